What follows belongs to an exercise in optimizing a design on an open flow for small area, a short achievable clock period and few clock cycles; a production flow would make more cautious choices. The RTL was checked by simulation tests, not by an equivalence proof against the original design. Runs are listed by start time; runs that overlapped did not see each other's results, and the first one shown may already differ from the original design. Not every run is shown, and edits may drop behaviour that the tests do not exercise. Power and IR drop assume default switching activity.

--- flow/config.mk ---
export PLATFORM = sky130hd
export DESIGN_NAME = FPU
export DESIGN_NICKNAME = FPU
export VERILOG_FILES = /design/flow/design.v
export SDC_FILE = /design/flow/constraint.sdc
export NUM_CORES = 4
export LEC_CHECK = 0
export CAP_MARGIN = 20
export CORE_MARGIN = 2
export CORE_UTILIZATION = 35
export GPL_TIMING_DRIVEN = 0
export SLEW_MARGIN = 20
--- flow/constraint.sdc ---
create_clock -name core_clock -period 12.0 [get_ports {clk}]
set_input_delay 2.4000 -clock core_clock [delete_from_list [all_inputs] [get_ports {clk}]]
set_output_delay 2.4000 -clock core_clock [all_outputs]
set_load 0.01 [all_outputs]
--- flow/design.v ---
`default_nettype none
module fabs (
    input wire [31:0] x,
    output wire [31:0] y,
    input wire clk,
    input wire rstn);
assign y = {1'b0, x[30:0]};
endmodule
module fneg (
    input wire [31:0] x,
    output wire [31:0] y,
    input wire clk,
    input wire rstn);
wire s = x[31];
assign y = {~s, x[30:0]};
endmodule
`default_nettype wire
`default_nettype none
module fadd #(NSTAGE = 2)(
    input wire [31:0] x1,
    input wire [31:0] x2,
    output wire [31:0] y,
    output wire ovf,
    input wire clk,
    input wire rstn); 
wire [31:0] lx = (x1[30:0] >= x2[30:0]) ? x1 : x2;
wire [31:0] sx = (x1[30:0] >= x2[30:0]) ? x2 : x1;
wire [7:0] shift = lx[30:23] - sx[30:23];
wire [25:0] lf25 = {1'b1, lx[22:0], 2'b00};
wire [23:0] sfp1 = (sx[30:23] == 8'b0) ? 0 : {1'b1, sx[22:0]};
wire [25:0] sf25 =  (shift == 0) ? {sfp1, 2'b00} :
                    (shift == 1) ? {1'b0, sfp1, 1'b0} :
                    (shift == 2) ? {2'b0, sfp1} :
                    (shift == 3) ? {3'b0, sfp1[23:1]} :
                    (shift == 4) ? {4'b0, sfp1[23:2]} :
                    (shift == 5) ? {5'b0, sfp1[23:3]} :
                    (shift == 6) ? {6'b0, sfp1[23:4]} :
                    (shift == 7) ? {7'b0, sfp1[23:5]} :
                    (shift == 8) ? {8'b0, sfp1[23:6]} :
                    (shift == 9) ? {9'b0, sfp1[23:7]} :
                    (shift == 10) ? {10'b0, sfp1[23:8]} :
                    (shift == 11) ? {11'b0, sfp1[23:9]} :
                    (shift == 12) ? {12'b0, sfp1[23:10]} :
                    (shift == 13) ? {13'b0, sfp1[23:11]} :
                    (shift == 14) ? {14'b0, sfp1[23:12]} :
                    (shift == 15) ? {15'b0, sfp1[23:13]} :
                    (shift == 16) ? {16'b0, sfp1[23:14]} :
                    (shift == 17) ? {17'b0, sfp1[23:15]} :
                    (shift == 18) ? {18'b0, sfp1[23:16]} :
                    (shift == 19) ? {19'b0, sfp1[23:17]} :
                    (shift == 20) ? {20'b0, sfp1[23:18]} :
                    (shift == 21) ? {21'b0, sfp1[23:19]} :
                    (shift == 22) ? {22'b0, sfp1[23:20]} :
                    (shift == 23) ? {23'b0, sfp1[23:21]} :
                    (shift == 24) ? {24'b0, sfp1[23:22]} :
                    (shift == 25) ? {25'b0, sfp1[23]} : 26'b0;
reg [31:0] lxr[1:0];
reg [31:0] sxr;
reg [25:0] lf25r, sf25r;
wire [26:0] af26 = (lxr[0][31]^sxr[31]) ? lf25r - sf25r : lf25r + sf25r;
wire inc =  (af26[26]) ? af26[2] :
            (af26[25]) ? af26[1] :
            (af26[24]) ? af26[0] : 0;
wire [23:0] afnc =  (af26[26]) ? af26[26:3] :
                    (af26[25]) ? af26[25:2] :
                    (af26[24]) ? af26[24:1] :
                    (af26[23]) ? af26[23:0] : 
                    (af26[22]) ? {af26[22:0], 1'b0} :
                    (af26[21]) ? {af26[21:0], 2'b0} :
                    (af26[20]) ? {af26[20:0], 3'b0} :
                    (af26[19]) ? {af26[19:0], 4'b0} :
                    (af26[18]) ? {af26[18:0], 5'b0} :
                    (af26[17]) ? {af26[17:0], 6'b0} :
                    (af26[16]) ? {af26[16:0], 7'b0} :
                    (af26[15]) ? {af26[15:0], 8'b0} :
                    (af26[14]) ? {af26[14:0], 9'b0} :
                    (af26[13]) ? {af26[13:0], 10'b0} :
                    (af26[12]) ? {af26[12:0], 11'b0} :
                    (af26[11]) ? {af26[11:0], 12'b0} :
                    (af26[10]) ? {af26[10:0], 13'b0} :
                    (af26[9]) ? {af26[9:0], 14'b0} :
                    (af26[8]) ? {af26[8:0], 15'b0} :
                    (af26[7]) ? {af26[7:0], 16'b0} :
                    (af26[6]) ? {af26[6:0], 17'b0} :
                    (af26[5]) ? {af26[5:0], 18'b0} :
                    (af26[4]) ? {af26[4:0], 19'b0} :
                    (af26[3]) ? {af26[3:0], 20'b0} :
                    (af26[2]) ? {af26[2:0], 21'b0} :
                    (af26[1]) ? {af26[1:0], 22'b0} :
                    (af26[0]) ? {af26[0], 23'b0} : 0;
wire [4:0] top =    (af26[26]) ? 26 :
                    (af26[25]) ? 25 :
                    (af26[24]) ? 24 :
                    (af26[23]) ? 23 : 
                    (af26[22]) ? 22 :
                    (af26[21]) ? 21 :
                    (af26[20]) ? 20 :
                    (af26[19]) ? 19 :
                    (af26[18]) ? 18 :
                    (af26[17]) ? 17 :
                    (af26[16]) ? 16 :
                    (af26[15]) ? 15 :
                    (af26[14]) ? 14 :
                    (af26[13]) ? 13 :
                    (af26[12]) ? 12 :
                    (af26[11]) ? 11 :
                    (af26[10]) ? 10 :
                    (af26[9]) ? 9 :
                    (af26[8]) ? 8 :
                    (af26[7]) ? 7 :
                    (af26[6]) ? 6 :
                    (af26[5]) ? 5 :
                    (af26[4]) ? 4 :
                    (af26[3]) ? 3 :
                    (af26[2]) ? 2 :
                    (af26[1]) ? 1 :
                    (af26[0]) ? 0 : 0;
reg [23:0] afncr;
reg incr;
reg [4:0] topr;
wire [24:0] af = afncr + incr;
wire [4:0] ttop = topr + af[24];
wire [8:0] ae = lxr[1][30:23] + ttop - 25;
wire ys = lxr[1][31];
wire [7:0] ye = (ae[8]) ? ((ttop >= 25) ? 8'b11111111 : 8'b0) : ae[7:0];
wire [22:0] yf = (ye == 8'b0 || ye == 8'b11111111) ? 23'b0 : af[22:0];
assign y = (&lxr[1][30:23]) ? lxr[1] : {ys, ye, yf};
assign ovf = (ye == 8'b0 || ye == 8'b11111111) && (|af[22:0]);
always @(posedge clk) begin
    if(~rstn) begin
        lxr[0] <= 'b0;
        sxr <= 'b0;
        lf25r <= 'b0;
        sf25r <= 'b0;
        afncr <= 'b0;
        incr <= 'b0;
        topr <= 'b0;
    end else begin
        lxr[0] <= lx;
        lxr[1] <= lxr[0];
        sxr <= sx;
        lf25r <= lf25;
        sf25r <= sf25;
        afncr <= afnc;
        incr <= inc;
        topr <= top;
    end
end
endmodule
`default_nettype wire
`default_nettype none
module fsub #(NSTAGE = 2)(
    input wire [31:0] x1,
    input wire [31:0] x2,
    output wire [31:0] y,
    output wire ovf,
    input wire clk,
    input wire rstn); 
wire [31:0] lx = (x1[30:0] >= x2[30:0]) ? x1 : {~x2[31], x2[30:0]};
wire [31:0] sx = (x1[30:0] >= x2[30:0]) ? {~x2[31], x2[30:0]} : x1;
wire [7:0] shift = lx[30:23] - sx[30:23];
wire [25:0] lf25 = {1'b1, lx[22:0], 2'b00};
wire [23:0] sfp1 = (sx[30:23] == 8'b0) ? 0 : {1'b1, sx[22:0]};
wire [25:0] sf25 =  (shift == 0) ? {sfp1, 2'b00} :
                    (shift == 1) ? {1'b0, sfp1, 1'b0} :
                    (shift == 2) ? {2'b0, sfp1} :
                    (shift == 3) ? {3'b0, sfp1[23:1]} :
                    (shift == 4) ? {4'b0, sfp1[23:2]} :
                    (shift == 5) ? {5'b0, sfp1[23:3]} :
                    (shift == 6) ? {6'b0, sfp1[23:4]} :
                    (shift == 7) ? {7'b0, sfp1[23:5]} :
                    (shift == 8) ? {8'b0, sfp1[23:6]} :
                    (shift == 9) ? {9'b0, sfp1[23:7]} :
                    (shift == 10) ? {10'b0, sfp1[23:8]} :
                    (shift == 11) ? {11'b0, sfp1[23:9]} :
                    (shift == 12) ? {12'b0, sfp1[23:10]} :
                    (shift == 13) ? {13'b0, sfp1[23:11]} :
                    (shift == 14) ? {14'b0, sfp1[23:12]} :
                    (shift == 15) ? {15'b0, sfp1[23:13]} :
                    (shift == 16) ? {16'b0, sfp1[23:14]} :
                    (shift == 17) ? {17'b0, sfp1[23:15]} :
                    (shift == 18) ? {18'b0, sfp1[23:16]} :
                    (shift == 19) ? {19'b0, sfp1[23:17]} :
                    (shift == 20) ? {20'b0, sfp1[23:18]} :
                    (shift == 21) ? {21'b0, sfp1[23:19]} :
                    (shift == 22) ? {22'b0, sfp1[23:20]} :
                    (shift == 23) ? {23'b0, sfp1[23:21]} :
                    (shift == 24) ? {24'b0, sfp1[23:22]} :
                    (shift == 25) ? {25'b0, sfp1[23]} : 26'b0;
reg [31:0] lxr[1:0];
reg [31:0] sxr;
reg [25:0] lf25r, sf25r;
wire [26:0] af26 = (lxr[0][31]^sxr[31]) ? lf25r - sf25r : lf25r + sf25r;
wire inc =  (af26[26]) ? af26[2] :
            (af26[25]) ? af26[1] :
            (af26[24]) ? af26[0] : 0;
wire [23:0] afnc =  (af26[26]) ? af26[26:3] :
                    (af26[25]) ? af26[25:2] :
                    (af26[24]) ? af26[24:1] :
                    (af26[23]) ? af26[23:0] : 
                    (af26[22]) ? {af26[22:0], 1'b0} :
                    (af26[21]) ? {af26[21:0], 2'b0} :
                    (af26[20]) ? {af26[20:0], 3'b0} :
                    (af26[19]) ? {af26[19:0], 4'b0} :
                    (af26[18]) ? {af26[18:0], 5'b0} :
                    (af26[17]) ? {af26[17:0], 6'b0} :
                    (af26[16]) ? {af26[16:0], 7'b0} :
                    (af26[15]) ? {af26[15:0], 8'b0} :
                    (af26[14]) ? {af26[14:0], 9'b0} :
                    (af26[13]) ? {af26[13:0], 10'b0} :
                    (af26[12]) ? {af26[12:0], 11'b0} :
                    (af26[11]) ? {af26[11:0], 12'b0} :
                    (af26[10]) ? {af26[10:0], 13'b0} :
                    (af26[9]) ? {af26[9:0], 14'b0} :
                    (af26[8]) ? {af26[8:0], 15'b0} :
                    (af26[7]) ? {af26[7:0], 16'b0} :
                    (af26[6]) ? {af26[6:0], 17'b0} :
                    (af26[5]) ? {af26[5:0], 18'b0} :
                    (af26[4]) ? {af26[4:0], 19'b0} :
                    (af26[3]) ? {af26[3:0], 20'b0} :
                    (af26[2]) ? {af26[2:0], 21'b0} :
                    (af26[1]) ? {af26[1:0], 22'b0} :
                    (af26[0]) ? {af26[0], 23'b0} : 0;
wire [4:0] top =    (af26[26]) ? 26 :
                    (af26[25]) ? 25 :
                    (af26[24]) ? 24 :
                    (af26[23]) ? 23 : 
                    (af26[22]) ? 22 :
                    (af26[21]) ? 21 :
                    (af26[20]) ? 20 :
                    (af26[19]) ? 19 :
                    (af26[18]) ? 18 :
                    (af26[17]) ? 17 :
                    (af26[16]) ? 16 :
                    (af26[15]) ? 15 :
                    (af26[14]) ? 14 :
                    (af26[13]) ? 13 :
                    (af26[12]) ? 12 :
                    (af26[11]) ? 11 :
                    (af26[10]) ? 10 :
                    (af26[9]) ? 9 :
                    (af26[8]) ? 8 :
                    (af26[7]) ? 7 :
                    (af26[6]) ? 6 :
                    (af26[5]) ? 5 :
                    (af26[4]) ? 4 :
                    (af26[3]) ? 3 :
                    (af26[2]) ? 2 :
                    (af26[1]) ? 1 :
                    (af26[0]) ? 0 : 0;
reg [23:0] afncr;
reg incr;
reg [4:0] topr;
wire [24:0] af = afncr + incr;
wire [4:0] ttop = topr + af[24];
wire [8:0] ae = lxr[1][30:23] + ttop - 25;
wire ys = lxr[1][31];
wire [7:0] ye = (ae[8]) ? ((ttop >= 25) ? 8'b11111111 : 8'b0) : ae[7:0];
wire [22:0] yf = (ye == 8'b0 || ye == 8'b11111111) ? 23'b0 : af[22:0];
assign y = (&lxr[1][30:23]) ? lxr[1] : {ys, ye, yf};
assign ovf = (ye == 8'b0 || ye == 8'b11111111) && (|af[22:0]);
always @(posedge clk) begin
    if(~rstn) begin
        lxr[0] <= 'b0;
        sxr <= 'b0;
        lf25r <= 'b0;
        sf25r <= 'b0;
        afncr <= 'b0;
        incr <= 'b0;
        topr <= 'b0;
    end else begin
        lxr[0] <= lx;
        lxr[1] <= lxr[0];
        sxr <= sx;
        lf25r <= lf25;
        sf25r <= sf25;
        afncr <= afnc;
        incr <= inc;
        topr <= top;
    end
end
endmodule
`default_nettype wire
`default_nettype none
module fmul #(parameter NSTAGE = 2)(
    input wire [31:0] x1,
    input wire [31:0] x2,
    output wire [31:0] y,
    output wire ovf,
    input wire clk,
    input wire rstn);
wire [22:0] m1 = x1[22:0];
wire [22:0] m2 = x2[22:0];
wire [12:0] hi1 = {1'b1, m1[22:11]};
wire [10:0] lo1 = m1[10:0];
wire [12:0] hi2 = {1'b1, m2[22:11]};
wire [10:0] lo2 = m2[10:0];
reg [31:0] x1r[2:0];
reg [31:0] x2r[2:0];
reg [12:0] hi1r, hi2r;
reg [10:0] lo1r, lo2r;
wire [25:0] hh = hi1r * hi2r;
wire [23:0] hl = hi1r * lo2r;
wire [23:0] lh = lo1r * hi2r;
reg [25:0] hhr;
reg [23:0] hlr;
reg [23:0] lhr;
wire [26:0] mmul = hhr + hlr[23:11] + lhr[23:11] + 2;
wire [22:0] ym0 =   (mmul[26] == 1) ? mmul[25:3] :
                    (mmul[25] == 1) ? mmul[24:2] :
                    (mmul[24] == 1) ? mmul[23:1] : mmul[22:0];
wire s1 = x1r[1][31];
wire s2 = x2r[1][31];
wire ys = s1 ^ s2;
wire [7:0] e1= x1r[1][30:23];
wire [7:0] e2= x2r[1][30:23];
wire [9:0] ye0 = e1 + e2 + 129;       
wire iszero = (~(|x1r[1][30:23]) | ~(|x2r[1][30:23]));
wire isinf = (&x1r[1][30:23]) | (&x2r[1][30:23]);
wire [8:0] ye1 =    (ye0[9] == 1) ? 255 :
                    (ye0[8] == 0) ? 0 :
                    (mmul[26] == 1) ? ye0[7:0] + 2 :
                    (mmul[25] == 1) ? ye0[7:0] + 1 : ye0[7:0];
wire [7:0] ye = (ye1[8]) ? 255 : ye1[7:0];
wire [22:0] ym = (ye == 255 || ye == 0) ? 0 : ym0;
assign y =  (iszero) ? {ys, 31'b0} :
            (isinf) ? {ys, 8'b11111111, 23'b0} : {ys, ye, ym};
assign ovf = (ye0[9] == 1) ? 1 : 0;
always @(posedge clk) begin
    if(~rstn) begin
        x1r[0] <= 'b0;
        x2r[0] <= 'b0;
        hhr <= 'b0;
        hlr <= 'b0;
        lhr <= 'b0;
        hi1r <= 'b0;
        hi2r <= 'b0;
        lo1r <= 'b0;
        lo2r <= 'b0;
    end else begin
        x1r[0] <= x1;
        x2r[0] <= x2;
        x1r[1] <= x1r[0];
        x2r[1] <= x2r[0];
        hi1r <= hi1;
        lo1r <= lo1;
        hi2r <= hi2;
        lo2r <= lo2;
        hhr <= hh;
        hlr <= hl;
        lhr <= lh;
    end
end
endmodule
`default_nettype wire
`default_nettype none
module fhalf (
    input wire [31:0] x,
    output wire [31:0] y,
    input wire clk,
    input wire rstn);
wire [7:0] e = x[30:23];
wire [22:0] m = x[22:0];
wire [7:0] xem1 =   (e == 8'b00000000) ? 8'b00000000 :
                    (e == 8'b11111111) ? 8'b11111111 : e - 1;
assign y = (e == 8'b00000001) ? ( (&m) ? {x[31], 8'b00000001, 23'b0} : {x[31], 8'b0, x[23:1]} + (x[0] & x[1])) :
            {x[31], xem1, x[22:0]};
endmodule
`default_nettype wire
`default_nettype none
module ftoi #(parameter NSTAGE = 1)(
    input wire [31:0] x,
    output wire [31:0] y,
    input wire clk,
    input wire rstn);
wire [7:0] e = x[30:23];
wire [22:0] m = x[22:0];
wire [31:0] absyni =(e < 8'b01111110) ? 32'b0 :
                    (e == 8'b01111110) ? 32'b1 :
                    (e == 8'b01111111) ? 32'b1 :
                    (e == 8'b10000000) ? {31'b1, m[22]}:
                    (e == 8'b10000001) ? {30'b1, m[22:21]} :
                    (e == 8'b10000010) ? {29'b1, m[22:20]} :
                    (e == 8'b10000011) ? {28'b1, m[22:19]} :
                    (e == 8'b10000100) ? {27'b1, m[22:18]} :
                    (e == 8'b10000101) ? {26'b1, m[22:17]} :
                    (e == 8'b10000110) ? {25'b1, m[22:16]} :
                    (e == 8'b10000111) ? {24'b1, m[22:15]} :
                    (e == 8'b10001000) ? {23'b1, m[22:14]} :
                    (e == 8'b10001001) ? {22'b1, m[22:13]} :
                    (e == 8'b10001010) ? {21'b1, m[22:12]} :
                    (e == 8'b10001011) ? {20'b1, m[22:11]} :
                    (e == 8'b10001100) ? {19'b1, m[22:10]} :
                    (e == 8'b10001101) ? {18'b1, m[22:9]} :
                    (e == 8'b10001110) ? {17'b1, m[22:8]} :
                    (e == 8'b10001111) ? {16'b1, m[22:7]} :
                    (e == 8'b10010000) ? {15'b1, m[22:6]} :
                    (e == 8'b10010001) ? {14'b1, m[22:5]} :
                    (e == 8'b10010010) ? {13'b1, m[22:4]} :
                    (e == 8'b10010011) ? {12'b1, m[22:3]} :
                    (e == 8'b10010100) ? {11'b1, m[22:2]} :
                    (e == 8'b10010101) ? {10'b1, m[22:1]} :
                    (e == 8'b10010110) ? {9'b1, m[22:0]} :
                    (e == 8'b10010111) ? {8'b1, m[22:0], 1'b0} :
                    (e == 8'b10011000) ? {7'b1, m[22:0], 2'b0} :
                    (e == 8'b10011001) ? {6'b1, m[22:0], 3'b0} :
                    (e == 8'b10011010) ? {5'b1, m[22:0], 4'b0} :
                    (e == 8'b10011011) ? {4'b1, m[22:0], 5'b0} :
                    (e == 8'b10011100) ? {3'b1, m[22:0], 6'b0} :
                    (e == 8'b10011101) ? {2'b1, m[22:0], 7'b0} :
                        {1'b1, 31'b0};
wire inc =  (e == 8'b01111111) ? m[22] :
            (e == 8'b10000000) ? m[21] :
            (e == 8'b10000001) ? m[20] :
            (e == 8'b10000010) ? m[19] :
            (e == 8'b10000011) ? m[18] :
            (e == 8'b10000100) ? m[17] :
            (e == 8'b10000101) ? m[16] :
            (e == 8'b10000110) ? m[15] :
            (e == 8'b10000111) ? m[14] :
            (e == 8'b10001000) ? m[13] :
            (e == 8'b10001001) ? m[12] :
            (e == 8'b10001010) ? m[11] :
            (e == 8'b10001011) ? m[10] :
            (e == 8'b10001100) ? m[9] :
            (e == 8'b10001101) ? m[8] :
            (e == 8'b10001110) ? m[7] :
            (e == 8'b10001111) ? m[6] :
            (e == 8'b10010000) ? m[5] :
            (e == 8'b10010001) ? m[4] :
            (e == 8'b10010010) ? m[3] :
            (e == 8'b10010011) ? m[2] :
            (e == 8'b10010100) ? m[1] :
            (e == 8'b10010101) ? m[0] : 1'b0;
reg [31:0] xr;
reg [31:0] absynir;
reg incr;
wire [31:0] absy = absynir + incr;
wire s = xr[31];
assign y = (s == 0) ? absy : (~absy) + 1'b1;
always @(posedge clk) begin
    if(~rstn) begin
        xr <= 'b0;
        absynir <= 'b0;
        incr <= 'b0;
    end else begin
        xr <= x;
        absynir <= absyni;
        incr <= inc;
    end
end
endmodule
`default_nettype wire
`default_nettype none
module itof #(parameter NSTAGE = 1) (
    input wire [31:0] x,
    output wire [31:0] y,
    input wire clk,
    input wire rstn);
wire s = x[31];      
wire [31:0] absx = (s == 0) ? x : (~x) + 1'b1;       
wire [31:0] yni =   (absx[30] == 1) ? {s, 8'b10011101, absx[29:7]} :
                    (absx[29] == 1) ? {s, 8'b10011100, absx[28:6]} :
                    (absx[28] == 1) ? {s, 8'b10011011, absx[27:5]} :
                    (absx[27] == 1) ? {s, 8'b10011010, absx[26:4]} :
                    (absx[26] == 1) ? {s, 8'b10011001, absx[25:3]} :
                    (absx[25] == 1) ? {s, 8'b10011000, absx[24:2]} :
                    (absx[24] == 1) ? {s, 8'b10010111, absx[23:1]} :
                    (absx[23] == 1) ? {s, 8'b10010110, absx[22:0]} :
                    (absx[22] == 1) ? {s, 8'b10010101, absx[21:0], 1'b0} :
                    (absx[21] == 1) ? {s, 8'b10010100, absx[20:0], 2'b0} :
                    (absx[20] == 1) ? {s, 8'b10010011, absx[19:0], 3'b0} :
                    (absx[19] == 1) ? {s, 8'b10010010, absx[18:0], 4'b0} :
                    (absx[18] == 1) ? {s, 8'b10010001, absx[17:0], 5'b0} :
                    (absx[17] == 1) ? {s, 8'b10010000, absx[16:0], 6'b0} :
                    (absx[16] == 1) ? {s, 8'b10001111, absx[15:0], 7'b0} :
                    (absx[15] == 1) ? {s, 8'b10001110, absx[14:0], 8'b0} :
                    (absx[14] == 1) ? {s, 8'b10001101, absx[13:0], 9'b0} :
                    (absx[13] == 1) ? {s, 8'b10001100, absx[12:0], 10'b0} :
                    (absx[12] == 1) ? {s, 8'b10001011, absx[11:0], 11'b0} :
                    (absx[11] == 1) ? {s, 8'b10001010, absx[10:0], 12'b0} :
                    (absx[10] == 1) ? {s, 8'b10001001, absx[9:0], 13'b0} :
                    (absx[9] == 1) ? {s, 8'b10001000, absx[8:0], 14'b0} :
                    (absx[8] == 1) ? {s, 8'b10000111, absx[7:0], 15'b0} :
                    (absx[7] == 1) ? {s, 8'b10000110, absx[6:0], 16'b0} :
                    (absx[6] == 1) ? {s, 8'b10000101, absx[5:0], 17'b0} :
                    (absx[5] == 1) ? {s, 8'b10000100, absx[4:0], 18'b0} :
                    (absx[4] == 1) ? {s, 8'b10000011, absx[3:0], 19'b0} :
                    (absx[3] == 1) ? {s, 8'b10000010, absx[2:0], 20'b0} :
                    (absx[2] == 1) ? {s, 8'b10000001, absx[1:0], 21'b0} :
                    (absx[1] == 1) ? {s, 8'b10000000, absx[0], 22'b0} :
                    (absx[0] == 1) ? {s, 8'b01111111, 23'b0} : 
                    (absx[31] == 1) ? {1'b1, 8'b10011110, 23'b0} : 32'b0;
wire inc =  (absx[30] == 1) ? absx[6] :
            (absx[29] == 1) ? absx[5] :
            (absx[28] == 1) ? absx[4] :
            (absx[27] == 1) ? absx[3] :
            (absx[26] == 1) ? absx[2] :
            (absx[25] == 1) ? absx[1] :
            (absx[24] == 1) ? absx[0] : 1'b0;
reg [31:0] ynir;
reg incr;
wire [23:0] mp = ynir[22:0] + incr;
wire [8:0] ep =  ynir[30:23] + mp[23];
wire ys = ynir[31];
wire [7:0] ye = ep[7:0];
wire [22:0] ym = (mp[23]) ? {1'b0, mp[22:1]} : mp[22:0];
assign y = {ys, ye, ym};
always @(posedge clk) begin
    if(~rstn) begin
        ynir <= 'b0;
        incr <= 'b0;
    end else begin
        ynir <= yni;
        incr <= inc;
    end
end
endmodule
`default_nettype wire
`default_nettype none
module floor #(parameter NSTAGE = 1)(
    input wire [31:0] x,
    output wire [31:0] y,
    input wire clk,
    input wire rstn);
wire s = x[31];
wire [7:0] e = x[30:23];
wire [22:0] m = x[22:0];
wire [23:0] mni =   (e <= 8'b01111111) ? 24'b0 :
                    (e == 8'b10000000) ? {1'b0, m[22], 22'b0} :
                    (e == 8'b10000001) ? {1'b0, m[22:21], 21'b0} :
                    (e == 8'b10000010) ? {1'b0, m[22:20], 20'b0} :
                    (e == 8'b10000011) ? {1'b0, m[22:19], 19'b0} :
                    (e == 8'b10000100) ? {1'b0, m[22:18], 18'b0} :
                    (e == 8'b10000101) ? {1'b0, m[22:17], 17'b0} :
                    (e == 8'b10000110) ? {1'b0, m[22:16], 16'b0} :
                    (e == 8'b10000111) ? {1'b0, m[22:15], 15'b0} :
                    (e == 8'b10001000) ? {1'b0, m[22:14], 14'b0} :
                    (e == 8'b10001001) ? {1'b0, m[22:13], 13'b0} :
                    (e == 8'b10001010) ? {1'b0, m[22:12], 12'b0} :
                    (e == 8'b10001011) ? {1'b0, m[22:11], 11'b0} :
                    (e == 8'b10001100) ? {1'b0, m[22:10], 10'b0} :
                    (e == 8'b10001101) ? {1'b0, m[22:9], 9'b0} :
                    (e == 8'b10001110) ? {1'b0, m[22:8], 8'b0} :
                    (e == 8'b10001111) ? {1'b0, m[22:7], 7'b0} :
                    (e == 8'b10010000) ? {1'b0, m[22:6], 6'b0} :
                    (e == 8'b10010001) ? {1'b0, m[22:5], 5'b0} :
                    (e == 8'b10010010) ? {1'b0, m[22:4], 4'b0} :
                    (e == 8'b10010011) ? {1'b0, m[22:3], 3'b0} :
                    (e == 8'b10010100) ? {1'b0, m[22:2], 2'b0} :
                    (e == 8'b10010101) ? {1'b0, m[22:1], 1'b0} : {1'b0, m};
wire [23:0] restbit =   (e < 8'b01111111) ? {|(x[30:0]), 23'b0} :
                        (e == 8'b01111111) ? {|(m[22:0]), 23'b0} :
                        (e == 8'b10000000) ? {1'b0, |(m[21:0]), 22'b0} :
                        (e == 8'b10000001) ? {2'b0, |(m[20:0]), 21'b0} :
                        (e == 8'b10000010) ? {3'b0, |(m[19:0]), 20'b0} :
                        (e == 8'b10000011) ? {4'b0, |(m[18:0]), 19'b0} :
                        (e == 8'b10000100) ? {5'b0, |(m[17:0]), 18'b0} :
                        (e == 8'b10000101) ? {6'b0, |(m[16:0]), 17'b0} :
                        (e == 8'b10000110) ? {7'b0, |(m[15:0]), 16'b0} :
                        (e == 8'b10000111) ? {8'b0, |(m[14:0]), 15'b0} :
                        (e == 8'b10001000) ? {9'b0, |(m[13:0]), 14'b0} :
                        (e == 8'b10001001) ? {10'b0, |(m[12:0]), 13'b0} :
                        (e == 8'b10001010) ? {11'b0, |(m[11:0]), 12'b0} :
                        (e == 8'b10001011) ? {12'b0, |(m[10:0]), 11'b0} :
                        (e == 8'b10001100) ? {13'b0, |(m[9:0]), 10'b0} :
                        (e == 8'b10001101) ? {14'b0, |(m[8:0]), 9'b0} :
                        (e == 8'b10001110) ? {15'b0, |(m[7:0]), 8'b0} :
                        (e == 8'b10001111) ? {16'b0, |(m[6:0]), 7'b0} :
                        (e == 8'b10010000) ? {17'b0, |(m[5:0]), 6'b0} :
                        (e == 8'b10010001) ? {18'b0, |(m[4:0]), 5'b0} :
                        (e == 8'b10010010) ? {19'b0, |(m[3:0]), 4'b0} :
                        (e == 8'b10010011) ? {20'b0, |(m[2:0]), 3'b0} :
                        (e == 8'b10010100) ? {21'b0, |(m[1:0]), 2'b0} :
                        (e == 8'b10010101) ? {22'b0, m[0], 1'b0} : 24'b0;
wire [7:0] xep = (e < 8'b01111111) ? 8'b0 : e;
reg [31:0] xr;
reg [31:0] mnir;
reg [23:0] restbitr;
reg [7:0] xepr;
wire ys = xr[31];
wire [23:0] mp = (ys) ? mnir + restbitr : mnir;
wire [8:0] ep = (xepr == 8'b0) ? ((mp[23]) ? 9'b001111111 : 9'b000000000) : xepr + mp[23];
wire [7:0] ye = ep[7:0];
wire [22:0] ym = (mp[23]) ? {1'b0, mp[22:1]} : mp[22:0];
always @(posedge clk) begin
    if(~rstn) begin
        xr <= 'b0;
        mnir <= 'b0;
        restbitr <= 'b0;
        xepr <= 'b0;
    end else begin
        xr <= x;
        mnir <= mni;
        restbitr <= restbit;
        xepr <= xep;
    end
end
assign y = {ys, ye, ym};
endmodule
`default_nettype wire
`default_nettype none
module feq (
    input wire [31:0] x1,
    input wire [31:0] x2,
    output wire y,
    input wire clk,
    input wire rstn);
assign y = (x1 == x2);
endmodule
`default_nettype wire
`default_nettype none
module fle (
    input wire [31:0] x1,
    input wire [31:0] x2,
    output wire y,
    input wire clk,
    input wire rstn);
wire s1 = x1[31];
wire [30:0] abs1 = x1[30:0];
wire s2 = x2[31];
wire [30:0] abs2 = x2[30:0];
wire absle, abseq;
assign absle = (abs1 <= abs2);
assign abseq = (abs1 == abs2);
assign y = (~s1 & ~s2 & absle) | (s1 & ~s2) | (s1 & s2 & (~absle | abseq));
endmodule
`default_nettype wire
`default_nettype none
module fless (
    input wire [31:0] x1,
    input wire [31:0] x2,
    output wire y,
    input wire clk,
    input wire rstn);
wire s1 = x1[31];
wire [30:0] abs1 = x1[30:0];
wire s2 = x2[31];
wire [30:0] abs2 = x2[30:0];
wire abslt, abseq;
assign abslt = (abs1 < abs2);
assign abseq = (abs1 == abs2);
assign y = (~s1 & ~s2 & abslt) | (s1 & ~s2 & ((|x1[30:0]) | (|x2[30:0]))) | (s1 & s2 & ~abslt & ~abseq);
endmodule
`default_nettype wire
`default_nettype none
module fmin (
    input wire [31:0] x1,
    input wire [31:0] x2,
    output wire [31:0] y,
    input wire clk,
    input wire rstn);
wire s1 = x1[31];
wire [30:0] abs1 = x1[30:0];
wire s2 = x2[31];
wire [30:0] abs2 = x2[30:0];
wire absle = (abs1 <= abs2);
wire abseq = (abs1 == abs2);
wire le = (~s1 & ~s2 & absle) | (s1 & ~s2) | (s1 & s2 & (~absle | abseq));
assign y = (le) ? x1 : x2;
endmodule
module fmax (
    input wire [31:0] x1,
    input wire [31:0] x2,
    output wire [31:0] y,
    input wire clk,
    input wire rstn);
wire s1 = x1[31];
wire [30:0] abs1 = x1[30:0];
wire s2 = x2[31];
wire [30:0] abs2 = x2[30:0];
wire absle = (abs1 <= abs2);
wire abseq = (abs1 == abs2);
wire le = (~s1 & ~s2 & absle) | (s1 & ~s2) | (s1 & s2 & (~absle | abseq));
assign y = (le) ? x2 : x1;
endmodule
`default_nettype wire
`default_nettype none
module fiszero (
    input wire [31:0] x,
    output wire y,
    input wire clk,
    input wire rstn);
assign y = ~(|x[30:0]);
endmodule
module fispos (
    input wire [31:0] x,
    output wire y,
    input wire clk,
    input wire rstn);
assign y = (~x[31] && |x);
endmodule
module fisneg (
    input wire [31:0] x,
    output wire y,
    input wire clk,
    input wire rstn);
assign y = (x[31] && |x[30:0]);
endmodule
`default_nettype wire
module FPU(clk, rstn, ctl, x1, x2, y, ready, en);
    input clk, rstn;
    input [4:0] ctl;
    input [31:0] x1, x2;
    input en;
    output reg ready;
    output reg [31:0] y;
    reg [3:0] count;
    wire fadd = (ctl == 0);
    wire fsub = (ctl == 1);
    wire fmul = (ctl == 2);
    wire fhalf = (ctl == 5);
    wire ftoi = (ctl == 6);
    wire itof = (ctl == 7);
    wire floor = (ctl == 8);
    wire feq = (ctl == 9);
    wire fle = (ctl == 10);
    wire fabs = (ctl == 11);
    wire fneg = (ctl == 12);
    wire fless = (ctl == 13);
    wire fmin = (ctl == 14);
    wire fmax = (ctl == 15);
    wire fiszero = (ctl == 16);
    wire fispos = (ctl == 17);
    wire fisneg = (ctl == 18);
    wire fsqr = (ctl == 20);
    wire [31:0] fadd_y, fsub_y, fmul_y, fhalf_y, fabs_y, fneg_y;
    wire [31:0] ftoi_y, itof_y, floor_y, fmin_y, fmax_y, fsqr_y;
    wire feq_y, fle_y, fiszero_y, fispos_y, fisneg_y, fless_y;
    wire fadd_ovf, fsub_ovf, fmul_ovf, fsqr_ovf;
    fadd fadd_instance(x1, x2, fadd_y, fadd_ovf, clk, rstn);
    fsub fsub_instance(x1, x2, fsub_y, fsub_ovf, clk, rstn);
    fmul fmul_instance(x1, x2, fmul_y, fmul_ovf, clk, rstn);
    fhalf fhalf_instance(x1, fhalf_y, clk, rstn);
    ftoi ftoi_instance(x1, ftoi_y, clk, rstn);
    itof itof_instance(x1, itof_y, clk, rstn);
    floor floor_instance(x1, floor_y, clk, rstn);
    feq feq_instance(x1, x2, feq_y, clk, rstn);
    fle fle_instance(x1, x2, fle_y, clk, rstn);
    fabs fabs_instance(x1, fabs_y, clk, rstn);
    fneg fneg_instance(x1, fneg_y, clk, rstn);
    fless fless_instance(x1, x2, fless_y, clk, rstn);
    fmin fmin_instance(x1, x2, fmin_y, clk, rstn);
    fmax fmax_instance(x1, x2, fmax_y, clk, rstn);
    fiszero fiszero_instance(x1, fiszero_y, clk, rstn);
    fispos fis_instance(x1, fispos_y, clk, rstn);
    fisneg fisneg_instance(x1, fisneg_y, clk, rstn);
    fmul fsqr_instance(x1, x1, fsqr_y, fsqr_ovf, clk, rstn);
    localparam FADD_NSTAGE = 2;
    localparam FSUB_NSTAGE = 2;
    localparam FMUL_NSTAGE = 2;
    localparam FHALF_NSTAGE = 0;
    localparam FTOI_NSTAGE = 1;
    localparam ITOF_NSTAGE = 1;
    localparam FLOOR_NSTAGE = 1;
    localparam FEQ_NSTAGE = 0;
    localparam FLE_NSTAGE = 0;
    localparam FABS_NSTAGE = 0;
    localparam FNEG_NSTAGE = 0;
    localparam FLESS_NSTAGE = 0;
    localparam FMIN_NSTAGE = 0;
    localparam FMAX_NSTAGE = 0;
    localparam FISZERO_NSTAGE = 0;
    localparam FISPOS_NSTAGE = 0;
    localparam FISNEG_NSTAGE = 0;
    localparam FSQR_NSTAGE = FMUL_NSTAGE;
    always @(posedge clk) begin
        if(~rstn) begin
            ready <= 0;
            y <= 0;
            count <= 0;
        end else if (en) begin
            if(fadd) begin
                count <= FADD_NSTAGE;
                ready <= 0;
            end else if(fsub) begin
                count <= FSUB_NSTAGE;
                ready <= 0;
            end else if(fmul) begin
                count <= FMUL_NSTAGE;
                ready <= 0;
            end else if(fhalf) begin
                count <= FHALF_NSTAGE;
                y <= fhalf_y;
                ready <= 1;
            end else if(ftoi) begin
                count <= FTOI_NSTAGE;
                ready <= 0;
            end else if(itof) begin
                count <= ITOF_NSTAGE;
                ready <= 0;
            end else if(floor) begin
                count <= FLOOR_NSTAGE;
                ready <= 0;
            end else if(feq) begin
                count <= FEQ_NSTAGE;
                y <= {31'b0, feq_y};
                ready <= 1;
            end else if(fle) begin
                count <= FLE_NSTAGE;
                y <= {31'b0, fle_y};
                ready <= 1;
            end else if(fabs) begin
                count <= FABS_NSTAGE;
                y <= fabs_y;
                ready <= 1;
            end else if(fneg) begin
                count <= FNEG_NSTAGE;
                y <= fneg_y;
                ready <= 1;
            end else if(fless) begin
                count <= FLESS_NSTAGE;
                y <= {31'b0, fless_y};
                ready <= 1;
            end else if(fmin) begin
                count <= FMIN_NSTAGE;
                y <= fmin_y;
                ready <= 1;
            end else if(fmax) begin
                count <= FMAX_NSTAGE;
                y <= fmax_y;
                ready <= 1;
            end else if(fiszero) begin
                count <= FISZERO_NSTAGE;
                y <= {31'b0, fiszero_y};
                ready <= 1;
            end else if(fispos) begin
                count <= FISPOS_NSTAGE;
                y <= {31'b0, fispos_y};
                ready <= 1;
            end else if(fisneg) begin
                count <= FISNEG_NSTAGE;
                y <= {31'b0, fisneg_y};
                ready <= 1;
            end else if(fsqr) begin
                count <= FSQR_NSTAGE;
                ready <= 0;
            end
        end else if (count == 1) begin
            if(fadd) begin
                y <= fadd_y;
            end else if (fsub) begin
                y <= fsub_y;
            end else if (fmul) begin
                y <= fmul_y;
            end else if (ftoi) begin
                y <= ftoi_y;
            end else if (itof) begin
                y <= itof_y;
            end else if (floor) begin
                y <= floor_y;
            end else if (fsqr) begin
                y <= fsqr_y;
            end
            ready <= 1;
            count <= 0;
        end else if (count == 0) begin
            ready <= 0;
        end else begin
            count <= count - 1;
        end
    end
endmodule
--- flow/run.sh ---
#!/bin/bash
# synth_recipe.tcl (not shown) runs the flow's synth.tcl, then flattens the netlist and writes it again
# the make line also repeats each setting of config.mk as NAME=value (left out here)
make -C /OpenROAD-flow-scripts/flow DESIGN_CONFIG=/design/flow/config.mk WORK_HOME=/design/flow/orfs CLKGATE_MAP_FILE= SYNTH_SCRIPT=/design/flow/synth_recipe.tcl finish
==> impl_metrics.json, run 1 <==
{
  "synth_warnings": 11,
  "cap_violations": 0,
  "min_from": "fmul_instance.x2r[0][31]",
  "p_int_uw": 6786,
  "cp_num_buf_inv": 10,
  "die_area_sq_um": 211800,
  "regToRegSetupSlack_ns": 1.55,
  "switching_power_uw": 10960,
  "reg2reg_depth": 25,
  "hold_buffers": 0,
  "clkPwrFrac_pct": 11.0,
  "p_comb_share_pct": 76.9,
  "hold_viol_final": 0,
  "setup_violations": 0,
  "cts_sinks": 483,
  "ios": 105,
  "synth_nets": 10900,
  "cp.arrival_ns": 11.19,
  "finalCritPeriodShare_pct": 88.56,
  "p_per_area_nw_per_um2": 222.2,
  "finalCriticalPeriod_ns": 10.63,
  "dpl.hpwl_um": 334400,
  "timing.hold.ws_ns": 0.4032,
  "grt_max_degree": 41,
  "worstHoldEndpoint": "fmul_instance.x2r[1][31]",
  "rsz0062_at_grt": "no",
  "h-tree-depth": 2,
  "synthCells": 9762,
  "coreArea_sq_um": 207100,
  "initial_core_util_pct": 35.18,
  "ys_seq_area_share_pct": 13.97,
  "cts_tree": "done",
  "die_h_um": 460.2,
  "drt_wl_total_um": 416300,
  "crit_required_ns": 12.56,
  "area_growth_syn_to_layout_pct": 9.598,
  "cpMaxStageDelayCell": "clkdlybuf4s50_1",
  "r2r-start": "fadd_instance.sf25r[0]",
  "synth_ff_type": "dfxtp_1",
  "antenna_found_initial": 49,
  "place_congestion": 1.063,
  "port_buffers": 104,
  "power_frac_seq_pct": 12.1,
  "p_leak_uw": 0.03195,
  "status": "no timing/DRC/antenna violations",
  "fin_setup_tns_ns": 0,
  "drtIter0Drc": 12060,
  "synthArstFlopShare_pct": 0,
  "grt_pass1_vias": 78510,
  "drtPass1Iterations": 10,
  "postRouteAntennaNets": 0,
  "viasPerCell": 6.430,
  "reg2reg_to": "fadd_instance.afncr[12]",
  "peakVddDrop_v": 0.0002315,
  "vias": 82280,
  "num_rows": 167,
  "endpoint_kind": "flop",
  "clock_skew_ns": 0.06780,
  "critPathTopFamily": "buffers and inverters",
  "worst_hold_path_type": "reg2reg",
  "final_max_slew_viol_count": 0,
  "cpMostUsedCell": "clkbuf_1",
  "synth.avg_cell_area_sq_um": 7.462,
  "clock.fmax_mhz": 94.09,
  "insertion_delay_ns": 0.75,
  "drc": 0,
  "slowest_delay_ns": 0.75,
  "path_clk_slew_ns": 0.06,
  "swShare_pct": 61.75,
  "crit_path_max_fanout": 10,
  "crit_type": "in2reg",
  "grt_pass1_wl_um": 585800,
  "yosys_register_bits": 483,
  "cts-root-buf": "clkbuf_16",
  "post_cts_resized": 0,
  "die_width_um": 460.2,
  "numCtsBuffers": 60,
  "ys_types": 103,
  "whs_path_depth": 0,
  "fillers": 21890,
  "crit_path_start_kind": "input pin",
  "syn-cell-area_sq_um": 72850,
  "grt.total_usage_pct": 38.10,
  "worst_slew_pin_slew_ns": 1.304,
  "grt.overflow.total": 0,
  "finalNetCount": 11080,
  "layout-drive-gt1-share_pct": 2.813,
  "synth-edff-count": 51,
  "cts_buffer_depth": 3,
  "slew_headroom_pct": 12.29,
  "wl_per_cell_um": 32.53,
  "post_cts_buffers": 0
}
[stage by stage]
stage | total power (uW) | setup slack [ns] | instances | instance area [sq um] | utilization [%]
finish | 17740 | 1.372 | 12800 | 79840 | 38.56
global route | 18480 | 1.177 | 12780 | 79790 | 38.53
CTS | 17070 | 1.761 | 12780 | 79770 | 38.52
detailed placement | 15050 | 1.009 | 12660 | 77690 | 37.52
global placement | 15090 | 0.7911 | 12650 | 77380 | 37.37
floorplan | 10280 | 4.271 | 9762 | 72850 | -
[power groups by stage]
stage	clock network [uW]	logic [uW]	registers (uW)
after global routing	2030	14300	2160
after global placement	0	12900	2160
final	1950	13600	2150
after floorplan	0	8250	2030
after detailed placement	0	12900	2160
after CTS	1970	13000	2130
[cell type report]
cell class / instances / area (sq um) / area share (%)
Inverter: 753 / 2826 / 3.540
Multi-Input combinational cell: 7747 / 56950 / 71.33
Antenna cell: 18 / 45.04 / 0.05642
Tap cell: 2788 / 3488 / 4.369
Clock inverter: 37 / 374.1 / 0.4686
Timing Repair Buffer: 115 / 1261 / 1.580
Clock buffer: 76 / 1707 / 2.138
Buffer: 779 / 3010 / 3.771
Sequential cell: 483 / 10180 / 12.75
[layer usage]
metal / up-vias / track usage (%) / part of all wire, %
met3: 1078 / 9.436 / 11
met2: 5516 / 55.78 / 41
met4: 30 / 21.09 / 6.7
met1: 40510 / 50.98 / 41
li1: 35150 / - / -
met5: - / 0 / 0.049
[cell usage after synthesis, types with 97 or more instances]
cell type  count  area share, %
inv_1        745            3.8
xor2_1       184            2.2
dfxtp_1      432             12
nor2_1       832            4.3
and2_1       375            3.2
a31oi_1      134            1.2
nand2_1      973            5.0
clkbuf_1     721            3.7
a211oi_1     182            1.9
o22ai_1       97           0.83
nor3_1       252            1.7
a21oi_1      663            4.6
nand3_1      300            2.1
xnor2_1      305            3.7
fa_1         527             14
ha_1         539            9.3
o211ai_1     218            2.2
o221ai_1      99            1.2
and3_1       106           0.91
a221oi_1     103            1.2
o21ai_0      615            4.2
[how the worst max path moves through the flow]
stage                      start                       to  slack, ns  cells after the start
final                     x2[23]   fsub_instance.sf25r[5]       1.37                     28
after detailed placement  x2[23]  fsub_instance.sf25r[20]       1.01                     28
after global routing      x2[23]  fsub_instance.sf25r[20]       1.18                     28
after global placement     x1[0]   fsub_instance.sf25r[9]       0.79                     26
after floorplan           x2[23]   fsub_instance.sf25r[9]       4.27                     27
after CTS                 x2[23]  fsub_instance.sf25r[20]       1.76                     28
[worst register-to-register path, delay by kind of cell (launching register included)]
kind            cells  cell delay (ns)
buf+inv             4             1.72
xor+xnor            2             0.44
flops               1             0.48
fa+ha+maj           2             1.03
simple gates       12             4.76
compound gates      5             1.91
[placed cells by master, fill, tap and decap left out, types with 60 or more instances in the layout]
cell / count
nand2_1: 973
nor2_1: 832
inv_1: 745
clkbuf_1: 699
a21oi_1: 663
o21ai_0: 614
ha_1: 539
fa_1: 527
dfxtp_1: 432
and2_1: 375
xnor2_1: 301
nand3_1: 300
nor3_1: 251
o211ai_1: 218
xor2_1: 182
a211oi_1: 182
a31oi_1: 133
and3_1: 106
a221oi_1: 103
clkdlybuf4s50_1: 103
o221ai_1: 99
o22ai_1: 97
nand4_1: 71
mux2i_1: 67
clkbuf_16: 64
o31ai_1: 61
nand2b_1: 60
a311oi_1: 60
[logic make-up (layout without fill, tap and decap cells)]
kind of cell / Yosys count / after routing / share of synthesized area, %
AND/OR/NAND/NOR: 3277 / 3277 / 21.43
flip-flops: 483 / 483 / 13.97
adder cells (fa/ha/maj): 1066 / 1066 / 23.74
multiplexers: 90 / 90 / 1.297
other: 0 / 18 / 0
XOR/XNOR: 489 / 489 / 5.879
buffers and inverters: 1532 / 1760 / 7.957
AO/OA/AOI/OAI: 2825 / 2825 / 25.73
[registers in the layout, indices dropped and copies added (netlist names), 8 cells and up]
register and flops:
floor_instance.restbitr 23, floor_instance.xepr 8, fsub_instance.afncr 24, y 32
fmul_instance.hlr 13, fmul_instance.x2r 20, fmul_instance.lo2r 10, fsqr_instance.hi1r 11
fadd_instance.afncr 24, fmul_instance.lhr 13, fmul_instance.hhr 26, fsqr_instance.hlr 13
fsqr_instance.hhr 25, fadd_instance.lxr 64, ftoi_instance.absynir 32, fmul_instance.hi2r 11
itof_instance.ynir 31, fmul_instance.x1r 9, floor_instance.mnir 23, fsub_instance.sf25r 23
floor_instance.xr 21
Testbench counts, summed over its fixed seeds: cycles 193,782.
==> run 2: changes to the inputs <==
==> flow/design.v (replaced) <==
`default_nettype none
module fadd_core(
    input wire [31:0] x1,
    input wire [31:0] b,
    input wire x1ge,
    output wire [30:0] far_r,     
    output wire [24:0] N,         
    output wire near,             
    output wire [7:0] eL,         
    output wire special,          
    output wire [31:0] spec_y,
    output wire sL);              
wire [7:0] e1 = x1[30:23];
wire [7:0] e2 = b[30:23];
wire [22:0] m1 = x1[22:0];
wire [22:0] m2 = b[22:0];
wire op = x1[31] ^ b[31];
wire [8:0] d12 = {1'b0, e1} - {1'b0, e2};
wire [8:0] d21 = {1'b0, e2} - {1'b0, e1};
wire e2gt = d12[8];                  
wire ee = (e1 == e2);
wire [7:0] shift = e2gt ? d21[7:0] : d12[7:0];
assign eL = e2gt ? e2 : e1;
wire sh1 = (shift == 8'd1);
wire x1big = ~e2gt & ~ee;
wire [22:0] mLf = x1big ? m1 : m2;
wire [22:0] mSf = x1big ? m2 : m1;
wire [25:0] lf = {1'b1, mLf, 2'b00};
wire [25:0] sf = {1'b1, mSf, 2'b00} >> shift;
wire [26:0] sum = op ? {1'b0, lf} - {1'b0, sf} : {1'b0, lf} + {1'b0, sf};
wire [24:0] r26 = {1'b0, sum[26:3]} + {24'b0, sum[2]};
wire [24:0] r25 = {1'b0, sum[25:2]} + {24'b0, sum[1]};
wire [24:0] r24 = {1'b0, sum[24:1]} + {24'b0, sum[0]};
wire [9:0] eLm1 = {2'b0, eL} - 10'd1;
wire [9:0] eLp1 = {2'b0, eL} + 10'd1;
wire [9:0] eLp2 = {2'b0, eL} + 10'd2;
wire [7:0] xm1 = eLm1[7:0];
wire [7:0] x0 = eL;
wire [7:0] xp1 = eLp1[8] ? 8'hff : eLp1[7:0];
wire [7:0] xp2 = eLp2[8] ? 8'hff : eLp2[7:0];
wire zm1 = (xm1 == 8'h00) | (xm1 == 8'hff);
wire z0 = (x0 == 8'h00) | (x0 == 8'hff);
wire zp1 = (xp1 == 8'h00) | (xp1 == 8'hff);
wire zp2 = (xp2 == 8'h00) | (xp2 == 8'hff);
wire [7:0] ye_26 = r26[24] ? xp2 : xp1;
wire z_26 = r26[24] ? zp2 : zp1;
wire [7:0] ye_25 = r25[24] ? xp1 : x0;
wire z_25 = r25[24] ? zp1 : z0;
wire [7:0] ye_24 = r24[24] ? x0 : xm1;
wire z_24 = r24[24] ? z0 : zm1;
wire [30:0] f26 = {ye_26, z_26 ? 23'b0 : r26[22:0]};
wire [30:0] f25 = {ye_25, z_25 ? 23'b0 : r25[22:0]};
wire [30:0] f24 = {ye_24, z_24 ? 23'b0 : r24[22:0]};
assign far_r = sum[26] ? f26 : sum[25] ? f25 : f24;
wire [23:0] A = {1'b1, m1};
wire [23:0] B = {1'b1, m2};
wire [23:0] P = x1ge ? A : B;
wire [23:0] Q = x1ge ? B : A;
wire [24:0] D = (ee ? {1'b0, P} : {P, 1'b0}) - {1'b0, Q};
assign N = ee ? {D[23:0], 1'b0} : D;
assign near = op & (ee | (sh1 & ~D[24]));
assign sL = x1ge ? x1[31] : b[31];
wire [31:0] lx = x1ge ? x1 : b;
wire eSz = (e1 == 8'h00) | (e2 == 8'h00);
wire eLz = (e1 == 8'h00) & (e2 == 8'h00);
wire eLinf = (e1 == 8'hff) | (e2 == 8'hff);
assign special = eLinf | eSz;
assign spec_y = (~eLinf & eLz) ? {sL, 31'b0} : lx;
endmodule
`default_nettype wire
module fmul_core(input wire [22:0] m1, input wire [22:0] m2, output wire [25:0] mm);
    wire ao0 = m2[11] ^ 1'b0;
    wire at0 = (m2[12] & ~m2[11] & ~1'b0) | (~m2[12] & m2[11] & 1'b0);
    wire an0 = m2[12];
    wire p1 = ((ao0 & m1[0])) ^ an0;
    wire p2 = ((ao0 & m1[1]) | (at0 & m1[0])) ^ an0;
    wire p3 = ((ao0 & m1[2]) | (at0 & m1[1])) ^ an0;
    wire p4 = ((ao0 & m1[3]) | (at0 & m1[2])) ^ an0;
    wire p5 = ((ao0 & m1[4]) | (at0 & m1[3])) ^ an0;
    wire p6 = ((ao0 & m1[5]) | (at0 & m1[4])) ^ an0;
    wire p7 = ((ao0 & m1[6]) | (at0 & m1[5])) ^ an0;
    wire p8 = ((ao0 & m1[7]) | (at0 & m1[6])) ^ an0;
    wire p9 = ((ao0 & m1[8]) | (at0 & m1[7])) ^ an0;
    wire p10 = ((ao0 & m1[9]) | (at0 & m1[8])) ^ an0;
    wire p11 = ((ao0 & m1[10]) | (at0 & m1[9])) ^ an0;
    wire p12 = ((ao0 & m1[11]) | (at0 & m1[10])) ^ an0;
    wire p13 = ((ao0 & m1[12]) | (at0 & m1[11])) ^ an0;
    wire p14 = ((ao0 & m1[13]) | (at0 & m1[12])) ^ an0;
    wire p15 = ((ao0 & m1[14]) | (at0 & m1[13])) ^ an0;
    wire p16 = ((ao0 & m1[15]) | (at0 & m1[14])) ^ an0;
    wire p17 = ((ao0 & m1[16]) | (at0 & m1[15])) ^ an0;
    wire p18 = ((ao0 & m1[17]) | (at0 & m1[16])) ^ an0;
    wire p19 = ((ao0 & m1[18]) | (at0 & m1[17])) ^ an0;
    wire p20 = ((ao0 & m1[19]) | (at0 & m1[18])) ^ an0;
    wire p21 = ((ao0 & m1[20]) | (at0 & m1[19])) ^ an0;
    wire p22 = ((ao0 & m1[21]) | (at0 & m1[20])) ^ an0;
    wire p23 = ((ao0 & m1[22]) | (at0 & m1[21])) ^ an0;
    wire p24 = (ao0 | (at0 & m1[22])) ^ an0;
    wire p25 = (at0) ^ an0;
    wire q26 = ~an0;
    wire ao1 = m2[13] ^ m2[12];
    wire at1 = (m2[14] & ~m2[13] & ~m2[12]) | (~m2[14] & m2[13] & m2[12]);
    wire an1 = m2[14];
    wire p27 = ((ao1 & m1[0])) ^ an1;
    wire p28 = ((ao1 & m1[1]) | (at1 & m1[0])) ^ an1;
    wire p29 = ((ao1 & m1[2]) | (at1 & m1[1])) ^ an1;
    wire p30 = ((ao1 & m1[3]) | (at1 & m1[2])) ^ an1;
    wire p31 = ((ao1 & m1[4]) | (at1 & m1[3])) ^ an1;
    wire p32 = ((ao1 & m1[5]) | (at1 & m1[4])) ^ an1;
    wire p33 = ((ao1 & m1[6]) | (at1 & m1[5])) ^ an1;
    wire p34 = ((ao1 & m1[7]) | (at1 & m1[6])) ^ an1;
    wire p35 = ((ao1 & m1[8]) | (at1 & m1[7])) ^ an1;
    wire p36 = ((ao1 & m1[9]) | (at1 & m1[8])) ^ an1;
    wire p37 = ((ao1 & m1[10]) | (at1 & m1[9])) ^ an1;
    wire p38 = ((ao1 & m1[11]) | (at1 & m1[10])) ^ an1;
    wire p39 = ((ao1 & m1[12]) | (at1 & m1[11])) ^ an1;
    wire p40 = ((ao1 & m1[13]) | (at1 & m1[12])) ^ an1;
    wire p41 = ((ao1 & m1[14]) | (at1 & m1[13])) ^ an1;
    wire p42 = ((ao1 & m1[15]) | (at1 & m1[14])) ^ an1;
    wire p43 = ((ao1 & m1[16]) | (at1 & m1[15])) ^ an1;
    wire p44 = ((ao1 & m1[17]) | (at1 & m1[16])) ^ an1;
    wire p45 = ((ao1 & m1[18]) | (at1 & m1[17])) ^ an1;
    wire p46 = ((ao1 & m1[19]) | (at1 & m1[18])) ^ an1;
    wire p47 = ((ao1 & m1[20]) | (at1 & m1[19])) ^ an1;
    wire p48 = ((ao1 & m1[21]) | (at1 & m1[20])) ^ an1;
    wire p49 = ((ao1 & m1[22]) | (at1 & m1[21])) ^ an1;
    wire p50 = (ao1 | (at1 & m1[22])) ^ an1;
    wire p51 = (at1) ^ an1;
    wire q52 = ~an1;
    wire ao2 = m2[15] ^ m2[14];
    wire at2 = (m2[16] & ~m2[15] & ~m2[14]) | (~m2[16] & m2[15] & m2[14]);
    wire an2 = m2[16];
    wire p53 = ((ao2 & m1[0])) ^ an2;
    wire p54 = ((ao2 & m1[1]) | (at2 & m1[0])) ^ an2;
    wire p55 = ((ao2 & m1[2]) | (at2 & m1[1])) ^ an2;
    wire p56 = ((ao2 & m1[3]) | (at2 & m1[2])) ^ an2;
    wire p57 = ((ao2 & m1[4]) | (at2 & m1[3])) ^ an2;
    wire p58 = ((ao2 & m1[5]) | (at2 & m1[4])) ^ an2;
    wire p59 = ((ao2 & m1[6]) | (at2 & m1[5])) ^ an2;
    wire p60 = ((ao2 & m1[7]) | (at2 & m1[6])) ^ an2;
    wire p61 = ((ao2 & m1[8]) | (at2 & m1[7])) ^ an2;
    wire p62 = ((ao2 & m1[9]) | (at2 & m1[8])) ^ an2;
    wire p63 = ((ao2 & m1[10]) | (at2 & m1[9])) ^ an2;
    wire p64 = ((ao2 & m1[11]) | (at2 & m1[10])) ^ an2;
    wire p65 = ((ao2 & m1[12]) | (at2 & m1[11])) ^ an2;
    wire p66 = ((ao2 & m1[13]) | (at2 & m1[12])) ^ an2;
    wire p67 = ((ao2 & m1[14]) | (at2 & m1[13])) ^ an2;
    wire p68 = ((ao2 & m1[15]) | (at2 & m1[14])) ^ an2;
    wire p69 = ((ao2 & m1[16]) | (at2 & m1[15])) ^ an2;
    wire p70 = ((ao2 & m1[17]) | (at2 & m1[16])) ^ an2;
    wire p71 = ((ao2 & m1[18]) | (at2 & m1[17])) ^ an2;
    wire p72 = ((ao2 & m1[19]) | (at2 & m1[18])) ^ an2;
    wire p73 = ((ao2 & m1[20]) | (at2 & m1[19])) ^ an2;
    wire p74 = ((ao2 & m1[21]) | (at2 & m1[20])) ^ an2;
    wire p75 = ((ao2 & m1[22]) | (at2 & m1[21])) ^ an2;
    wire p76 = (ao2 | (at2 & m1[22])) ^ an2;
    wire p77 = (at2) ^ an2;
    wire q78 = ~an2;
    wire ao3 = m2[17] ^ m2[16];
    wire at3 = (m2[18] & ~m2[17] & ~m2[16]) | (~m2[18] & m2[17] & m2[16]);
    wire an3 = m2[18];
    wire p79 = ((ao3 & m1[0])) ^ an3;
    wire p80 = ((ao3 & m1[1]) | (at3 & m1[0])) ^ an3;
    wire p81 = ((ao3 & m1[2]) | (at3 & m1[1])) ^ an3;
    wire p82 = ((ao3 & m1[3]) | (at3 & m1[2])) ^ an3;
    wire p83 = ((ao3 & m1[4]) | (at3 & m1[3])) ^ an3;
    wire p84 = ((ao3 & m1[5]) | (at3 & m1[4])) ^ an3;
    wire p85 = ((ao3 & m1[6]) | (at3 & m1[5])) ^ an3;
    wire p86 = ((ao3 & m1[7]) | (at3 & m1[6])) ^ an3;
    wire p87 = ((ao3 & m1[8]) | (at3 & m1[7])) ^ an3;
    wire p88 = ((ao3 & m1[9]) | (at3 & m1[8])) ^ an3;
    wire p89 = ((ao3 & m1[10]) | (at3 & m1[9])) ^ an3;
    wire p90 = ((ao3 & m1[11]) | (at3 & m1[10])) ^ an3;
    wire p91 = ((ao3 & m1[12]) | (at3 & m1[11])) ^ an3;
    wire p92 = ((ao3 & m1[13]) | (at3 & m1[12])) ^ an3;
    wire p93 = ((ao3 & m1[14]) | (at3 & m1[13])) ^ an3;
    wire p94 = ((ao3 & m1[15]) | (at3 & m1[14])) ^ an3;
    wire p95 = ((ao3 & m1[16]) | (at3 & m1[15])) ^ an3;
    wire p96 = ((ao3 & m1[17]) | (at3 & m1[16])) ^ an3;
    wire p97 = ((ao3 & m1[18]) | (at3 & m1[17])) ^ an3;
    wire p98 = ((ao3 & m1[19]) | (at3 & m1[18])) ^ an3;
    wire p99 = ((ao3 & m1[20]) | (at3 & m1[19])) ^ an3;
    wire p100 = ((ao3 & m1[21]) | (at3 & m1[20])) ^ an3;
    wire p101 = ((ao3 & m1[22]) | (at3 & m1[21])) ^ an3;
    wire p102 = (ao3 | (at3 & m1[22])) ^ an3;
    wire p103 = (at3) ^ an3;
    wire q104 = ~an3;
    wire ao4 = m2[19] ^ m2[18];
    wire at4 = (m2[20] & ~m2[19] & ~m2[18]) | (~m2[20] & m2[19] & m2[18]);
    wire an4 = m2[20];
    wire p105 = ((ao4 & m1[0])) ^ an4;
    wire p106 = ((ao4 & m1[1]) | (at4 & m1[0])) ^ an4;
    wire p107 = ((ao4 & m1[2]) | (at4 & m1[1])) ^ an4;
    wire p108 = ((ao4 & m1[3]) | (at4 & m1[2])) ^ an4;
    wire p109 = ((ao4 & m1[4]) | (at4 & m1[3])) ^ an4;
    wire p110 = ((ao4 & m1[5]) | (at4 & m1[4])) ^ an4;
    wire p111 = ((ao4 & m1[6]) | (at4 & m1[5])) ^ an4;
    wire p112 = ((ao4 & m1[7]) | (at4 & m1[6])) ^ an4;
    wire p113 = ((ao4 & m1[8]) | (at4 & m1[7])) ^ an4;
    wire p114 = ((ao4 & m1[9]) | (at4 & m1[8])) ^ an4;
    wire p115 = ((ao4 & m1[10]) | (at4 & m1[9])) ^ an4;
    wire p116 = ((ao4 & m1[11]) | (at4 & m1[10])) ^ an4;
    wire p117 = ((ao4 & m1[12]) | (at4 & m1[11])) ^ an4;
    wire p118 = ((ao4 & m1[13]) | (at4 & m1[12])) ^ an4;
    wire p119 = ((ao4 & m1[14]) | (at4 & m1[13])) ^ an4;
    wire p120 = ((ao4 & m1[15]) | (at4 & m1[14])) ^ an4;
    wire p121 = ((ao4 & m1[16]) | (at4 & m1[15])) ^ an4;
    wire p122 = ((ao4 & m1[17]) | (at4 & m1[16])) ^ an4;
    wire p123 = ((ao4 & m1[18]) | (at4 & m1[17])) ^ an4;
    wire p124 = ((ao4 & m1[19]) | (at4 & m1[18])) ^ an4;
    wire p125 = ((ao4 & m1[20]) | (at4 & m1[19])) ^ an4;
    wire p126 = ((ao4 & m1[21]) | (at4 & m1[20])) ^ an4;
    wire p127 = ((ao4 & m1[22]) | (at4 & m1[21])) ^ an4;
    wire p128 = (ao4 | (at4 & m1[22])) ^ an4;
    wire p129 = (at4) ^ an4;
    wire q130 = ~an4;
    wire ao5 = m2[21] ^ m2[20];
    wire at5 = (m2[22] & ~m2[21] & ~m2[20]) | (~m2[22] & m2[21] & m2[20]);
    wire an5 = m2[22];
    wire p131 = ((ao5 & m1[0])) ^ an5;
    wire p132 = ((ao5 & m1[1]) | (at5 & m1[0])) ^ an5;
    wire p133 = ((ao5 & m1[2]) | (at5 & m1[1])) ^ an5;
    wire p134 = ((ao5 & m1[3]) | (at5 & m1[2])) ^ an5;
    wire p135 = ((ao5 & m1[4]) | (at5 & m1[3])) ^ an5;
    wire p136 = ((ao5 & m1[5]) | (at5 & m1[4])) ^ an5;
    wire p137 = ((ao5 & m1[6]) | (at5 & m1[5])) ^ an5;
    wire p138 = ((ao5 & m1[7]) | (at5 & m1[6])) ^ an5;
    wire p139 = ((ao5 & m1[8]) | (at5 & m1[7])) ^ an5;
    wire p140 = ((ao5 & m1[9]) | (at5 & m1[8])) ^ an5;
    wire p141 = ((ao5 & m1[10]) | (at5 & m1[9])) ^ an5;
    wire p142 = ((ao5 & m1[11]) | (at5 & m1[10])) ^ an5;
    wire p143 = ((ao5 & m1[12]) | (at5 & m1[11])) ^ an5;
    wire p144 = ((ao5 & m1[13]) | (at5 & m1[12])) ^ an5;
    wire p145 = ((ao5 & m1[14]) | (at5 & m1[13])) ^ an5;
    wire p146 = ((ao5 & m1[15]) | (at5 & m1[14])) ^ an5;
    wire p147 = ((ao5 & m1[16]) | (at5 & m1[15])) ^ an5;
    wire p148 = ((ao5 & m1[17]) | (at5 & m1[16])) ^ an5;
    wire p149 = ((ao5 & m1[18]) | (at5 & m1[17])) ^ an5;
    wire p150 = ((ao5 & m1[19]) | (at5 & m1[18])) ^ an5;
    wire p151 = ((ao5 & m1[20]) | (at5 & m1[19])) ^ an5;
    wire p152 = ((ao5 & m1[21]) | (at5 & m1[20])) ^ an5;
    wire p153 = ((ao5 & m1[22]) | (at5 & m1[21])) ^ an5;
    wire p154 = (ao5 | (at5 & m1[22])) ^ an5;
    wire p155 = (at5) ^ an5;
    wire q156 = ~an5;
    wire ao6 = 1'b1 ^ m2[22];
    wire at6 = (1'b0 & ~1'b1 & ~m2[22]) | (~1'b0 & 1'b1 & m2[22]);
    wire an6 = 1'b0;
    wire p157 = ((ao6 & m1[0])) ^ an6;
    wire p158 = ((ao6 & m1[1]) | (at6 & m1[0])) ^ an6;
    wire p159 = ((ao6 & m1[2]) | (at6 & m1[1])) ^ an6;
    wire p160 = ((ao6 & m1[3]) | (at6 & m1[2])) ^ an6;
    wire p161 = ((ao6 & m1[4]) | (at6 & m1[3])) ^ an6;
    wire p162 = ((ao6 & m1[5]) | (at6 & m1[4])) ^ an6;
    wire p163 = ((ao6 & m1[6]) | (at6 & m1[5])) ^ an6;
    wire p164 = ((ao6 & m1[7]) | (at6 & m1[6])) ^ an6;
    wire p165 = ((ao6 & m1[8]) | (at6 & m1[7])) ^ an6;
    wire p166 = ((ao6 & m1[9]) | (at6 & m1[8])) ^ an6;
    wire p167 = ((ao6 & m1[10]) | (at6 & m1[9])) ^ an6;
    wire p168 = ((ao6 & m1[11]) | (at6 & m1[10])) ^ an6;
    wire p169 = ((ao6 & m1[12]) | (at6 & m1[11])) ^ an6;
    wire p170 = ((ao6 & m1[13]) | (at6 & m1[12])) ^ an6;
    wire p171 = ((ao6 & m1[14]) | (at6 & m1[13])) ^ an6;
    wire p172 = ((ao6 & m1[15]) | (at6 & m1[14])) ^ an6;
    wire p173 = ((ao6 & m1[16]) | (at6 & m1[15])) ^ an6;
    wire p174 = ((ao6 & m1[17]) | (at6 & m1[16])) ^ an6;
    wire p175 = ((ao6 & m1[18]) | (at6 & m1[17])) ^ an6;
    wire p176 = ((ao6 & m1[19]) | (at6 & m1[18])) ^ an6;
    wire p177 = ((ao6 & m1[20]) | (at6 & m1[19])) ^ an6;
    wire p178 = ((ao6 & m1[21]) | (at6 & m1[20])) ^ an6;
    wire p179 = ((ao6 & m1[22]) | (at6 & m1[21])) ^ an6;
    wire p180 = (ao6 | (at6 & m1[22])) ^ an6;
    wire p181 = (at6) ^ an6;
    wire q182 = ~an6;
    wire bo0 = m2[0] ^ 1'b0;
    wire bt0 = (m2[1] & ~m2[0] & ~1'b0) | (~m2[1] & m2[0] & 1'b0);
    wire bn0 = m2[1];
    wire p183 = ((bo0 & m1[11])) ^ bn0;
    wire p184 = ((bo0 & m1[12]) | (bt0 & m1[11])) ^ bn0;
    wire p185 = ((bo0 & m1[13]) | (bt0 & m1[12])) ^ bn0;
    wire p186 = ((bo0 & m1[14]) | (bt0 & m1[13])) ^ bn0;
    wire p187 = ((bo0 & m1[15]) | (bt0 & m1[14])) ^ bn0;
    wire p188 = ((bo0 & m1[16]) | (bt0 & m1[15])) ^ bn0;
    wire p189 = ((bo0 & m1[17]) | (bt0 & m1[16])) ^ bn0;
    wire p190 = ((bo0 & m1[18]) | (bt0 & m1[17])) ^ bn0;
    wire p191 = ((bo0 & m1[19]) | (bt0 & m1[18])) ^ bn0;
    wire p192 = ((bo0 & m1[20]) | (bt0 & m1[19])) ^ bn0;
    wire p193 = ((bo0 & m1[21]) | (bt0 & m1[20])) ^ bn0;
    wire p194 = ((bo0 & m1[22]) | (bt0 & m1[21])) ^ bn0;
    wire p195 = (bo0 | (bt0 & m1[22])) ^ bn0;
    wire p196 = (bt0) ^ bn0;
    wire q197 = ~bn0;
    wire bo1 = m2[2] ^ m2[1];
    wire bt1 = (m2[3] & ~m2[2] & ~m2[1]) | (~m2[3] & m2[2] & m2[1]);
    wire bn1 = m2[3];
    wire p198 = ((bo1 & m1[11])) ^ bn1;
    wire p199 = ((bo1 & m1[12]) | (bt1 & m1[11])) ^ bn1;
    wire p200 = ((bo1 & m1[13]) | (bt1 & m1[12])) ^ bn1;
    wire p201 = ((bo1 & m1[14]) | (bt1 & m1[13])) ^ bn1;
    wire p202 = ((bo1 & m1[15]) | (bt1 & m1[14])) ^ bn1;
    wire p203 = ((bo1 & m1[16]) | (bt1 & m1[15])) ^ bn1;
    wire p204 = ((bo1 & m1[17]) | (bt1 & m1[16])) ^ bn1;
    wire p205 = ((bo1 & m1[18]) | (bt1 & m1[17])) ^ bn1;
    wire p206 = ((bo1 & m1[19]) | (bt1 & m1[18])) ^ bn1;
    wire p207 = ((bo1 & m1[20]) | (bt1 & m1[19])) ^ bn1;
    wire p208 = ((bo1 & m1[21]) | (bt1 & m1[20])) ^ bn1;
    wire p209 = ((bo1 & m1[22]) | (bt1 & m1[21])) ^ bn1;
    wire p210 = (bo1 | (bt1 & m1[22])) ^ bn1;
    wire p211 = (bt1) ^ bn1;
    wire q212 = ~bn1;
    wire bo2 = m2[4] ^ m2[3];
    wire bt2 = (m2[5] & ~m2[4] & ~m2[3]) | (~m2[5] & m2[4] & m2[3]);
    wire bn2 = m2[5];
    wire p213 = ((bo2 & m1[11])) ^ bn2;
    wire p214 = ((bo2 & m1[12]) | (bt2 & m1[11])) ^ bn2;
    wire p215 = ((bo2 & m1[13]) | (bt2 & m1[12])) ^ bn2;
    wire p216 = ((bo2 & m1[14]) | (bt2 & m1[13])) ^ bn2;
    wire p217 = ((bo2 & m1[15]) | (bt2 & m1[14])) ^ bn2;
    wire p218 = ((bo2 & m1[16]) | (bt2 & m1[15])) ^ bn2;
    wire p219 = ((bo2 & m1[17]) | (bt2 & m1[16])) ^ bn2;
    wire p220 = ((bo2 & m1[18]) | (bt2 & m1[17])) ^ bn2;
    wire p221 = ((bo2 & m1[19]) | (bt2 & m1[18])) ^ bn2;
    wire p222 = ((bo2 & m1[20]) | (bt2 & m1[19])) ^ bn2;
    wire p223 = ((bo2 & m1[21]) | (bt2 & m1[20])) ^ bn2;
    wire p224 = ((bo2 & m1[22]) | (bt2 & m1[21])) ^ bn2;
    wire p225 = (bo2 | (bt2 & m1[22])) ^ bn2;
    wire p226 = (bt2) ^ bn2;
    wire q227 = ~bn2;
    wire bo3 = m2[6] ^ m2[5];
    wire bt3 = (m2[7] & ~m2[6] & ~m2[5]) | (~m2[7] & m2[6] & m2[5]);
    wire bn3 = m2[7];
    wire p228 = ((bo3 & m1[11])) ^ bn3;
    wire p229 = ((bo3 & m1[12]) | (bt3 & m1[11])) ^ bn3;
    wire p230 = ((bo3 & m1[13]) | (bt3 & m1[12])) ^ bn3;
    wire p231 = ((bo3 & m1[14]) | (bt3 & m1[13])) ^ bn3;
    wire p232 = ((bo3 & m1[15]) | (bt3 & m1[14])) ^ bn3;
    wire p233 = ((bo3 & m1[16]) | (bt3 & m1[15])) ^ bn3;
    wire p234 = ((bo3 & m1[17]) | (bt3 & m1[16])) ^ bn3;
    wire p235 = ((bo3 & m1[18]) | (bt3 & m1[17])) ^ bn3;
    wire p236 = ((bo3 & m1[19]) | (bt3 & m1[18])) ^ bn3;
    wire p237 = ((bo3 & m1[20]) | (bt3 & m1[19])) ^ bn3;
    wire p238 = ((bo3 & m1[21]) | (bt3 & m1[20])) ^ bn3;
    wire p239 = ((bo3 & m1[22]) | (bt3 & m1[21])) ^ bn3;
    wire p240 = (bo3 | (bt3 & m1[22])) ^ bn3;
    wire p241 = (bt3) ^ bn3;
    wire q242 = ~bn3;
    wire bo4 = m2[8] ^ m2[7];
    wire bt4 = (m2[9] & ~m2[8] & ~m2[7]) | (~m2[9] & m2[8] & m2[7]);
    wire bn4 = m2[9];
    wire p243 = ((bo4 & m1[11])) ^ bn4;
    wire p244 = ((bo4 & m1[12]) | (bt4 & m1[11])) ^ bn4;
    wire p245 = ((bo4 & m1[13]) | (bt4 & m1[12])) ^ bn4;
    wire p246 = ((bo4 & m1[14]) | (bt4 & m1[13])) ^ bn4;
    wire p247 = ((bo4 & m1[15]) | (bt4 & m1[14])) ^ bn4;
    wire p248 = ((bo4 & m1[16]) | (bt4 & m1[15])) ^ bn4;
    wire p249 = ((bo4 & m1[17]) | (bt4 & m1[16])) ^ bn4;
    wire p250 = ((bo4 & m1[18]) | (bt4 & m1[17])) ^ bn4;
    wire p251 = ((bo4 & m1[19]) | (bt4 & m1[18])) ^ bn4;
    wire p252 = ((bo4 & m1[20]) | (bt4 & m1[19])) ^ bn4;
    wire p253 = ((bo4 & m1[21]) | (bt4 & m1[20])) ^ bn4;
    wire p254 = ((bo4 & m1[22]) | (bt4 & m1[21])) ^ bn4;
    wire p255 = (bo4 | (bt4 & m1[22])) ^ bn4;
    wire p256 = (bt4) ^ bn4;
    wire q257 = ~bn4;
    wire bo5 = m2[10] ^ m2[9];
    wire bt5 = (1'b0 & ~m2[10] & ~m2[9]) | (~1'b0 & m2[10] & m2[9]);
    wire bn5 = 1'b0;
    wire p258 = ((bo5 & m1[11])) ^ bn5;
    wire p259 = ((bo5 & m1[12]) | (bt5 & m1[11])) ^ bn5;
    wire p260 = ((bo5 & m1[13]) | (bt5 & m1[12])) ^ bn5;
    wire p261 = ((bo5 & m1[14]) | (bt5 & m1[13])) ^ bn5;
    wire p262 = ((bo5 & m1[15]) | (bt5 & m1[14])) ^ bn5;
    wire p263 = ((bo5 & m1[16]) | (bt5 & m1[15])) ^ bn5;
    wire p264 = ((bo5 & m1[17]) | (bt5 & m1[16])) ^ bn5;
    wire p265 = ((bo5 & m1[18]) | (bt5 & m1[17])) ^ bn5;
    wire p266 = ((bo5 & m1[19]) | (bt5 & m1[18])) ^ bn5;
    wire p267 = ((bo5 & m1[20]) | (bt5 & m1[19])) ^ bn5;
    wire p268 = ((bo5 & m1[21]) | (bt5 & m1[20])) ^ bn5;
    wire p269 = ((bo5 & m1[22]) | (bt5 & m1[21])) ^ bn5;
    wire p270 = (bo5 | (bt5 & m1[22])) ^ bn5;
    wire p271 = (bt5) ^ bn5;
    wire q272 = ~bn5;
    wire s273 = 1'b1 ^ an6 ^ p13;
    wire c274 = (1'b1 & an6) | (1'b1 & p13) | (an6 & p13);
    wire s275 = p14 ^ p38;
    wire c276 = p14 & p38;
    wire s277 = 1'b1 ^ q197 ^ p15;
    wire c278 = (1'b1 & q197) | (1'b1 & p15) | (q197 & p15);
    wire s279 = 1'b1 ^ p16;
    wire c280 = 1'b1 & p16;
    wire s281 = p12 ^ p36 ^ p60;
    wire c282 = (p12 & p36) | (p12 & p60) | (p36 & p60);
    wire s283 = p84 ^ p108;
    wire c284 = p84 & p108;
    wire s285 = p37 ^ p61 ^ p85;
    wire c286 = (p37 & p61) | (p37 & p85) | (p61 & p85);
    wire s287 = p109 ^ p133 ^ p157;
    wire c288 = (p109 & p133) | (p109 & p157) | (p133 & p157);
    wire s289 = p195 ^ p208 ^ p221;
    wire c290 = (p195 & p208) | (p195 & p221) | (p208 & p221);
    wire s291 = p62 ^ p86 ^ p110;
    wire c292 = (p62 & p86) | (p62 & p110) | (p86 & p110);
    wire s293 = p134 ^ p158 ^ p196;
    wire c294 = (p134 & p158) | (p134 & p196) | (p158 & p196);
    wire s295 = p209 ^ p222 ^ p235;
    wire c296 = (p209 & p222) | (p209 & p235) | (p222 & p235);
    wire s297 = p248 ^ p261;
    wire c298 = p248 & p261;
    wire s299 = p39 ^ p63 ^ p87;
    wire c300 = (p39 & p63) | (p39 & p87) | (p63 & p87);
    wire s301 = p111 ^ p135 ^ p159;
    wire c302 = (p111 & p135) | (p111 & p159) | (p135 & p159);
    wire s303 = p210 ^ p223 ^ p236;
    wire c304 = (p210 & p223) | (p210 & p236) | (p223 & p236);
    wire s305 = p249 ^ p262 ^ c276;
    wire c306 = (p249 & p262) | (p249 & c276) | (p262 & c276);
    wire s307 = p40 ^ p64 ^ p88;
    wire c308 = (p40 & p64) | (p40 & p88) | (p64 & p88);
    wire s309 = p112 ^ p136 ^ p160;
    wire c310 = (p112 & p136) | (p112 & p160) | (p136 & p160);
    wire s311 = p211 ^ p224 ^ p237;
    wire c312 = (p211 & p224) | (p211 & p237) | (p224 & p237);
    wire s313 = p250 ^ p263 ^ s279;
    wire c314 = (p250 & p263) | (p250 & s279) | (p263 & s279);
    wire s315 = q212 ^ p17 ^ p41;
    wire c316 = (q212 & p17) | (q212 & p41) | (p17 & p41);
    wire s317 = p65 ^ p89 ^ p113;
    wire c318 = (p65 & p89) | (p65 & p113) | (p89 & p113);
    wire s319 = p137 ^ p161 ^ p225;
    wire c320 = (p137 & p161) | (p137 & p225) | (p161 & p225);
    wire s321 = p238 ^ p251 ^ p264;
    wire c322 = (p238 & p251) | (p238 & p264) | (p251 & p264);
    wire s323 = 1'b1 ^ p18 ^ p42;
    wire c324 = (1'b1 & p18) | (1'b1 & p42) | (p18 & p42);
    wire s325 = p66 ^ p90 ^ p114;
    wire c326 = (p66 & p90) | (p66 & p114) | (p90 & p114);
    wire s327 = p138 ^ p162 ^ p226;
    wire c328 = (p138 & p162) | (p138 & p226) | (p162 & p226);
    wire s329 = p239 ^ p252;
    wire c330 = p239 & p252;
    wire s331 = q227 ^ p19 ^ p43;
    wire c332 = (q227 & p19) | (q227 & p43) | (p19 & p43);
    wire s333 = p67 ^ p91 ^ p115;
    wire c334 = (p67 & p91) | (p67 & p115) | (p91 & p115);
    wire s335 = p139 ^ p163 ^ p240;
    wire c336 = (p139 & p163) | (p139 & p240) | (p163 & p240);
    wire s337 = 1'b1 ^ p20 ^ p44;
    wire c338 = (1'b1 & p20) | (1'b1 & p44) | (p20 & p44);
    wire s339 = p68 ^ p92 ^ p116;
    wire c340 = (p68 & p92) | (p68 & p116) | (p92 & p116);
    wire s341 = p140 ^ p164;
    wire c342 = p140 & p164;
    wire s343 = q242 ^ p21 ^ p45;
    wire c344 = (q242 & p21) | (q242 & p45) | (p21 & p45);
    wire s345 = p69 ^ p93 ^ p117;
    wire c346 = (p69 & p93) | (p69 & p117) | (p93 & p117);
    wire s347 = 1'b1 ^ p22 ^ p46;
    wire c348 = (1'b1 & p22) | (1'b1 & p46) | (p22 & p46);
    wire s349 = p70 ^ p94;
    wire c350 = p70 & p94;
    wire s351 = q257 ^ p23 ^ p47;
    wire c352 = (q257 & p23) | (q257 & p47) | (p23 & p47);
    wire s353 = 1'b1 ^ p24;
    wire c354 = 1'b1 & p24;
    wire s355 = an5 ^ p11;
    wire c356 = an5 & p11;
    wire s357 = bn5 ^ p193;
    wire c358 = bn5 & p193;
    wire s359 = p132 ^ p194 ^ p207;
    wire c360 = (p132 & p194) | (p132 & p207) | (p194 & p207);
    wire s361 = p220 ^ p233 ^ p246;
    wire c362 = (p220 & p233) | (p220 & p246) | (p233 & p246);
    wire s363 = p259 ^ s283;
    wire c364 = p259 & s283;
    wire s365 = p234 ^ p247 ^ p260;
    wire c366 = (p234 & p247) | (p234 & p260) | (p247 & p260);
    wire s367 = c284 ^ c282 ^ s273;
    wire c368 = (c284 & c282) | (c284 & s273) | (c282 & s273);
    wire s369 = s285 ^ s287 ^ s289;
    wire c370 = (s285 & s287) | (s285 & s289) | (s287 & s289);
    wire s371 = s275 ^ s297 ^ c274;
    wire c372 = (s275 & s297) | (s275 & c274) | (s297 & c274);
    wire s373 = c286 ^ c288 ^ c290;
    wire c374 = (c286 & c288) | (c286 & c290) | (c288 & c290);
    wire s375 = s291 ^ s293 ^ s295;
    wire c376 = (s291 & s293) | (s291 & s295) | (s293 & s295);
    wire s377 = c298 ^ c292 ^ c294;
    wire c378 = (c298 & c292) | (c298 & c294) | (c292 & c294);
    wire s379 = c296 ^ s277 ^ s299;
    wire c380 = (c296 & s277) | (c296 & s299) | (s277 & s299);
    wire s381 = s301 ^ s303 ^ s305;
    wire c382 = (s301 & s303) | (s301 & s305) | (s303 & s305);
    wire s383 = c278 ^ c300 ^ c302;
    wire c384 = (c278 & c300) | (c278 & c302) | (c300 & c302);
    wire s385 = c304 ^ s307 ^ s309;
    wire c386 = (c304 & s307) | (c304 & s309) | (s307 & s309);
    wire s387 = s311 ^ c306 ^ s313;
    wire c388 = (s311 & c306) | (s311 & s313) | (c306 & s313);
    wire s389 = c280 ^ c308 ^ c310;
    wire c390 = (c280 & c308) | (c280 & c310) | (c308 & c310);
    wire s391 = c312 ^ s315 ^ s317;
    wire c392 = (c312 & s315) | (c312 & s317) | (s315 & s317);
    wire s393 = s319 ^ s321 ^ c314;
    wire c394 = (s319 & s321) | (s319 & c314) | (s321 & c314);
    wire s395 = p265 ^ s329 ^ c316;
    wire c396 = (p265 & s329) | (p265 & c316) | (s329 & c316);
    wire s397 = c318 ^ c320 ^ c322;
    wire c398 = (c318 & c320) | (c318 & c322) | (c320 & c322);
    wire s399 = s323 ^ s325 ^ s327;
    wire c400 = (s323 & s325) | (s323 & s327) | (s325 & s327);
    wire s401 = p253 ^ p266 ^ c330;
    wire c402 = (p253 & p266) | (p253 & c330) | (p266 & c330);
    wire s403 = c324 ^ c326 ^ c328;
    wire c404 = (c324 & c326) | (c324 & c328) | (c326 & c328);
    wire s405 = s331 ^ s333 ^ s335;
    wire c406 = (s331 & s333) | (s331 & s335) | (s333 & s335);
    wire s407 = p241 ^ p254 ^ p267;
    wire c408 = (p241 & p254) | (p241 & p267) | (p254 & p267);
    wire s409 = s341 ^ c332 ^ c334;
    wire c410 = (s341 & c332) | (s341 & c334) | (c332 & c334);
    wire s411 = c336 ^ s337 ^ s339;
    wire c412 = (c336 & s337) | (c336 & s339) | (s337 & s339);
    wire s413 = p141 ^ p165 ^ p255;
    wire c414 = (p141 & p165) | (p141 & p255) | (p165 & p255);
    wire s415 = p268 ^ c342 ^ c338;
    wire c416 = (p268 & c342) | (p268 & c338) | (c342 & c338);
    wire s417 = c340 ^ s343 ^ s345;
    wire c418 = (c340 & s343) | (c340 & s345) | (s343 & s345);
    wire s419 = p118 ^ p142 ^ p166;
    wire c420 = (p118 & p142) | (p118 & p166) | (p142 & p166);
    wire s421 = p256 ^ p269 ^ s349;
    wire c422 = (p256 & p269) | (p256 & s349) | (p269 & s349);
    wire s423 = c344 ^ c346 ^ s347;
    wire c424 = (c344 & c346) | (c344 & s347) | (c346 & s347);
    wire s425 = p71 ^ p95 ^ p119;
    wire c426 = (p71 & p95) | (p71 & p119) | (p95 & p119);
    wire s427 = p143 ^ p167 ^ p270;
    wire c428 = (p143 & p167) | (p143 & p270) | (p167 & p270);
    wire s429 = c350 ^ c348 ^ s351;
    wire c430 = (c350 & c348) | (c350 & s351) | (c348 & s351);
    wire s431 = p48 ^ p72 ^ p96;
    wire c432 = (p48 & p72) | (p48 & p96) | (p72 & p96);
    wire s433 = p120 ^ p144 ^ p168;
    wire c434 = (p120 & p144) | (p120 & p168) | (p144 & p168);
    wire s435 = p271 ^ s353 ^ c352;
    wire c436 = (p271 & s353) | (p271 & c352) | (s353 & c352);
    wire s437 = q272 ^ p25 ^ p49;
    wire c438 = (q272 & p25) | (q272 & p49) | (p25 & p49);
    wire s439 = p73 ^ p97 ^ p121;
    wire c440 = (p73 & p97) | (p73 & p121) | (p97 & p121);
    wire s441 = p145 ^ p169 ^ c354;
    wire c442 = (p145 & p169) | (p145 & c354) | (p169 & c354);
    wire s443 = q26 ^ p50 ^ p74;
    wire c444 = (q26 & p50) | (q26 & p74) | (p50 & p74);
    wire s445 = p98 ^ p122 ^ p146;
    wire c446 = (p98 & p122) | (p98 & p146) | (p122 & p146);
    wire s447 = 1'b1 ^ p51 ^ p75;
    wire c448 = (1'b1 & p51) | (1'b1 & p75) | (p51 & p75);
    wire s449 = p99 ^ p123;
    wire c450 = p99 & p123;
    wire s451 = q52 ^ p76 ^ p100;
    wire c452 = (q52 & p76) | (q52 & p100) | (p76 & p100);
    wire s453 = 1'b1 ^ p77;
    wire c454 = 1'b1 & p77;
    wire s455 = an3 ^ p7;
    wire c456 = an3 & p7;
    wire s457 = p8 ^ p32;
    wire c458 = p8 & p32;
    wire s459 = an4 ^ p9 ^ p33;
    wire c460 = (an4 & p9) | (an4 & p33) | (p9 & p33);
    wire s461 = p57 ^ p81;
    wire c462 = p57 & p81;
    wire s463 = p10 ^ p34 ^ p58;
    wire c464 = (p10 & p34) | (p10 & p58) | (p34 & p58);
    wire s465 = p82 ^ p106;
    wire c466 = p82 & p106;
    wire s467 = p35 ^ p59 ^ p83;
    wire c468 = (p35 & p59) | (p35 & p83) | (p59 & p83);
    wire s469 = p107 ^ p131 ^ s355;
    wire c470 = (p107 & p131) | (p107 & s355) | (p131 & s355);
    wire s471 = bn3 ^ p189;
    wire c472 = bn3 & p189;
    wire s473 = p190 ^ p203;
    wire c474 = p190 & p203;
    wire s475 = bn4 ^ p191 ^ p204;
    wire c476 = (bn4 & p191) | (bn4 & p204) | (p191 & p204);
    wire s477 = p217 ^ p230;
    wire c478 = p217 & p230;
    wire s479 = p192 ^ p205 ^ p218;
    wire c480 = (p192 & p205) | (p192 & p218) | (p205 & p218);
    wire s481 = p231 ^ p244;
    wire c482 = p231 & p244;
    wire s483 = p206 ^ p219 ^ p232;
    wire c484 = (p206 & p219) | (p206 & p232) | (p219 & p232);
    wire s485 = p245 ^ p258 ^ s357;
    wire c486 = (p245 & p258) | (p245 & s357) | (p258 & s357);
    wire s487 = c356 ^ c358 ^ s281;
    wire c488 = (c356 & c358) | (c356 & s281) | (c358 & s281);
    wire s489 = s359 ^ s361 ^ s363;
    wire c490 = (s359 & s361) | (s359 & s363) | (s361 & s363);
    wire s491 = c360 ^ c362 ^ s365;
    wire c492 = (c360 & c362) | (c360 & s365) | (c362 & s365);
    wire s493 = c364 ^ s367 ^ s369;
    wire c494 = (c364 & s367) | (c364 & s369) | (s367 & s369);
    wire s495 = c366 ^ s371 ^ s373;
    wire c496 = (c366 & s371) | (c366 & s373) | (s371 & s373);
    wire s497 = c368 ^ c370 ^ s375;
    wire c498 = (c368 & c370) | (c368 & s375) | (c370 & s375);
    wire s499 = c372 ^ c374 ^ s377;
    wire c500 = (c372 & c374) | (c372 & s377) | (c374 & s377);
    wire s501 = c376 ^ s379 ^ s381;
    wire c502 = (c376 & s379) | (c376 & s381) | (s379 & s381);
    wire s503 = c378 ^ s383 ^ c380;
    wire c504 = (c378 & s383) | (c378 & c380) | (s383 & c380);
    wire s505 = s385 ^ c382 ^ s387;
    wire c506 = (s385 & c382) | (s385 & s387) | (c382 & s387);
    wire s507 = c384 ^ s389 ^ c386;
    wire c508 = (c384 & s389) | (c384 & c386) | (s389 & c386);
    wire s509 = s391 ^ s393 ^ c388;
    wire c510 = (s391 & s393) | (s391 & c388) | (s393 & c388);
    wire s511 = c390 ^ s395 ^ s397;
    wire c512 = (c390 & s395) | (c390 & s397) | (s395 & s397);
    wire s513 = c392 ^ s399 ^ c394;
    wire c514 = (c392 & s399) | (c392 & c394) | (s399 & c394);
    wire s515 = s401 ^ c396 ^ c398;
    wire c516 = (s401 & c396) | (s401 & c398) | (c396 & c398);
    wire s517 = s403 ^ c400 ^ s405;
    wire c518 = (s403 & c400) | (s403 & s405) | (c400 & s405);
    wire s519 = s407 ^ c402 ^ c404;
    wire c520 = (s407 & c402) | (s407 & c404) | (c402 & c404);
    wire s521 = s409 ^ c406 ^ s411;
    wire c522 = (s409 & c406) | (s409 & s411) | (c406 & s411);
    wire s523 = c408 ^ s413 ^ c410;
    wire c524 = (c408 & s413) | (c408 & c410) | (s413 & c410);
    wire s525 = s415 ^ c412 ^ s417;
    wire c526 = (s415 & c412) | (s415 & s417) | (c412 & s417);
    wire s527 = c414 ^ s419 ^ c416;
    wire c528 = (c414 & s419) | (c414 & c416) | (s419 & c416);
    wire s529 = s421 ^ c418 ^ s423;
    wire c530 = (s421 & c418) | (s421 & s423) | (c418 & s423);
    wire s531 = c420 ^ s425 ^ s427;
    wire c532 = (c420 & s425) | (c420 & s427) | (s425 & s427);
    wire s533 = c422 ^ c424 ^ s429;
    wire c534 = (c422 & c424) | (c422 & s429) | (c424 & s429);
    wire s535 = c426 ^ c428 ^ s431;
    wire c536 = (c426 & c428) | (c426 & s431) | (c428 & s431);
    wire s537 = s433 ^ s435 ^ c430;
    wire c538 = (s433 & s435) | (s433 & c430) | (s435 & c430);
    wire s539 = c432 ^ c434 ^ s437;
    wire c540 = (c432 & c434) | (c432 & s437) | (c434 & s437);
    wire s541 = s439 ^ s441 ^ c436;
    wire c542 = (s439 & s441) | (s439 & c436) | (s441 & c436);
    wire s543 = p170 ^ c438 ^ c440;
    wire c544 = (p170 & c438) | (p170 & c440) | (c438 & c440);
    wire s545 = s443 ^ s445 ^ c442;
    wire c546 = (s443 & s445) | (s443 & c442) | (s445 & c442);
    wire s547 = p147 ^ p171 ^ s449;
    wire c548 = (p147 & p171) | (p147 & s449) | (p171 & s449);
    wire s549 = c444 ^ c446 ^ s447;
    wire c550 = (c444 & c446) | (c444 & s447) | (c446 & s447);
    wire s551 = p124 ^ p148 ^ p172;
    wire c552 = (p124 & p148) | (p124 & p172) | (p148 & p172);
    wire s553 = c450 ^ c448 ^ s451;
    wire c554 = (c450 & c448) | (c450 & s451) | (c448 & s451);
    wire s555 = p101 ^ p125 ^ p149;
    wire c556 = (p101 & p125) | (p101 & p149) | (p125 & p149);
    wire s557 = p173 ^ s453 ^ c452;
    wire c558 = (p173 & s453) | (p173 & c452) | (s453 & c452);
    wire s559 = q78 ^ p102 ^ p126;
    wire c560 = (q78 & p102) | (q78 & p126) | (p102 & p126);
    wire s561 = p150 ^ p174 ^ c454;
    wire c562 = (p150 & p174) | (p150 & c454) | (p174 & c454);
    wire s563 = 1'b1 ^ p103 ^ p127;
    wire c564 = (1'b1 & p103) | (1'b1 & p127) | (p103 & p127);
    wire s565 = p151 ^ p175;
    wire c566 = p151 & p175;
    wire s567 = q104 ^ p128 ^ p152;
    wire c568 = (q104 & p128) | (q104 & p152) | (p128 & p152);
    wire s569 = 1'b1 ^ p129;
    wire c570 = 1'b1 & p129;
    wire s571 = an2 ^ p5;
    wire c572 = an2 & p5;
    wire s573 = p6 ^ p30;
    wire c574 = p6 & p30;
    wire s575 = p31 ^ p55 ^ p79;
    wire c576 = (p31 & p55) | (p31 & p79) | (p55 & p79);
    wire s577 = p56 ^ p80 ^ c456;
    wire c578 = (p56 & p80) | (p56 & c456) | (p80 & c456);
    wire s579 = p105 ^ c458 ^ s461;
    wire c580 = (p105 & c458) | (p105 & s461) | (c458 & s461);
    wire s581 = c462 ^ s465 ^ c460;
    wire c582 = (c462 & s465) | (c462 & c460) | (s465 & c460);
    wire s583 = c466 ^ c464 ^ s467;
    wire c584 = (c466 & c464) | (c466 & s467) | (c464 & s467);
    wire s585 = bn2 ^ p187;
    wire c586 = bn2 & p187;
    wire s587 = p188 ^ p201;
    wire c588 = p188 & p201;
    wire s589 = p202 ^ p215 ^ p228;
    wire c590 = (p202 & p215) | (p202 & p228) | (p215 & p228);
    wire s591 = p216 ^ p229 ^ c472;
    wire c592 = (p216 & p229) | (p216 & c472) | (p229 & c472);
    wire s593 = p243 ^ c474 ^ s477;
    wire c594 = (p243 & c474) | (p243 & s477) | (c474 & s477);
    wire s595 = c478 ^ s481 ^ c476;
    wire c596 = (c478 & s481) | (c478 & c476) | (s481 & c476);
    wire s597 = c482 ^ c480 ^ s483;
    wire c598 = (c482 & c480) | (c482 & s483) | (c480 & s483);
    wire s599 = c468 ^ c484 ^ c470;
    wire c600 = (c468 & c484) | (c468 & c470) | (c484 & c470);
    wire s601 = c486 ^ s487 ^ s489;
    wire c602 = (c486 & s487) | (c486 & s489) | (s487 & s489);
    wire s603 = c488 ^ s491 ^ c490;
    wire c604 = (c488 & s491) | (c488 & c490) | (s491 & c490);
    wire s605 = c492 ^ s495 ^ c494;
    wire c606 = (c492 & s495) | (c492 & c494) | (s495 & c494);
    wire s607 = c496 ^ s499 ^ c498;
    wire c608 = (c496 & s499) | (c496 & c498) | (s499 & c498);
    wire s609 = c500 ^ s503 ^ c502;
    wire c610 = (c500 & s503) | (c500 & c502) | (s503 & c502);
    wire s611 = c504 ^ s507 ^ c506;
    wire c612 = (c504 & s507) | (c504 & c506) | (s507 & c506);
    wire s613 = c508 ^ s511 ^ s513;
    wire c614 = (c508 & s511) | (c508 & s513) | (s511 & s513);
    wire s615 = c512 ^ s515 ^ s517;
    wire c616 = (c512 & s515) | (c512 & s517) | (s515 & s517);
    wire s617 = c516 ^ s519 ^ c518;
    wire c618 = (c516 & s519) | (c516 & c518) | (s519 & c518);
    wire s619 = c520 ^ s523 ^ c522;
    wire c620 = (c520 & s523) | (c520 & c522) | (s523 & c522);
    wire s621 = c524 ^ s527 ^ c526;
    wire c622 = (c524 & s527) | (c524 & c526) | (s527 & c526);
    wire s623 = s531 ^ c528 ^ c530;
    wire c624 = (s531 & c528) | (s531 & c530) | (c528 & c530);
    wire s625 = c532 ^ s535 ^ c534;
    wire c626 = (c532 & s535) | (c532 & c534) | (s535 & c534);
    wire s627 = c536 ^ s539 ^ s541;
    wire c628 = (c536 & s539) | (c536 & s541) | (s539 & s541);
    wire s629 = s543 ^ c540 ^ s545;
    wire c630 = (s543 & c540) | (s543 & s545) | (c540 & s545);
    wire s631 = c544 ^ s547 ^ s549;
    wire c632 = (c544 & s547) | (c544 & s549) | (s547 & s549);
    wire s633 = s551 ^ c548 ^ c550;
    wire c634 = (s551 & c548) | (s551 & c550) | (c548 & c550);
    wire s635 = c552 ^ s555 ^ s557;
    wire c636 = (c552 & s555) | (c552 & s557) | (s555 & s557);
    wire s637 = c556 ^ s559 ^ s561;
    wire c638 = (c556 & s559) | (c556 & s561) | (s559 & s561);
    wire s639 = s565 ^ c560 ^ s563;
    wire c640 = (s565 & c560) | (s565 & s563) | (c560 & s563);
    wire s641 = p176 ^ c566 ^ c564;
    wire c642 = (p176 & c566) | (p176 & c564) | (c566 & c564);
    wire s643 = p153 ^ p177 ^ s569;
    wire c644 = (p153 & p177) | (p153 & s569) | (p177 & s569);
    wire s645 = q130 ^ p154 ^ p178;
    wire c646 = (q130 & p154) | (q130 & p178) | (p154 & p178);
    wire s647 = 1'b1 ^ p155;
    wire c648 = 1'b1 & p155;
    wire s649 = an1 ^ p3;
    wire c650 = an1 & p3;
    wire s651 = p4 ^ p28;
    wire c652 = p4 & p28;
    wire s653 = p29 ^ p53 ^ s571;
    wire c654 = (p29 & p53) | (p29 & s571) | (p53 & s571);
    wire s655 = p54 ^ c572 ^ s573;
    wire c656 = (p54 & c572) | (p54 & s573) | (c572 & s573);
    wire s657 = c574 ^ s455 ^ s575;
    wire c658 = (c574 & s455) | (c574 & s575) | (s455 & s575);
    wire s659 = s457 ^ c576 ^ s577;
    wire c660 = (s457 & c576) | (s457 & s577) | (c576 & s577);
    wire s661 = s459 ^ c578 ^ s579;
    wire c662 = (s459 & c578) | (s459 & s579) | (c578 & s579);
    wire s663 = s463 ^ c580 ^ s581;
    wire c664 = (s463 & c580) | (s463 & s581) | (c580 & s581);
    wire s665 = c582 ^ s469 ^ s583;
    wire c666 = (c582 & s469) | (c582 & s583) | (s469 & s583);
    wire s667 = bn1 ^ p185;
    wire c668 = bn1 & p185;
    wire s669 = p186 ^ p199;
    wire c670 = p186 & p199;
    wire s671 = p200 ^ p213 ^ s585;
    wire c672 = (p200 & p213) | (p200 & s585) | (p213 & s585);
    wire s673 = p214 ^ c586 ^ s587;
    wire c674 = (p214 & c586) | (p214 & s587) | (c586 & s587);
    wire s675 = c588 ^ s471 ^ s589;
    wire c676 = (c588 & s471) | (c588 & s589) | (s471 & s589);
    wire s677 = s473 ^ c590 ^ s591;
    wire c678 = (s473 & c590) | (s473 & s591) | (c590 & s591);
    wire s679 = s475 ^ c592 ^ s593;
    wire c680 = (s475 & c592) | (s475 & s593) | (c592 & s593);
    wire s681 = s479 ^ c594 ^ s595;
    wire c682 = (s479 & c594) | (s479 & s595) | (c594 & s595);
    wire s683 = c596 ^ s485 ^ s597;
    wire c684 = (c596 & s485) | (c596 & s597) | (s485 & s597);
    wire s685 = c584 ^ c598 ^ s599;
    wire c686 = (c584 & c598) | (c584 & s599) | (c598 & s599);
    wire s687 = c666 ^ c684 ^ s601;
    wire c688 = (c666 & c684) | (c666 & s601) | (c684 & s601);
    wire s689 = s685 ^ s687;
    wire c690 = s685 & s687;
    wire s691 = c600 ^ s493 ^ s603;
    wire c692 = (c600 & s493) | (c600 & s603) | (s493 & s603);
    wire s693 = c602 ^ c686 ^ c688;
    wire c694 = (c602 & c686) | (c602 & c688) | (c686 & c688);
    wire s695 = s691 ^ c690;
    wire c696 = s691 & c690;
    wire s697 = c604 ^ s497 ^ s605;
    wire c698 = (c604 & s497) | (c604 & s605) | (s497 & s605);
    wire s699 = c692 ^ s697 ^ c694;
    wire c700 = (c692 & s697) | (c692 & c694) | (s697 & c694);
    wire s701 = s501 ^ c606 ^ s607;
    wire c702 = (s501 & c606) | (s501 & s607) | (c606 & s607);
    wire s703 = c698 ^ s701;
    wire c704 = c698 & s701;
    wire s705 = c608 ^ s505 ^ s609;
    wire c706 = (c608 & s505) | (c608 & s609) | (s505 & s609);
    wire s707 = c702 ^ c704;
    wire c708 = c702 & c704;
    wire s709 = s509 ^ c610 ^ s611;
    wire c710 = (s509 & c610) | (s509 & s611) | (c610 & s611);
    wire s711 = c706 ^ s709;
    wire c712 = c706 & s709;
    wire s713 = c510 ^ s613 ^ c612;
    wire c714 = (c510 & s613) | (c510 & c612) | (s613 & c612);
    wire s715 = c710 ^ s713;
    wire c716 = c710 & s713;
    wire s717 = c514 ^ s615 ^ c614;
    wire c718 = (c514 & s615) | (c514 & c614) | (s615 & c614);
    wire s719 = c714 ^ s717;
    wire c720 = c714 & s717;
    wire s721 = s521 ^ c616 ^ s617;
    wire c722 = (s521 & c616) | (s521 & s617) | (c616 & s617);
    wire s723 = s721 ^ c718;
    wire c724 = s721 & c718;
    wire s725 = s525 ^ c618 ^ s619;
    wire c726 = (s525 & c618) | (s525 & s619) | (c618 & s619);
    wire s727 = c722 ^ s725;
    wire c728 = c722 & s725;
    wire s729 = s529 ^ c620 ^ s621;
    wire c730 = (s529 & c620) | (s529 & s621) | (c620 & s621);
    wire s731 = c726 ^ s729;
    wire c732 = c726 & s729;
    wire s733 = s533 ^ c622 ^ s623;
    wire c734 = (s533 & c622) | (s533 & s623) | (c622 & s623);
    wire s735 = c730 ^ s733;
    wire c736 = c730 & s733;
    wire s737 = s537 ^ c624 ^ s625;
    wire c738 = (s537 & c624) | (s537 & s625) | (c624 & s625);
    wire s739 = c734 ^ s737;
    wire c740 = c734 & s737;
    wire s741 = c538 ^ s627 ^ c626;
    wire c742 = (c538 & s627) | (c538 & c626) | (s627 & c626);
    wire s743 = c738 ^ s741;
    wire c744 = c738 & s741;
    wire s745 = c542 ^ s629 ^ c628;
    wire c746 = (c542 & s629) | (c542 & c628) | (s629 & c628);
    wire s747 = c742 ^ s745;
    wire c748 = c742 & s745;
    wire s749 = c546 ^ s631 ^ c630;
    wire c750 = (c546 & s631) | (c546 & c630) | (s631 & c630);
    wire s751 = s749 ^ c746;
    wire c752 = s749 & c746;
    wire s753 = s553 ^ c632 ^ s633;
    wire c754 = (s553 & c632) | (s553 & s633) | (c632 & s633);
    wire s755 = s753 ^ c750;
    wire c756 = s753 & c750;
    wire s757 = c554 ^ c634 ^ s635;
    wire c758 = (c554 & c634) | (c554 & s635) | (c634 & s635);
    wire s759 = c754 ^ s757;
    wire c760 = c754 & s757;
    wire s761 = c558 ^ s637 ^ c636;
    wire c762 = (c558 & s637) | (c558 & c636) | (s637 & c636);
    wire s763 = c758 ^ s761;
    wire c764 = c758 & s761;
    wire s765 = c562 ^ s639 ^ c638;
    wire c766 = (c562 & s639) | (c562 & c638) | (s639 & c638);
    wire s767 = s765 ^ c762;
    wire c768 = s765 & c762;
    wire s769 = s567 ^ s641 ^ c640;
    wire c770 = (s567 & s641) | (s567 & c640) | (s641 & c640);
    wire s771 = s769 ^ c766;
    wire c772 = s769 & c766;
    wire s773 = c568 ^ c642 ^ s643;
    wire c774 = (c568 & c642) | (c568 & s643) | (c642 & s643);
    wire s775 = c770 ^ s773;
    wire c776 = c770 & s773;
    wire s777 = c570 ^ s645 ^ c644;
    wire c778 = (c570 & s645) | (c570 & c644) | (s645 & c644);
    wire s779 = s777 ^ c774;
    wire c780 = s777 & c774;
    wire s781 = p179 ^ s647 ^ c646;
    wire c782 = (p179 & s647) | (p179 & c646) | (s647 & c646);
    wire s783 = s781 ^ c778;
    wire c784 = s781 & c778;
    wire s785 = q156 ^ p180 ^ c648;
    wire c786 = (q156 & p180) | (q156 & c648) | (p180 & c648);
    wire s787 = s785 ^ c782;
    wire c788 = s785 & c782;
    wire s789 = 1'b1 ^ p181;
    wire c790 = 1'b1 & p181;
    wire s791 = s789 ^ c786;
    wire c792 = s789 & c786;
    wire s793 = q182 ^ c790;
    wire c794 = q182 & c790;
    wire [10:0] loa_a = {s665, s663, s661, s659, s657, s655, s653, s651, p27, p2, an0};
    wire [10:0] loa_b = {c664, c662, c660, c658, c656, c654, c652, c650, s649, 1'b0, p1};
    wire [11:0] loa_s = {1'b0, loa_a} + {1'b0, loa_b};
    wire [10:0] lob_a = {s683, s681, s679, s677, s675, s673, s671, s669, p198, p184, bn0};
    wire [10:0] lob_b = {c682, c680, c678, c676, c674, c672, c670, c668, s667, 1'b0, p183};
    wire [11:0] lob_s = {1'b0, lob_a} + {1'b0, lob_b};
    wire [26:0] ra = {c792, c788, c784, c780, c776, c772, c768, c764, c760, c756, c752, c748, c744, c740, c736, c732, c728, c724, c720, c716, c712, c708, s705, c700, c696, s693, s689};
    wire [26:0] rb = {s793, s791, s787, s783, s779, s775, s771, s767, s763, s759, s755, s751, s747, s743, s739, s735, s731, s727, s723, s719, s715, s711, s707, s703, s699, s695, loa_s[11]};
    wire [27:0] sum2 = {ra, 1'b1} + {rb, lob_s[11]};
    assign mm = sum2[26:1];
endmodule
`default_nettype none
module FPU(clk, rstn, ctl, x1, x2, y, ready, en);
    input wire clk, rstn;
    input wire [4:0] ctl;
    input wire [31:0] x1, x2;
    input wire en;
    output reg ready;
    output reg [31:0] y;
    wire [31:0] res;
    fpu_comb core(.ctl(ctl), .x1(x1), .x2(x2), .y(res));
    always @(posedge clk) begin
        if (~rstn) ready <= 1'b0;
        else ready <= en;
        y <= res;
    end
endmodule
module fpu_comb(
    input wire [4:0] ctl,
    input wire [31:0] x1,
    input wire [31:0] x2,
    output wire [31:0] y);
    wire is_add  = (ctl[4:1] == 4'd0);           
    wire is_mul  = (ctl == 5'd2) | (ctl == 5'd20);
    wire is_sqr  = ctl[4] & ctl[2];              
    wire is_half = (ctl == 5'd5);
    wire is_ftoi = (ctl == 5'd6);
    wire is_itof = (ctl == 5'd7);
    wire is_floor = (ctl == 5'd8);
    wire s1 = x1[31];
    wire s2 = x2[31];
    wire [30:0] a1 = x1[30:0];
    wire [30:0] a2 = x2[30:0];
    wire [7:0] e = x1[30:23];
    wire [22:0] m = x1[22:0];
    wire abslt = (a1 < a2);
    wire abseq = (a1 == a2);
    wire absgt = ~abslt & ~abseq;
    wire nz1 = |a1;
    wire nz2 = |a2;
    wire le_y   = (~s1 & ~s2 & ~absgt) | (s1 & ~s2) | (s1 & s2 & ~abslt);
    wire less_y = (~s1 & ~s2 & abslt) | (s1 & ~s2 & (nz1 | nz2)) | (s1 & s2 & absgt);
    wire eq_y   = abseq & (s1 == s2);
    wire [31:0] b = {s2 ^ ctl[0], a2};
    wire [30:0] far_r;
    wire [24:0] N;
    wire near, add_special, sL;
    wire [7:0] eL;
    wire [31:0] add_spec_y;
    fadd_core adder(.x1(x1), .b(b), .x1ge(~abslt), .far_r(far_r), .N(N), .near(near),
                    .eL(eL), .special(add_special), .spec_y(add_spec_y), .sL(sL));
    wire [31:0] absx = s1 ? (~x1) + 32'd1 : x1;
    wire [31:0] tsrc = {1'b1, m, 8'b0};
    reg [31:0] trev;
    integer i;
    always @(*)
        for (i = 0; i < 32; i = i + 1) trev[i] = tsrc[31 - i];
    wire [31:0] Z = is_itof ? {absx[30:0], 1'b0} : is_ftoi ? trev : {N, 7'b0};
    wire [31:0] zp = {Z[31:1], 1'b1};
    wire z16 = ~|zp[31:16];
    wire [15:0] h16 = z16 ? zp[15:0] : zp[31:16];
    wire z8 = ~|h16[15:8];
    wire [7:0] h8 = z8 ? h16[7:0] : h16[15:8];
    wire z4 = ~|h8[7:4];
    wire [3:0] h4 = z4 ? h8[3:0] : h8[7:4];
    wire z2 = ~|h4[3:2];
    wire [1:0] h2 = z2 ? h4[1:0] : h4[3:2];
    wire zzero = ~|Z[31:1];
    wire [4:0] lzz = zzero ? 5'd25 : {z16, z8, z4, z2, ~h2[1]};
    wire [7:0] tsh = 8'd157 - e;
    wire [4:0] amt = is_ftoi ? tsh[4:0] : lzz;
    wire [31:0] Zs = Z << amt;
    wire [22:0] nmant = Zs[30:8];
    wire [8:0] en = {1'b0, eL} - {4'b0, lzz};
    wire ye_z = en[8] | (en[7:0] == 8'h00);
    wire [30:0] near_r = ye_z ? 31'b0 : {en[7:0], nmant};
    wire [31:0] add_y = add_special ? add_spec_y : {sL, near ? near_r : far_r};
    wire [31:0] m2x = is_sqr ? x1 : x2;
    wire [25:0] mmul;
    fmul_core mult(.m1(x1[22:0]), .m2(m2x[22:0]), .mm(mmul));
    wire [22:0] ym0 = mmul[25] ? mmul[24:2] : mmul[23:1];
    wire [7:0] e2 = m2x[30:23];
    wire [9:0] ye0 = e + e2 + 10'd129;
    wire [8:0] ye0p1 = ye0[7:0] + 9'd1;
    wire [7:0] ye_c0 = ye0[9] ? 8'hff : (ye0[8] == 1'b0) ? 8'h00 : ye0[7:0];
    wire [7:0] ye_c1 = ye0[9] ? 8'hff : (ye0[8] == 1'b0) ? 8'h00 : ye0p1[8] ? 8'hff : ye0p1[7:0];
    wire ext_c0 = (ye_c0 == 8'hff) | (ye_c0 == 8'h00);
    wire ext_c1 = (ye_c1 == 8'hff) | (ye_c1 == 8'h00);
    wire [7:0] ye_m = mmul[25] ? ye_c1 : ye_c0;
    wire [22:0] ym = (mmul[25] ? ext_c1 : ext_c0) ? 23'b0 : ym0;
    wire ys_m = s1 ^ m2x[31];
    wire mzero = ~(|e) | ~(|e2);
    wire minf = (&e) | (&e2);
    wire [31:0] mul_y = mzero ? {ys_m, 31'b0} : minf ? {ys_m, 8'hff, 23'b0} : {ys_m, ye_m, ym};
    reg [31:0] W;
    always @(*)
        for (i = 0; i < 32; i = i + 1) W[i] = Zs[31 - i];
    wire [31:0] ti_a = (e < 8'd126) ? 32'd0 : (e == 8'd126) ? 32'd1 : (e > 8'd157) ? 32'h80000000 : {1'b0, W[31:1]};
    wire ti_inc = (e >= 8'd127) & (e <= 8'd157) & W[0];
    wire [31:0] ftoi_a = ti_a ^ {32{s1}};
    wire ftoi_b = ti_inc ^ s1;
    wire [7:0] ie = 8'd157 - {3'b0, lzz};
    wire [31:0] itof_a = absx[31] ? {1'b1, 8'h9e, 23'b0} : zzero ? 32'd0 : {s1, ie, nmant};
    wire itof_b = ~absx[31] & ~zzero & (lzz <= 5'd6) & Zs[7];
    wire [22:0] fm = (e >= 8'd150) ? 23'h0 : (e <= 8'd127) ? 23'h7fffff : (23'h7fffff >> (e - 8'd127));
    wire fl_frac = (e < 8'd127) ? nz1 : |(m & fm);
    wire fl_up = s1 & fl_frac;
    wire [31:0] floor_a = (e < 8'd127) ? (fl_up ? {s1, 8'd126, 23'h7fffff} : {s1, 31'b0})
                                       : {s1, e, fl_up ? (m | fm) : (m & ~fm)};
    wire [7:0] xem1 = (e == 8'h00) ? 8'h00 : (e == 8'hff) ? 8'hff : e - 8'd1;
    wire e_is1 = (e == 8'h01);
    wire [31:0] half_a = e_is1 ? ((&m) ? {s1, 8'h01, 23'b0} : {s1, 8'b0, x1[23:1]}) : {s1, xem1, m};
    wire half_b = e_is1 & ~(&m) & x1[0] & x1[1];
    wire [31:0] inc_a = is_ftoi ? ftoi_a : is_itof ? itof_a : is_floor ? floor_a : half_a;
    wire inc_b = is_ftoi ? ftoi_b : is_itof ? itof_b : is_floor ? 1'b0 | fl_up : half_b;
    wire [31:0] inc_y = inc_a + {31'b0, inc_b};
    reg [31:0] res;    
    always @(*) begin
        case (ctl)
            5'd5, 5'd6, 5'd7, 5'd8: res = inc_y;
            5'd9: res = {31'b0, eq_y};
            5'd10: res = {31'b0, le_y};
            5'd11: res = {1'b0, a1};
            5'd12: res = {~s1, a1};
            5'd13: res = {31'b0, less_y};
            5'd14: res = le_y ? x1 : x2;
            5'd15: res = le_y ? x2 : x1;
            5'd16: res = {31'b0, ~nz1};
            5'd17: res = {31'b0, ~s1 & nz1};
            5'd18: res = {31'b0, s1 & nz1};
            default: res = 32'bx;
        endcase
    end
    assign y = is_add ? add_y : is_mul ? mul_y : res;
endmodule
`default_nettype wire
--- a/flow/config.mk
+++ b/flow/config.mk
@@ -6,7 +6,9 @@
 export NUM_CORES = 4
 export LEC_CHECK = 0
+export ABC_AREA = 1
 export CAP_MARGIN = 20
 export CORE_MARGIN = 2
 export CORE_UTILIZATION = 35
-export GPL_TIMING_DRIVEN = 0
+export GPL_TIMING_DRIVEN = 1
+export SETUP_SLACK_MARGIN = 0.1
 export SLEW_MARGIN = 20
==> impl_metrics.json, run 2 <==
{
  "ys_seq_area_share_pct": 1.805,
  "cpMaxStageDelayCell": "clkdlybuf4s50_1",
  "clock.fmax_mhz": 87.28,
  "path_clk_slew_ns": 0.06,
  "place_congestion": 1.050,
  "status": "no timing/DRC/antenna violations",
  "yosys-top-cells-count": "nand2_1 (1,488), inv_1 (791), nand3_1 (582)",
  "crit_path_start_kind": "input pin",
  "fillers": 11460,
  "synth-xor-area-share_pct": 7.608,
  "die_area_sq_um": 107200,
  "use_met3_pct": 7.067,
  "drt_wl_total_um": 197200,
  "crit_type": "in2reg",
  "cpMostUsedCell": "nand2_1",
  "synth_fa_ha_area_share_pct": 19.51,
  "wl_per_cell_um": 25.14,
  "cts-root-buf": "clkbuf_16",
  "rsz0062_at_grt": "no",
  "utilization_pct": 39.74,
  "cts_buffer_depth": 2,
  "cts_sinks": 33,
  "synth_largest_area_cell": "nand2_1",
  "synth_warnings": 2,
  "finalCritPeriodShare_pct": 95.48,
  "layout-drive-gt1-share_pct": 11.60,
  "worst_slew_pin_slew_ns": 1.181,
  "num_rows": 118,
  "antenna_found_initial": 13,
  "endpoint_kind": "flop",
  "cp.arrival_ns": 11.65,
  "grt.overflow.total": 0,
  "hold_viol_final": 0,
  "gr-usage-met1_pct": 49.32,
  "h-tree-depth": 2,
  "cp_num_buf_inv": 9,
  "grt_max_degree": 90,
  "drtPass1Iterations": 8,
  "synthCells": 6329,
  "cts_tree": "done",
  "synth_mux_area_share_pct": 0.1367,
  "numCtsBuffers": 5,
  "viasPerCell": 5.894,
  "final_max_slew_viol_count": 0,
  "reg_top3": "y x32, ready x1",
  "drtIter0Drc": 6029,
  "synth_top_area_share_pct": 15.26,
  "worst_hold_path_type": "in2reg",
  "hold_buffers": 0,
  "finalNetCount": 6978,
  "ios": 105,
  "synth_compound_area_share_pct": 21.25,
  "setup_violations": 0,
  "yosys_register_bits": 33,
  "ys_types": 74,
  "synth_ff_type": "dfxtp_1",
  "slew_headroom_pct": 20.73,
  "crit_required_ns": 12.20,
  "synth_area_leaders": "nand2_1 (15%), fa_1 (11%), ha_1 (8.7%)",
  "drc": 0,
  "coreArea_sq_um": 103600,
  "largest_reg_flops": 32,
  "crit_path_max_fanout": 29,
  "vias": 46230,
  "regMostFlops": "y",
  "syn-cell-area_sq_um": 36610,
  "die_width_um": 327.4,
  "finalCriticalPeriod_ns": 11.46,
  "dpl.hpwl_um": 157300,
  "synth-edff-count": 0,
  "cp-startpoint": "x1[16]",
  "synthArstFlopShare_pct": 0,
  "initial_core_util_pct": 35.32,
  "slowest_delay_ns": 0.64,
  "cap_violations": 0,
  "critPathTopFamily": "simple AND/OR/NAND/NOR gates",
  "grt_busiest_layer": "met2",
  "grt_pass1_wl_um": 283700,
  "area_growth_syn_to_layout_pct": 12.53,
  "final_cell_mix": "nand2_1 (1,484), inv_1 (779), nand3_1 (581)",
  "port_buffers": 104,
  "synth_most_common_cell": "nand2_1",
  "synth_top_family_by_area": "simple AND/OR/NAND/NOR gates",
  "postRouteAntennaNets": 0,
  "met2_usage_pct": 51.34,
  "synthSimpleGateAreaFrac_pct": 36.15,
  "grt_pass1_vias": 41770,
  "synth.avg_cell_area_sq_um": 5.784,
  "die_h_um": 327.4,
  "layout_commonest_cell": "nand2_1",
  "grt.total_usage_pct": 35.29,
  "min_from": "en",
  "synth_nets": 6853
}
==> run 2: kinds of logic after synthesis <==
logic type / after synthesis
AO/OA/AOI/OAI: 1345
XOR/XNOR: 318
adder cells (fa/ha/maj): 452
buffers and inverters: 1252
flip-flops: 33
multiplexers: 5
AND/OR/NAND/NOR: 2924
==> run 2: timing repair <==
| action | CTS | global route |
|---|---|---|
| endpoints found under the setup margin | 0 | 32 |
| resized for setup | 0 | 66 |
| buffers inserted | 0 | 1 |
==> run 2: area by class of cell <==
type / count / area [sq um] / share of cell area (%)
multi-input combinational: 5047 / 31220 / 75.80
timing repair buffer: 474 / 4024 / 9.768
inverter: 893 / 3362 / 8.161
tap: 1380 / 1727 / 4.192
sequential: 33 / 660.6 / 1.604
clock buffer: 6 / 138.9 / 0.3371
clock inverter: 2 / 37.54 / 0.09112
antenna: 8 / 20.02 / 0.04860
==> run 2: routing by layer <==
metal	vias to the layer above	routed length (um)
li1	21220	-
met1	21660	83030
met2	2822	80070
met3	511	22300
met4	12	11590
met5	-	186
==> run 2: final timing paths <==
check,end,slack [ns],cells past startpoint
hold / removal,ready,2.65,3
setup / recovery,y[14],0.54,63
==> run 2: stage by stage <==
step                      worst slack, ns  instance area (sq um)  TNS, ns  std cells  hold WS [ns]
final                              0.5426                  41190        0       7843         2.647
after global routing              0.07473                  41180        0       7837         2.669
after CTS                          0.1362                  40970        0       7831         2.649
after detailed placement          -0.1087                  40790  -0.1152       7823         2.952
after global placement            -0.1614                  40790  -0.2550       7823         2.928
after floorplan                     1.270                  36610        0       6329         2.493
Testbench counts for the RTL of run 2, summed over its fixed seeds: cycles 80,000.
Power of run 2 is not shown: the default activity estimate is doubtful for this run.
==> run 3: changes to the inputs <==
--- a/flow/design.v
+++ b/flow/design.v
@@ -989,5 +989,4 @@
     wire ye_z = en[8] | (en[7:0] == 8'h00);
     wire [30:0] near_r = ye_z ? 31'b0 : {en[7:0], nmant};
-    wire [31:0] add_y = add_special ? add_spec_y : {sL, near ? near_r : far_r};
     wire [31:0] m2x = is_sqr ? x1 : x2;
     wire [25:0] mmul;
@@ -1046,5 +1045,16 @@
         endcase
     end
-    assign y = is_add ? add_y : is_mul ? mul_y : res;
+    wire sel_spec = is_add & add_special;
+    wire sel_add = is_add & ~add_special;
+    wire sel_near = sel_add & near;
+    wire sel_far = sel_add & ~near;
+    wire sel_mul = is_mul;
+    wire sel_res = ~is_add & ~is_mul;
+    assign y = ({32{sel_spec}} & add_spec_y)
+             | ({32{sel_add}} & {sL, 31'b0})
+             | ({32{sel_near}} & {1'b0, near_r})
+             | ({32{sel_far}} & {1'b0, far_r})
+             | ({32{sel_mul}} & mul_y)
+             | ({32{sel_res}} & res);
 endmodule
 `default_nettype wire
--- a/flow/config.mk
+++ b/flow/config.mk
@@ -11,4 +11,4 @@
 export CORE_UTILIZATION = 35
 export GPL_TIMING_DRIVEN = 1
-export SETUP_SLACK_MARGIN = 0.1
+export SETUP_SLACK_MARGIN = 0.3
 export SLEW_MARGIN = 20
==> impl_metrics.json, run 3 <==
{
  "status": "no timing/DRC/antenna violations",
  "slew_headroom_pct": 34.54,
  "postRouteAntennaNets": 0,
  "wl_per_cell_um": 24.97,
  "hold_viol_final": 0,
  "drc": 0,
  "path_clk_slew_ns": 0.06,
  "die_h_um": 324.8,
  "setup_violations": 0,
  "cpMaxStageDelayCell": "fa_1",
  "finalCritPeriodShare_pct": 93.75,
  "ios": 105,
  "regMostFlops": "y",
  "synth_area_leaders": "nand2_1 (16%), fa_1 (11%), nand3_1 (10%)",
  "final_max_slew_viol_count": 0,
  "viasPerCell": 5.848,
  "cp_num_buf_inv": 10,
  "drtIter0Drc": 6345,
  "numCtsBuffers": 5,
  "final_cell_mix": "nand2_1 (1,469), inv_1 (805), nand3_1 (726)",
  "layout-drive-gt1-share_pct": 13.76,
  "synth_largest_area_cell": "nand2_1",
  "highest_layer": "met5",
  "grt.overflow.total": 0,
  "syn-cell-area_sq_um": 36010,
  "worst_hold_path_type": "in2reg",
  "synth_warnings": 2,
  "worst_slew_pin_slew_ns": 0.9753,
  "synth-edff-count": 0,
  "wl_met1_um": 81980,
  "synth.avg_cell_area_sq_um": 5.701,
  "wl_met3_um": 22190,
  "synth_most_common_cell": "nand2_1",
  "layout_commonest_cell": "nand2_1",
  "vias": 47280,
  "crit_path_start_kind": "input pin",
  "slowest_delay_ns": 0.53,
  "clock.fmax_mhz": 88.89,
  "ys_seq_area_share_pct": 1.835,
  "cts_tree": "done",
  "grt.total_usage_pct": 36.56,
  "crit_path_max_fanout": 17,
  "cts_sinks": 33,
  "place_congestion": 1.072,
  "synthCells": 6317,
  "ys_types": 66,
  "crit_type": "in2reg",
  "port_buffers": 104,
  "cp.arrival_ns": 11.43,
  "drtPass1Iterations": 7,
  "crit_required_ns": 12.18,
  "reg_top3": "y x32, ready x1",
  "h-tree-depth": 2,
  "dp_cells": 8055,
  "endpoint_kind": "flop",
  "dpl.hpwl_um": 163100,
  "largest_reg_flops": 32,
  "synth_top_area_share_pct": 15.51,
  "rsz0062_at_grt": "no",
  "hold_buffers": 0,
  "final_cells": 8084,
  "coreArea_sq_um": 101900,
  "cap_violations": 0,
  "cts-root-buf": "clkbuf_16",
  "wl_met2_um": 82980,
  "num_rows": 117,
  "cts_buffer_depth": 2,
  "area_growth_syn_to_layout_pct": 19.66,
  "die_width_um": 324.8,
  "synth_nets": 6842,
  "antenna_found_initial": 6,
  "synthArstFlopShare_pct": 0,
  "finalCriticalPeriod_ns": 11.25,
  "die_area_sq_um": 105500,
  "grt_pass1_wl_um": 291400,
  "initial_core_util_pct": 35.34,
  "grt_pass1_vias": 43850,
  "synth_ff_type": "dfxtp_1",
  "yosys-top-cells-count": "nand2_1 (1,488), inv_1 (817), nand3_1 (731)",
  "fillers": 11320,
  "finalNetCount": 7240,
  "yosys_register_bits": 33,
  "grt_max_degree": 89,
  "cpMostUsedCell": "nand2_1",
  "critPathTopFamily": "adder cells",
  "drt_wl_total_um": 201900
}
run 3: changes by cell type in the layout (fill, tap and decap cells not counted), sizes merged, moves of 13 or more:
| cell | delta |
|---|---|
| nand2 | -57 |
| buf | +276 |
| a21oi | -14 |
| clkdlybuf4s50 | -13 |
| xor2 | +22 |
| dlymetal6s2s | +13 |
| a31oi | +21 |
| nor3 | -21 |
| nor2 | -21 |
| o21a | -18 |
| o211ai | -41 |
| nand3 | +121 |
run 3: final timing paths:
path / startpoint / end / slack, ns / depth (start not counted)
setup / recovery: ctl[2] / y[22] / 0.75 / 39
hold / removal: en / ready / 2.64 / 3
run 3: area by class of cell:
cell class                      count  area, sq um  area share [%]
Sequential cell                    33        660.6           1.533
Clock buffer                        5        125.1          0.2904
Multi-Input combinational cell   5042        31000           71.94
Timing Repair Buffer              754         6241           14.48
Inverter                          879         3316           7.695
Antenna cell                        1        2.502        0.005808
Clock inverter                      2        35.03         0.08131
Tap cell                         1368         1712           3.972
run 3: per-stage QoR:
stage	worst slack [ns]	hold slack, ns	utilization, %	instance area (sq um)	setup TNS, ns
detailed placement	-0.5571	2.941	41.40	42180	-11.96
finish	0.7501	2.640	42.29	43090	0
CTS	0.3156	2.639	41.57	42350	0
floorplan	1.181	2.493	-	36010	0
global route	0.2928	2.651	42.29	43090	0
global placement	-0.6797	2.922	41.40	42180	-15.72
run 3: what timing repair did:
item | CTS | global route
buffers inserted | 0 | 17
cloned | 0 | 4
endpoints found under the setup margin | 32 | 32
resized for setup | 11 | 165
pin swaps | 0 | 28
run 3: cells by family (layout without fill, tap and decap cells):
| family | Yosys count | after routing | synth area share [%] |
|---|---|---|---|
| adders and majority gates | 453 | 453 | 19.87 |
| buffers and inverters | 1242 | 1640 | 13.45 |
| DFF | 33 | 33 | 1.835 |
| other | 0 | 1 | 0 |
| AOI/OAI and AO/OA | 1293 | 1293 | 20.46 |
| xor gates and xnor gates | 343 | 343 | 8.342 |
| and+or+nand+nor | 2950 | 2950 | 35.96 |
| muxes | 3 | 3 | 0.08339 |
run 3: layer usage:
layer,vias to the layer above,track usage [%]
met2,2876,54.75
met3,618,7.114
met4,6,21.31
met1,22060,48.64
li1,21720,-
met5,-,0
Testbench counts for the RTL of run 3, summed over its fixed seeds: cycles 80,000.
Power of run 3 is not shown: the default activity estimate is doubtful for this run.
==> run 4: changes to the inputs <==
--- a/flow/design.v
+++ b/flow/design.v
@@ -28,8 +28,16 @@
 wire [25:0] lf = {1'b1, mLf, 2'b00};
 wire [25:0] sf = {1'b1, mSf, 2'b00} >> shift;
-wire [26:0] sum = op ? {1'b0, lf} - {1'b0, sf} : {1'b0, lf} + {1'b0, sf};
-wire [24:0] r26 = {1'b0, sum[26:3]} + {24'b0, sum[2]};
-wire [24:0] r25 = {1'b0, sum[25:2]} + {24'b0, sum[1]};
-wire [24:0] r24 = {1'b0, sum[24:1]} + {24'b0, sum[0]};
+wire [24:0] U = {1'b0, lf[25:2]};
+wire [24:0] V = {1'b0, sf[25:2]};
+wire [24:0] Vp = op ? ~V : V;
+wire [25:0] S0 = {1'b0, U} + {1'b0, Vp};
+wire [25:0] S1 = {1'b0, U} + {1'b0, Vp} + 26'd1;
+wire c0 = (sf[1:0] == 2'b00);
+wire [24:0] Qs = c0 ? S1[24:0] : S0[24:0];
+wire hi26 = ~op & S0[24];             
+wire hi25 = op ? Qs[23] : ~S0[24];    
+wire [24:0] r26 = S1[25:1];
+wire [24:0] r25 = (op ? (sf[1:0] != 2'b11) : sf[1]) ? S1[24:0] : S0[24:0];
+wire [24:0] r24 = {(sf[1] ? S0[23:0] : S1[23:0]), sf[1]};
 wire [9:0] eLm1 = {2'b0, eL} - 10'd1;
 wire [9:0] eLp1 = {2'b0, eL} + 10'd1;
@@ -52,5 +60,5 @@
 wire [30:0] f25 = {ye_25, z_25 ? 23'b0 : r25[22:0]};
 wire [30:0] f24 = {ye_24, z_24 ? 23'b0 : r24[22:0]};
-assign far_r = sum[26] ? f26 : sum[25] ? f25 : f24;
+assign far_r = hi26 ? f26 : hi25 ? f25 : f24;
 wire [23:0] A = {1'b1, m1};
 wire [23:0] B = {1'b1, m2};
@@ -937,5 +945,5 @@
     wire is_add  = (ctl[4:1] == 4'd0);           
     wire is_mul  = (ctl == 5'd2) | (ctl == 5'd20);
-    wire is_sqr  = ctl[4] & ctl[2];              
+    wire is_sqr  = ctl[4];
     wire is_half = (ctl == 5'd5);
     wire is_ftoi = (ctl == 5'd6);
@@ -1028,21 +1036,24 @@
     wire inc_b = is_ftoi ? ftoi_b : is_itof ? itof_b : is_floor ? 1'b0 | fl_up : half_b;
     wire [31:0] inc_y = inc_a + {31'b0, inc_b};
-    reg [31:0] res;    
+    reg bit_y;
     always @(*) begin
         case (ctl)
-            5'd5, 5'd6, 5'd7, 5'd8: res = inc_y;
-            5'd9: res = {31'b0, eq_y};
-            5'd10: res = {31'b0, le_y};
-            5'd11: res = {1'b0, a1};
-            5'd12: res = {~s1, a1};
-            5'd13: res = {31'b0, less_y};
-            5'd14: res = le_y ? x1 : x2;
-            5'd15: res = le_y ? x2 : x1;
-            5'd16: res = {31'b0, ~nz1};
-            5'd17: res = {31'b0, ~s1 & nz1};
-            5'd18: res = {31'b0, s1 & nz1};
-            default: res = 32'bx;
+            5'd9: bit_y = eq_y;
+            5'd10: bit_y = le_y;
+            5'd13: bit_y = less_y;
+            5'd16: bit_y = ~nz1;
+            5'd17: bit_y = ~s1 & nz1;
+            5'd18: bit_y = s1 & nz1;
+            default: bit_y = 1'b0;
         endcase
     end
+    wire sel_inc = (ctl == 5'd5) | (ctl == 5'd6) | (ctl == 5'd7) | (ctl == 5'd8);
+    wire sel_mm = (ctl == 5'd14) | (ctl == 5'd15);
+    wire sel_ab = (ctl == 5'd11) | (ctl == 5'd12);
+    wire [31:0] mm_y = (le_y ^ ctl[0]) ? x1 : x2;
+    wire [31:0] res = ({32{sel_inc}} & inc_y)
+                    | ({32{sel_mm}} & mm_y)
+                    | ({32{sel_ab}} & {ctl[2] & ~s1, a1})
+                    | {31'b0, bit_y};
     wire sel_spec = is_add & add_special;
     wire sel_add = is_add & ~add_special;
--- a/flow/config.mk
+++ b/flow/config.mk
@@ -11,4 +11,4 @@
 export CORE_UTILIZATION = 35
 export GPL_TIMING_DRIVEN = 1
-export SETUP_SLACK_MARGIN = 0.3
+export SETUP_SLACK_MARGIN = 0.1
 export SLEW_MARGIN = 20
==> impl_metrics.json, run 4 <==
{
  "drtPass1Iterations": 9,
  "fillers": 10430,
  "worst_slew_pin_slew_ns": 1.192,
  "vias": 42150,
  "ys_seq_area_share_pct": 1.986,
  "antennaDiodeCount": 0,
  "min_from": "en",
  "synthArstFlopShare_pct": 0,
  "multi_input_comb_area_sq_um": 28550,
  "grt.total_usage_pct": 34.75,
  "place_congestion": 1.101,
  "drt_wl_total_um": 176600,
  "setup_violations": 0,
  "die_width_um": 312.3,
  "grt.overflow.total": 0,
  "synthCells": 5664,
  "postRouteAntennaNets": 0,
  "clock.fmax_mhz": 85.82,
  "dpl.hpwl_um": 141300,
  "endpoint_kind": "flop",
  "h-tree-depth": 2,
  "finalNetCount": 6255,
  "reg_top3": "y x32, ready x1",
  "synth_top_area_share_pct": 13.86,
  "finalCriticalPeriod_ns": 11.65,
  "grt_pass1_vias": 38470,
  "wl_per_cell_um": 25.14,
  "hold_viol_final": 0,
  "cpMostUsedCell": "fa_1",
  "gr-usage-met1_pct": 47.80,
  "regMostFlops": "y",
  "synth_most_common_cell": "nand2_1",
  "met2_usage_pct": 50.54,
  "final_max_slew_viol_count": 0,
  "synth-edff-count": 0,
  "crit_required_ns": 12.16,
  "seqCellArea_sq_um": 660.6,
  "rsz0062_at_grt": "no",
  "antenna_found_initial": 6,
  "hold_buffers": 0,
  "cts_buffer_depth": 2,
  "layout_commonest_cell": "nand2_1",
  "yosys_register_bits": 33,
  "grt_busiest_layer": "met2",
  "cpMaxStageDelayCell": "clkdlybuf4s50_1",
  "slowest_delay_ns": 0.63,
  "utilization_pct": 39.69,
  "crit_path_max_fanout": 20,
  "numCtsBuffers": 5,
  "use_met3_pct": 8.248,
  "coreArea_sq_um": 94590,
  "cts_sinks": 33,
  "cp-startpoint": "x2[14]",
  "fin_setup_tns_ns": 0,
  "worst_hold_path_type": "in2reg",
  "grt_max_degree": 93,
  "drc": 0,
  "path_clk_slew_ns": 0.06,
  "synth.avg_cell_area_sq_um": 5.874,
  "cp.arrival_ns": 11.81,
  "ios": 105,
  "ys_types": 67,
  "synth_ff_type": "dfxtp_1",
  "grt_pass1_wl_um": 256700,
  "num_rows": 113,
  "initial_core_util_pct": 35.17,
  "layout-drive-gt1-share_pct": 9.587,
  "die_area_sq_um": 97530,
  "synth_area_leaders": "nand2_1 (14%), fa_1 (12%), ha_1 (8.6%)",
  "viasPerCell": 6.002,
  "endpoint": "y[17]",
  "drtIter0Drc": 5910,
  "status": "no timing/DRC/antenna violations",
  "finalCritPeriodShare_pct": 97.10,
  "crit_path_start_kind": "input pin",
  "synth_nets": 6162,
  "synth_largest_area_cell": "nand2_1",
  "area_growth_syn_to_layout_pct": 12.84,
  "cap_violations": 0,
  "port_buffers": 104,
  "yosys-top-cells-count": "nand2_1 (1,228), inv_1 (732), nand3_1 (547)",
  "slew_headroom_pct": 20.45,
  "largest_reg_flops": 32,
  "die_h_um": 312.3,
  "cts-root-buf": "clkbuf_16",
  "final_cell_mix": "nand2_1 (1,223), inv_1 (729), nand3_1 (545)",
  "cts_tree": "done",
  "crit_type": "in2reg",
  "synth_warnings": 2,
  "syn-cell-area_sq_um": 33270
}
==> run 4: repair_timing <==
action                     CTS  global route
pin swaps                    0             8
cloned                       0             2
setup endpoints to repair    1            32
resized for setup            1           106
setup buffers                0            10
==> run 4: how the worst min path moves through the flow <==
stage	endpoint	slack, ns	depth (start not counted)
CTS	ready	2.64	3
finish	ready	2.64	3
global route	ready	2.69	3
floorplan	ready	2.49	2
global placement	ready	2.92	3
detailed placement	ready	2.93	3
==> run 4: cells by family after synthesis <==
group | share of synthesized area, %
compound gates | 22.29
xor+xnor | 9.135
fa+ha+maj | 20.49
buf+inv | 13.31
flops | 1.986
mux | 0.3009
simple gates | 32.49
==> run 4: routing by layer <==
metal | wire length, um | vias up
met5 | 25 | -
met1 | 71840 | 19800
met3 | 21900 | 532
met4 | 11010 | 4
met2 | 71810 | 2657
li1 | - | 19160
==> run 4: cell type report <==
class                   instances  share of cell area (%)
clock buffers                   5                  0.3333
inverters                     790                   7.936
flip-flops and latches         33                   1.760
multi-input cells            4498                   76.06
repair buffers                428                   9.629
clock inverters                 3                 0.04666
well taps                    1265                   4.216
repair inverters                1                 0.02000
==> run 4: worst max-delay path, delay by kind of cell <==
| kind | cells | cell delay, ns |
|---|---|---|
| compound gates | 13 | 2.85 |
| xor+xnor | 1 | 0.18 |
| fa+ha+maj | 7 | 3.05 |
| buf+inv | 12 | 2.34 |
| simple gates | 7 | 0.92 |
==> run 4: through the flow <==
stage	area, sq um	instances	hold WS [ns]	setup WS (ns)
2_1_floorplan	33270	5664	2.493	0.8787
5_1_grt	37540	7023	2.691	0.05969
3_5_place_dp	36950	7003	2.933	-0.2343
4_1_cts	37090	7011	2.636	0.1337
3_3_place_gp	36950	7003	2.924	-0.1150
6_report	37540	7023	2.640	0.3483
Testbench counts for the RTL of run 4, summed over its fixed seeds: cycles 80,000.
Power of run 4 is not shown: default switching activity piles up to over one toggle a cycle in this logic, so the estimate is an artifact.
==> run 5: changes to the inputs <==
--- a/flow/design.v
+++ b/flow/design.v
@@ -31,33 +31,38 @@
 wire [24:0] V = {1'b0, sf[25:2]};
 wire [24:0] Vp = op ? ~V : V;
-wire [25:0] S0 = {1'b0, U} + {1'b0, Vp};
-wire [25:0] S1 = {1'b0, U} + {1'b0, Vp} + 26'd1;
+wire [24:0] ap = U ^ Vp;
+wire [24:0] ag = U & Vp;
+reg [24:0] pg, pp;
+integer k, l;
+always @(*) begin
+    pg = ag;
+    pp = ap;
+    for (l = 1; l < 32; l = l * 2)
+        for (k = 0; k < 25; k = k + 1)
+            if ((k / l) % 2 == 1) begin
+                pg[k] = pg[k] | (pp[k] & pg[(k / l) * l - 1]);
+                pp[k] = pp[k] & pp[(k / l) * l - 1];
+            end
+end
+wire [25:0] S0 = {pg[24], ap ^ {pg[23:0], 1'b0}};
+wire [25:0] S1 = {pg[24] | pp[24], ap ^ {pg[23:0] | pp[23:0], 1'b1}};
 wire c0 = (sf[1:0] == 2'b00);
 wire [24:0] Qs = c0 ? S1[24:0] : S0[24:0];
 wire hi26 = ~op & S0[24];             
 wire hi25 = op ? Qs[23] : ~S0[24];    
-wire [24:0] r26 = S1[25:1];
+wire [23:0] r26 = S1[24:1];
 wire [24:0] r25 = (op ? (sf[1:0] != 2'b11) : sf[1]) ? S1[24:0] : S0[24:0];
 wire [24:0] r24 = {(sf[1] ? S0[23:0] : S1[23:0]), sf[1]};
 wire [9:0] eLm1 = {2'b0, eL} - 10'd1;
 wire [9:0] eLp1 = {2'b0, eL} + 10'd1;
-wire [9:0] eLp2 = {2'b0, eL} + 10'd2;
 wire [7:0] xm1 = eLm1[7:0];
 wire [7:0] x0 = eL;
 wire [7:0] xp1 = eLp1[8] ? 8'hff : eLp1[7:0];
-wire [7:0] xp2 = eLp2[8] ? 8'hff : eLp2[7:0];
 wire zm1 = (xm1 == 8'h00) | (xm1 == 8'hff);
 wire z0 = (x0 == 8'h00) | (x0 == 8'hff);
 wire zp1 = (xp1 == 8'h00) | (xp1 == 8'hff);
-wire zp2 = (xp2 == 8'h00) | (xp2 == 8'hff);
-wire [7:0] ye_26 = r26[24] ? xp2 : xp1;
-wire z_26 = r26[24] ? zp2 : zp1;
-wire [7:0] ye_25 = r25[24] ? xp1 : x0;
-wire z_25 = r25[24] ? zp1 : z0;
-wire [7:0] ye_24 = r24[24] ? x0 : xm1;
-wire z_24 = r24[24] ? z0 : zm1;
-wire [30:0] f26 = {ye_26, z_26 ? 23'b0 : r26[22:0]};
-wire [30:0] f25 = {ye_25, z_25 ? 23'b0 : r25[22:0]};
-wire [30:0] f24 = {ye_24, z_24 ? 23'b0 : r24[22:0]};
+wire [30:0] f26 = {xp1, zp1 ? 23'b0 : r26[22:0]};
+wire [30:0] f25 = {r25[24] ? xp1 : x0, z0 ? 23'b0 : r25[22:0]};
+wire [30:0] f24 = {r24[24] ? x0 : xm1, zm1 ? 23'b0 : r24[22:0]};
 assign far_r = hi26 ? f26 : hi25 ? f25 : f24;
 wire [23:0] A = {1'b1, m1};
--- a/flow/config.mk
+++ b/flow/config.mk
@@ -9,6 +9,7 @@
 export CAP_MARGIN = 20
 export CORE_MARGIN = 2
-export CORE_UTILIZATION = 35
+export CORE_UTILIZATION = 45
 export GPL_TIMING_DRIVEN = 1
-export SETUP_SLACK_MARGIN = 0.1
+export PLACE_DENSITY = 0.65
+export SETUP_SLACK_MARGIN = 0.2
 export SLEW_MARGIN = 20
==> impl_metrics.json, run 5 <==
{
  "status": "no timing/DRC/antenna violations",
  "crit_path_start_kind": "input pin",
  "rsz0062_at_grt": "no",
  "ios": 105,
  "coreArea_sq_um": 71730,
  "dpl-instance-area_sq_um": 37420,
  "multi_input_comb_area_sq_um": 27990,
  "syn-cell-area_sq_um": 32740,
  "cpMostUsedCell": "nand2_1",
  "synth_largest_area_cell": "nand2_1",
  "cts_sinks": 33,
  "synth-edff-count": 0,
  "postRouteAntennaNets": 0,
  "grt.overflow.total": 0,
  "synth.avg_cell_area_sq_um": 5.903,
  "viasPerCell": 6.187,
  "hold_buffers": 0,
  "clock.fmax_mhz": 87.01,
  "synth_warnings": 3,
  "finalCritPeriodShare_pct": 95.77,
  "slew_headroom_pct": 16.76,
  "cap_violations": 0,
  "drc": 0,
  "area_growth_syn_to_layout_pct": 16.46,
  "synth_most_common_cell": "nand2_1",
  "worst_slew_pin_slew_ns": 1.232,
  "cpMaxStageDelayCell": "clkdlybuf4s50_1",
  "crit_required_ns": 12.19,
  "grt.total_usage_pct": 44.98,
  "cp.arrival_ns": 11.68,
  "slowest_delay_ns": 0.74,
  "reg_top3": "y x32, ready x1",
  "grt_pass1_vias": 38080,
  "num_rows": 98,
  "layout_commonest_cell": "nand2_1",
  "yosys-top-cells-count": "nand2_1 (1,285), inv_1 (716), nand3_1 (523)",
  "worst_hold_path_type": "in2reg",
  "initial_core_util_pct": 45.65,
  "crit_path_max_fanout": 17,
  "dpl.hpwl_um": 140600,
  "finalCriticalPeriod_ns": 11.49,
  "layout-drive-gt1-share_pct": 13.62,
  "largest_reg_flops": 32,
  "synthArstFlopShare_pct": 0,
  "port_buffers": 104,
  "cts-root-buf": "clkbuf_16",
  "synthCells": 5547,
  "die_area_sq_um": 74940,
  "path_clk_slew_ns": 0.08,
  "yosys_register_bits": 33,
  "regMostFlops": "y",
  "hold_viol_final": 0,
  "final_cell_mix": "nand2_1 (1,270), inv_1 (711), nand3_1 (515)",
  "fillers": 7593,
  "vias": 42020,
  "design_area_sq_um": 38130,
  "antenna_found_initial": 11,
  "setup_violations": 0,
  "final_max_slew_viol_count": 0,
  "grt_max_degree": 79,
  "finalNetCount": 6334,
  "place_congestion": 1.101,
  "die_width_um": 273.7,
  "crit_type": "in2reg",
  "h-tree-depth": 2,
  "cts_tree": "done",
  "cts_buffer_depth": 2,
  "dp_cells": 6753,
  "synth_ff_type": "dfxtp_1",
  "final_cells": 6792,
  "numCtsBuffers": 5,
  "synth_area_leaders": "nand2_1 (15%), fa_1 (12%), ha_1 (8.5%)",
  "drtIter0Drc": 5946,
  "die_h_um": 273.7,
  "drtPass1Iterations": 6,
  "endpoint_kind": "flop",
  "ys_types": 72,
  "synth_top_area_share_pct": 14.73,
  "ys_seq_area_share_pct": 2.018,
  "wl_per_cell_um": 25.65,
  "seqCellArea_sq_um": 660.6,
  "drt_wl_total_um": 174200,
  "grt_pass1_wl_um": 250200,
  "synth_nets": 6044
}
==> run 5: cell count changes after synthesis, sizes merged, moves of 9 or more <==
cell / previous run / this run
xor2: 321 / 298
nand2: 1258 / 1323
o211ai: 96 / 105
inv: 770 / 781
o21ai: 534 / 462
nor4: 45 / 28
o2111ai: 23 / 12
buf: 107 / 121
nor2: 406 / 364
nand3: 565 / 551
nand4: 93 / 84
nand3b: 9 / 18
clkinv: 20 / 9
clkbuf: 236 / 218
==> run 5: metrics by stage <==
stage | util [%] | hold WS [ns] | setup TNS, ns | setup slack [ns]
global route | 53.14 | 2.645 | 0 | 0.1018
floorplan | - | 2.493 | 0 | 1.135
finish | 53.16 | 2.602 | 0 | 0.5071
global placement | 52.16 | 2.940 | 0 | 0.06664
CTS | 52.39 | 2.605 | 0 | 0.2310
detailed placement | 52.17 | 2.944 | -0.4182 | -0.05690
==> run 5: worst paths after layout <==
path / start / end / slack, ns / cells past startpoint
max: x1[14] / y[0] / 0.51 / 38
min: en / ready / 2.60 / 3
==> run 5: what timing repair did <==
item	4_1_cts	5_1_grt
buffers inserted	0	22
setup endpoints to repair	0	32
gates resized for setup	0	110
==> run 5: cell families (layout without fill, tap and decap cells) <==
family	Yosys count	in the layout	synth area share, %
AOI/OAI and AO/OA	1186	1186	21.51
xor gates and xnor gates	326	326	8.720
adders and majority gates	425	425	20.87
buffers and inverters	1129	1417	13.51
DFF	33	33	2.018
muxes	6	6	0.1872
other	0	5	0
and+or+nand+nor	2442	2444	33.18
==> run 5: per-layer routing <==
metal	vias to the layer above	routed length [um]	global-route usage, %
met1	19570	69010	59.34
li1	19060	-	-
met4	8	13160	26.91
met5	-	54	0
met2	2784	71110	66.35
met3	599	20900	10.58
==> run 5: cell type report <==
class / instances / share of cell area [%]
diodes: 5 / 0.03281
clock buffers: 5 / 0.3281
clock inverters: 2 / 0.09188
inverters: 790 / 7.803
multi-input cells: 4387 / 73.40
flip-flops and latches: 33 / 1.733
well taps: 950 / 3.117
repair buffers: 620 / 13.50
==> run 5: worst max-delay path, delay by kind of cell <==
| family | cells | cell delay (ns) |
|---|---|---|
| buffers and inverters | 11 | 2.12 |
| AOI/OAI and AO/OA | 9 | 2.06 |
| and+or+nand+nor | 10 | 1.64 |
| adders and majority gates | 7 | 3.21 |
| xor gates and xnor gates | 1 | 0.23 |
Testbench counts for the RTL of run 5, summed over its fixed seeds: cycles 80,000.
Power of run 5 is not shown: the default activity estimate is doubtful for this run.
==> run 6: changes to the inputs <==
--- a/flow/config.mk
+++ b/flow/config.mk
@@ -9,7 +9,7 @@
 export CAP_MARGIN = 20
 export CORE_MARGIN = 2
-export CORE_UTILIZATION = 45
+export CORE_UTILIZATION = 40
 export GPL_TIMING_DRIVEN = 1
 export PLACE_DENSITY = 0.65
-export SETUP_SLACK_MARGIN = 0.2
+export SETUP_SLACK_MARGIN = 0.15
 export SLEW_MARGIN = 20
==> impl_metrics.json, run 6 <==
{
  "status": "no timing/DRC/antenna violations",
  "fillers": 8740,
  "antenna_found_initial": 12,
  "cpMostUsedCell": "inv_1",
  "largest_reg_flops": 32,
  "layout-drive-gt1-share_pct": 13.60,
  "area_growth_syn_to_layout_pct": 16.55,
  "setup_violations": 0,
  "grt.overflow.total": 0,
  "hold_buffers": 0,
  "grt.total_usage_pct": 39.96,
  "synthCells": 5547,
  "syn-cell-area_sq_um": 32740,
  "grt_pass1_wl_um": 253500,
  "reg_top3": "y x32, ready x1",
  "design_area_sq_um": 38160,
  "die_area_sq_um": 84160,
  "wl_per_cell_um": 25.38,
  "initial_core_util_pct": 40.52,
  "grt_max_degree": 79,
  "synth_ff_type": "dfxtp_1",
  "finalCritPeriodShare_pct": 95.31,
  "ios": 105,
  "drc": 0,
  "fin_setup_tns_ns": 0,
  "synthArstFlopShare_pct": 0,
  "crit_type": "in2reg",
  "crit_path_max_fanout": 10,
  "utilization_pct": 47.23,
  "endpoint_kind": "flop",
  "crit_path_start_kind": "input pin",
  "cap_violations": 0,
  "die_h_um": 290.1,
  "drtIter0Drc": 5810,
  "layout_commonest_cell": "nand2_1",
  "dpl.hpwl_um": 140500,
  "synth_area_leaders": "nand2_1 (15%), fa_1 (12%), ha_1 (8.5%)",
  "finalNetCount": 6327,
  "die_width_um": 290.1,
  "synth.avg_cell_area_sq_um": 5.903,
  "numCtsBuffers": 5,
  "cts_buffer_depth": 2,
  "clock.fmax_mhz": 87.43,
  "num_rows": 104,
  "vias": 41690,
  "slew_headroom_pct": 27.43,
  "yosys_register_bits": 33,
  "cp_num_buf_inv": 13,
  "finalCriticalPeriod_ns": 11.44,
  "viasPerCell": 6.045,
  "synth_largest_area_cell": "nand2_1",
  "drt_wl_total_um": 175000,
  "place_congestion": 1.083,
  "coreArea_sq_um": 80810,
  "final_max_slew_viol_count": 0,
  "ys_seq_area_share_pct": 2.018,
  "synth-edff-count": 0,
  "ys_types": 72,
  "yosys-top-cells-count": "nand2_1 (1,285), inv_1 (716), nand3_1 (523)",
  "cp.arrival_ns": 11.62,
  "cts_sinks": 33,
  "grt_pass1_vias": 38660,
  "crit_required_ns": 12.18,
  "cts_tree": "done",
  "drtPass1Iterations": 6,
  "cpMaxStageDelayCell": "clkdlybuf4s50_1",
  "dpl-instance-area_sq_um": 37500,
  "port_buffers": 104,
  "rsz0062_at_grt": "no",
  "synth_nets": 6044,
  "worst_hold_path_type": "in2reg",
  "path_clk_slew_ns": 0.07,
  "final_cell_mix": "nand2_1 (1,269), inv_1 (711), nand3_1 (519)",
  "h-tree-depth": 2,
  "cts-root-buf": "clkbuf_16",
  "regMostFlops": "y",
  "worst_slew_pin_slew_ns": 1.077,
  "hold_viol_final": 0,
  "critPathTopFamily": "adder cells",
  "synth_top_area_share_pct": 14.73,
  "synth_most_common_cell": "nand2_1",
  "synth_warnings": 3,
  "postRouteAntennaNets": 0,
  "slowest_delay_ns": 0.75
}
==> run 6: cell counts after synthesis <==
No cell type changed its count.
==> run 6: area by class of cell <==
| cell class | instances | area, sq um | area share [%] |
|---|---|---|---|
| tap | 1060 | 1326 | 3.475 |
| clock inverter | 1 | 7.507 | 0.01967 |
| antenna | 6 | 15.01 | 0.03934 |
| sequential | 33 | 660.6 | 1.731 |
| inverter | 790 | 2973 | 7.790 |
| timing repair buffer | 614 | 5035 | 13.19 |
| multi-input combinational | 4386 | 28010 | 73.39 |
| clock buffer | 6 | 138.9 | 0.3639 |
==> run 6: worst paths after layout <==
kind / start / endpoint / slack (ns) / cells after the start
max: x1[21] / y[0] / 0.56 / 41
min: en / ready / 2.61 / 3
==> run 6: through the flow <==
step           setup slack, ns  hold slack (ns)  instances
6_report                0.5628            2.610       6896
5_1_grt                 0.1388            2.651       6891
4_1_cts                 0.3723            2.609       6869
3_5_place_dp           0.07553            2.933       6862
3_3_place_gp            0.2405            2.926       6862
2_1_floorplan            1.135            2.493       5547
==> run 6: kinds of logic (layout without fill, tap and decap cells) <==
kind of cell | count (synthesis) | count (layout) | share of synthesized area (%)
other cells | 0 | 6 | 0
simple gates | 2442 | 2443 | 33.18
fa+ha+maj | 425 | 425 | 20.87
mux | 6 | 6 | 0.1872
flops | 33 | 33 | 2.018
compound gates | 1186 | 1186 | 21.51
xor+xnor | 326 | 326 | 8.720
buf+inv | 1129 | 1411 | 13.51
==> run 6: timing repair <==
action,CTS,global route
setup endpoints to repair,0,32
buffers inserted,0,20
resized for setup,0,129
==> run 6: layer usage <==
layer | global-route usage, % | share of wire [%] | up-vias
met5 | 0 | 0.047 | -
met4 | 23.25 | 7.5 | 12
met3 | 10.32 | 12 | 640
met2 | 59.43 | 41 | 2675
met1 | 52.08 | 40 | 19290
li1 | - | - | 19070
==> run 6: worst min-delay path, cell delays in order <==
cell	delay, ns
clkdlybuf4s50_1	0.39
nand2_1	0.05
inv_1	0.03
Power of run 6 is not shown: the default activity estimate is doubtful for this run.
==> run 7: changes to the inputs <==
--- a/flow/design.v
+++ b/flow/design.v
@@ -31,20 +31,6 @@
 wire [24:0] V = {1'b0, sf[25:2]};
 wire [24:0] Vp = op ? ~V : V;
-wire [24:0] ap = U ^ Vp;
-wire [24:0] ag = U & Vp;
-reg [24:0] pg, pp;
-integer k, l;
-always @(*) begin
-    pg = ag;
-    pp = ap;
-    for (l = 1; l < 32; l = l * 2)
-        for (k = 0; k < 25; k = k + 1)
-            if ((k / l) % 2 == 1) begin
-                pg[k] = pg[k] | (pp[k] & pg[(k / l) * l - 1]);
-                pp[k] = pp[k] & pp[(k / l) * l - 1];
-            end
-end
-wire [25:0] S0 = {pg[24], ap ^ {pg[23:0], 1'b0}};
-wire [25:0] S1 = {pg[24] | pp[24], ap ^ {pg[23:0] | pp[23:0], 1'b1}};
+wire [25:0] S0 = {1'b0, U} + {1'b0, Vp};
+wire [25:0] S1 = {1'b0, U} + {1'b0, Vp} + 26'd1;
 wire c0 = (sf[1:0] == 2'b00);
 wire [24:0] Qs = c0 ? S1[24:0] : S0[24:0];
@@ -1005,5 +991,4 @@
     wire [25:0] mmul;
     fmul_core mult(.m1(x1[22:0]), .m2(m2x[22:0]), .mm(mmul));
-    wire [22:0] ym0 = mmul[25] ? mmul[24:2] : mmul[23:1];
     wire [7:0] e2 = m2x[30:23];
     wire [9:0] ye0 = e + e2 + 10'd129;
@@ -1013,10 +998,12 @@
     wire ext_c0 = (ye_c0 == 8'hff) | (ye_c0 == 8'h00);
     wire ext_c1 = (ye_c1 == 8'hff) | (ye_c1 == 8'h00);
-    wire [7:0] ye_m = mmul[25] ? ye_c1 : ye_c0;
-    wire [22:0] ym = (mmul[25] ? ext_c1 : ext_c0) ? 23'b0 : ym0;
+    wire [30:0] mn_c1 = {ye_c1, ext_c1 ? 23'b0 : mmul[24:2]};
+    wire [30:0] mn_c0 = {ye_c0, ext_c0 ? 23'b0 : mmul[23:1]};
+    wire [30:0] mul_n = mmul[25] ? mn_c1 : mn_c0;
     wire ys_m = s1 ^ m2x[31];
     wire mzero = ~(|e) | ~(|e2);
     wire minf = (&e) | (&e2);
-    wire [31:0] mul_y = mzero ? {ys_m, 31'b0} : minf ? {ys_m, 8'hff, 23'b0} : {ys_m, ye_m, ym};
+    wire mul_special = mzero | minf;
+    wire [31:0] mul_spec_y = {ys_m, (minf & ~mzero) ? 8'hff : 8'h00, 23'b0};
     reg [31:0] W;
     always @(*)
@@ -1065,5 +1052,6 @@
     wire sel_near = sel_add & near;
     wire sel_far = sel_add & ~near;
-    wire sel_mul = is_mul;
+    wire sel_muls = is_mul & mul_special;
+    wire sel_mul = is_mul & ~mul_special;
     wire sel_res = ~is_add & ~is_mul;
     assign y = ({32{sel_spec}} & add_spec_y)
@@ -1071,5 +1059,6 @@
              | ({32{sel_near}} & {1'b0, near_r})
              | ({32{sel_far}} & {1'b0, far_r})
-             | ({32{sel_mul}} & mul_y)
+             | ({32{sel_muls}} & mul_spec_y)
+             | ({32{sel_mul}} & {ys_m, mul_n})
              | ({32{sel_res}} & res);
 endmodule
--- a/flow/config.mk
+++ b/flow/config.mk
@@ -9,7 +9,6 @@
 export CAP_MARGIN = 20
 export CORE_MARGIN = 2
-export CORE_UTILIZATION = 40
+export CORE_UTILIZATION = 35
 export GPL_TIMING_DRIVEN = 1
-export PLACE_DENSITY = 0.65
-export SETUP_SLACK_MARGIN = 0.15
+export SETUP_SLACK_MARGIN = 0.1
 export SLEW_MARGIN = 20
==> impl_metrics.json, run 7 <==
{
  "slew_headroom_pct": 20.55,
  "viasPerCell": 5.968,
  "drc": 0,
  "synth_top_family_by_area": "simple AND/OR/NAND/NOR gates",
  "layout_commonest_cell": "nand2_1",
  "ys_types": 77,
  "synthSimpleGateAreaFrac_pct": 33.00,
  "synth_largest_area_cell": "nand2_1",
  "fin_setup_tns_ns": 0,
  "endpoint_kind": "flop",
  "synth_nets": 6060,
  "die_h_um": 311.6,
  "synth.avg_cell_area_sq_um": 5.947,
  "syn-cell-area_sq_um": 33110,
  "grt.total_usage_pct": 35.19,
  "slowest_delay_ns": 0.62,
  "grt_pass1_vias": 38130,
  "synth-xor-area-share_pct": 8.915,
  "synth_warnings": 2,
  "die_area_sq_um": 97070,
  "antenna_found_initial": 9,
  "cts_buffer_depth": 2,
  "synth_most_common_cell": "nand2_1",
  "min_from": "en",
  "vias": 41280,
  "drtPass1Iterations": 8,
  "drt_wl_total_um": 178000,
  "crit_required_ns": 12.17,
  "place_congestion": 1.116,
  "drtIter0Drc": 5655,
  "whs_path_depth": 3,
  "crit_type": "in2reg",
  "hold_buffers": 0,
  "final_max_slew_viol_count": 0,
  "finalCriticalPeriod_ns": 11.58,
  "hold_viol_final": 0,
  "synth_mux_area_share_pct": 0.4233,
  "synth_area_leaders": "nand2_1 (13%), fa_1 (12%), ha_1 (8.4%)",
  "grt_max_degree": 70,
  "path_clk_slew_ns": 0.07,
  "synth_fa_ha_area_share_pct": 20.40,
  "synth_ff_type": "dfxtp_1",
  "yosys-top-cells-count": "nand2_1 (1,181), inv_1 (679), nand3_1 (556)",
  "ios": 105,
  "reg_top3": "y x32, ready x1",
  "layout-drive-gt1-share_pct": 11.27,
  "largest_reg_flops": 32,
  "cts_sinks": 33,
  "fillers": 10330,
  "synth_compound_area_share_pct": 22.21,
  "numCtsBuffers": 5,
  "final_cell_mix": "nand2_1 (1,175), inv_1 (676), nand3_1 (551)",
  "coreArea_sq_um": 93470,
  "cpMostUsedCell": "inv_1",
  "worst_slew_pin_slew_ns": 1.176,
  "synthCells": 5567,
  "status": "no timing/DRC/antenna violations",
  "ys_seq_area_share_pct": 1.995,
  "synth-edff-count": 0,
  "regMostFlops": "y",
  "wl_per_cell_um": 25.73,
  "clock.fmax_mhz": 86.33,
  "synthArstFlopShare_pct": 0,
  "initial_core_util_pct": 35.42,
  "grt.overflow.total": 0,
  "postRouteAntennaNets": 0,
  "synth_top_area_share_pct": 13.39,
  "area_growth_syn_to_layout_pct": 12.85,
  "grt_pass1_wl_um": 255800,
  "yosys_register_bits": 33,
  "crit_path_max_fanout": 23,
  "dpl.hpwl_um": 142000,
  "setup_violations": 0,
  "h-tree-depth": 2,
  "crit_path_start_kind": "input pin",
  "cpMaxStageDelayCell": "clkdlybuf4s50_1",
  "cts_tree": "done",
  "finalCritPeriodShare_pct": 96.52,
  "cp.arrival_ns": 11.76,
  "port_buffers": 104,
  "cap_violations": 0,
  "worst_hold_path_type": "in2reg",
  "rsz0062_at_grt": "yes",
  "worstHoldEndpoint": "ready",
  "die_width_um": 311.6,
  "finalNetCount": 6153,
  "cp_num_buf_inv": 14,
  "cts-root-buf": "clkbuf_16",
  "num_rows": 112,
  "critPathTopFamily": "adder cells"
}
-- run 7: cell types whose count changed after synthesis, sizes merged, moves of 9 or more --
cell / change
mux2i: +9
a31oi: -13
nand2: -109
a21oi: +26
inv: -39
nand3: +51
xor2: +15
o21ai: +110
o2111ai: +10
o22ai: -19
o211ai: -42
-- run 7: cell families after synthesis --
group / after synthesis
XOR/XNOR: 337
adder cells (fa/ha/maj): 421
AND/OR/NAND/NOR: 2398
AO/OA/AOI/OAI: 1261
multiplexers: 14
flip-flops: 33
buffers and inverters: 1103
-- run 7: worst max path at each step --
| stage | startpoint | to | slack [ns] | cells past startpoint |
|---|---|---|---|---|
| floorplan | x1[23] | y[6] | 1.45 | 52 |
| CTS | x1[23] | y[6] | 0.15 | 52 |
| global route | x2[23] | y[25] | 0.02 | 57 |
| finish | x2[14] | y[16] | 0.42 | 41 |
| global placement | x1[23] | y[16] | -0.38 | 51 |
| detailed placement | x1[23] | y[16] | -0.29 | 51 |
-- run 7: cell type report --
type / count / area (sq um) / share of cell area [%]
multi-input cells: 4431 / 28490 / 76.26
clock inverters: 2 / 37.54 / 0.1005
repair buffers: 434 / 3611 / 9.665
clock buffers: 6 / 138.9 / 0.3717
flip-flops and latches: 33 / 660.6 / 1.768
well taps: 1254 / 1569 / 4.200
diodes: 2 / 5.005 / 0.01340
inverters: 755 / 2848 / 7.622
-- run 7: per-layer routing --
metal | GRT usage, % | vias to the layer above | wire length [um]
met2 | 53.84 | 2552 | 75770
met1 | 44.04 | 19310 | 67880
met3 | 7.560 | 575 | 19410
li1 | - | 18840 | -
met4 | 24.37 | 6 | 14890
met5 | 0 | - | 34
-- run 7: timing repair --
action | in CTS | in global routing
endpoints found under the setup margin | 3 | 32
gates cloned | 0 | 2
gates resized for setup | 2 | 72
setup buffers | 4 | 19
pin swaps | 0 | 5
-- run 7: per-stage QoR --
stage | worst slack, ns | hold slack (ns) | cell area, sq um | std cells | util, %
after detailed placement | -0.2911 | 2.941 | 36670 | 6882 | 39.24
after global placement | -0.3793 | 2.926 | 36670 | 6882 | 39.23
after CTS | 0.1487 | 2.629 | 36890 | 6894 | 39.47
after global routing | 0.01604 | 2.650 | 37350 | 6915 | 39.96
final | 0.4171 | 2.631 | 37360 | 6917 | 39.97
after floorplan | 1.450 | 2.493 | 33110 | 5567 | -
Testbench counts for the RTL of run 7, summed over its fixed seeds: cycles 80,000.
Power of run 7 is not shown: default switching activity piles up to over one toggle a cycle in this logic, so the estimate is an artifact.
==> run 8: changes to the inputs <==
--- a/flow/config.mk
+++ b/flow/config.mk
@@ -9,6 +9,7 @@
 export CAP_MARGIN = 20
 export CORE_MARGIN = 2
-export CORE_UTILIZATION = 35
+export CORE_UTILIZATION = 40
 export GPL_TIMING_DRIVEN = 1
-export SETUP_SLACK_MARGIN = 0.1
+export PLACE_DENSITY = 0.65
+export SETUP_SLACK_MARGIN = 0.15
 export SLEW_MARGIN = 20
==> impl_metrics.json, run 8 <==
{
  "status": "no timing/DRC/antenna violations",
  "synth_largest_area_cell": "nand2_1",
  "crit_type": "in2reg",
  "slew_headroom_pct": 15.69,
  "timing.hold.ws_ns": 2.608,
  "multi_input_comb_area_sq_um": 28390,
  "crit_path_max_fanout": 36,
  "yosys_register_bits": 33,
  "final_max_slew_viol_count": 0,
  "finalCriticalPeriod_ns": 11.48,
  "reg_top3": "y x32, ready x1",
  "die_area_sq_um": 85080,
  "ys_seq_area_share_pct": 1.995,
  "drc": 0,
  "cts_tree": "done",
  "synth-edff-count": 0,
  "syn-cell-area_sq_um": 33110,
  "cpMostUsedCell": "nand2_1",
  "ios": 105,
  "ys_types": 77,
  "final_cell_mix": "nand2_1 (1,176), inv_1 (679), nand3_1 (555)",
  "synthCells": 5567,
  "cts_buffer_depth": 2,
  "regMostFlops": "y",
  "path_clk_slew_ns": 0.07,
  "vias": 41320,
  "area_growth_syn_to_layout_pct": 11.83,
  "numCtsBuffers": 5,
  "grt_pass1_wl_um": 251100,
  "synth_most_common_cell": "nand2_1",
  "setup_violations": 0,
  "grt_max_degree": 70,
  "die_h_um": 291.7,
  "clock.fmax_mhz": 87.10,
  "finalCritPeriodShare_pct": 95.67,
  "cts_sinks": 33,
  "h-tree-depth": 2,
  "postRouteAntennaNets": 0,
  "synth_top_area_share_pct": 13.39,
  "endpoint_kind": "flop",
  "slowest_delay_ns": 0.55,
  "drt_wl_total_um": 173100,
  "die_width_um": 291.7,
  "rsz0062_at_grt": "yes",
  "cpMaxStageDelayCell": "clkdlybuf4s50_1",
  "fillers": 8940,
  "initial_core_util_pct": 40.38,
  "layout-drive-gt1-share_pct": 10.91,
  "drtPass1Iterations": 6,
  "yosys-top-cells-count": "nand2_1 (1,181), inv_1 (679), nand3_1 (556)",
  "cp.arrival_ns": 11.60,
  "viasPerCell": 6.134,
  "grt_pass1_vias": 38310,
  "grt.overflow.total": 0,
  "synth_nets": 6060,
  "crit_path_start_kind": "input pin",
  "hold_buffers": 0,
  "seqCellArea_sq_um": 660.6,
  "synthArstFlopShare_pct": 0,
  "cts-root-buf": "clkbuf_16",
  "finalNetCount": 6154,
  "synth_ff_type": "dfxtp_1",
  "crit_required_ns": 12.12,
  "coreArea_sq_um": 81980,
  "port_buffers": 104,
  "dpl.hpwl_um": 136600,
  "largest_reg_flops": 32,
  "synth_area_leaders": "nand2_1 (13%), fa_1 (12%), ha_1 (8.4%)",
  "cap_violations": 0,
  "drtIter0Drc": 5730,
  "antenna_found_initial": 6,
  "layout_commonest_cell": "nand2_1",
  "place_congestion": 1.114,
  "grt.total_usage_pct": 39.17,
  "worst_slew_pin_slew_ns": 1.263,
  "hold_viol_final": 0,
  "num_rows": 105,
  "synth_warnings": 2,
  "worst_hold_path_type": "in2reg",
  "synth.avg_cell_area_sq_um": 5.947,
  "wl_per_cell_um": 25.69
}
==> run 8: cell counts after synthesis <==
Identical to the previous run, type by type.
==> run 8: cell families after synthesis <==
| logic type | synth area share (%) |
|---|---|
| AO/OA/AOI/OAI | 22.21 |
| XOR/XNOR | 8.915 |
| adder cells (fa/ha/maj) | 20.40 |
| buffers and inverters | 13.05 |
| flip-flops | 1.995 |
| multiplexers | 0.4233 |
| AND/OR/NAND/NOR | 33.00 |
==> run 8: timing repair <==
action / 4_1_cts / 5_1_grt
endpoints found under the setup margin: 0 / 32
setup buffers: 0 / 5
hold endpoints to repair: 0 / 0
gates resized for setup: 0 / 55
==> run 8: metal layers <==
| metal | routed length (um) | part of all wire (%) | track usage (%) |
|---|---|---|---|
| met5 | 0 | 0 | 0 |
| met4 | 15040 | 8.7 | 27.91 |
| met3 | 20000 | 12 | 9.256 |
| met2 | 72900 | 42 | 59.61 |
| met1 | 65120 | 38 | 48.55 |
==> run 8: final cells by class <==
type / instances / area share, %
timing repair buffer: 435 / 9.811
clock buffer: 6 / 0.3751
multi-input combinational: 4431 / 76.68
tap: 1070 / 3.616
antenna: 4 / 0.02704
clock inverter: 2 / 0.03717
inverter: 755 / 7.665
sequential: 33 / 1.784
==> run 8: final timing paths <==
path	cells after the start	slack, ns	startpoint	endpoint
max	55	0.52	x1[29]	y[5]
min	3	2.61	en	ready
==> run 8: through the flow <==
stage / area, sq um / setup slack (ns) / util, % / std cells / TNS [ns]
6_report: 37020 / 0.5194 / 45.16 / 6736 / 0
5_1_grt: 37010 / 0.05887 / 45.15 / 6732 / 0
3_3_place_gp: 36610 / -0.1133 / 44.65 / 6718 / -0.1133
3_5_place_dp: 36610 / -0.1009 / 44.65 / 6718 / -0.1102
4_1_cts: 36760 / 0.1996 / 44.84 / 6726 / 0
2_1_floorplan: 33110 / 1.450 / - / 5567 / 0
==> run 8: critical path, delay by kind of cell <==
family / cells / cell delay (ns)
AO/OA/AOI/OAI: 8 / 1.94
AND/OR/NAND/NOR: 34 / 4.65
buffers and inverters: 9 / 1.44
multiplexers: 1 / 0.16
adder cells (fa/ha/maj): 3 / 0.97
Power of run 8 is not shown: the default activity estimate is doubtful for this run.

what the ideal ports hide:
The flow's constraints put no driver on any port. The routed layouts listed below were extracted and timed again, unchanged, in two steps. Step 1, drivers: a clkbuf_16 drives clk and a buf_2 each remaining input, both assumed. Step 2 also shifts input and output timing later by t, the mid clock arrival at the registers, as if the neighbouring blocks saw the same clock. Slacks: no drivers / after step 1 / after step 2; pairs: no drivers / after step 1.
run | t, ns | setup slack, ns | worst slew at a driven data input, ns | cell pins on the clock port's net
run 1 | 0.799 | 1.372 / 1.422 / 0.623 | 0.15 | 1
run 2 | 0.333 | 0.543 / 0.556 / 0.223 | 0.16 | 1
run 3 | 0.340 | 0.750 / 0.774 / 0.434 | 0.13 | 1
run 4 | 0.325 | 0.348 / 0.359 / 0.034 | 0.07 | 1
run 5 | 0.373 | 0.507 / 0.543 / 0.170 | 0.14 | 1
run 6 | 0.354 | 0.563 / 0.540 / 0.186 | 0.11 | 1
run 7 | 0.355 | 0.417 / 0.448 / 0.093 | 0.10 | 1
run 8 | 0.360 | 0.519 / 0.542 / 0.182 | 0.07 | 1
After both steps setup and hold are still met in every run listed. The setup slack of run 1, which loses most, moves by +0.050 ns with the drivers and by -0.749 ns with both steps.
